From an optimization exercise on the open Yosys and OpenROAD flow, aimed at small area and a short achievable clock period; shortcuts taken in it are not production practice. RTL that was checked went through simulation tests only; none was proved equivalent to the original. Runs are listed by start time; runs that overlapped did not see each other's results, and the first one shown may already differ from the original design. The series may have gaps, and a smaller design here may also do less where the tests do not look. Function not checked in runs 3 to 5 and 12: the RTL went through the layout flow alone. The flow treats the clock pin as an ideal source, which a real chip does not have. Power is estimated from default activity; no workload was simulated.

**flow/config.mk**
```make
export PLATFORM = sky130hd
export DESIGN_NAME = top_cv
export DESIGN_NICKNAME = top_cv
export VERILOG_FILES = /design/flow/design.v
export SDC_FILE = /design/flow/constraint.sdc
export NUM_CORES = 4
export LEC_CHECK = 0
export CAP_MARGIN = 20
export CORE_MARGIN = 2
export CORE_UTILIZATION = 40
export SLEW_MARGIN = 20
```
**flow/constraint.sdc**
```tcl
create_clock -name core_clock -period 12.0 [get_ports {clk}]
set_input_delay 2.4000 -clock core_clock [delete_from_list [all_inputs] [get_ports {clk}]]
set_output_delay 2.4000 -clock core_clock [all_outputs]
set_load 0.01 [all_outputs]
```
**flow/design.v**
```verilog
`timescale 1ns/1ps
`default_nettype none
module convenc #(
  parameter [2:0] G0 = 3'b111,  
  parameter [2:0] G1 = 3'b101   
)(
  input  wire clk,
  input  wire rst_n,
  input  wire in_valid,
  input  wire bit_in,         
  output reg  out_valid,
  output reg  y0,             
  output reg  y1              
);
  reg d1, d0;
  wire [2:0] regvec = {bit_in, d1, d0};  
  wire y0_next = ^(regvec & G0);  
  wire y1_next = ^(regvec & G1);
  always @(posedge clk or negedge rst_n) begin
    if (!rst_n) begin  
      d1 <= 1'b0;
      d0 <= 1'b0;
      y0 <= 1'b0;
      y1 <= 1'b0;
      out_valid <= 1'b0;
    end else begin  
      out_valid <= in_valid;    
      if (in_valid) begin
        y0 <= y0_next;
        y1 <= y1_next;
        d0 <= d1;
        d1 <= bit_in;
      end
    end
  end
endmodule
`timescale 1ns/1ps
/*verilator lint_off DECLFILENAME*/
module viterbi_decoder_7_5
#(
    parameter TB_LEN = 32   
)
(
    input              clk,
    input              rst,           
    input              sym_valid,     
    input      [1:0]   rx_sym,        
    output reg         bit_valid,     
    output reg         bit_out        
);
    integer i;
    reg [15:0] pm_cur   [0:3];
    reg [TB_LEN-1:0] path_reg_cur [0:3];
    reg [15:0]       pm_calc   [0:3];
    reg [TB_LEN-1:0] path_calc [0:3];
    reg [31:0] sym_count;
    /*verilator lint_off BLKSEQ*/
    function [1:0] hamming2;
        input [1:0] a;
        input [1:0] b;
        reg   [1:0] x;
        begin
            x = a ^ b;
            hamming2 = x[0] + x[1];
        end
    endfunction
    function [1:0] enc_out_7_5;
        input [1:0] s;   
        input       u;
        reg   v1, v0, s1, s0;
        begin
            s1 = s[1];
            s0 = s[0];
            v1 = u ^ s0 ^ s1;
            v0 = u ^ s1;
            enc_out_7_5 = {v1, v0};
        end
    endfunction
    function [15:0] sat_add16;
        input [15:0] a;
        input [15:0] b;
        reg   [16:0] sum;
        begin
            sum = a + b;
            if (sum[16] == 1'b1) sat_add16 = 16'hFFFF;
            else                 sat_add16 = sum[15:0];
        end
    endfunction
    function [1:0] argmin4;
        input [15:0] m0, m1, m2, m3;
        reg   [15:0] best;
        reg   [1:0]  idx;
        begin
            best = m0; idx = 2'd0;
            if (m1 < best) begin best = m1; idx = 2'd1; end
            if (m2 < best) begin best = m2; idx = 2'd2; end
            if (m3 < best) begin best = m3; idx = 2'd3; end
            argmin4 = idx;
        end
    endfunction
    /*verilator lint_on BLKSEQ*/
    always @(posedge clk) begin
        if (rst) begin
            pm_cur[0] <= 16'd0;
            pm_cur[1] <= 16'h3FFF;
            pm_cur[2] <= 16'h3FFF;
            pm_cur[3] <= 16'h3FFF;
            for (i=0;i<4;i=i+1) begin
                path_reg_cur[i] <= {TB_LEN{1'b0}};
                pm_calc[i]      = 16'd0;
                path_calc[i]    = {TB_LEN{1'b0}};
            end
            sym_count <= 32'd0;
            bit_valid <= 1'b0;
            bit_out   <= 1'b0;
        end else begin
            for (i=0;i<4;i=i+1) begin
                pm_cur[i]        <= pm_cur[i];
                path_reg_cur[i]  <= path_reg_cur[i];
            end
            bit_valid <= (sym_count >= TB_LEN) ? 1'b1 : 1'b0;
            bit_out   <= bit_out;
            if (sym_valid) begin
                begin : NEXT_00
                    reg [1:0] q, p0, p1;
                    reg       u;
                    reg [1:0] e0, e1;
                    reg [1:0] d0, d1;
                    reg [15:0] m0, m1;
                    q  = 2'b00; u  = q[0];
                    p0 = {1'b0, q[1]}; p1 = {1'b1, q[1]};
                    e0 = enc_out_7_5(p0, u); e1 = enc_out_7_5(p1, u);
                    d0 = hamming2(rx_sym, e0); d1 = hamming2(rx_sym, e1);
                    m0 = sat_add16(pm_cur[p0], {14'd0, d0});
                    m1 = sat_add16(pm_cur[p1], {14'd0, d1});
                    if (m0 <= m1) begin
                        pm_calc[q]   = m0;
                        path_calc[q] = {path_reg_cur[p0][TB_LEN-2:0], u};
                    end else begin
                        pm_calc[q]   = m1;
                        path_calc[q] = {path_reg_cur[p1][TB_LEN-2:0], u};
                    end
                end
                begin : NEXT_01
                    reg [1:0] q, p0, p1;
                    reg       u;
                    reg [1:0] e0, e1;
                    reg [1:0] d0, d1;
                    reg [15:0] m0, m1;
                    q  = 2'b01; u  = q[0];
                    p0 = {1'b0, q[1]}; p1 = {1'b1, q[1]};
                    e0 = enc_out_7_5(p0, u); e1 = enc_out_7_5(p1, u);
                    d0 = hamming2(rx_sym, e0); d1 = hamming2(rx_sym, e1);
                    m0 = sat_add16(pm_cur[p0], {14'd0, d0});
                    m1 = sat_add16(pm_cur[p1], {14'd0, d1});
                    if (m0 <= m1) begin
                        pm_calc[q]   = m0;
                        path_calc[q] = {path_reg_cur[p0][TB_LEN-2:0], u};
                    end else begin
                        pm_calc[q]   = m1;
                        path_calc[q] = {path_reg_cur[p1][TB_LEN-2:0], u};
                    end
                end
                begin : NEXT_10
                    reg [1:0] q, p0, p1;
                    reg       u;
                    reg [1:0] e0, e1;
                    reg [1:0] d0, d1;
                    reg [15:0] m0, m1;
                    q  = 2'b10; u  = q[0];
                    p0 = {1'b0, q[1]}; p1 = {1'b1, q[1]};
                    e0 = enc_out_7_5(p0, u); e1 = enc_out_7_5(p1, u);
                    d0 = hamming2(rx_sym, e0); d1 = hamming2(rx_sym, e1);
                    m0 = sat_add16(pm_cur[p0], {14'd0, d0});
                    m1 = sat_add16(pm_cur[p1], {14'd0, d1});
                    if (m0 <= m1) begin
                        pm_calc[q]   = m0;
                        path_calc[q] = {path_reg_cur[p0][TB_LEN-2:0], u};
                    end else begin
                        pm_calc[q]   = m1;
                        path_calc[q] = {path_reg_cur[p1][TB_LEN-2:0], u};
                    end
                end
                begin : NEXT_11
                    reg [1:0] q, p0, p1;
                    reg       u;
                    reg [1:0] e0, e1;
                    reg [1:0] d0, d1;
                    reg [15:0] m0, m1;
                    q  = 2'b11; u  = q[0];
                    p0 = {1'b0, q[1]}; p1 = {1'b1, q[1]};
                    e0 = enc_out_7_5(p0, u); e1 = enc_out_7_5(p1, u);
                    d0 = hamming2(rx_sym, e0); d1 = hamming2(rx_sym, e1);
                    m0 = sat_add16(pm_cur[p0], {14'd0, d0});
                    m1 = sat_add16(pm_cur[p1], {14'd0, d1});
                    if (m0 <= m1) begin
                        pm_calc[q]   = m0;
                        path_calc[q] = {path_reg_cur[p0][TB_LEN-2:0], u};
                    end else begin
                        pm_calc[q]   = m1;
                        path_calc[q] = {path_reg_cur[p1][TB_LEN-2:0], u};
                    end
                end
                for (i=0;i<4;i=i+1) begin
                    pm_cur[i]       <= pm_calc[i];
                    path_reg_cur[i] <= path_calc[i];
                end
                sym_count <= sym_count + 32'd1;
                begin : OUTPUT_STAGE
                    reg [1:0] best_idx;
                    best_idx = argmin4(pm_calc[0], pm_calc[1], pm_calc[2], pm_calc[3]);
                    bit_valid <= (sym_count + 32'd1 >= TB_LEN) ? 1'b1 : 1'b0;
                    bit_out   <= path_calc[best_idx][TB_LEN-1];   
                end
            end
        end
    end
endmodule
`timescale 1ns/1ps
`default_nettype none
module ber_tester
#(
    parameter integer TB_LEN = 12
)(
    input  wire        clk,
    input  wire        rst,             
    input  wire        ref_valid,
    input  wire        ref_bit,
    input  wire        advance,
    input  wire        dec_valid,
    input  wire        dec_bit,
    input  wire [15:0] total_bits,
    output reg         done,
    output reg  [31:0] bits_compared,
    output reg  [31:0] bit_errors
);
    reg [TB_LEN-1:0] ref_pipe;
    wire             ref_in = ref_valid ? ref_bit : 1'b0;
    reg [15:0] pushes;
    always @(posedge clk) begin
        if (rst) begin
            ref_pipe      <= {TB_LEN{1'b0}};
            pushes        <= 16'd0;
            bits_compared <= 32'd0;
            bit_errors    <= 32'd0;
            done          <= 1'b0;
        end else begin
            if (advance) begin
                ref_pipe <= {ref_pipe[TB_LEN-2:0], ref_in};
                if (pushes != 16'hFFFF)
                    pushes <= pushes + 16'd1;
            end
            if (dec_valid && !done) begin
                if (ref_pipe[TB_LEN-1] ^ dec_bit)
                    bit_errors <= bit_errors + 32'd1;
                bits_compared <= bits_compared + 32'd1;
                if (bits_compared + 32'd1 == {16'd0, total_bits})
                    done <= 1'b1;
            end
        end
    end
endmodule
`default_nettype wire
`timescale 1ns/1ps
`default_nettype none
module top_cv #(
    parameter integer TB_LEN  = 32,    
    parameter integer PAY_LEN = 10     
)(
    input  wire clk,
    input  wire enc_rst_n,       
    input  wire enc_in_valid,
    input  wire enc_bit_in,
    output wire enc_out_valid,
    output wire enc_y0,          
    output wire enc_y1,          
    input  wire       dec_rst,         
    input  wire       dec_sym_valid,
    input  wire [1:0] dec_rx_sym,      
    output wire       dec_bit_valid,
    output wire       dec_bit_out,
    output wire        ber_done,
    output wire [31:0] ber_bits,
    output wire [31:0] ber_errs
);
    convenc u_enc (
        .clk       (clk),
        .rst_n     (enc_rst_n),
        .in_valid  (enc_in_valid),
        .bit_in    (enc_bit_in),
        .out_valid (enc_out_valid),
        .y0        (enc_y0),
        .y1        (enc_y1)
    );
    viterbi_decoder_7_5 #(
        .TB_LEN(TB_LEN)
    ) u_dec (
        .clk       (clk),
        .rst       (dec_rst),
        .sym_valid (dec_sym_valid),
        .rx_sym    (dec_rx_sym),
        .bit_valid (dec_bit_valid),
        .bit_out   (dec_bit_out)
    );
    reg  [31:0] enc_payload_cnt;
    wire        ref_valid = enc_in_valid && (enc_payload_cnt < PAY_LEN);
    wire        ref_bit   = enc_bit_in;
    always @(posedge clk or negedge enc_rst_n) begin
        if (!enc_rst_n) begin
            enc_payload_cnt <= 32'd0;
        end else if (enc_in_valid) begin
            if (enc_payload_cnt < PAY_LEN)
                enc_payload_cnt <= enc_payload_cnt + 32'd1;
        end
    end
    wire [15:0] PAY_LEN_16 = PAY_LEN[15:0];
    ber_tester #(
        .TB_LEN(TB_LEN)
    ) u_ber (
        .clk           (clk),
        .rst           (dec_rst),          
        .ref_valid     (ref_valid),
        .ref_bit       (ref_bit),
        .advance       (dec_sym_valid),    
        .dec_valid     (dec_bit_valid),
        .dec_bit       (dec_bit_out),
        .total_bits    (PAY_LEN_16),
        .done          (ber_done),
        .bits_compared (ber_bits),
        .bit_errors    (ber_errs)
    );
endmodule
`default_nettype wire
```
**flow/run.sh**
```bash
#!/bin/bash
# synth_recipe.tcl (not shown) runs the flow's synth.tcl, then flattens the netlist and writes it again
# the make line also repeats each setting of config.mk as NAME=value (left out here)
make -C /OpenROAD-flow-scripts/flow DESIGN_CONFIG=/design/flow/config.mk WORK_HOME=/design/flow/orfs CLKGATE_MAP_FILE= SYNTH_SCRIPT=/design/flow/synth_recipe.tcl finish
```
==> impl_metrics.csv, run 1 <==
group,metric,value,unit
outcome,run_status,"complete, no violations",
critical_path,worstPathArrival,12.00,ns
sta,postLayoutSetupSlackWorst,0.506,ns
cts,root_buffer,"clkbuf_16",
sta,fmax,87.0,MHz
sta,rsz0062_at_grt,"false",
floorplanning,die_x,236,um
grt,grt_pass1_wl,91100,um
synth,synth_seq_cells,351,
detailed_routing,wl,56200,um
sta,setup_tns,0,ns
power,internal-power,0.00276,W
cts,path_clk_slew,0.06,ns
detailed_routing,viasPerCell,5.39,
detailed_routing,drc,0,
cts,cts_hold_buf,0,
synth,synth-main-ff-cell,"dfxtp_1",
cts,cts_made_buffers,41,
critical_path,path_class,"in -> reg",
grt,grt_max_degree,146,
critical_path,critPathTopFamily,"compound AO/OA/AOI/OAI gates",
sta,hold_viol,0,
cells_and_area,antennaDiodeCount,0,
cells_and_area,utilization,48.5,%
cells_and_area,stdcell_count,3515,
synth,yosys_warnings,8,
synth,synth.distinct_cells,82,
synth,syn_inst,2645,
critical_path,endpoint_kind,"register",
detailed_routing,ant_nets,0,
synth,synth_top_area_cell,"dfxtp_1",
cells_and_area,most-common-layout-cells,"446 x nor2_1, 314 x dfxtp_1, 215 x buf_4, 193 x nand2_1, 177 x mux2i_1",
placed_design,gp_congestion,0.920,
synth,synth-edff-count,0,
detailed_routing,firstDrtPassIters,5,
grt,grt_pass1_vias,17911,
grt,grtUsageTotal,19.5,%
placed_design,dpl.cell_count,3429,
detailed_routing,wl_per_cell,16.0,um
power,p_per_area,166,nW/um^2
critical_path,crit_buf_inv,5,
cts,cts_tree,"built",
detailed_routing,drt_iter0_drc,1308,
synth,synth_top_area_share,29.2,%
sta,skew,0.0352,ns
sta,fin_crit,11.49,ns
cts,ctsHtreeMaxLevel,2,
critical_path,worst_ep_required_time,12.51,ns
detailed_routing,route.top_layer_used,"met4",
cells_and_area,final_nets,2928,
power,leakage,11.0,nW
floorplanning,fp-row-count,85,
power,power,0.00431,W
detailed_routing,met1_length,26700,um
cells_and_area,fill_cells,5118,
critical_path,critical-path-max-stage-delay,0.42,ns
floorplanning,die_area,55800,um^2
synth,synth_area_per_cell,8.15,um^2
placed_design,place_hpwl,40200,um
min_path,hold_path_class,"reg -> reg",
cells_and_area,layout-drive-gt1-share,14.2,%
cts,clock_path_buffers,3,
power,switching_share,36.0,%
grt,overflow,0,
run,maxCapViolCount,0,
critical_path,critPathMaxFanout,8,
floorplanning,io_pins,78,
grt,antenna_found_initial,0,
detailed_routing,wl_met2,26100,um
sta,worst_pin_slew,1.01,ns
floorplanning,coreArea,53600,um^2
power,combinationalPowerShare,39.6,%
power,p_clk_share,29.7,%
detailed_routing,dr_wl_met3,1980,um
cts,clk_latency,0.59,ns
cts,numClockSinks,351,
synth,ys_seq_area_share,33.4,%
critical_path,crit_top_cell,"ha_1",
power,ir_drop,0.116,mV
critical_path,slowest_stage,"a221oi_4",
placed_design,place_ws,-0.960,ns
cells_and_area,final_common_cell,"nor2_1",
detailed_routing,num_vias,18943,
sta,slew_viol_final,0,
critical_path,cp-start-kind,"input pin",
floorplanning,die_h,236,um
power,seqPwrFrac,30.7,%
sta,setup_viol_count_final,0,
power,switchingPower,0.00155,W
cells_and_area,syn2layout_area_growth,20.6,%
synth,syn_area,21600,um^2
placed_design,io_buffers,77,
synth,ys_async_sr_fraction,10.5,%
floorplanning,start_util,40.2,%
synth,synth_area_leaders,"dfxtp_1 29%, mux2i_1 8.4%, nor2_1 7.9%",
sta,fin_crit_sh,95.8,%
sta,maxSlewHeadroom,32.7,%
[routing by layer]
metal / GRT usage, % / up-vias
met4: 6.10 / 0
met5: 0 / -
met1: 26.4 / 8963
li1: - / 9582
met2: 32.4 / 308
met3: 2.50 / 90
[synth_stat cells, types with 49 or more instances]
cell,instances
nor2_1,454
dfxtp_1,314
nand2_1,195
mux2i_1,180
clkbuf_1,165
ha_1,129
a211oi_1,123
a21oi_1,119
xor2_1,110
nand3_1,76
o21ai_0,74
nand4_1,64
xnor2_1,64
inv_1,57
nor2b_1,49
[worst paths after layout]
path | from | endpoint | slack, ns | depth (start not counted)
min in group asynchronous | enc_rst_n | enc_payload_cnt[20]$_DFFE_PN0P_ | 2.25 | 2
hold reg to reg | enc_payload_cnt[23]$_DFFE_PN0P_ | enc_payload_cnt[23]$_DFFE_PN0P_ | 0.37 | 0
setup reg to reg | u_dec.pm_cur[2][0]$_SDFFE_PP1P_ | u_dec.bit_out$_SDFFE_PP0P_ | 2.39 | 50
setup / recovery | dec_rx_sym[0] | u_dec.bit_out$_SDFFE_PP0P_ | 0.51 | 52
max in group asynchronous | enc_rst_n | enc_payload_cnt[25]$_DFFE_PN0P_ | 9.44 | 2
hold / removal | enc_payload_cnt[23]$_DFFE_PN0P_ | enc_payload_cnt[23]$_DFFE_PN0P_ | 0.37 | 0
[cell type report]
class	instances	area (um^2)	area share, %
Clock buffer	53	1150	4.43
Clock inverter	22	258	0.991
Inverter	58	218	0.837
Multi-Input combinational cell	2034	13800	53.0
Sequential cell	351	7210	27.7
Tap cell	696	871	3.35
Timing Repair Buffer	301	2500	9.63
[flip-flops by register name (all words and copies together), names as in the netlist]
name and cells:
u_dec.sym_count 32, u_dec.pm_cur 64, u_enc.d1 1, u_dec.path_reg_cur 119
u_ber.done 1, u_ber.bit_errors 32, u_ber.ref_pipe 32, u_dec.bit_valid 1
u_enc.out_valid 1, u_ber.bits_compared 32, u_dec.bit_out 1, u_enc.y0 1
u_enc.y1 1, enc_payload_cnt 32, u_enc.d0 1
[stage by stage]
step | cell area [um^2] | hold WS (ns)
after floorplan | 21600 | 0.421
after global placement | 24100 | 0.357
after detailed placement | 24100 | 0.361
after CTS | 25600 | 0.374
after global routing | 26000 | 0.381
final | 26000 | 0.371
[cells by family after synthesis]
logic type	after synthesis	synth area share, %
AOI/OAI and AO/OA	497	15.5
xor gates and xnor gates	174	7.07
adders and majority gates	133	7.86
buffers and inverters	262	4.71
DFF	351	33.4
muxes	192	8.98
and+or+nand+nor	1036	22.4
[power groups by stage]
stage	logic (W)	clock network [W]	registers [W]
2_1_floorplan	0.00110	0	0.00130
3_3_place_gp	0.00155	0	0.00134
3_5_place_dp	0.00159	0	0.00134
4_1_cts	0.00162	0.00132	0.00132
5_1_grt	0.00189	0.00136	0.00133
6_report	0.00171	0.00128	0.00132
[what timing repair did]
item,in CTS,in global routing
pin swaps,7,30
endpoints found under the setup margin,1,1
cloned,0,2
buffers inserted,2,7
gates resized for setup,23,77
==> run 2: changes to the inputs <==
==> flow/design.v (replaced) <==
`timescale 1ns/1ps
`default_nettype none
module convenc (
  input  wire clk,
  input  wire rst_n,
  input  wire in_valid,
  input  wire bit_in,
  output reg  out_valid,
  output reg  y0,
  output reg  y1
);
  reg d1, d0;
  always @(posedge clk or negedge rst_n) begin
    if (!rst_n) begin
      d1 <= 1'b0;
      d0 <= 1'b0;
      y0 <= 1'b0;
      y1 <= 1'b0;
      out_valid <= 1'b0;
    end else begin
      out_valid <= in_valid;
      if (in_valid) begin
        y0 <= bit_in ^ d1 ^ d0;
        y1 <= bit_in ^ d0;
        d0 <= d1;
        d1 <= bit_in;
      end
    end
  end
endmodule
`default_nettype wire
`timescale 1ns/1ps
/*verilator lint_off DECLFILENAME*/
module viterbi_decoder_7_5
(
    input              clk,
    input              rst,           
    input              sym_valid,
    input      [1:0]   rx_sym,        
    output             bit_valid,     
    output reg         bit_out,
    output             early          
);
    reg  signed [2:0] x, y, z;
    reg         [5:0] cnt;            
    reg        [31:2] sv0, sv1, sv2, sv3;
    wire first = (cnt == 6'd0);
    wire signed [3:0] xe = x, ye = y, ze = z;
    function signed [3:0] fu; input signed [3:0] v; fu = (v < -4'sd2) ? v + 4'sd1 : -4'sd1; endfunction
    function signed [3:0] fv; input signed [3:0] v; fv = (v <  4'sd2) ? v - 4'sd1 :  4'sd1; endfunction
    function signed [3:0] fm; input signed [3:0] v; fm = (v <  4'sd0) ? v         :  4'sd0; endfunction
    wire xa = xe < -4'sd2, xb = xe < 4'sd0, xc = xe < 4'sd2;
    wire ya = ye < -4'sd2, yb = ye < 4'sd0, yc = ye < 4'sd2;
    wire signed [3:0] ux = fu(xe), vx = fv(xe), mx = fm(xe);
    wire signed [3:0] uy = fu(ye), vy = fv(ye), my = fm(ye);
    wire [3:0]        dec_c [0:3];
    wire signed [3:0] xn_c  [0:3];
    wire signed [3:0] yn_c  [0:3];
    wire signed [3:0] zn_c  [0:3];
    wire              bit_c [0:3];
    genvar r;
    generate
        for (r = 0; r < 4; r = r + 1) begin : g_sym
            wire signed [3:0] p0 = (r == 0) ? ux : (r == 3) ? vx : mx;    
            wire signed [3:0] p1 = (r == 0) ? vx : (r == 3) ? ux : mx;    
            wire signed [3:0] q0 = (r == 1) ? vy : (r == 2) ? uy : my;    
            wire signed [3:0] q1 = (r == 1) ? uy : (r == 2) ? vy : my;    
            wire d0 = (r == 0) ? xa : (r == 3) ? xc : xb;
            wire d1 = (r == 0) ? xc : (r == 3) ? xa : xb;
            wire d2 = (r == 1) ? yc : (r == 2) ? ya : yb;
            wire d3 = (r == 1) ? ya : (r == 2) ? yc : yb;
            wire [3:0] d = {d3, d2, d1, d0};
            wire signed [3:0] n2 = ze + q0;
            wire signed [3:0] n3 = ze + q1;
            assign dec_c[r] = d;
            assign xn_c[r]  = n2 - p0;
            assign yn_c[r]  = n3 - p1;
            assign zn_c[r]  = p1 - p0;
            wire w01 = p1 < p0;
            wire w23 = n3 < n2;
            wire signed [3:0] m01 = w01 ? p1 : p0;
            wire signed [3:0] m23 = w23 ? n3 : n2;
            wire hi = m23 < m01;
            wire [1:0] best = hi ? {1'b1, w23} : {1'b0, w01};
            wire [1:0] sel = {d[best], best[1]};
            assign bit_c[r] = (sel == 2'd0) ? sv0[30] : (sel == 2'd1) ? sv1[30] :
                              (sel == 2'd2) ? sv2[30] : sv3[30];
        end
    endgenerate
    wire [3:0]        dec  = dec_c[rx_sym];
    wire signed [3:0] x_nx = xn_c[rx_sym];
    wire signed [3:0] y_nx = yn_c[rx_sym];
    wire signed [3:0] z_nx = zn_c[rx_sym];
    assign bit_valid = cnt[5];
    assign early     = ~cnt[5] & ~cnt[4] & (~cnt[3] | (~cnt[2] & ~cnt[1]));
    always @(posedge clk) begin
        if (rst) begin
            x <= 3'sd3;
            y <= 3'sd0;
        end else if (sym_valid) begin
            x <= first ? 3'sd3 : x_nx[2:0];
            y <= first ? 3'sd3 : y_nx[2:0];
        end
        if (sym_valid)
            z <= z_nx[2:0];
        if (rst)
            cnt <= 6'd0;
        else if (sym_valid && !cnt[5])
            cnt <= cnt + 6'd1;
        if (sym_valid) begin
            sv0 <= {~(dec[0] ? sv2[30:2] : sv0[30:2]), dec[0]};
            sv1 <= {~(dec[1] ? sv2[30:2] : sv0[30:2]), dec[1]};
            sv2 <= {~(dec[2] ? sv3[30:2] : sv1[30:2]), dec[2]};
            sv3 <= {~(dec[3] ? sv3[30:2] : sv1[30:2]), dec[3]};
            bit_out <= bit_c[rx_sym];    
        end
    end
endmodule
`timescale 1ns/1ps
`default_nettype none
module ber_tester (
    input  wire       clk,
    input  wire       rst,
    input  wire       ref_in,
    input  wire       advance,
    input  wire       early,        
    input  wire       dec_valid,    
    input  wire       dec_bit,
    output reg        done,
    output reg  [3:0] bits_compared,
    output reg  [3:0] bit_errors
);
    reg [9:0] q;
    always @(posedge clk) begin
        if (advance && (early || dec_valid))
            q <= {ref_in, q[9:1]};
        if (rst) begin
            bits_compared <= 4'd0;
            bit_errors    <= 4'd0;
            done          <= 1'b0;
        end else if (dec_valid && !done) begin
            if (q[0] ^ dec_bit)
                bit_errors <= bit_errors + 4'd1;
            bits_compared <= bits_compared + 4'd1;
            if (bits_compared == 4'd9)
                done <= 1'b1;
        end
    end
endmodule
`default_nettype wire
`timescale 1ns/1ps
`default_nettype none
module top_cv (
    input  wire clk,
    input  wire enc_rst_n,
    input  wire enc_in_valid,
    input  wire enc_bit_in,
    output wire enc_out_valid,
    output wire enc_y0,
    output wire enc_y1,
    input  wire       dec_rst,
    input  wire       dec_sym_valid,
    input  wire [1:0] dec_rx_sym,
    output wire       dec_bit_valid,
    output wire       dec_bit_out,
    output wire        ber_done,
    output wire [31:0] ber_bits,
    output wire [31:0] ber_errs
);
    convenc u_enc (
        .clk       (clk),
        .rst_n     (enc_rst_n),
        .in_valid  (enc_in_valid),
        .bit_in    (enc_bit_in),
        .out_valid (enc_out_valid),
        .y0        (enc_y0),
        .y1        (enc_y1)
    );
    wire early;
    viterbi_decoder_7_5 u_dec (
        .clk       (clk),
        .rst       (dec_rst),
        .sym_valid (dec_sym_valid),
        .rx_sym    (dec_rx_sym),
        .bit_valid (dec_bit_valid),
        .bit_out   (dec_bit_out),
        .early     (early)
    );
    reg  [3:0] pay_cnt;
    wire       pay_full = pay_cnt[3] & pay_cnt[1];
    always @(posedge clk or negedge enc_rst_n) begin
        if (!enc_rst_n)
            pay_cnt <= 4'd0;
        else if (enc_in_valid && !pay_full)
            pay_cnt <= pay_cnt + 4'd1;
    end
    wire [3:0] bits4, errs4;
    ber_tester u_ber (
        .clk           (clk),
        .rst           (dec_rst),
        .ref_in        (enc_in_valid & enc_bit_in & ~pay_full),
        .advance       (dec_sym_valid),
        .early         (early),
        .dec_valid     (dec_bit_valid),
        .dec_bit       (dec_bit_out),
        .done          (ber_done),
        .bits_compared (bits4),
        .bit_errors    (errs4)
    );
    assign ber_bits = {28'd0, bits4};
    assign ber_errs = {28'd0, errs4};
endmodule
`default_nettype wire
==> flow/flow/run.sh (new file) <==
#!/bin/bash
# Layout flow: the standard flow (standard.sh, with the standard
# synthesis) with three changes:
#  - after floorplanning, half/full adder cells with an unused output are
#    replaced by the plain gate for the output that is used (fix_adders.tcl);
#  - clock tree synthesis inserts no dummy loads;
#  - ports are buffered with buf_2 cells rather than the default choice.
# Each tool's output goes to the ORFS logs under orfs/logs; make's own
# output goes to standard.log here.
set -euo pipefail
here=$(pwd)
export POST_FLOORPLAN_TCL="$here/flow/fix_adders.tcl"
export CTS_ARGS="-sink_clustering_enable -repair_clock_nets -dont_use_dummy_load"
export BUFFER_PORTS_ARGS="-buffer_cell sky130_fd_sc_hd__buf_2"
bash standard.sh > "$here/standard.log" 2>&1
==> flow/flow/fix_adders.tcl (new file) <==
# Half and full adder cells that synthesis left with one output unused are
# replaced by the plain gate for the output that is used (an unused cell
# output is a driver without parasitics, and the plain gate is smaller).
set block [ord::get_db_block]
set db [ord::get_db]

proc net_used {it} {
  set n [$it getNet]
  if {$n == "NULL" || $n == ""} { return 0 }
  return [expr {[llength [$n getITerms]] + [llength [$n getBTerms]] > 1}]
}

set k 0
foreach inst [$block getInsts] {
  set m [[$inst getMaster] getName]
  if {[regexp {^sky130_fd_sc_hd__(ha|fa)_\d+$} $m -> kind] == 0} { continue }
  set sum [$inst findITerm SUM]
  set cout [$inst findITerm COUT]
  set su [net_used $sum]
  set cu [net_used $cout]
  if {$su && $cu} { continue }
  set ins {}
  foreach p [expr {$kind eq "ha" ? {A B} : {A B CIN}}] {
    lappend ins [[$inst findITerm $p] getNet]
  }
  set out ""
  if {$su} {
    set cell [expr {$kind eq "ha" ? "sky130_fd_sc_hd__xor2_1" : "sky130_fd_sc_hd__xor3_1"}]
    set out [$sum getNet]
  } elseif {$cu} {
    set cell [expr {$kind eq "ha" ? "sky130_fd_sc_hd__and2_1" : "sky130_fd_sc_hd__maj3_1"}]
    set out [$cout getNet]
  }
  set name [$inst getName]
  foreach it [$inst getITerms] { $it disconnect }
  odb::dbInst_destroy $inst
  incr k
  if {$out eq ""} { continue }
  set new [odb::dbInst_create $block [$db findMaster $cell] "${name}_g"]
  set pins [expr {$kind eq "ha" ? {A B} : {A B C}}]
  foreach p $pins n $ins { [$new findITerm $p] connect $n }
  [$new findITerm X] connect $out
}
puts "fix_adders: replaced $k adder cells"
==> flow/standard.sh (new file) <==
#!/bin/bash
# synth_recipe.tcl (not shown) runs the flow's synth.tcl, then flattens the netlist and writes it again
# the make line also repeats each setting of config.mk as NAME=value (left out here)
make -C /OpenROAD-flow-scripts/flow DESIGN_CONFIG=/design/flow/config.mk WORK_HOME=/design/flow/orfs CLKGATE_MAP_FILE= SYNTH_SCRIPT=/design/flow/synth_recipe.tcl "${@:-finish}"
removed: flow/run.sh
==> run 2 against run 1 <==
- largest power group is now registers
- die area down 59%
- design area down 64%
- non-clock buffer count down 274
- first-iteration DRC count down 81%
==> impl_metrics.csv, run 2 <==
group,metric,value,unit
min_path,hold_path_class,"reg -> reg",
grt,overflow,0,
sta,fin_crit,5.53,ns
critical_path,critPathTopFamily,"adder cells",
placed_design,gp_congestion,0.871,
outcome,run_status,"complete, no violations",
cts,cts_hold_buf,0,
cts,cts_tree,"built",
sta,skew,0.0199,ns
critical_path,r2r_end,"u_dec.bit_out$_DFFE_PP_",
synth,synth_top_area_share,44.6,%
sta,fmax,181,MHz
floorplanning,coreArea,21600,um^2
sta,slew_viol_final,0,
critical_path,critical_path.cell_chain,"clkinv_1, ha_1, or3_1, inv_1, fa_1, xor2_1, inv_1, ha_1, nor2b_1, o21a_4, o21ai_4, mux2i_1, ha_1, nand2_1, a31oi_1, a21oi_1, o211a_1, o2111a_1, or4b_1, o22a_1",
min_path,min_to,"u_ber.q[5]$_DFFE_PP_",
synth,ys_seq_area_share,52.0,%
sta,setup_viol_count_final,0,
sta,worst_pin_slew,0.885,ns
grt,grt_pass1_vias,5198,
sta,postLayoutSetupSlackWorst,6.47,ns
detailed_routing,viasPerCell,5.14,
critical_path,critical-path-max-stage-delay,0.58,ns
synth,synth_top_cells_by_count,"130 x edfxtp_1, 126 x mux2i_1, 56 x buf_4",
critical_path,cp-start-kind,"register",
synth,synth_area_per_cell,12.7,um^2
power,p_per_area,172,nW/um^2
synth,synth_seq_cells,160,
min_path,hold_start,"u_ber.q[6]$_DFFE_PP_",
critical_path,endpoint_kind,"register",
cts,cts_resized,0,
placed_design,place_ws,6.54,ns
min_path,holdPathStages,0,
synth,synth-main-ff-cell,"edfxtp_1",
synth,synth_most_common_cell,"edfxtp_1",
sta,fin_crit_sh,46.1,%
floorplanning,io_pins,78,
critical_path,slowest_stage,"dfxtp_1",
synth,syn_area,8760,um^2
grt,grt_pass1_wl,26600,um
critical_path,critPathMaxFanout,11,
floorplanning,fp-row-count,54,
grt,grtUsageTotal,14.4,%
cts,clk_latency,0.42,ns
synth,ys_async_sr_fraction,5.63,%
placed_design,place_area,8920,um^2
run,maxCapViolCount,0,
grt,antenna_found_initial,0,
synth,synth_top_area_cell,"edfxtp_1",
cells_and_area,syn2layout_area_growth,6.79,%
placed_design,io_buffers,21,
synth,yosys_warnings,4,
cts,path_clk_slew,0.06,ns
floorplanning,die_h,152,um
sta,maxSlewHeadroom,41.0,%
sta,hold_viol,0,
cts,clock_path_buffers,2,
cells_and_area,layout-drive-gt1-share,9.73,%
critical_path,reg2reg_from,"u_dec.y[1]$_SDFFE_PP0P_",
synth,synth.distinct_cells,62,
power,power,0.00161,W
synth,synth-edff-count,130,
sta,setup_tns,0,ns
placed_design,place_hpwl,11000,um
critical_path,crit_top_cell,"ha_1",
critical_path,worst_ep_required_time,12.15,ns
critical_path,worstRegToRegCells,20,
detailed_routing,drc,0,
cts,cts_setup_buffers,0,
synth,syn_inst,690,
cts,ctsHtreeMaxLevel,4,
sta,rsz0062_at_grt,"false",
critical_path,path_class,"reg -> reg",
detailed_routing,wl,16100,um
critical_path,crit_buf_inv,3,
cts,numClockSinks,160,
cells_and_area,final_common_cell,"edfxtp_1",
detailed_routing,drt_iter0_drc,247,
critical_path,r2r_setup_slack,6.47,ns
cts,root_buffer,"clkbuf_16",
cells_and_area,final_nets,773,
power,leakage,3.46,nW
floorplanning,die_x,152,um
cells_and_area,fill_cells,2004,
floorplanning,start_util,40.5,%
detailed_routing,ant_nets,0,
cts,cts_made_buffers,17,
synth,synth_area_leaders,"edfxtp_1 45%, mux2i_1 14%, ha_1 6.6%",
detailed_routing,firstDrtPassIters,5,
cells_and_area,most-common-layout-cells,"130 x edfxtp_1, 126 x mux2i_1, 57 x conb_1, 41 x nor2_1, 39 x inv_1",
grt,grt_max_degree,70,
cells_and_area,design_area,9350,um^2
cells_and_area,antennaDiodeCount,0,
floorplanning,die_area,23100,um^2
detailed_routing,num_vias,5083,
detailed_routing,wl_per_cell,16.3,um
critical_path,worstPathArrival,5.68,ns
power,ir_drop,0.0989,mV
==> run 2: cell types whose count changed in the layout (fill, tap and decap cells not counted), moves of 51 or more <==
cell,delta
a211oi_1,-117
a21oi_1,-88
buf_4,-208
clkdlybuf4s50_1,-73
conb_1,+57
dfxtp_1,-293
edfxtp_1,+130
ha_1,-86
mux2i_1,-51
nand2_1,-170
nand3_1,-66
nand4_1,-58
nor2_1,-405
xor2_1,-91
==> run 2: final cells by class <==
type | instances | area (um^2) | area share (%)
well taps | 280 | 350 | 3.75
clock buffers | 17 | 425 | 4.55
inverters | 41 | 154 | 1.65
repair buffers | 27 | 153 | 1.63
flip-flops and latches | 160 | 4550 | 48.7
multi-input cells | 464 | 3720 | 39.8
==> run 2: worst max path at each step <==
stage                                  startpoint                       to  cells past startpoint
final                     u_dec.y[1]$_SDFFE_PP0P_  u_dec.bit_out$_DFFE_PP_                     20
after global routing      u_dec.y[1]$_SDFFE_PP0P_  u_dec.bit_out$_DFFE_PP_                     21
after CTS                 u_dec.y[1]$_SDFFE_PP0P_  u_dec.bit_out$_DFFE_PP_                     20
after detailed placement  u_dec.y[1]$_SDFFE_PP0P_  u_dec.bit_out$_DFFE_PP_                     20
after global placement    u_dec.y[1]$_SDFFE_PP0P_  u_dec.bit_out$_DFFE_PP_                     20
after floorplan           u_dec.y[1]$_SDFFE_PP0P_  u_dec.bit_out$_DFFE_PP_                     21
==> run 2: cells by family after synthesis <==
logic type | Yosys count | share of synthesized area, %
XOR/XNOR | 32 | 3.20
AND/OR/NAND/NOR | 103 | 5.60
flip-flops | 160 | 52.0
other | 2 | 0.0858
AO/OA/AOI/OAI | 78 | 5.93
buffers and inverters | 121 | 7.83
adder cells (fa/ha/maj) | 56 | 8.65
multiplexers | 138 | 16.7
==> run 2: worst register-to-register path: stages (launching register included) <==
cell	delay, ns
dfxtp_1	0.58
clkinv_1	0.34
ha_1	0.39
or3_1	0.14
inv_1	0.07
fa_1	0.43
xor2_1	0.30
inv_1	0.10
ha_1	0.34
nor2b_1	0.17
o21a_4	0.14
o21ai_4	0.29
mux2i_1	0.12
ha_1	0.33
nand2_1	0.06
a31oi_1	0.27
a21oi_1	0.09
o211a_1	0.13
o2111a_1	0.23
or4b_1	0.52
o22a_1	0.22
==> run 2: layer usage <==
layer,GRT usage (%),routed length [um],up-vias
li1,-,-,2418
met1,18.8,7490,2547
met2,23.7,7810,95
met3,3.14,530,23
met4,5.07,269,0
met5,0,0,-
==> run 2: metrics by stage <==
step	std cells	hold slack [ns]	utilization, %
floorplan	745	0.400	-
global placement	972	0.404	41.3
detailed placement	972	0.407	41.3
CTS	989	0.419	43.2
global route	989	0.423	43.2
finish	989	0.417	43.2
==> run 2: report_power, final <==
part,leakage (nW),switching [W],internal [W]
clock network,0.209,0.000185,0.000245
logic,1.71,0.000265,0.000203
registers,1.55,0.0000374,0.000674
==> run 3: changes to the inputs <==
--- a/flow/design.v
+++ b/flow/design.v
@@ -43,64 +43,183 @@
 );
-    reg  signed [2:0] x, y, z;
-    reg         [5:0] cnt;            
-    reg        [31:2] sv0, sv1, sv2, sv3;
-    wire first = (cnt == 6'd0);
-    wire signed [3:0] xe = x, ye = y, ze = z;
-    function signed [3:0] fu; input signed [3:0] v; fu = (v < -4'sd2) ? v + 4'sd1 : -4'sd1; endfunction
-    function signed [3:0] fv; input signed [3:0] v; fv = (v <  4'sd2) ? v - 4'sd1 :  4'sd1; endfunction
-    function signed [3:0] fm; input signed [3:0] v; fm = (v <  4'sd0) ? v         :  4'sd0; endfunction
-    wire xa = xe < -4'sd2, xb = xe < 4'sd0, xc = xe < 4'sd2;
-    wire ya = ye < -4'sd2, yb = ye < 4'sd0, yc = ye < 4'sd2;
-    wire signed [3:0] ux = fu(xe), vx = fv(xe), mx = fm(xe);
-    wire signed [3:0] uy = fu(ye), vy = fv(ye), my = fm(ye);
-    wire [3:0]        dec_c [0:3];
-    wire signed [3:0] xn_c  [0:3];
-    wire signed [3:0] yn_c  [0:3];
-    wire signed [3:0] zn_c  [0:3];
-    wire              bit_c [0:3];
-    genvar r;
-    generate
-        for (r = 0; r < 4; r = r + 1) begin : g_sym
-            wire signed [3:0] p0 = (r == 0) ? ux : (r == 3) ? vx : mx;    
-            wire signed [3:0] p1 = (r == 0) ? vx : (r == 3) ? ux : mx;    
-            wire signed [3:0] q0 = (r == 1) ? vy : (r == 2) ? uy : my;    
-            wire signed [3:0] q1 = (r == 1) ? uy : (r == 2) ? vy : my;    
-            wire d0 = (r == 0) ? xa : (r == 3) ? xc : xb;
-            wire d1 = (r == 0) ? xc : (r == 3) ? xa : xb;
-            wire d2 = (r == 1) ? yc : (r == 2) ? ya : yb;
-            wire d3 = (r == 1) ? ya : (r == 2) ? yc : yb;
-            wire [3:0] d = {d3, d2, d1, d0};
-            wire signed [3:0] n2 = ze + q0;
-            wire signed [3:0] n3 = ze + q1;
-            assign dec_c[r] = d;
-            assign xn_c[r]  = n2 - p0;
-            assign yn_c[r]  = n3 - p1;
-            assign zn_c[r]  = p1 - p0;
-            wire w01 = p1 < p0;
-            wire w23 = n3 < n2;
-            wire signed [3:0] m01 = w01 ? p1 : p0;
-            wire signed [3:0] m23 = w23 ? n3 : n2;
-            wire hi = m23 < m01;
-            wire [1:0] best = hi ? {1'b1, w23} : {1'b0, w01};
-            wire [1:0] sel = {d[best], best[1]};
-            assign bit_c[r] = (sel == 2'd0) ? sv0[30] : (sel == 2'd1) ? sv1[30] :
-                              (sel == 2'd2) ? sv2[30] : sv3[30];
-        end
-    endgenerate
-    wire [3:0]        dec  = dec_c[rx_sym];
-    wire signed [3:0] x_nx = xn_c[rx_sym];
-    wire signed [3:0] y_nx = yn_c[rx_sym];
-    wire signed [3:0] z_nx = zn_c[rx_sym];
+  localparam integer SW = 6;
+  function [SW+5:0] acs;   
+    input [SW-1:0] s;
+    input [1:0] rx;
+    begin
+      case ({s, rx})
+        {6'd0, 2'd0}: acs = {6'd1, 4'b0000, 2'd0};
+        {6'd0, 2'd1}: acs = {6'd2, 4'b0100, 2'd0};
+        {6'd0, 2'd2}: acs = {6'd2, 4'b1000, 2'd0};
+        {6'd0, 2'd3}: acs = {6'd3, 4'b0000, 2'd0};
+        {6'd1, 2'd0}: acs = {6'd4, 4'b0000, 2'd0};
+        {6'd1, 2'd1}: acs = {6'd5, 4'b0000, 2'd0};
+        {6'd1, 2'd2}: acs = {6'd6, 4'b0000, 2'd0};
+        {6'd1, 2'd3}: acs = {6'd7, 4'b0000, 2'd0};
+        {6'd2, 2'd0}: acs = {6'd8, 4'b0000, 2'd0};
+        {6'd2, 2'd1}: acs = {6'd9, 4'b0000, 2'd1};
+        {6'd2, 2'd2}: acs = {6'd10, 4'b0000, 2'd1};
+        {6'd2, 2'd3}: acs = {6'd11, 4'b0000, 2'd0};
+        {6'd3, 2'd0}: acs = {6'd12, 4'b0000, 2'd1};
+        {6'd3, 2'd1}: acs = {6'd13, 4'b0000, 2'd1};
+        {6'd3, 2'd2}: acs = {6'd14, 4'b0000, 2'd1};
+        {6'd3, 2'd3}: acs = {6'd15, 4'b0000, 2'd1};
+        {6'd4, 2'd0}: acs = {6'd4, 4'b0000, 2'd0};
+        {6'd4, 2'd1}: acs = {6'd5, 4'b0100, 2'd0};
+        {6'd4, 2'd2}: acs = {6'd6, 4'b1000, 2'd0};
+        {6'd4, 2'd3}: acs = {6'd7, 4'b0000, 2'd0};
+        {6'd5, 2'd0}: acs = {6'd8, 4'b0000, 2'd0};
+        {6'd5, 2'd1}: acs = {6'd16, 4'b0100, 2'd1};
+        {6'd5, 2'd2}: acs = {6'd17, 4'b1000, 2'd1};
+        {6'd5, 2'd3}: acs = {6'd11, 4'b0000, 2'd0};
+        {6'd6, 2'd0}: acs = {6'd18, 4'b0010, 2'd0};
+        {6'd6, 2'd1}: acs = {6'd9, 4'b0000, 2'd1};
+        {6'd6, 2'd2}: acs = {6'd10, 4'b0000, 2'd1};
+        {6'd6, 2'd3}: acs = {6'd19, 4'b0001, 2'd0};
+        {6'd7, 2'd0}: acs = {6'd20, 4'b0010, 2'd1};
+        {6'd7, 2'd1}: acs = {6'd13, 4'b0000, 2'd1};
+        {6'd7, 2'd2}: acs = {6'd14, 4'b0000, 2'd1};
+        {6'd7, 2'd3}: acs = {6'd21, 4'b0001, 2'd1};
+        {6'd8, 2'd0}: acs = {6'd22, 4'b1110, 2'd0};
+        {6'd8, 2'd1}: acs = {6'd23, 4'b0100, 2'd0};
+        {6'd8, 2'd2}: acs = {6'd24, 4'b1000, 2'd0};
+        {6'd8, 2'd3}: acs = {6'd25, 4'b1101, 2'd0};
+        {6'd9, 2'd0}: acs = {6'd26, 4'b1110, 2'd0};
+        {6'd9, 2'd1}: acs = {6'd27, 4'b0100, 2'd3};
+        {6'd9, 2'd2}: acs = {6'd28, 4'b1000, 2'd3};
+        {6'd9, 2'd3}: acs = {6'd29, 4'b1101, 2'd0};
+        {6'd10, 2'd0}: acs = {6'd25, 4'b0010, 2'd2};
+        {6'd10, 2'd1}: acs = {6'd24, 4'b0111, 2'd2};
+        {6'd10, 2'd2}: acs = {6'd23, 4'b1011, 2'd2};
+        {6'd10, 2'd3}: acs = {6'd22, 4'b0001, 2'd2};
+        {6'd11, 2'd0}: acs = {6'd29, 4'b0010, 2'd2};
+        {6'd11, 2'd1}: acs = {6'd28, 4'b0111, 2'd1};
+        {6'd11, 2'd2}: acs = {6'd27, 4'b1011, 2'd1};
+        {6'd11, 2'd3}: acs = {6'd26, 4'b0001, 2'd2};
+        {6'd12, 2'd0}: acs = {6'd19, 4'b1110, 2'd2};
+        {6'd12, 2'd1}: acs = {6'd10, 4'b1111, 2'd3};
+        {6'd12, 2'd2}: acs = {6'd9, 4'b1111, 2'd3};
+        {6'd12, 2'd3}: acs = {6'd18, 4'b1101, 2'd2};
+        {6'd13, 2'd0}: acs = {6'd21, 4'b1110, 2'd3};
+        {6'd13, 2'd1}: acs = {6'd14, 4'b1111, 2'd3};
+        {6'd13, 2'd2}: acs = {6'd13, 4'b1111, 2'd3};
+        {6'd13, 2'd3}: acs = {6'd20, 4'b1101, 2'd3};
+        {6'd14, 2'd0}: acs = {6'd7, 4'b1111, 2'd2};
+        {6'd14, 2'd1}: acs = {6'd6, 4'b0111, 2'd2};
+        {6'd14, 2'd2}: acs = {6'd5, 4'b1011, 2'd2};
+        {6'd14, 2'd3}: acs = {6'd4, 4'b1111, 2'd2};
+        {6'd15, 2'd0}: acs = {6'd11, 4'b1111, 2'd2};
+        {6'd15, 2'd1}: acs = {6'd17, 4'b0111, 2'd3};
+        {6'd15, 2'd2}: acs = {6'd16, 4'b1011, 2'd3};
+        {6'd15, 2'd3}: acs = {6'd8, 4'b1111, 2'd2};
+        {6'd16, 2'd0}: acs = {6'd30, 4'b1110, 2'd0};
+        {6'd16, 2'd1}: acs = {6'd27, 4'b0100, 2'd3};
+        {6'd16, 2'd2}: acs = {6'd28, 4'b1000, 2'd3};
+        {6'd16, 2'd3}: acs = {6'd30, 4'b1101, 2'd2};
+        {6'd17, 2'd0}: acs = {6'd25, 4'b0010, 2'd2};
+        {6'd17, 2'd1}: acs = {6'd30, 4'b0111, 2'd2};
+        {6'd17, 2'd2}: acs = {6'd30, 4'b1011, 2'd2};
+        {6'd17, 2'd3}: acs = {6'd22, 4'b0001, 2'd2};
+        {6'd18, 2'd0}: acs = {6'd22, 4'b0010, 2'd0};
+        {6'd18, 2'd1}: acs = {6'd30, 4'b0100, 2'd0};
+        {6'd18, 2'd2}: acs = {6'd30, 4'b1000, 2'd0};
+        {6'd18, 2'd3}: acs = {6'd25, 4'b0001, 2'd0};
+        {6'd19, 2'd0}: acs = {6'd30, 4'b0010, 2'd0};
+        {6'd19, 2'd1}: acs = {6'd28, 4'b0100, 2'd1};
+        {6'd19, 2'd2}: acs = {6'd27, 4'b1000, 2'd1};
+        {6'd19, 2'd3}: acs = {6'd30, 4'b0001, 2'd2};
+        {6'd20, 2'd0}: acs = {6'd19, 4'b1110, 2'd2};
+        {6'd20, 2'd1}: acs = {6'd10, 4'b0111, 2'd3};
+        {6'd20, 2'd2}: acs = {6'd9, 4'b1011, 2'd3};
+        {6'd20, 2'd3}: acs = {6'd18, 4'b1101, 2'd2};
+        {6'd21, 2'd0}: acs = {6'd11, 4'b1110, 2'd2};
+        {6'd21, 2'd1}: acs = {6'd17, 4'b0111, 2'd3};
+        {6'd21, 2'd2}: acs = {6'd16, 4'b1011, 2'd3};
+        {6'd21, 2'd3}: acs = {6'd8, 4'b1101, 2'd2};
+        {6'd22, 2'd0}: acs = {6'd31, 4'b0000, 2'd0};
+        {6'd22, 2'd1}: acs = {6'd24, 4'b0100, 2'd0};
+        {6'd22, 2'd2}: acs = {6'd23, 4'b1000, 2'd0};
+        {6'd22, 2'd3}: acs = {6'd32, 4'b0000, 2'd0};
+        {6'd23, 2'd0}: acs = {6'd33, 4'b0010, 2'd0};
+        {6'd23, 2'd1}: acs = {6'd16, 4'b0100, 2'd1};
+        {6'd23, 2'd2}: acs = {6'd17, 4'b1000, 2'd1};
+        {6'd23, 2'd3}: acs = {6'd33, 4'b0001, 2'd2};
+        {6'd24, 2'd0}: acs = {6'd18, 4'b0010, 2'd0};
+        {6'd24, 2'd1}: acs = {6'd34, 4'b0100, 2'd3};
+        {6'd24, 2'd2}: acs = {6'd34, 4'b1000, 2'd1};
+        {6'd24, 2'd3}: acs = {6'd19, 4'b0001, 2'd0};
+        {6'd25, 2'd0}: acs = {6'd26, 4'b0010, 2'd0};
+        {6'd25, 2'd1}: acs = {6'd35, 4'b0000, 2'd1};
+        {6'd25, 2'd2}: acs = {6'd36, 4'b0000, 2'd1};
+        {6'd25, 2'd3}: acs = {6'd29, 4'b0001, 2'd0};
+        {6'd26, 2'd0}: acs = {6'd33, 4'b1110, 2'd0};
+        {6'd26, 2'd1}: acs = {6'd17, 4'b0100, 2'd3};
+        {6'd26, 2'd2}: acs = {6'd16, 4'b1000, 2'd3};
+        {6'd26, 2'd3}: acs = {6'd33, 4'b1101, 2'd2};
+        {6'd27, 2'd0}: acs = {6'd32, 4'b1110, 2'd2};
+        {6'd27, 2'd1}: acs = {6'd23, 4'b0111, 2'd2};
+        {6'd27, 2'd2}: acs = {6'd24, 4'b1011, 2'd2};
+        {6'd27, 2'd3}: acs = {6'd31, 4'b1101, 2'd2};
+        {6'd28, 2'd0}: acs = {6'd29, 4'b1110, 2'd2};
+        {6'd28, 2'd1}: acs = {6'd36, 4'b0111, 2'd3};
+        {6'd28, 2'd2}: acs = {6'd35, 4'b1011, 2'd3};
+        {6'd28, 2'd3}: acs = {6'd26, 4'b1101, 2'd2};
+        {6'd29, 2'd0}: acs = {6'd19, 4'b0010, 2'd2};
+        {6'd29, 2'd1}: acs = {6'd34, 4'b0111, 2'd3};
+        {6'd29, 2'd2}: acs = {6'd34, 4'b1011, 2'd1};
+        {6'd29, 2'd3}: acs = {6'd18, 4'b0001, 2'd2};
+        {6'd30, 2'd0}: acs = {6'd33, 4'b0010, 2'd0};
+        {6'd30, 2'd1}: acs = {6'd34, 4'b0100, 2'd3};
+        {6'd30, 2'd2}: acs = {6'd34, 4'b1000, 2'd1};
+        {6'd30, 2'd3}: acs = {6'd33, 4'b0001, 2'd2};
+        {6'd31, 2'd0}: acs = {6'd4, 4'b0000, 2'd0};
+        {6'd31, 2'd1}: acs = {6'd33, 4'b0100, 2'd0};
+        {6'd31, 2'd2}: acs = {6'd33, 4'b1000, 2'd0};
+        {6'd31, 2'd3}: acs = {6'd7, 4'b0000, 2'd0};
+        {6'd32, 2'd0}: acs = {6'd34, 4'b0010, 2'd1};
+        {6'd32, 2'd1}: acs = {6'd13, 4'b0000, 2'd1};
+        {6'd32, 2'd2}: acs = {6'd14, 4'b0000, 2'd1};
+        {6'd32, 2'd3}: acs = {6'd34, 4'b0001, 2'd1};
+        {6'd33, 2'd0}: acs = {6'd18, 4'b0010, 2'd0};
+        {6'd33, 2'd1}: acs = {6'd16, 4'b0100, 2'd1};
+        {6'd33, 2'd2}: acs = {6'd17, 4'b1000, 2'd1};
+        {6'd33, 2'd3}: acs = {6'd19, 4'b0001, 2'd0};
+        {6'd34, 2'd0}: acs = {6'd19, 4'b1110, 2'd2};
+        {6'd34, 2'd1}: acs = {6'd17, 4'b0111, 2'd3};
+        {6'd34, 2'd2}: acs = {6'd16, 4'b1011, 2'd3};
+        {6'd34, 2'd3}: acs = {6'd18, 4'b1101, 2'd2};
+        {6'd35, 2'd0}: acs = {6'd34, 4'b1110, 2'd3};
+        {6'd35, 2'd1}: acs = {6'd14, 4'b0100, 2'd3};
+        {6'd35, 2'd2}: acs = {6'd13, 4'b1000, 2'd3};
+        {6'd35, 2'd3}: acs = {6'd34, 4'b1101, 2'd3};
+        {6'd36, 2'd0}: acs = {6'd7, 4'b0010, 2'd2};
+        {6'd36, 2'd1}: acs = {6'd33, 4'b0111, 2'd2};
+        {6'd36, 2'd2}: acs = {6'd33, 4'b1011, 2'd2};
+        {6'd36, 2'd3}: acs = {6'd4, 4'b0001, 2'd2};
+        default: acs = {SW+6{1'b0}};
+      endcase
+    end
+  endfunction
+    reg  [SW-1:0] st;
+    reg  [5:0]    cnt;                
+    reg  [31:2]   sv0, sv1, sv2, sv3;
+    wire [SW+5:0] a     = acs(st, rx_sym);
+    wire [SW-1:0] st_nx = a[SW+5:6];
+    wire [3:0]    dec   = a[5:2];
+    wire [1:0]    sel   = a[1:0];
     assign bit_valid = cnt[5];
     assign early     = ~cnt[5] & ~cnt[4] & (~cnt[3] | (~cnt[2] & ~cnt[1]));
+    reg sel_bit;
+    always @(*) begin
+        case (sel)
+            2'd0: sel_bit = sv0[30];
+            2'd1: sel_bit = sv1[30];
+            2'd2: sel_bit = sv2[30];
+            default: sel_bit = sv3[30];
+        endcase
+    end
     always @(posedge clk) begin
-        if (rst) begin
-            x <= 3'sd3;
-            y <= 3'sd0;
-        end else if (sym_valid) begin
-            x <= first ? 3'sd3 : x_nx[2:0];
-            y <= first ? 3'sd3 : y_nx[2:0];
-        end
-        if (sym_valid)
-            z <= z_nx[2:0];
+        if (rst)
+            st <= {SW{1'b0}};
+        else if (sym_valid)
+            st <= st_nx;
         if (rst)
@@ -114,3 +233,3 @@
             sv3 <= {~(dec[3] ? sv3[30:2] : sv1[30:2]), dec[3]};
-            bit_out <= bit_c[rx_sym];    
+            bit_out <= sel_bit;   
         end
==> run 3 against run 2 <==
- maximum frequency is 11% higher
- clock-buffer cell count did not move
- still clean
- worst setup slack better by 0.55 ns
- register-to-register slack improved by 2.0 ns
- non-clock buffer count rose by 2
- wire length is 9.4% higher
- critical endpoint is now u_dec.sv1[10]$_DFFE_PP_
- largest cell class unchanged
==> impl_metrics.csv, run 3 <==
group,metric,value,unit
critical_path,critPathMaxFanout,29,
sta,skew,0.0178,ns
sta,maxSlewHeadroom,28.1,%
cts,cts_hold_buf,0,
critical_path,cp-start-kind,"input pin",
floorplanning,coreArea,21100,um^2
cells_and_area,antennaDiodeCount,0,
cts,clk_latency,0.42,ns
run,maxCapViolCount,0,
synth,synth_seq_cells,157,
power,seqPwrFrac,49.8,%
floorplanning,die_h,151,um
synth,synth_top_area_cell,"edfxtp_1",
cts,cts_resized,0,
cells_and_area,most-common-layout-cells,"127 x edfxtp_1, 121 x mux2i_1, 56 x conb_1, 47 x nor2_1, 41 x a21oi_1",
floorplanning,start_util,40.9,%
floorplanning,io_pins,78,
detailed_routing,ant_nets,0,
synth,syn_area,8630,um^2
critical_path,critical_path.cell_chain,"buf_2, inv_1, ha_1, nor2b_1, a211o_1, a211oi_1, o21a_2, mux2i_1",
placed_design,io_buffers,21,
synth,ys_seq_area_share,51.6,%
synth,yosys.area_share.simple,7.84,%
sta,setup_tns,0,ns
synth,synth_top_family_by_area,"multiplexers",
grt,antenna_found_initial,0,
detailed_routing,num_vias,5546,
cells_and_area,layout-drive-gt1-share,8.16,%
floorplanning,fp-row-count,53,
cts,numClockSinks,157,
sta,fin_crit,4.98,ns
critical_path,worstPathArrival,5.09,ns
synth,ys_async_sr_fraction,5.73,%
grt,grt_max_degree,76,
power,ir_drop,0.104,mV
sta,slew_viol_final,0,
cells_and_area,design_area,9010,um^2
power,p_clk_share,28.4,%
detailed_routing,wl_per_cell,17.4,um
cts,root_buffer,"clkbuf_16",
cells_and_area,fill_cells,1973,
sta,hold_slack,0.421,ns
synth,yosys.area_share.xor_xnor,2.13,%
grt,grt_pass1_vias,5398,
synth,synth_most_common_cell,"edfxtp_1",
synth,synth_adder_area_share,3.22,%
sta,postLayoutSetupSlackWorst,7.02,ns
cts,path_clk_slew,0.06,ns
cells_and_area,syn2layout_area_growth,4.41,%
synth,syn_inst,740,
cts,cts_setup_buffers,0,
sta,fin_crit_sh,41.5,%
critical_path,slowest_stage,"o21a_2",
power,power,0.00149,W
sta,fmax,201,MHz
detailed_routing,firstDrtPassIters,5,
cts,cts_made_buffers,17,
grt,grt_pass1_wl,28400,um
synth,synth-edff-count,127,
critical_path,path_class,"in -> reg",
outcome,run_status,"complete, no violations",
cts,cts_tree,"built",
critical_path,critical-path-max-stage-delay,0.82,ns
cts,ctsHtreeMaxLevel,4,
min_path,hold_path_class,"reg -> reg",
synth,synth.distinct_cells,65,
detailed_routing,drc,0,
synth,synth_compound_area_share,11.5,%
sta,hold_viol,0,
synth,synth_area_per_cell,11.7,um^2
placed_design,place_hpwl,11100,um
grt,overflow,0,
synth,synth_top_area_share,44.2,%
placed_design,gp_congestion,0.917,
power,p_per_area,166,nW/um^2
floorplanning,die_area,22800,um^2
cts,clock_path_buffers,2,
placed_design,place_ws,6.58,ns
floorplanning,die_x,151,um
grt,grtUsageTotal,16.0,%
synth,synth_top_cells_by_count,"127 x edfxtp_1, 122 x mux2i_1, 62 x buf_4",
power,switching_share,27.9,%
detailed_routing,wl,17600,um
synth,yosys_warnings,4,
detailed_routing,drt_iter0_drc,405,
power,internal-power,0.00108,W
synth,synth_area_leaders,"edfxtp_1 44%, mux2i_1 14%, buf_4 5.4%",
power,leakage,3.62,nW
detailed_routing,viasPerCell,5.49,
sta,setup_viol_count_final,0,
synth,synth-main-ff-cell,"edfxtp_1",
power,switchingPower,0.000416,W
power,combinationalPowerShare,21.8,%
critical_path,worst_ep_required_time,12.11,ns
sta,worst_pin_slew,1.08,ns
cells_and_area,final_common_cell,"edfxtp_1",
synth,muxShareOfSynthArea,14.9,%
sta,rsz0062_at_grt,"false",
critical_path,endpoint_kind,"register",
cells_and_area,final_nets,766,
placed_design,place_area,8590,um^2
[run 3: changes by cell type after synthesis, sizes merged, moves of 6 or more]
cell	change
nor2	+6
buf	+17
ha	-27
inv	-25
o21ai	+9
xor2	-6
clkbuf	+9
a21oi	+20
a311oi	+6
nand2	+10
nor2b	+9
nand2b	+10
fa	-6
[run 3: worst paths after layout]
kind / start / to / slack (ns) / depth (start not counted)
max: dec_rx_sym[1] / u_dec.sv1[10]$_DFFE_PP_ / 7.02 / 8
min: u_ber.q[9]$_DFFE_PP_ / u_ber.q[8]$_DFFE_PP_ / 0.42 / 0
max reg2reg: u_dec.st[0]$_SDFFE_PP0P_ / u_dec.sv1[10]$_DFFE_PP_ / 8.43 / 8
min reg2reg: u_ber.q[9]$_DFFE_PP_ / u_ber.q[8]$_DFFE_PP_ / 0.42 / 0
max in group asynchronous: enc_rst_n / pay_cnt[3]$_DFFE_PN0P_ / 10.00 / 1
min in group asynchronous: enc_rst_n / u_enc.y1$_DFFE_PN0P_ / 1.82 / 1
[run 3: per-stage QoR]
stage | util [%] | std cells
5_1_grt | 42.7 | 1010
6_report | 42.7 | 1010
2_1_floorplan | - | 795
3_5_place_dp | 40.7 | 993
3_3_place_gp | 40.7 | 993
4_1_cts | 42.7 | 1010
[run 3: logic make-up (layout without fill, tap and decap cells)]
logic type | count (synthesis) | count (layout)
buf+inv | 122 | 62
compound gates | 151 | 151
other cells | 1 | 56
xor+xnor | 21 | 21
fa+ha+maj | 21 | 9
simple gates | 140 | 152
mux | 127 | 127
flops | 157 | 157
[run 3: power groups by stage]
stage | clock network, W | registers (W) | logic (W)
2_1_floorplan | 0 | 0.000740 | 0.000269
3_3_place_gp | 0 | 0.000749 | 0.000319
3_5_place_dp | 0 | 0.000752 | 0.000327
4_1_cts | 0.000436 | 0.000744 | 0.000328
5_1_grt | 0.000455 | 0.000752 | 0.000360
6_report | 0.000424 | 0.000743 | 0.000326
[run 3: worst max-delay path: cells and delay by family]
family | cells | cell delay (ns)
AND/OR/NAND/NOR | 1 | 0.24
adder cells (fa/ha/maj) | 1 | 0.43
multiplexers | 1 | 0.19
AO/OA/AOI/OAI | 3 | 1.38
buffers and inverters | 2 | 0.44
[run 3: final cells by class]
class	count	area [um^2]	share of cell area (%)
clock buffer	17	425	4.72
sequential	157	4460	49.5
tap	275	344	3.82
multi-input combinational	516	3560	39.5
inverter	16	60.1	0.666
timing repair buffer	29	168	1.86
[run 3: routing by layer]
layer | routed length (um) | track usage [%] | share of wire, % | vias up
li1 | - | - | - | 2597
met1 | 7570 | 20.6 | 43 | 2729
met2 | 8620 | 25.6 | 49 | 179
met3 | 852 | 3.37 | 4.8 | 41
met4 | 575 | 8.36 | 3.3 | 0
met5 | 0 | 0 | 0 | -
==> run 4: changes to the inputs <==
--- a/flow/flow/run.sh
+++ b/flow/flow/run.sh
@@ -12,3 +12,3 @@
 export POST_FLOORPLAN_TCL="$here/flow/fix_adders.tcl"
-export CTS_ARGS="-sink_clustering_enable -repair_clock_nets -dont_use_dummy_load"
+export CTS_ARGS="-sink_clustering_enable -repair_clock_nets -dont_use_dummy_load -buf_list {sky130_fd_sc_hd__clkbuf_4 sky130_fd_sc_hd__clkbuf_8} -root_buf sky130_fd_sc_hd__clkbuf_8"
 export BUFFER_PORTS_ARGS="-buffer_cell sky130_fd_sc_hd__buf_2"
==> run 4 against run 3 <==
- highest routed layer unchanged
- combinational power is essentially flat
- still clean on timing, DRC and antenna
- clock-buffer cell count did not move
- worst setup slack worse by 0.014 ns
- cell count did not move
- critical endpoint unchanged
- hold slack improved by 0.0045 ns
- critical path depth stayed put
- first-iteration DRC count decreased by 6.7%
- total power decreased by 9.3%
- sequential power hardly changed
==> impl_metrics.csv, run 4 <==
group,metric,value,unit
floorplanning,fp-row-count,53,
detailed_routing,firstDrtPassIters,5,
cts,cts_made_buffers,17,
cts,numClockSinks,157,
placed_design,gp_congestion,0.917,
placed_design,place_hpwl,11100,um
synth,synth_most_common_cell,"edfxtp_1",
detailed_routing,wl_per_cell,17.3,um
synth,synth_top_area_cell,"edfxtp_1",
synth,synth.distinct_cells,65,
placed_design,place_area,8590,um^2
floorplanning,die_h,151,um
grt,grtUsageTotal,15.9,%
critical_path,worst_ep_required_time,12.13,ns
synth,ys_seq_area_share,51.6,%
synth,synth-edff-count,127,
synth,yosys_warnings,4,
sta,worst_pin_slew,1.10,ns
sta,skew,0.0256,ns
critical_path,cp-startpoint,"dec_rx_sym[1]",
sta,rsz0062_at_grt,"false",
cells_and_area,layout-drive-gt1-share,8.16,%
power,ir_drop,0.0947,mV
cells_and_area,fill_cells,1996,
power,p_per_area,154,nW/um^2
cts,clock_path_buffers,2,
floorplanning,start_util,40.9,%
sta,hold_viol,0,
power,power,0.00135,W
detailed_routing,drc,0,
grt,grt_pass1_vias,5375,
cts,cts_tree,"built",
cells_and_area,syn2layout_area_growth,2.19,%
critical_path,worstRegToRegCells,8,
cts,cts_resized,0,
floorplanning,io_pins,78,
synth,synth_area_per_cell,11.7,um^2
sta,setup_tns,0,ns
cells_and_area,final_nets,766,
synth,syn_inst,740,
grt,grt_max_degree,76,
critical_path,r2r_end,"u_dec.sv1[10]$_DFFE_PP_",
sta,maxSlewHeadroom,26.9,%
placed_design,io_buffers,21,
detailed_routing,num_vias,5522,
min_path,hold_path_class,"reg -> reg",
critical_path,path_class,"in -> reg",
detailed_routing,viasPerCell,5.47,
synth,synth-main-ff-cell,"edfxtp_1",
cts,root_buffer,"clkbuf_8",
critical_path,reg2reg_from,"u_dec.st[0]$_SDFFE_PP0P_",
critical_path,r2r_setup_slack,8.42,ns
synth,ys_async_sr_fraction,5.73,%
grt,grt_pass1_wl,28200,um
sta,fin_crit_sh,41.6,%
sta,slew_viol_final,0,
detailed_routing,ant_nets,0,
cts,cts_setup_buffers,0,
cts,path_clk_slew,0.08,ns
detailed_routing,drt_iter0_drc,378,
detailed_routing,wl,17500,um
cts,ctsHtreeMaxLevel,4,
cells_and_area,final_common_cell,"edfxtp_1",
grt,antenna_found_initial,0,
critical_path,cp-start-kind,"input pin",
floorplanning,coreArea,21100,um^2
critical_path,endpoint_kind,"register",
floorplanning,die_area,22800,um^2
cells_and_area,most-common-layout-cells,"127 x edfxtp_1, 121 x mux2i_1, 56 x conb_1, 47 x nor2_1, 41 x a21oi_1",
critical_path,worstPathArrival,5.12,ns
grt,overflow,0,
outcome,run_status,"complete, no violations",
synth,syn_area,8630,um^2
cells_and_area,design_area,8820,um^2
power,leakage,3.54,nW
synth,synth_top_cells_by_count,"127 x edfxtp_1, 122 x mux2i_1, 62 x buf_4",
cells_and_area,antennaDiodeCount,0,
critical_path,critPathMaxFanout,29,
cts,cts_hold_buf,0,
sta,fmax,200,MHz
floorplanning,die_x,151,um
cts,clk_latency,0.44,ns
sta,setup_viol_count_final,0,
run,maxCapViolCount,0,
synth,synth_seq_cells,157,
synth,synth_area_leaders,"edfxtp_1 44%, mux2i_1 14%, buf_4 5.4%",
synth,synth_top_area_share,44.2,%
sta,fin_crit,4.99,ns
critical_path,crit_end,"u_dec.sv1[10]$_DFFE_PP_",
run 4: final cells by class:
| type | count | area, um^2 | area share, % |
|---|---|---|---|
| flip-flops and latches | 157 | 4460 | 50.6 |
| multi-input cells | 516 | 3560 | 40.3 |
| well taps | 275 | 344 | 3.90 |
| clock buffers | 17 | 234 | 2.65 |
| repair buffers | 29 | 168 | 1.90 |
| inverters | 16 | 60.1 | 0.681 |
run 4: cells by family after synthesis:
group                    Yosys count  synth area share, %
AO/OA/AOI/OAI                    151                 11.5
XOR/XNOR                          21                 2.13
adder cells (fa/ha/maj)           21                 3.22
buffers and inverters            122                 8.74
flip-flops                       157                 51.6
multiplexers                     127                 14.9
other                              1               0.0434
AND/OR/NAND/NOR                  140                 7.84
run 4: power by group:
part / switching, W / internal [W] / leakage (nW)
clock network: 0.000162 / 0.000125 / 0.122
registers: 0.0000435 / 0.000698 / 1.52
logic: 0.000193 / 0.000133 / 1.90
total: 0.000399 / 0.000956 / 3.54
run 4: stage by stage:
stage | util (%) | setup WS [ns] | hold slack (ns) | cells
finish | 41.8 | 7.01 | 0.426 | 1010
global route | 41.8 | 6.82 | 0.443 | 1010
CTS | 41.8 | 7.04 | 0.430 | 1010
detailed placement | 40.7 | 6.58 | 0.408 | 993
global placement | 40.7 | 6.71 | 0.407 | 993
floorplan | - | 7.32 | 0.400 | 795
run 4: metal layers:
metal,up-vias,wire length [um],GRT usage [%]
li1,2588,-,-
met1,2722,7580,20.5
met2,165,8550,25.5
met3,47,732,3.19
met4,0,626,8.22
met5,-,0,0
run 4: worst max-delay path, stage by stage:
cell and delay (ns):
buf_2 0.21, inv_1 0.23, ha_1 0.44, nor2b_1 0.24, a211o_1 0.33, a211oi_1 0.24
o21a_2 0.82, mux2i_1 0.19
run 4: worst min-delay path by stage:
stage | slack, ns | cells past startpoint | endpoint | startpoint
global placement | 0.41 | 0 | u_ber.q[0]$_DFFE_PP_ | u_ber.q[1]$_DFFE_PP_
finish | 0.43 | 0 | u_ber.q[8]$_DFFE_PP_ | u_ber.q[9]$_DFFE_PP_
floorplan | 0.40 | 0 | u_ber.q[0]$_DFFE_PP_ | u_ber.q[1]$_DFFE_PP_
global route | 0.44 | 0 | u_ber.q[0]$_DFFE_PP_ | u_ber.q[1]$_DFFE_PP_
detailed placement | 0.41 | 0 | u_ber.q[4]$_DFFE_PP_ | u_ber.q[5]$_DFFE_PP_
CTS | 0.43 | 0 | u_ber.q[8]$_DFFE_PP_ | u_ber.q[9]$_DFFE_PP_
==> run 5: changes to the inputs <==
--- a/flow/flow/run.sh
+++ b/flow/flow/run.sh
@@ -12,4 +12,5 @@
 export POST_FLOORPLAN_TCL="$here/flow/fix_adders.tcl"
-export CTS_ARGS="-sink_clustering_enable -repair_clock_nets -dont_use_dummy_load -buf_list {sky130_fd_sc_hd__clkbuf_4 sky130_fd_sc_hd__clkbuf_8} -root_buf sky130_fd_sc_hd__clkbuf_8"
+export CTS_ARGS="-sink_clustering_enable -repair_clock_nets -dont_use_dummy_load"
 export BUFFER_PORTS_ARGS="-buffer_cell sky130_fd_sc_hd__buf_2"
+export SETUP_SLACK_MARGIN=8.5
 bash standard.sh > "$here/standard.log" 2>&1
==> run 5 against run 4 <==
- global-route usage up 1.3 points
- hold slack worse by 0.013 ns
- clock-buffer cell count unchanged
- largest power group unchanged
- highest routed layer unchanged
==> impl_metrics.csv, run 5 <==
group,metric,value,unit
outcome,run_status,"complete, no violations",
cts,cts_made_buffers,17,
synth,yosys_warnings,4,
critical_path,worstPathArrival,4.21,ns
detailed_routing,drc,0,
floorplanning,die_x,151,um
synth,syn_area,8630,um^2
synth,synth-edff-count,127,
floorplanning,io_pins,78,
cells_and_area,antennaDiodeCount,0,
floorplanning,start_util,40.9,%
cts,path_clk_slew,0.07,ns
critical_path,slowest_stage,"fa_2",
grt,overflow,0,
min_path,hold_path_class,"reg -> reg",
critical_path,critical-path-max-stage-delay,0.21,ns
power,ir_drop,0.107,mV
placed_design,gp_congestion,0.903,
cells_and_area,most-common-layout-cells,"127 x edfxtp_1, 121 x mux2i_1, 56 x conb_1, 46 x nor2_1, 36 x a21oi_1",
synth,synth_most_common_cell,"edfxtp_1",
floorplanning,die_h,151,um
cts,numClockSinks,157,
detailed_routing,num_vias,5873,
cells_and_area,layout-drive-gt1-share,18.8,%
cells_and_area,utilization,46.9,%
cts,root_buffer,"clkbuf_16",
floorplanning,coreArea,21100,um^2
power,leakage,4.01,nW
critical_path,critical_path.cell_chain,"buf_12, inv_12, fa_2, nand2b_1, buf_4, buf_4, buf_4, buf_4, a21oi_2, o31ai_4, o21a_4, buf_4, mux2i_1",
detailed_routing,wl,19800,um
sta,fmax,247,MHz
synth,synth_area_per_cell,11.7,um^2
sta,setup_tns,0,ns
synth,syn_inst,740,
critical_path,worst_ep_required_time,12.15,ns
placed_design,place_hpwl,10700,um
synth,ys_seq_area_share,51.6,%
sta,fin_crit_sh,33.8,%
sta,hold_slack,0.413,ns
synth,synth_seq_cells,157,
critical_path,endpoint_kind,"register",
detailed_routing,viasPerCell,5.56,
sta,maxSlewHeadroom,30.6,%
placed_design,io_buffers,21,
grt,grtUsageTotal,17.2,%
floorplanning,fp-row-count,53,
grt,grt_pass1_wl,30000,um
sta,skew,0.0259,ns
sta,setup_viol_count_final,0,
synth,synth_top_area_share,44.2,%
sta,hold_viol,0,
critical_path,crit_top_cell,"buf_4",
run,maxCapViolCount,0,
sta,fin_crit,4.06,ns
critical_path,critPathMaxFanout,14,
floorplanning,die_area,22800,um^2
min_path,hold_start,"u_ber.q[9]$_DFFE_PP_",
cells_and_area,final_nets,813,
grt,antenna_found_initial,0,
synth,synth_area_leaders,"edfxtp_1 44%, mux2i_1 14%, buf_4 5.4%",
cts,cts_tree,"built",
power,power,0.00160,W
grt,grt_max_degree,77,
critical_path,cp-startpoint,"dec_rx_sym[0]",
detailed_routing,firstDrtPassIters,6,
synth,synth_top_area_cell,"edfxtp_1",
cells_and_area,final_common_cell,"edfxtp_1",
detailed_routing,drt_iter0_drc,613,
sta,slew_viol_final,0,
power,p_per_area,162,nW/um^2
detailed_routing,wl_per_cell,18.7,um
sta,worst_pin_slew,1.04,ns
sta,rsz0062_at_grt,"true",
grt,grt_pass1_vias,5588,
critical_path,cp-start-kind,"input pin",
synth,ys_async_sr_fraction,5.73,%
synth,synth-main-ff-cell,"edfxtp_1",
synth,synth.distinct_cells,65,
cts,clock_path_buffers,2,
critical_path,reg2reg_from,"u_dec.st[0]$_SDFFE_PP0P_",
detailed_routing,ant_nets,0,
synth,synth_top_cells_by_count,"127 x edfxtp_1, 122 x mux2i_1, 62 x buf_4",
cts,clk_latency,0.42,ns
cells_and_area,syn2layout_area_growth,14.6,%
critical_path,path_class,"in -> reg",
cts,ctsHtreeMaxLevel,4,
==> run 5: worst max-delay path, delay by kind of cell <==
family,cells,cell delay [ns]
adders and majority gates,1,0.21
and+or+nand+nor,1,0.08
muxes,1,0.12
AOI/OAI and AO/OA,3,0.51
buffers and inverters,7,0.88
==> run 5: layout make-up <==
type | instances | area (um^2)
fill | 1848 | 11200
sequential | 157 | 4460
multi-input combinational | 518 | 3790
timing repair buffer | 74 | 796
clock buffer | 17 | 425
tap | 275 | 344
inverter | 16 | 76.3
==> run 5: layer usage <==
| layer | vias to the layer above | part of all wire (%) | global-route usage, % |
|---|---|---|---|
| met5 | - | 0 | 0 |
| met4 | 0 | 1.9 | 5.14 |
| met3 | 34 | 5.2 | 3.80 |
| met2 | 201 | 48 | 26.8 |
| met1 | 2934 | 45 | 24.1 |
| li1 | 2704 | - | - |
==> run 5: through the flow <==
| stage | setup slack [ns] | std cells | cell area (um^2) |
|---|---|---|---|
| floorplan | 7.74 | 795 | 8980 |
| global placement | 6.74 | 992 | 8630 |
| CTS | 8.00 | 1044 | 9640 |
| global route | 7.87 | 1057 | 9900 |
| detailed placement | 6.64 | 992 | 8630 |
| finish | 7.94 | 1057 | 9900 |
==> run 5: final timing paths <==
| kind | endpoint | slack [ns] | cells past startpoint |
|---|---|---|---|
| worst max-delay path | u_dec.sv1[28]$_DFFE_PP_ | 7.94 | 13 |
| worst min-delay path | u_ber.q[8]$_DFFE_PP_ | 0.41 | 0 |
| worst max register to register | u_dec.sv0[30]$_DFFE_PP_ | 8.54 | 11 |
| worst min register to register | u_ber.q[8]$_DFFE_PP_ | 0.41 | 0 |
| max in group asynchronous | pay_cnt[3]$_DFFE_PN0P_ | 10.00 | 1 |
| min in group asynchronous | pay_cnt[0]$_DFFE_PN0P_ | 1.81 | 1 |
==> run 5: kinds of logic (layout without fill, tap and decap cells) <==
kind of cell | count (synthesis) | count (layout) | share of synthesized area (%)
flops | 157 | 157 | 51.6
xor+xnor | 21 | 21 | 2.13
mux | 127 | 127 | 14.9
compound gates | 151 | 153 | 11.5
fa+ha+maj | 21 | 9 | 3.22
buf+inv | 122 | 107 | 8.74
simple gates | 140 | 152 | 7.84
other cells | 1 | 56 | 0.0434
==> run 5: power breakdown <==
part	switching (W)	leakage (nW)	internal, W	total, W
clock network	0.000184	0.209	0.000245	0.000429
logic	0.000227	2.29	0.000200	0.000428
registers	0.0000472	1.52	0.000699	0.000747
total	0.000459	4.01	0.00115	0.00160
==> run 5: what timing repair did <==
action / CTS / global route
hold buffers: 0 / 0
pin swaps: 15 / 23
setup buffers: 30 / 10
setup endpoints to repair: 194 / 125
gates resized for setup: 55 / 34
cloned: 5 / 3
==> run 6: changes to the inputs <==
==> flow/design.v (replaced) <==
`timescale 1ns/1ps
`default_nettype none
module convenc (
  input  wire clk,
  input  wire rst_n,
  input  wire in_valid,
  input  wire bit_in,
  output reg  out_valid,
  output reg  y0,
  output reg  y1
);
  reg d1, d0;
  always @(posedge clk or negedge rst_n) begin
    if (!rst_n) begin
      d1 <= 1'b0;
      d0 <= 1'b0;
      y0 <= 1'b0;
      y1 <= 1'b0;
      out_valid <= 1'b0;
    end else begin
      out_valid <= in_valid;
      if (in_valid) begin
        y0 <= bit_in ^ d1 ^ d0;
        y1 <= bit_in ^ d0;
        d0 <= d1;
        d1 <= bit_in;
      end
    end
  end
endmodule
`default_nettype wire
`timescale 1ns/1ps
/*verilator lint_off DECLFILENAME*/
module viterbi_decoder_7_5
(
    input              clk,
    input              rst,           
    input              sym_valid,
    input      [1:0]   rx_sym,        
    output             bit_valid,     
    output reg         bit_out,
    output             early          
);
    localparam integer SW = 6;
    localparam integer OW = SW + 6;
    reg  [SW-1:0] st;
    reg  [5:0]    cnt;                
    reg  [31:2]   sv0, sv1, sv2, sv3;
    wire [4*OW-1:0] tab;
    acs_table u_tab (.s(st), .o(tab));
    wire [OW-1:0] a     = tab[rx_sym*OW +: OW];
    wire [SW-1:0] st_nx = a[OW-1:6];
    wire [3:0]    dec   = a[5:2];
    wire [3:0] bit_c;
    genvar r;
    generate
        for (r = 0; r < 4; r = r + 1) begin : g_sym
            wire [1:0] sel = tab[r*OW +: 2];
            assign bit_c[r] = (sel == 2'd0) ? sv0[30] : (sel == 2'd1) ? sv1[30] :
                              (sel == 2'd2) ? sv2[30] : sv3[30];
        end
    endgenerate
    assign bit_valid = cnt[5];
    assign early     = ~cnt[5] & ~cnt[4] & (~cnt[3] | (~cnt[2] & ~cnt[1]));
    always @(posedge clk) begin
        if (rst)
            st <= {SW{1'b0}};
        else if (sym_valid)
            st <= st_nx;
        if (rst)
            cnt <= 6'd0;
        else if (sym_valid && !cnt[5])
            cnt <= cnt + 6'd1;
        if (sym_valid) begin
            sv0 <= {~(dec[0] ? sv2[30:2] : sv0[30:2]), dec[0]};
            sv1 <= {~(dec[1] ? sv2[30:2] : sv0[30:2]), dec[1]};
            sv2 <= {~(dec[2] ? sv3[30:2] : sv1[30:2]), dec[2]};
            sv3 <= {~(dec[3] ? sv3[30:2] : sv1[30:2]), dec[3]};
            bit_out <= bit_c[rx_sym];    
        end
    end
endmodule
module acs_table (
    input      [5:0] s,
    output reg [47:0] o    
);
    always @(*) begin
        case (s)
            6'd0: o = {6'd3, 4'b0000, 2'd0, 6'd2, 4'b1000, 2'd0, 6'd2, 4'b0100, 2'd0, 6'd1, 4'b0000, 2'd0};
            6'd1: o = {6'd7, 4'b0000, 2'd0, 6'd6, 4'b0000, 2'd0, 6'd5, 4'b0000, 2'd0, 6'd4, 4'b0000, 2'd0};
            6'd2: o = {6'd11, 4'b0000, 2'd0, 6'd10, 4'b0000, 2'd1, 6'd9, 4'b0000, 2'd1, 6'd8, 4'b0000, 2'd0};
            6'd3: o = {6'd15, 4'b0000, 2'd1, 6'd14, 4'b0000, 2'd1, 6'd13, 4'b0000, 2'd1, 6'd12, 4'b0000, 2'd1};
            6'd4: o = {6'd7, 4'b0000, 2'd0, 6'd6, 4'b1000, 2'd0, 6'd5, 4'b0100, 2'd0, 6'd4, 4'b0000, 2'd0};
            6'd5: o = {6'd11, 4'b0000, 2'd0, 6'd17, 4'b1000, 2'd1, 6'd16, 4'b0100, 2'd1, 6'd8, 4'b0000, 2'd0};
            6'd6: o = {6'd19, 4'b0001, 2'd0, 6'd10, 4'b0000, 2'd1, 6'd9, 4'b0000, 2'd1, 6'd18, 4'b0010, 2'd0};
            6'd7: o = {6'd21, 4'b0001, 2'd1, 6'd14, 4'b0000, 2'd1, 6'd13, 4'b0000, 2'd1, 6'd20, 4'b0010, 2'd1};
            6'd8: o = {6'd25, 4'b1101, 2'd0, 6'd24, 4'b1000, 2'd0, 6'd23, 4'b0100, 2'd0, 6'd22, 4'b1110, 2'd0};
            6'd9: o = {6'd29, 4'b1101, 2'd0, 6'd28, 4'b1000, 2'd3, 6'd27, 4'b0100, 2'd3, 6'd26, 4'b1110, 2'd0};
            6'd10: o = {6'd22, 4'b0001, 2'd2, 6'd23, 4'b1011, 2'd2, 6'd24, 4'b0111, 2'd2, 6'd25, 4'b0010, 2'd2};
            6'd11: o = {6'd26, 4'b0001, 2'd2, 6'd27, 4'b1011, 2'd1, 6'd28, 4'b0111, 2'd1, 6'd29, 4'b0010, 2'd2};
            6'd12: o = {6'd18, 4'b1101, 2'd2, 6'd9, 4'b1111, 2'd3, 6'd10, 4'b1111, 2'd3, 6'd19, 4'b1110, 2'd2};
            6'd13: o = {6'd20, 4'b1101, 2'd3, 6'd13, 4'b1111, 2'd3, 6'd14, 4'b1111, 2'd3, 6'd21, 4'b1110, 2'd3};
            6'd14: o = {6'd4, 4'b1111, 2'd2, 6'd5, 4'b1011, 2'd2, 6'd6, 4'b0111, 2'd2, 6'd7, 4'b1111, 2'd2};
            6'd15: o = {6'd8, 4'b1111, 2'd2, 6'd16, 4'b1011, 2'd3, 6'd17, 4'b0111, 2'd3, 6'd11, 4'b1111, 2'd2};
            6'd16: o = {6'd30, 4'b1101, 2'd2, 6'd28, 4'b1000, 2'd3, 6'd27, 4'b0100, 2'd3, 6'd30, 4'b1110, 2'd0};
            6'd17: o = {6'd22, 4'b0001, 2'd2, 6'd30, 4'b1011, 2'd2, 6'd30, 4'b0111, 2'd2, 6'd25, 4'b0010, 2'd2};
            6'd18: o = {6'd25, 4'b0001, 2'd0, 6'd30, 4'b1000, 2'd0, 6'd30, 4'b0100, 2'd0, 6'd22, 4'b0010, 2'd0};
            6'd19: o = {6'd30, 4'b0001, 2'd2, 6'd27, 4'b1000, 2'd1, 6'd28, 4'b0100, 2'd1, 6'd30, 4'b0010, 2'd0};
            6'd20: o = {6'd18, 4'b1101, 2'd2, 6'd9, 4'b1011, 2'd3, 6'd10, 4'b0111, 2'd3, 6'd19, 4'b1110, 2'd2};
            6'd21: o = {6'd8, 4'b1101, 2'd2, 6'd16, 4'b1011, 2'd3, 6'd17, 4'b0111, 2'd3, 6'd11, 4'b1110, 2'd2};
            6'd22: o = {6'd32, 4'b0000, 2'd0, 6'd23, 4'b1000, 2'd0, 6'd24, 4'b0100, 2'd0, 6'd31, 4'b0000, 2'd0};
            6'd23: o = {6'd33, 4'b0001, 2'd2, 6'd17, 4'b1000, 2'd1, 6'd16, 4'b0100, 2'd1, 6'd33, 4'b0010, 2'd0};
            6'd24: o = {6'd19, 4'b0001, 2'd0, 6'd34, 4'b1000, 2'd1, 6'd34, 4'b0100, 2'd3, 6'd18, 4'b0010, 2'd0};
            6'd25: o = {6'd29, 4'b0001, 2'd0, 6'd36, 4'b0000, 2'd1, 6'd35, 4'b0000, 2'd1, 6'd26, 4'b0010, 2'd0};
            6'd26: o = {6'd33, 4'b1101, 2'd2, 6'd16, 4'b1000, 2'd3, 6'd17, 4'b0100, 2'd3, 6'd33, 4'b1110, 2'd0};
            6'd27: o = {6'd31, 4'b1101, 2'd2, 6'd24, 4'b1011, 2'd2, 6'd23, 4'b0111, 2'd2, 6'd32, 4'b1110, 2'd2};
            6'd28: o = {6'd26, 4'b1101, 2'd2, 6'd35, 4'b1011, 2'd3, 6'd36, 4'b0111, 2'd3, 6'd29, 4'b1110, 2'd2};
            6'd29: o = {6'd18, 4'b0001, 2'd2, 6'd34, 4'b1011, 2'd1, 6'd34, 4'b0111, 2'd3, 6'd19, 4'b0010, 2'd2};
            6'd30: o = {6'd33, 4'b0001, 2'd2, 6'd34, 4'b1000, 2'd1, 6'd34, 4'b0100, 2'd3, 6'd33, 4'b0010, 2'd0};
            6'd31: o = {6'd7, 4'b0000, 2'd0, 6'd33, 4'b1000, 2'd0, 6'd33, 4'b0100, 2'd0, 6'd4, 4'b0000, 2'd0};
            6'd32: o = {6'd34, 4'b0001, 2'd1, 6'd14, 4'b0000, 2'd1, 6'd13, 4'b0000, 2'd1, 6'd34, 4'b0010, 2'd1};
            6'd33: o = {6'd19, 4'b0001, 2'd0, 6'd17, 4'b1000, 2'd1, 6'd16, 4'b0100, 2'd1, 6'd18, 4'b0010, 2'd0};
            6'd34: o = {6'd18, 4'b1101, 2'd2, 6'd16, 4'b1011, 2'd3, 6'd17, 4'b0111, 2'd3, 6'd19, 4'b1110, 2'd2};
            6'd35: o = {6'd34, 4'b1101, 2'd3, 6'd13, 4'b1000, 2'd3, 6'd14, 4'b0100, 2'd3, 6'd34, 4'b1110, 2'd3};
            6'd36: o = {6'd4, 4'b0001, 2'd2, 6'd33, 4'b1011, 2'd2, 6'd33, 4'b0111, 2'd2, 6'd7, 4'b0010, 2'd2};
            default: o = {48{1'b0}};
        endcase
    end
endmodule
`timescale 1ns/1ps
`default_nettype none
module ber_tester (
    input  wire       clk,
    input  wire       rst,
    input  wire       ref_in,
    input  wire       advance,
    input  wire       early,        
    input  wire       dec_valid,    
    input  wire       dec_bit,
    output reg        done,
    output reg  [3:0] bits_compared,
    output reg  [3:0] bit_errors
);
    reg [9:0] q;
    always @(posedge clk) begin
        if (advance && (early || dec_valid))
            q <= {ref_in, q[9:1]};
        if (rst) begin
            bits_compared <= 4'd0;
            bit_errors    <= 4'd0;
            done          <= 1'b0;
        end else if (dec_valid && !done) begin
            if (q[0] ^ dec_bit)
                bit_errors <= bit_errors + 4'd1;
            bits_compared <= bits_compared + 4'd1;
            if (bits_compared == 4'd9)
                done <= 1'b1;
        end
    end
endmodule
`default_nettype wire
`timescale 1ns/1ps
`default_nettype none
module top_cv (
    input  wire clk,
    input  wire enc_rst_n,
    input  wire enc_in_valid,
    input  wire enc_bit_in,
    output wire enc_out_valid,
    output wire enc_y0,
    output wire enc_y1,
    input  wire       dec_rst,
    input  wire       dec_sym_valid,
    input  wire [1:0] dec_rx_sym,
    output wire       dec_bit_valid,
    output wire       dec_bit_out,
    output wire        ber_done,
    output wire [31:0] ber_bits,
    output wire [31:0] ber_errs
);
    convenc u_enc (
        .clk       (clk),
        .rst_n     (enc_rst_n),
        .in_valid  (enc_in_valid),
        .bit_in    (enc_bit_in),
        .out_valid (enc_out_valid),
        .y0        (enc_y0),
        .y1        (enc_y1)
    );
    wire early;
    viterbi_decoder_7_5 u_dec (
        .clk       (clk),
        .rst       (dec_rst),
        .sym_valid (dec_sym_valid),
        .rx_sym    (dec_rx_sym),
        .bit_valid (dec_bit_valid),
        .bit_out   (dec_bit_out),
        .early     (early)
    );
    reg  [3:0] pay_cnt;
    wire       pay_full = pay_cnt[3] & pay_cnt[1];
    always @(posedge clk or negedge enc_rst_n) begin
        if (!enc_rst_n)
            pay_cnt <= 4'd0;
        else if (enc_in_valid && !pay_full)
            pay_cnt <= pay_cnt + 4'd1;
    end
    wire [3:0] bits4, errs4;
    ber_tester u_ber (
        .clk           (clk),
        .rst           (dec_rst),
        .ref_in        (enc_in_valid & enc_bit_in & ~pay_full),
        .advance       (dec_sym_valid),
        .early         (early),
        .dec_valid     (dec_bit_valid),
        .dec_bit       (dec_bit_out),
        .done          (ber_done),
        .bits_compared (bits4),
        .bit_errors    (errs4)
    );
    assign ber_bits = {28'd0, bits4};
    assign ber_errs = {28'd0, errs4};
endmodule
`default_nettype wire
--- a/flow/flow/run.sh
+++ b/flow/flow/run.sh
@@ -12,3 +12,3 @@
 export POST_FLOORPLAN_TCL="$here/flow/fix_adders.tcl"
-export CTS_ARGS="-sink_clustering_enable -repair_clock_nets -dont_use_dummy_load"
+export CTS_ARGS="-sink_clustering_enable -repair_clock_nets -dont_use_dummy_load -buf_list sky130_fd_sc_hd__clkbuf_8 -root_buf sky130_fd_sc_hd__clkbuf_8"
 export BUFFER_PORTS_ARGS="-buffer_cell sky130_fd_sc_hd__buf_2"
--- a/flow/config.mk
+++ b/flow/config.mk
@@ -11 +11,2 @@
 export SLEW_MARGIN = 20
+export SYNTH_HIERARCHICAL = 1
==> run 6 against run 5 <==
- still clean
- non-clock buffer count fell by 37
- synthesized cell count fell by 1.8%
- design area decreased by 7.1%
- die area rose by 2.4%
- clock skew grew 0.00056 ns
- clock power down 33%
- utilization shrank 4.7 points
- area after synthesis increased by 2.4%
- global-route usage down 1.5 points
- register-to-register slack improved by 0.15 ns
- hold slack improved by 0.014 ns
- critical path depth fell by 9
- highest routed layer unchanged
==> impl_metrics.csv, run 6 <==
group,metric,value,unit
outcome,run_status,"complete, no violations",
placed_design,gp_congestion,0.876,
cells_and_area,layout-drive-gt1-share,12.7,%
grt,grt-busiest-layer,"met2",
sta,fin_crit_sh,28.7,%
floorplanning,coreArea,21800,um^2
synth,yosys_warnings,11,
floorplanning,start_util,40.6,%
cells_and_area,final_nets,742,
synth,synth_area_leaders,"edfxtp_1 43%, mux2i_1 14%, buf_4 6.7%",
run,maxCapViolCount,0,
cts,numClockSinks,157,
synth,synth_top_cells_by_count,"127 x edfxtp_1, 127 x mux2i_1, 79 x buf_4",
sta,fin_crit,3.44,ns
critical_path,crit_top_cell,"buf_12",
floorplanning,io_pins,78,
detailed_routing,wl_per_cell,18.8,um
synth,synth_top_area_cell,"edfxtp_1",
critical_path,worstPathArrival,3.59,ns
synth,syn_inst,727,
cts,clk_latency,0.43,ns
cts,cts_made_buffers,17,
grt,met1_usage,20.6,%
sta,skew,0.0265,ns
cts,cts_tree,"built",
synth,synth-main-ff-cell,"edfxtp_1",
synth,synth_top_area_share,43.1,%
synth,synth_area_per_cell,12.2,um^2
grt,antenna_found_initial,0,
power,leakage,3.17,nW
synth,synth_seq_cells,157,
critical_path,critPathMaxFanout,15,
sta,rsz0062_at_grt,"false",
min_path,hold_path_class,"reg -> reg",
floorplanning,die_area,23300,um^2
grt,met2_usage,25.0,%
placed_design,place_hpwl,10900,um
critical_path,endpoint_kind,"register",
grt,grtUsageTotal,15.7,%
power,ir_drop,0.0835,mV
detailed_routing,wl,18700,um
cells_and_area,most-common-layout-cells,"127 x mux2i_1, 127 x edfxtp_1, 56 x conb_1, 41 x a21oi_1, 36 x o21ai_0",
critical_path,critical_path.cell_chain,"buf_12, mux4_4, buf_12, mux2i_1",
detailed_routing,drc,0,
sta,maxSlewHeadroom,30.2,%
critical_path,path_class,"in -> reg",
power,p_per_area,184,nW/um^2
power,power,0.00169,W
synth,synth.distinct_cells,69,
sta,fmax,290,MHz
synth,ys_seq_area_share,50.4,%
sta,worst_pin_slew,1.04,ns
detailed_routing,viasPerCell,5.77,
cts,ctsHtreeMaxLevel,4,
sta,setup_viol_count_final,0,
grt,met3_usage,3.61,%
critical_path,worst_ep_required_time,12.14,ns
sta,slew_viol_final,0,
cts,root_buffer,"clkbuf_8",
critical_path,slowest_stage,"mux4_4",
detailed_routing,num_vias,5762,
floorplanning,die_x,153,um
detailed_routing,drt_iter0_drc,614,
grt,grt_max_degree,82,
detailed_routing,firstDrtPassIters,7,
cts,clock_path_buffers,2,
sta,hold_viol,0,
cells_and_area,antennaDiodeCount,0,
critical_path,critical-path-max-stage-delay,0.68,ns
grt,grt_pass1_wl,29400,um
sta,setup_tns,0,ns
synth,ys_async_sr_fraction,5.73,%
critical_path,cp-start-kind,"input pin",
floorplanning,fp-row-count,54,
cts,path_clk_slew,0.08,ns
grt,overflow,0,
synth,syn_area,8840,um^2
grt,grt_pass1_vias,5542,
detailed_routing,ant_nets,0,
floorplanning,die_h,153,um
synth,synth-edff-count,127,
cells_and_area,fill_cells,2036,
placed_design,io_buffers,21,
cells_and_area,syn2layout_area_growth,3.96,%
==> run 6: cell count changes in the layout (fill, tap and decap cells not counted), sizes merged, moves of 5 or more <==
cell / before / now
xor2: 9 / 2
mux2i: 122 / 127
nor2b: 15 / 7
a211oi: 9 / 3
o21ai: 31 / 42
xnor2: 12 / 6
nand2: 33 / 27
nand2b: 15 / 20
mux4: 1 / 18
a311oi: 6 / 1
nor2: 47 / 30
buf: 71 / 37
==> run 6: path summary, 6_finish.rpt <==
check / startpoint / to / slack, ns / cells past startpoint
worst max-delay path: dec_rx_sym[0] / u_dec.sv3[17]$_DFFE_PP_ / 8.56 / 4
worst min-delay path: u_ber.q[6]$_DFFE_PP_ / u_ber.q[5]$_DFFE_PP_ / 0.43 / 0
worst max register to register: u_dec.st[1]$_SDFFE_PP0P_ / u_dec.sv3[17]$_DFFE_PP_ / 8.69 / 10
worst min register to register: u_ber.q[6]$_DFFE_PP_ / u_ber.q[5]$_DFFE_PP_ / 0.43 / 0
max in group asynchronous: enc_rst_n / u_enc.d0$_DFFE_PN0P_ / 10.00 / 1
min in group asynchronous: enc_rst_n / u_enc.y1$_DFFE_PN0P_ / 1.80 / 1
==> run 6: worst max-delay path: cells and delay by family <==
family                 cells  cell delay [ns]
multiplexers               2             0.81
buffers and inverters      2             0.35
==> run 6: metrics by stage <==
| step | hold slack, ns | setup WS, ns | area, um^2 | cells | util (%) |
|---|---|---|---|---|---|
| after CTS | 0.431 | 8.53 | 9080 | 993 | 41.7 |
| final | 0.428 | 8.56 | 9190 | 999 | 42.3 |
| after detailed placement | 0.407 | 7.63 | 8640 | 968 | 39.7 |
| after global placement | 0.409 | 7.66 | 8640 | 968 | 39.7 |
| after global routing | 0.433 | 8.53 | 9190 | 999 | 42.3 |
| after floorplan | 0.400 | 8.30 | 9080 | 782 | - |
==> run 6: kinds of logic after synthesis <==
group / share of synthesized area, %
DFF: 50.4
AOI/OAI and AO/OA: 10.6
muxes: 18.4
buffers and inverters: 10.4
and+or+nand+nor: 7.13
adders and majority gates: 1.84
xor gates and xnor gates: 1.15
other: 0.0424
==> run 6: per-layer routing <==
metal / wire length, um / up-vias
met2: 9210 / 253
met1: 8030 / 2894
met5: 0 / -
met3: 1180 / 31
met4: 316 / 0
li1: - / 2584
==> run 6: cell type report <==
type                    count  area, um^2  share of cell area [%]
multi-input cells         494        3720                    40.5
clock buffers              17         234                    2.54
inverters                  14        56.3                   0.612
well taps                 280         350                    3.81
repair buffers             37         365                    3.97
flip-flops and latches    157        4470                    48.6
==> run 6: power breakdown <==
group	switching, W	total, W	internal, W
Clock	0.000163	0.000288	0.000125
Sequential	0.0000600	0.000783	0.000723
Combinational	0.000350	0.000623	0.000273
Total	0.000572	0.00169	0.00112
==> run 6: Yosys stat by module (local to each module, per instance) <==
module / area [um^2] / times used / cells
acs_table: 1730 / 1 / 279
ber_tester: 726 / 1 / 56
convenc: 204 / 1 / 12
top_cv: 618 / 1 / 70
viterbi_decoder_7_5: 5570 / 1 / 310
==> run 6: repair_timing <==
item | 4_1_cts | 5_1_grt
gates cloned | 4 | 0
buffers inserted | 4 | 6
gates resized for setup | 13 | 8
hold buffers | 0 | 0
setup endpoints to repair | 198 | 118
==> run 7: changes to the inputs <==
--- a/flow/flow/run.sh
+++ b/flow/flow/run.sh
@@ -14,3 +14,3 @@
 export BUFFER_PORTS_ARGS="-buffer_cell sky130_fd_sc_hd__buf_2"
-export SETUP_SLACK_MARGIN=8.5
+export SETUP_SLACK_MARGIN=8.8
 bash standard.sh > "$here/standard.log" 2>&1
==> run 7 against run 6 <==
- still clean on timing, DRC and antenna
- maximum frequency about the same
- critical path depth up 1
- area after synthesis unchanged
- first-iteration DRC count rose by 16%
- clock skew fell by 0.0020 ns
- register-to-register slack better by 0.02 ns
- clock-buffer cell count stayed put
- sequential share of layout area decreased by 2.0 points
- total power increased by 2.0%
- design area is 4.7% higher
- sequential power is essentially flat
==> impl_metrics.csv, run 7 <==
group,metric,value,unit
placed_design,place_ws,7.63,ns
floorplanning,start_util,40.6,%
cells_and_area,layout-drive-gt1-share,18.2,%
cells_and_area,fill_cells,2000,
synth,synth_seq_cells,157,
cells_and_area,syn2layout_area_growth,8.80,%
grt,antenna_found_initial,0,
cells_and_area,multi_input_area,3750,um^2
cts,clk_latency,0.42,ns
grt,grt_max_degree,72,
synth,synth-edff-count,127,
detailed_routing,drc,0,
synth,synth.distinct_cells,69,
cells_and_area,utilization,44.2,%
floorplanning,die_h,153,um
cts,cts_hold_buf,0,
sta,setup_viol_count_final,0,
synth,synth_top_cells_by_count,"127 x edfxtp_1, 127 x mux2i_1, 79 x buf_4",
sta,maxSlewHeadroom,32.8,%
min_path,hold_path_class,"reg -> reg",
detailed_routing,firstDrtPassIters,5,
cells_and_area,antennaDiodeCount,0,
grt,grt_pass1_vias,5417,
cts,path_clk_slew,0.08,ns
synth,synth_area_per_cell,12.2,um^2
detailed_routing,num_vias,5805,
placed_design,place_hpwl,10600,um
min_path,holdPathStages,0,
grt,overflow,0,
cts,cts_made_buffers,17,
critical_path,worstPathArrival,3.60,ns
synth,synth_top_area_cell,"edfxtp_1",
cells_and_area,final_common_cell,"edfxtp_1",
floorplanning,io_pins,78,
detailed_routing,drt_iter0_drc,711,
critical_path,endpoint_kind,"register",
detailed_routing,wl_per_cell,18.5,um
outcome,run_status,"complete, no violations",
synth,synth-main-ff-cell,"edfxtp_1",
synth,syn_area,8840,um^2
floorplanning,die_area,23300,um^2
power,leakage,3.38,nW
power,p_per_area,179,nW/um^2
sta,fin_crit,3.44,ns
cts,clock_path_buffers,2,
sta,setup_tns,0,ns
grt,grt_pass1_wl,29700,um
cts,root_buffer,"clkbuf_8",
synth,synth_top_area_share,43.1,%
floorplanning,coreArea,21800,um^2
synth,ys_seq_area_share,50.4,%
placed_design,io_buffers,21,
critical_path,cp-start-kind,"input pin",
cells_and_area,final_nets,772,
sta,fin_crit_sh,28.7,%
synth,yosys_warnings,11,
cells_and_area,most-common-layout-cells,"127 x edfxtp_1, 125 x mux2i_1, 56 x conb_1, 40 x a21oi_1, 37 x o21ai_0",
placed_design,gp_congestion,0.877,
sta,postLayoutSetupSlackWorst,8.56,ns
synth,ys_async_sr_fraction,5.73,%
critical_path,critPathMaxFanout,15,
grt,grtUsageTotal,15.9,%
critical_path,path_class,"in -> reg",
detailed_routing,viasPerCell,5.64,
sta,hold_viol,0,
cts,ctsHtreeMaxLevel,4,
cells_and_area,seq_area,4480,um^2
critical_path,worst_ep_required_time,12.15,ns
synth,syn_inst,727,
critical_path,worstRegToRegCells,10,
detailed_routing,ant_nets,0,
sta,slew_viol_final,0,
run,maxCapViolCount,0,
sta,skew,0.0245,ns
detailed_routing,wl,19000,um
cts,numClockSinks,157,
floorplanning,die_x,153,um
sta,worst_pin_slew,1.01,ns
sta,fmax,290,MHz
cts,cts_tree,"built",
power,ir_drop,0.0814,mV
floorplanning,fp-row-count,54,
sta,rsz0062_at_grt,"true",
synth,synth_area_leaders,"edfxtp_1 43%, mux2i_1 14%, buf_4 6.7%",
-- run 7: cell count changes in the layout (fill, tap and decap cells not counted), sizes merged --
| cell | change |
|---|---|
| buf | +30 |
-- run 7: final cells by class --
type,count,area share (%)
Sequential cell,157,46.6
Multi-Input combinational cell,494,39.0
Timing Repair Buffer,67,7.79
Tap cell,280,3.64
Clock buffer,17,2.43
Inverter,14,0.585
-- run 7: metal layers --
layer | routed length, um | track usage [%] | vias to the layer above
met4 | 318 | 4.45 | 0
met5 | 0 | 0 | -
met2 | 9520 | 26.3 | 224
met3 | 1110 | 3.53 | 25
met1 | 8060 | 21.2 | 2915
li1 | - | - | 2641
-- run 7: logic make-up (layout without fill, tap and decap cells) --
group                    Yosys count  in the layout  synth area share, %
other                              1             56               0.0424
adder cells (fa/ha/maj)           13              5                 1.84
AO/OA/AOI/OAI                    146            146                 10.6
multiplexers                     144            148                 18.4
XOR/XNOR                           9              9                 1.15
AND/OR/NAND/NOR                  122            130                 7.13
buffers and inverters            135             98                 10.4
flip-flops                       157            157                 50.4
-- run 7: where the power goes --
| group | internal, W | switching [W] | total (W) |
|---|---|---|---|
| logic | 0.000300 | 0.000358 | 0.000658 |
| clock network | 0.000125 | 0.000161 | 0.000286 |
| registers | 0.000723 | 0.0000600 | 0.000783 |
| total | 0.00115 | 0.000579 | 0.00173 |
-- run 7: final timing paths --
path,start,end,slack [ns]
min reg2reg,u_ber.q[9]$_DFFE_PP_,u_ber.q[8]$_DFFE_PP_,0.41
max reg2reg,u_dec.st[1]$_SDFFE_PP0P_,u_dec.sv3[23]$_DFFE_PP_,8.71
max,dec_rx_sym[0],u_dec.sv0[15]$_DFFE_PP_,8.56
min in group asynchronous,enc_rst_n,u_enc.out_valid$_DFF_PN0_,1.81
min,u_ber.q[9]$_DFFE_PP_,u_ber.q[8]$_DFFE_PP_,0.41
max in group asynchronous,enc_rst_n,pay_cnt[0]$_DFFE_PN0P_,10.01
-- run 7: repair_timing --
item / CTS / global route
hold endpoints to repair: 0 / 0
pin swaps: 0 / 1
gates cloned: 5 / 0
endpoints found under the setup margin: 215 / 130
resized for setup: 54 / 11
setup buffers: 30 / 9
-- run 7: per-module statistics from Yosys (local to each module, per instance) --
module               cell area (um^2)  flops+latches
ber_tester                        726             19
acs_table                        1730              0
viterbi_decoder_7_5              5570            129
convenc                           204              5
top_cv                            618              4
-- run 7: stage by stage --
| step | instance area [um^2] | hold WS (ns) | total power, W | instances |
|---|---|---|---|---|
| 2_1_floorplan | 9100 | 0.400 | 0.00127 | 782 |
| 3_3_place_gp | 8640 | 0.407 | 0.00133 | 968 |
| 3_5_place_dp | 8640 | 0.411 | 0.00134 | 968 |
| 4_1_cts | 9520 | 0.406 | 0.00172 | 1020 |
| 5_1_grt | 9620 | 0.417 | 0.00182 | 1029 |
| 6_report | 9620 | 0.406 | 0.00173 | 1029 |
-- run 7: critical path, stage by stage --
cell	delay (ns)
buf_16	0.10
buf_4	0.12
mux4_4	0.64
buf_12	0.20
mux2i_1	0.13
==> run 8: changes to the inputs <==
--- a/flow/design.v
+++ b/flow/design.v
@@ -90,16 +90,16 @@
             6'd1: o = {6'd7, 4'b0000, 2'd0, 6'd6, 4'b0000, 2'd0, 6'd5, 4'b0000, 2'd0, 6'd4, 4'b0000, 2'd0};
-            6'd2: o = {6'd11, 4'b0000, 2'd0, 6'd10, 4'b0000, 2'd1, 6'd9, 4'b0000, 2'd1, 6'd8, 4'b0000, 2'd0};
-            6'd3: o = {6'd15, 4'b0000, 2'd1, 6'd14, 4'b0000, 2'd1, 6'd13, 4'b0000, 2'd1, 6'd12, 4'b0000, 2'd1};
+            6'd2: o = {6'd11, 4'b0000, 2'd0, 6'd10, 4'b0000, 2'd1, 6'd9, 4'b0000, 2'd1, 6'd15, 4'b0000, 2'd0};
+            6'd3: o = {6'd8, 4'b0000, 2'd1, 6'd14, 4'b0000, 2'd1, 6'd13, 4'b0000, 2'd1, 6'd12, 4'b0000, 2'd1};
             6'd4: o = {6'd7, 4'b0000, 2'd0, 6'd6, 4'b1000, 2'd0, 6'd5, 4'b0100, 2'd0, 6'd4, 4'b0000, 2'd0};
-            6'd5: o = {6'd11, 4'b0000, 2'd0, 6'd17, 4'b1000, 2'd1, 6'd16, 4'b0100, 2'd1, 6'd8, 4'b0000, 2'd0};
+            6'd5: o = {6'd11, 4'b0000, 2'd0, 6'd17, 4'b1000, 2'd1, 6'd16, 4'b0100, 2'd1, 6'd15, 4'b0000, 2'd0};
             6'd6: o = {6'd19, 4'b0001, 2'd0, 6'd10, 4'b0000, 2'd1, 6'd9, 4'b0000, 2'd1, 6'd18, 4'b0010, 2'd0};
-            6'd7: o = {6'd21, 4'b0001, 2'd1, 6'd14, 4'b0000, 2'd1, 6'd13, 4'b0000, 2'd1, 6'd20, 4'b0010, 2'd1};
-            6'd8: o = {6'd25, 4'b1101, 2'd0, 6'd24, 4'b1000, 2'd0, 6'd23, 4'b0100, 2'd0, 6'd22, 4'b1110, 2'd0};
+            6'd7: o = {6'd21, 4'b0001, 2'd1, 6'd14, 4'b0000, 2'd1, 6'd13, 4'b0000, 2'd1, 6'd34, 4'b0010, 2'd1};
+            6'd15: o = {6'd25, 4'b1101, 2'd0, 6'd20, 4'b1000, 2'd0, 6'd23, 4'b0100, 2'd0, 6'd22, 4'b1110, 2'd0};
             6'd9: o = {6'd29, 4'b1101, 2'd0, 6'd28, 4'b1000, 2'd3, 6'd27, 4'b0100, 2'd3, 6'd26, 4'b1110, 2'd0};
-            6'd10: o = {6'd22, 4'b0001, 2'd2, 6'd23, 4'b1011, 2'd2, 6'd24, 4'b0111, 2'd2, 6'd25, 4'b0010, 2'd2};
+            6'd10: o = {6'd22, 4'b0001, 2'd2, 6'd23, 4'b1011, 2'd2, 6'd20, 4'b0111, 2'd2, 6'd25, 4'b0010, 2'd2};
             6'd11: o = {6'd26, 4'b0001, 2'd2, 6'd27, 4'b1011, 2'd1, 6'd28, 4'b0111, 2'd1, 6'd29, 4'b0010, 2'd2};
             6'd12: o = {6'd18, 4'b1101, 2'd2, 6'd9, 4'b1111, 2'd3, 6'd10, 4'b1111, 2'd3, 6'd19, 4'b1110, 2'd2};
-            6'd13: o = {6'd20, 4'b1101, 2'd3, 6'd13, 4'b1111, 2'd3, 6'd14, 4'b1111, 2'd3, 6'd21, 4'b1110, 2'd3};
+            6'd13: o = {6'd34, 4'b1101, 2'd3, 6'd13, 4'b1111, 2'd3, 6'd14, 4'b1111, 2'd3, 6'd21, 4'b1110, 2'd3};
             6'd14: o = {6'd4, 4'b1111, 2'd2, 6'd5, 4'b1011, 2'd2, 6'd6, 4'b0111, 2'd2, 6'd7, 4'b1111, 2'd2};
-            6'd15: o = {6'd8, 4'b1111, 2'd2, 6'd16, 4'b1011, 2'd3, 6'd17, 4'b0111, 2'd3, 6'd11, 4'b1111, 2'd2};
+            6'd8: o = {6'd15, 4'b1111, 2'd2, 6'd16, 4'b1011, 2'd3, 6'd17, 4'b0111, 2'd3, 6'd11, 4'b1111, 2'd2};
             6'd16: o = {6'd30, 4'b1101, 2'd2, 6'd28, 4'b1000, 2'd3, 6'd27, 4'b0100, 2'd3, 6'd30, 4'b1110, 2'd0};
@@ -108,20 +108,20 @@
             6'd19: o = {6'd30, 4'b0001, 2'd2, 6'd27, 4'b1000, 2'd1, 6'd28, 4'b0100, 2'd1, 6'd30, 4'b0010, 2'd0};
-            6'd20: o = {6'd18, 4'b1101, 2'd2, 6'd9, 4'b1011, 2'd3, 6'd10, 4'b0111, 2'd3, 6'd19, 4'b1110, 2'd2};
-            6'd21: o = {6'd8, 4'b1101, 2'd2, 6'd16, 4'b1011, 2'd3, 6'd17, 4'b0111, 2'd3, 6'd11, 4'b1110, 2'd2};
-            6'd22: o = {6'd32, 4'b0000, 2'd0, 6'd23, 4'b1000, 2'd0, 6'd24, 4'b0100, 2'd0, 6'd31, 4'b0000, 2'd0};
+            6'd34: o = {6'd18, 4'b1101, 2'd2, 6'd9, 4'b1011, 2'd3, 6'd10, 4'b0111, 2'd3, 6'd19, 4'b1110, 2'd2};
+            6'd21: o = {6'd15, 4'b1101, 2'd2, 6'd16, 4'b1011, 2'd3, 6'd17, 4'b0111, 2'd3, 6'd11, 4'b1110, 2'd2};
+            6'd22: o = {6'd32, 4'b0000, 2'd0, 6'd23, 4'b1000, 2'd0, 6'd20, 4'b0100, 2'd0, 6'd31, 4'b0000, 2'd0};
             6'd23: o = {6'd33, 4'b0001, 2'd2, 6'd17, 4'b1000, 2'd1, 6'd16, 4'b0100, 2'd1, 6'd33, 4'b0010, 2'd0};
-            6'd24: o = {6'd19, 4'b0001, 2'd0, 6'd34, 4'b1000, 2'd1, 6'd34, 4'b0100, 2'd3, 6'd18, 4'b0010, 2'd0};
+            6'd20: o = {6'd19, 4'b0001, 2'd0, 6'd24, 4'b1000, 2'd1, 6'd24, 4'b0100, 2'd3, 6'd18, 4'b0010, 2'd0};
             6'd25: o = {6'd29, 4'b0001, 2'd0, 6'd36, 4'b0000, 2'd1, 6'd35, 4'b0000, 2'd1, 6'd26, 4'b0010, 2'd0};
             6'd26: o = {6'd33, 4'b1101, 2'd2, 6'd16, 4'b1000, 2'd3, 6'd17, 4'b0100, 2'd3, 6'd33, 4'b1110, 2'd0};
-            6'd27: o = {6'd31, 4'b1101, 2'd2, 6'd24, 4'b1011, 2'd2, 6'd23, 4'b0111, 2'd2, 6'd32, 4'b1110, 2'd2};
+            6'd27: o = {6'd31, 4'b1101, 2'd2, 6'd20, 4'b1011, 2'd2, 6'd23, 4'b0111, 2'd2, 6'd32, 4'b1110, 2'd2};
             6'd28: o = {6'd26, 4'b1101, 2'd2, 6'd35, 4'b1011, 2'd3, 6'd36, 4'b0111, 2'd3, 6'd29, 4'b1110, 2'd2};
-            6'd29: o = {6'd18, 4'b0001, 2'd2, 6'd34, 4'b1011, 2'd1, 6'd34, 4'b0111, 2'd3, 6'd19, 4'b0010, 2'd2};
-            6'd30: o = {6'd33, 4'b0001, 2'd2, 6'd34, 4'b1000, 2'd1, 6'd34, 4'b0100, 2'd3, 6'd33, 4'b0010, 2'd0};
+            6'd29: o = {6'd18, 4'b0001, 2'd2, 6'd24, 4'b1011, 2'd1, 6'd24, 4'b0111, 2'd3, 6'd19, 4'b0010, 2'd2};
+            6'd30: o = {6'd33, 4'b0001, 2'd2, 6'd24, 4'b1000, 2'd1, 6'd24, 4'b0100, 2'd3, 6'd33, 4'b0010, 2'd0};
             6'd31: o = {6'd7, 4'b0000, 2'd0, 6'd33, 4'b1000, 2'd0, 6'd33, 4'b0100, 2'd0, 6'd4, 4'b0000, 2'd0};
-            6'd32: o = {6'd34, 4'b0001, 2'd1, 6'd14, 4'b0000, 2'd1, 6'd13, 4'b0000, 2'd1, 6'd34, 4'b0010, 2'd1};
+            6'd32: o = {6'd24, 4'b0001, 2'd1, 6'd14, 4'b0000, 2'd1, 6'd13, 4'b0000, 2'd1, 6'd24, 4'b0010, 2'd1};
             6'd33: o = {6'd19, 4'b0001, 2'd0, 6'd17, 4'b1000, 2'd1, 6'd16, 4'b0100, 2'd1, 6'd18, 4'b0010, 2'd0};
-            6'd34: o = {6'd18, 4'b1101, 2'd2, 6'd16, 4'b1011, 2'd3, 6'd17, 4'b0111, 2'd3, 6'd19, 4'b1110, 2'd2};
-            6'd35: o = {6'd34, 4'b1101, 2'd3, 6'd13, 4'b1000, 2'd3, 6'd14, 4'b0100, 2'd3, 6'd34, 4'b1110, 2'd3};
+            6'd24: o = {6'd18, 4'b1101, 2'd2, 6'd16, 4'b1011, 2'd3, 6'd17, 4'b0111, 2'd3, 6'd19, 4'b1110, 2'd2};
+            6'd35: o = {6'd24, 4'b1101, 2'd3, 6'd13, 4'b1000, 2'd3, 6'd14, 4'b0100, 2'd3, 6'd24, 4'b1110, 2'd3};
             6'd36: o = {6'd4, 4'b0001, 2'd2, 6'd33, 4'b1011, 2'd2, 6'd33, 4'b0111, 2'd2, 6'd7, 4'b0010, 2'd2};
-            default: o = {48{1'b0}};
+            default: o = {6'd18, 4'b1101, 2'd2, 6'd9, 4'b1011, 2'd3, 6'd10, 4'b0111, 2'd3, 6'd19, 4'b1110, 2'd2};
         endcase
--- a/flow/flow/run.sh
+++ b/flow/flow/run.sh
@@ -6,3 +6,6 @@
 #  - clock tree synthesis inserts no dummy loads;
-#  - ports are buffered with buf_2 cells rather than the default choice.
+#  - ports are buffered with buf_2 cells rather than the default choice;
+#  - after global placement all constant outputs share one tie cell
+#    (merge_ties.tcl);
+#  - timing repair aims at a setup slack of 8.5 ns (SETUP_SLACK_MARGIN).
 # Each tool's output goes to the ORFS logs under orfs/logs; make's own
@@ -12,5 +15,6 @@
 export POST_FLOORPLAN_TCL="$here/flow/fix_adders.tcl"
+export POST_GLOBAL_PLACE_TCL="$here/flow/merge_ties.tcl"
 export CTS_ARGS="-sink_clustering_enable -repair_clock_nets -dont_use_dummy_load -buf_list sky130_fd_sc_hd__clkbuf_8 -root_buf sky130_fd_sc_hd__clkbuf_8"
 export BUFFER_PORTS_ARGS="-buffer_cell sky130_fd_sc_hd__buf_2"
-export SETUP_SLACK_MARGIN=8.8
+export SETUP_SLACK_MARGIN=8.5
 bash standard.sh > "$here/standard.log" 2>&1
==> flow/flow/merge_ties.tcl (new file) <==
# All constant-0 loads are driven from one tie cell, and all constant-1 loads
# from one, instead of a tie cell per load (each tie cell also leaves its
# other output unused).
set block [ord::get_db_block]

proc tie_net {it} {
  set n [$it getNet]
  if {$n == "NULL" || $n == ""} { return "" }
  return $n
}

foreach pin {LO HI} other {HI LO} {
  set keep ""
  set gone 0
  foreach inst [$block getInsts] {
    if {[[$inst getMaster] getName] ne "sky130_fd_sc_hd__conb_1"} { continue }
    set n [tie_net [$inst findITerm $pin]]
    if {$n eq "" || [tie_net [$inst findITerm $other]] ne ""} { continue }
    if {$keep eq ""} { set keep $n; continue }
    foreach it [$n getITerms] {
      if {[$it getInst] eq $inst} { continue }
      $it disconnect
      $it connect $keep
    }
    foreach bt [$n getBTerms] {
      $bt disconnect
      $bt connect $keep
    }
    foreach it [$inst getITerms] { $it disconnect }
    odb::dbInst_destroy $inst
    odb::dbNet_destroy $n
    incr gone
  }
  puts "merge_ties: $pin: removed $gone tie cells"
}
==> run 8 against run 7 <==
- clock skew increased by 0.0030 ns
- synthesized cell count is 0.41% lower
- register-to-register slack got worse by 0.09 ns
- wire length decreased by 4.5%
- hold slack worse by 0.00064 ns
- area after synthesis decreased by 1.4%
- sequential power is 2% higher
- first-iteration DRC count is 4.6% lower
==> impl_metrics.csv, run 8 <==
group,metric,value,unit
outcome,run_status,"complete, no violations",
sta,rsz0062_at_grt,"false",
critical_path,worstPathArrival,3.59,ns
cells_and_area,multi_input_area,3460,um^2
placed_design,io_buffers,21,
critical_path,crit_end,"u_dec.sv2[21]$_DFFE_PP_",
sta,fin_crit_sh,28.7,%
detailed_routing,viasPerCell,5.87,
cells_and_area,seq_area,4460,um^2
min_path,hold_path_class,"reg -> reg",
floorplanning,die_x,152,um
grt,grtUsageTotal,16.0,%
cells_and_area,final_common_cell,"edfxtp_1",
cts,clk_latency,0.43,ns
synth,synth.distinct_cells,67,
power,ir_drop,0.0889,mV
grt,antenna_found_initial,0,
detailed_routing,wl_per_cell,19.2,um
critical_path,reg2reg_from,"u_dec.st[0]$_SDFFE_PP0P_",
critical_path,worst_ep_required_time,12.14,ns
sta,maxSlewHeadroom,39.8,%
synth,synth_top_cells_by_count,"127 x edfxtp_1, 125 x mux2i_1, 72 x buf_4",
synth,synth_area_leaders,"edfxtp_1 44%, mux2i_1 14%, buf_4 6.2%",
sta,skew,0.0275,ns
sta,fin_crit,3.45,ns
sta,hold_slack,0.405,ns
cells_and_area,antennaDiodeCount,0,
critical_path,path_class,"in -> reg",
run,maxCapViolCount,0,
floorplanning,fp-row-count,54,
synth,synth_seq_cells,157,
cts,root_buffer,"clkbuf_8",
placed_design,place_ws,7.62,ns
detailed_routing,wl,18200,um
detailed_routing,ant_nets,0,
synth,ys_async_sr_fraction,5.73,%
cells_and_area,most-common-layout-cells,"127 x edfxtp_1, 125 x mux2i_1, 54 x nor2_1, 41 x o21ai_0, 38 x a21oi_1",
sta,slew_viol_final,0,
detailed_routing,firstDrtPassIters,5,
cts,numClockSinks,157,
detailed_routing,drt_iter0_drc,678,
grt,overflow,0,
detailed_routing,num_vias,5554,
sta,worst_pin_slew,0.898,ns
floorplanning,die_area,23000,um^2
sta,fmax,290,MHz
synth,synth_area_per_cell,12.0,um^2
min_path,holdPathStages,0,
floorplanning,io_pins,78,
critical_path,worstRegToRegCells,9,
floorplanning,die_h,152,um
cells_and_area,final_nets,689,
critical_path,cp-startpoint,"dec_rx_sym[0]",
sta,hold_viol,0,
synth,syn_inst,724,
placed_design,place_hpwl,10500,um
synth,synth-edff-count,127,
cts,clock_path_buffers,2,
cells_and_area,syn2layout_area_growth,1.79,%
critical_path,r2r_setup_slack,8.62,ns
synth,ys_seq_area_share,51.1,%
detailed_routing,drc,0,
sta,setup_tns,0,ns
floorplanning,start_util,40.3,%
grt,grt_pass1_wl,28500,um
cts,cts_tree,"built",
grt,grt_max_degree,81,
cts,cts_hold_buf,0,
cts,cts_made_buffers,17,
power,p_per_area,189,nW/um^2
power,leakage,3.00,nW
sta,setup_viol_count_final,0,
critical_path,r2r_end,"u_dec.sv0[19]$_DFFE_PP_",
critical_path,endpoint_kind,"register",
grt,grt_pass1_vias,5307,
synth,synth_most_common_cell,"edfxtp_1",
synth,syn_area,8720,um^2
cells_and_area,layout-drive-gt1-share,12.6,%
floorplanning,coreArea,21600,um^2
cts,path_clk_slew,0.08,ns
sta,postLayoutSetupSlackWorst,8.55,ns
synth,synth_top_area_share,43.7,%
critical_path,cp-start-kind,"input pin",
critical_path,critPathMaxFanout,15,
cells_and_area,fill_cells,2054,
synth,yosys_warnings,11,
synth,synth-main-ff-cell,"edfxtp_1",
synth,synth_top_area_cell,"edfxtp_1",
cts,ctsHtreeMaxLevel,4,
[run 8: where the power goes]
part	switching, W	internal (W)
sequential	0.0000625	0.000734
clock	0.000161	0.000125
combinational	0.000339	0.000258
total	0.000562	0.00112
[run 8: cell type report]
class                   instances  area share [%]
clock buffers                  17            2.64
flip-flops and latches        157            50.3
inverters                      14           0.634
multi-input cells             443            39.0
repair buffers                 35            3.57
well taps                     280            3.95
[run 8: cell families after synthesis]
logic type               count (synthesis)  share of synthesized area [%]
AO/OA/AOI/OAI                          136                           9.98
XOR/XNOR                                 9                           1.16
adder cells (fa/ha/maj)                 13                           1.86
buffers and inverters                  128                           9.83
flip-flops                             157                           51.1
multiplexers                           143                           18.7
other                                    1                         0.0430
AND/OR/NAND/NOR                        137                           7.30
[run 8: metal layers]
layer / part of all wire, % / GRT usage [%]
met1: 44 / 21.8
met2: 47 / 25.0
met3: 7.1 / 3.80
met4: 2.4 / 5.74
met5: 0 / 0.455
[run 8: worst max-delay path: stages]
cell and delay (ns):
buf_12 0.15, mux4_2 0.81, mux2i_1 0.21
[run 8: modules after synthesis, one instance, submodules excluded]
module               cell area, um^2  flops+latches  cells inside  copies in the design
acs_table                       1600              0           276                     1
ber_tester                       726             19            56                     1
convenc                          204              5            12                     1
top_cv                           618              4            70                     1
viterbi_decoder_7_5             5570            129           310                     1
[run 8: worst min path at each step]
stage / startpoint / to / slack [ns]
floorplan: u_ber.q[1]$_DFFE_PP_ / u_ber.q[0]$_DFFE_PP_ / 0.40
global placement: u_ber.q[6]$_DFFE_PP_ / u_ber.q[5]$_DFFE_PP_ / 0.41
detailed placement: u_ber.q[1]$_DFFE_PP_ / u_ber.q[0]$_DFFE_PP_ / 0.41
CTS: u_ber.q[1]$_DFFE_PP_ / u_ber.q[0]$_DFFE_PP_ / 0.40
global route: u_ber.q[1]$_DFFE_PP_ / u_ber.q[0]$_DFFE_PP_ / 0.42
finish: u_ber.q[1]$_DFFE_PP_ / u_ber.q[0]$_DFFE_PP_ / 0.41
[run 8: stage by stage]
| step | total power [W] | instances | area (um^2) | utilization, % |
|---|---|---|---|---|
| floorplan | 0.00127 | 779 | 8960 | - |
| global placement | 0.00134 | 972 | 8580 | 39.7 |
| detailed placement | 0.00135 | 917 | 8370 | 38.7 |
| CTS | 0.00167 | 945 | 8850 | 40.9 |
| global route | 0.00177 | 946 | 8880 | 41.1 |
| finish | 0.00168 | 946 | 8880 | 41.1 |
[run 8: what timing repair did]
action | 4_1_cts | 5_1_grt
pin swaps | 0 | 0
buffers inserted | 7 | 1
gates resized for setup | 12 | 4
cloned | 4 | 0
endpoints found under the setup margin | 179 | 75
endpoints found under the hold margin | 0 | 0
==> run 9: changes to the inputs <==
--- a/flow/flow/run.sh
+++ b/flow/flow/run.sh
@@ -2,3 +2,3 @@
 # Layout flow: the standard flow (standard.sh, with the standard
-# synthesis) with three changes:
+# synthesis) with these changes:
 #  - after floorplanning, half/full adder cells with an unused output are
==> run 9 against run 8 <==
- die area did not move
- total power did not move
- design area did not move
- sequential power barely moved
==> impl_metrics.csv, run 9 <==
group,metric,value,unit
outcome,run_status,"complete, no violations",
cts,numClockSinks,157,
grt,grt_pass1_vias,5307,
floorplanning,io_pins,78,
critical_path,worstPathArrival,3.59,ns
critical_path,cp-start-kind,"input pin",
cts,cts_hold_buf,0,
sta,hold_viol,0,
power,p_per_area,189,nW/um^2
grt,grt_max_degree,81,
sta,postLayoutSetupSlackWorst,8.55,ns
detailed_routing,drc,0,
synth,yosys_warnings,11,
detailed_routing,drt_iter0_drc,678,
sta,rsz0062_at_grt,"false",
synth,synth.distinct_cells,67,
cts,path_clk_slew,0.08,ns
sta,skew,0.0275,ns
sta,setup_tns,0,ns
placed_design,io_buffers,21,
sta,maxSlewHeadroom,39.8,%
synth,synth_compound_area_share,9.98,%
critical_path,worst_ep_required_time,12.14,ns
power,switchingPower,0.000562,W
cells_and_area,antennaDiodeCount,0,
min_path,hold_path_class,"reg -> reg",
synth,synth_seq_cells,157,
sta,setup_viol_count_final,0,
synth,synth_top_area_share,43.7,%
cells_and_area,fill_cells,2054,
detailed_routing,wl_per_cell,19.2,um
synth,synth_top_cells_by_count,"127 x edfxtp_1, 125 x mux2i_1, 72 x buf_4",
grt,overflow,0,
critical_path,slowest_stage,"mux4_2",
cells_and_area,most-common-layout-cells,"127 x edfxtp_1, 125 x mux2i_1, 54 x nor2_1, 41 x o21ai_0, 38 x a21oi_1",
critical_path,worstRegToRegCells,9,
sta,fin_crit,3.45,ns
synth,syn_inst,724,
placed_design,place_hpwl,10500,um
cells_and_area,final_common_cell,"edfxtp_1",
floorplanning,die_area,23000,um^2
sta,fmax,290,MHz
floorplanning,die_x,152,um
grt,grt_pass1_wl,28500,um
critical_path,critPathMaxFanout,15,
synth,synth_adder_area_share,1.86,%
power,ir_drop,0.0889,mV
synth,muxShareOfSynthArea,18.7,%
synth,yosys.area_share.xor_xnor,1.16,%
synth,synth_area_per_cell,12.0,um^2
floorplanning,die_h,152,um
critical_path,critical_path.cell_chain,"buf_12, mux4_2, mux2i_1",
power,combinationalPowerShare,35.5,%
synth,syn_area,8720,um^2
synth,ys_async_sr_fraction,5.73,%
detailed_routing,num_vias,5554,
cells_and_area,layout-drive-gt1-share,12.6,%
critical_path,path_class,"in -> reg",
critical_path,critical-path-max-stage-delay,0.81,ns
synth,synth_top_area_cell,"edfxtp_1",
min_path,holdPathStages,0,
synth,synth_area_leaders,"edfxtp_1 44%, mux2i_1 14%, buf_4 6.2%",
critical_path,reg2reg_from,"u_dec.st[0]$_SDFFE_PP0P_",
power,internal-power,0.00112,W
detailed_routing,firstDrtPassIters,5,
cells_and_area,final_nets,689,
placed_design,place_ws,7.62,ns
synth,synth_top_family_by_area,"multiplexers",
cts,clock_path_buffers,2,
floorplanning,fp-row-count,54,
detailed_routing,viasPerCell,5.87,
floorplanning,start_util,40.3,%
synth,synth_most_common_cell,"edfxtp_1",
synth,ys_seq_area_share,51.1,%
critical_path,r2r_setup_slack,8.62,ns
min_path,hold_start,"u_ber.q[1]$_DFFE_PP_",
grt,grtUsageTotal,16.0,%
sta,fin_crit_sh,28.7,%
cts,cts_made_buffers,17,
cells_and_area,syn2layout_area_growth,1.79,%
sta,worst_pin_slew,0.898,ns
cts,clk_latency,0.43,ns
grt,antenna_found_initial,0,
power,p_clk_share,17.1,%
min_path,min_to,"u_ber.q[0]$_DFFE_PP_",
critical_path,r2r_end,"u_dec.sv0[19]$_DFFE_PP_",
power,leakage,3.00,nW
synth,synth-edff-count,127,
critical_path,endpoint_kind,"register",
power,seqPwrFrac,47.4,%
run,maxCapViolCount,0,
cts,cts_tree,"built",
floorplanning,coreArea,21600,um^2
sta,slew_viol_final,0,
cts,root_buffer,"clkbuf_8",
synth,yosys.area_share.simple,7.30,%
synth,synth-main-ff-cell,"edfxtp_1",
cts,ctsHtreeMaxLevel,4,
detailed_routing,ant_nets,0,
power,switching_share,33.5,%
detailed_routing,wl,18200,um
## run 9: how the worst max path moves through the flow
stage / startpoint / end / slack, ns
final: dec_rx_sym[0] / u_dec.sv2[21]$_DFFE_PP_ / 8.55
after detailed placement: dec_rx_sym[0] / u_dec.sv3[22]$_DFFE_PP_ / 7.62
after global placement: dec_rx_sym[0] / u_dec.sv3[7]$_DFFE_PP_ / 7.64
after global routing: u_dec.st[0]$_SDFFE_PP0P_ / u_dec.sv0[19]$_DFFE_PP_ / 8.50
after floorplan: dec_rx_sym[0] / u_dec.sv1[10]$_DFFE_PP_ / 8.30
after CTS: dec_rx_sym[0] / u_dec.sv2[16]$_DFFE_PP_ / 8.53
## run 9: modules after synthesis (local to each module, per instance)
module	times used	cells inside	area, um^2
acs_table	1	276	1600
ber_tester	1	56	726
convenc	1	12	204
top_cv	1	70	618
viterbi_decoder_7_5	1	310	5570
## run 9: critical path: cells and delay by family
kind | cells | cell delay, ns
muxes | 2 | 1.02
buffers and inverters | 1 | 0.15
## run 9: layout make-up
type	instances	area (um^2)	area share, %
clock buffer	17	234	2.64
inverter	14	56.3	0.634
multi-input combinational	443	3460	39.0
sequential	157	4460	50.3
tap	280	350	3.95
timing repair buffer	35	317	3.57
## run 9: power by group through the flow
| stage | Clock [W] | Sequential (W) | Combinational (W) |
|---|---|---|---|
| after CTS | 0.000294 | 0.000795 | 0.000585 |
| final | 0.000287 | 0.000796 | 0.000597 |
| after detailed placement | 0 | 0.000805 | 0.000540 |
| after global routing | 0.000315 | 0.000808 | 0.000647 |
| after global placement | 0 | 0.000802 | 0.000535 |
| after floorplan | 0 | 0.000788 | 0.000481 |
## run 9: cell families (layout without fill, tap and decap cells)
| kind of cell | after synthesis | after routing |
|---|---|---|
| adders and majority gates | 13 | 5 |
| and+or+nand+nor | 137 | 145 |
| buffers and inverters | 128 | 66 |
| xor gates and xnor gates | 9 | 9 |
| AOI/OAI and AO/OA | 136 | 136 |
| muxes | 143 | 147 |
| DFF | 157 | 157 |
| other | 1 | 1 |
## run 9: routing by layer
| metal | track usage (%) | wire, um | up-vias |
|---|---|---|---|
| li1 | - | - | 2517 |
| met1 | 21.8 | 7960 | 2735 |
| met2 | 25.0 | 8490 | 257 |
| met3 | 3.80 | 1290 | 45 |
| met4 | 5.74 | 428 | 0 |
| met5 | 0.455 | 0 | - |
## run 9: repair_timing
action / CTS / global route
resized for setup: 12 / 4
setup buffers: 7 / 1
gates cloned: 4 / 0
endpoints found under the setup margin: 179 / 75
## run 9: through the flow
step	instances	total power [W]	hold WS, ns	utilization, %	instance area, um^2
2_1_floorplan	779	0.00127	0.400	-	8960
3_3_place_gp	972	0.00134	0.410	39.7	8580
3_5_place_dp	917	0.00135	0.407	38.7	8370
4_1_cts	945	0.00167	0.404	40.9	8850
5_1_grt	946	0.00177	0.419	41.1	8880
6_report	946	0.00168	0.405	41.1	8880
==> run 10: changes to the inputs <==
--- a/flow/flow/run.sh
+++ b/flow/flow/run.sh
@@ -16,3 +16,3 @@
 export POST_GLOBAL_PLACE_TCL="$here/flow/merge_ties.tcl"
-export CTS_ARGS="-sink_clustering_enable -repair_clock_nets -dont_use_dummy_load -buf_list sky130_fd_sc_hd__clkbuf_8 -root_buf sky130_fd_sc_hd__clkbuf_8"
+export CTS_ARGS="-sink_clustering_enable -repair_clock_nets -dont_use_dummy_load -buf_list sky130_fd_sc_hd__clkbuf_8 -root_buf sky130_fd_sc_hd__clkbuf_8 -sink_clustering_size 45 -sink_clustering_max_diameter 100"
 export BUFFER_PORTS_ARGS="-buffer_cell sky130_fd_sc_hd__buf_2"
==> run 10 against run 9 <==
- wire length stayed put
- clock skew unchanged
- critical path depth did not move
- maximum frequency did not move
- global-route usage is the same
- worst setup slack is the same
- largest cell class unchanged
==> impl_metrics.csv, run 10 <==
group,metric,value,unit
sta,fmax,290,MHz
grt,grtUsageTotal,16.0,%
power,leakage,3.00,nW
critical_path,endpoint_kind,"register",
cts,cts_tree,"built",
critical_path,critPathMaxFanout,15,
synth,synth-edff-count,127,
detailed_routing,viasPerCell,5.87,
synth,ys_async_sr_fraction,5.73,%
sta,maxSlewHeadroom,39.8,%
grt,overflow,0,
sta,skew,0.0275,ns
detailed_routing,ant_nets,0,
sta,fin_crit_sh,28.7,%
power,ir_drop,0.0889,mV
grt,grt_pass1_vias,5307,
synth,yosys_warnings,11,
synth,synth_most_common_cell,"edfxtp_1",
sta,rsz0062_at_grt,"false",
grt,met1_usage,21.8,%
floorplanning,die_x,152,um
critical_path,worstPathArrival,3.59,ns
detailed_routing,drc,0,
detailed_routing,wl,18200,um
synth,syn_area,8720,um^2
cts,ctsHtreeMaxLevel,4,
synth,syn_inst,724,
cts,clk_latency,0.43,ns
synth,synth_area_per_cell,12.0,um^2
cells_and_area,most-common-layout-cells,"127 x edfxtp_1, 125 x mux2i_1, 54 x nor2_1, 41 x o21ai_0, 38 x a21oi_1",
cells_and_area,final_nets,689,
sta,fin_crit,3.45,ns
power,p_per_area,189,nW/um^2
cells_and_area,stdcell_count,946,
cells_and_area,layout-drive-gt1-share,12.6,%
floorplanning,io_pins,78,
grt,grt-busiest-layer,"met2",
detailed_routing,wl_per_cell,19.2,um
floorplanning,fp-row-count,54,
synth,synth_top_area_cell,"edfxtp_1",
placed_design,dpl.cell_count,917,
cells_and_area,antennaDiodeCount,0,
cells_and_area,syn2layout_area_growth,1.79,%
sta,slew_viol_final,0,
placed_design,place_hpwl,10500,um
sta,hold_viol,0,
synth,synth-main-ff-cell,"edfxtp_1",
cts,clock_path_buffers,2,
synth,ys_seq_area_share,51.1,%
synth,synth_top_area_share,43.7,%
placed_design,place_ws,7.62,ns
critical_path,critical_path.cell_chain,"buf_12, mux4_2, mux2i_1",
outcome,run_status,"complete, no violations",
critical_path,worst_ep_required_time,12.14,ns
critical_path,slowest_stage,"mux4_2",
floorplanning,coreArea,21600,um^2
cts,path_clk_slew,0.08,ns
detailed_routing,num_vias,5554,
sta,hold_slack,0.405,ns
grt,antenna_found_initial,0,
floorplanning,die_h,152,um
synth,synth_area_leaders,"edfxtp_1 44%, mux2i_1 14%, buf_4 6.2%",
cts,root_buffer,"clkbuf_8",
grt,grt_max_degree,81,
critical_path,path_class,"in -> reg",
critical_path,critical-path-max-stage-delay,0.81,ns
sta,postLayoutSetupSlackWorst,8.55,ns
critical_path,cp-start-kind,"input pin",
sta,worst_pin_slew,0.898,ns
min_path,hold_path_class,"reg -> reg",
grt,grt_pass1_wl,28500,um
detailed_routing,drt_iter0_drc,678,
cells_and_area,final_common_cell,"edfxtp_1",
synth,synth.distinct_cells,67,
detailed_routing,firstDrtPassIters,5,
synth,synth_top_cells_by_count,"127 x edfxtp_1, 125 x mux2i_1, 72 x buf_4",
cts,cts_made_buffers,17,
placed_design,io_buffers,21,
run,maxCapViolCount,0,
cts,numClockSinks,157,
synth,synth_seq_cells,157,
grt,met3_usage,3.80,%
grt,met2_usage,25.0,%
floorplanning,start_util,40.3,%
sta,setup_tns,0,ns
sta,setup_viol_count_final,0,
floorplanning,die_area,23000,um^2
==> run 10: metrics by stage <==
step / util (%) / total power, W / area [um^2]
after floorplan: - / 0.00127 / 8960
after global placement: 39.7 / 0.00134 / 8580
after detailed placement: 38.7 / 0.00135 / 8370
after CTS: 40.9 / 0.00167 / 8850
after global routing: 41.1 / 0.00177 / 8880
final: 41.1 / 0.00168 / 8880
==> run 10: per-layer routing <==
| metal | wire [um] | vias to the layer above |
|---|---|---|
| met5 | 0 | - |
| met4 | 428 | 0 |
| met3 | 1290 | 45 |
| met2 | 8490 | 257 |
| met1 | 7960 | 2735 |
| li1 | - | 2517 |
==> run 10: cell type report <==
cell class | instances | area [um^2]
multi-input cells | 443 | 3460
flip-flops and latches | 157 | 4460
inverters | 14 | 56.3
fillers | 2054 | 12700
well taps | 280 | 350
repair buffers | 35 | 317
clock buffers | 17 | 234
==> run 10: final timing paths <==
| check | end | slack, ns | from | depth (start not counted) |
|---|---|---|---|---|
| max | u_dec.sv2[21]$_DFFE_PP_ | 8.55 | dec_rx_sym[0] | 3 |
| min | u_ber.q[0]$_DFFE_PP_ | 0.41 | u_ber.q[1]$_DFFE_PP_ | 0 |
| max reg2reg | u_dec.sv0[19]$_DFFE_PP_ | 8.62 | u_dec.st[0]$_SDFFE_PP0P_ | 9 |
| min reg2reg | u_ber.q[0]$_DFFE_PP_ | 0.41 | u_ber.q[1]$_DFFE_PP_ | 0 |
| max in group asynchronous | u_enc.y1$_DFFE_PN0P_ | 9.99 | enc_rst_n | 1 |
| min in group asynchronous | pay_cnt[0]$_DFFE_PN0P_ | 1.81 | enc_rst_n | 1 |
==> run 10: cell families after synthesis <==
logic type / Yosys count / synth area share (%)
DFF: 157 / 51.1
adders and majority gates: 13 / 1.86
and+or+nand+nor: 137 / 7.30
other: 1 / 0.0430
muxes: 143 / 18.7
xor gates and xnor gates: 9 / 1.16
buffers and inverters: 128 / 9.83
AOI/OAI and AO/OA: 136 / 9.98
==> run 10: power by group <==
group	total, W	switching, W	internal, W
clock network	0.000287	0.000161	0.000125
registers	0.000796	0.0000625	0.000734
logic	0.000597	0.000339	0.000258
total	0.00168	0.000562	0.00112
==> run 10: modules after synthesis (local to each module, per instance) <==
module               cells  flops+latches
convenc                 12              5
acs_table              276              0
viterbi_decoder_7_5    310            129
ber_tester              56             19
top_cv                  70              4
==> run 10: worst max-delay path, delay by kind of cell <==
family | cells | cell delay [ns]
muxes | 2 | 1.02
buffers and inverters | 1 | 0.15
==> run 10: timing repair <==
| action | CTS | global route |
|---|---|---|
| gates resized for setup | 12 | 4 |
| cloned | 4 | 0 |
| endpoints found under the setup margin | 179 | 75 |
| hold buffers | 0 | 0 |
| buffers inserted | 7 | 1 |
==> run 11: changes to the inputs <==
--- a/flow/flow/run.sh
+++ b/flow/flow/run.sh
@@ -16,3 +16,3 @@
 export POST_GLOBAL_PLACE_TCL="$here/flow/merge_ties.tcl"
-export CTS_ARGS="-sink_clustering_enable -repair_clock_nets -dont_use_dummy_load -buf_list sky130_fd_sc_hd__clkbuf_8 -root_buf sky130_fd_sc_hd__clkbuf_8 -sink_clustering_size 45 -sink_clustering_max_diameter 100"
+export CTS_ARGS="-sink_clustering_enable -repair_clock_nets -dont_use_dummy_load -buf_list sky130_fd_sc_hd__clkbuf_8 -root_buf sky130_fd_sc_hd__clkbuf_8 -sink_clustering_size 30 -sink_clustering_max_diameter 100"
 export BUFFER_PORTS_ARGS="-buffer_cell sky130_fd_sc_hd__buf_2"
==> run 11 against run 10 <==
- critical path type unchanged
- global-route usage is the same
- critical endpoint unchanged
- clock-buffer cell count did not move
- register-to-register slack about the same
- non-clock buffer count stayed put
- first-iteration DRC count stayed put
==> impl_metrics.csv, run 11 <==
group,metric,value,unit
power,leakage,3.00,nW
detailed_routing,viasPerCell,5.87,
synth,synth_most_common_cell,"edfxtp_1",
synth,synth_seq_cells,157,
cts,cts_hold_buf,0,
synth,synth.distinct_cells,67,
synth,ys_seq_area_share,51.1,%
critical_path,r2r_setup_slack,8.62,ns
cells_and_area,layout-drive-gt1-share,12.6,%
synth,ys_async_sr_fraction,5.73,%
sta,maxSlewHeadroom,39.8,%
detailed_routing,wl_per_cell,19.2,um
power,power,0.00168,W
sta,slew_viol_final,0,
critical_path,endpoint_kind,"register",
critical_path,slowest_stage,"mux4_2",
floorplanning,die_x,152,um
sta,fin_crit,3.45,ns
critical_path,critical-path-max-stage-delay,0.81,ns
grt,grtUsageTotal,16.0,%
floorplanning,die_h,152,um
outcome,run_status,"complete, no violations",
cts,clk_latency,0.43,ns
synth,synth_top_area_cell,"edfxtp_1",
grt,grt_pass1_vias,5307,
critical_path,worst_ep_required_time,12.14,ns
critical_path,path_class,"in -> reg",
synth,synth_area_per_cell,12.0,um^2
cells_and_area,fill_cells,2054,
synth,synth-main-ff-cell,"edfxtp_1",
cts,clock_path_buffers,2,
cts,root_buffer,"clkbuf_8",
critical_path,critPathMaxFanout,15,
detailed_routing,ant_nets,0,
run,maxCapViolCount,0,
sta,setup_tns,0,ns
floorplanning,coreArea,21600,um^2
synth,syn_area,8720,um^2
cells_and_area,final_common_cell,"edfxtp_1",
synth,syn_inst,724,
cts,numClockSinks,157,
cells_and_area,most-common-layout-cells,"127 x edfxtp_1, 125 x mux2i_1, 54 x nor2_1, 41 x o21ai_0, 38 x a21oi_1",
synth,synth_top_cells_by_count,"127 x edfxtp_1, 125 x mux2i_1, 72 x buf_4",
min_path,hold_path_class,"reg -> reg",
grt,antenna_found_initial,0,
synth,synth-edff-count,127,
grt,grt_pass1_wl,28500,um
placed_design,place_hpwl,10500,um
grt,grt_max_degree,81,
sta,worst_pin_slew,0.898,ns
synth,synth_top_area_share,43.7,%
sta,hold_slack,0.405,ns
grt,overflow,0,
floorplanning,io_pins,78,
cells_and_area,final_nets,689,
cts,cts_made_buffers,17,
critical_path,cp-start-kind,"input pin",
cts,ctsHtreeMaxLevel,4,
sta,setup_viol_count_final,0,
sta,rsz0062_at_grt,"false",
floorplanning,die_area,23000,um^2
power,ir_drop,0.0889,mV
synth,synth_area_leaders,"edfxtp_1 44%, mux2i_1 14%, buf_4 6.2%",
detailed_routing,firstDrtPassIters,5,
sta,fin_crit_sh,28.7,%
detailed_routing,wl,18200,um
cells_and_area,syn2layout_area_growth,1.79,%
cts,cts_tree,"built",
floorplanning,start_util,40.3,%
sta,fmax,290,MHz
sta,skew,0.0275,ns
detailed_routing,drt_iter0_drc,678,
detailed_routing,num_vias,5554,
power,p_per_area,189,nW/um^2
critical_path,worstPathArrival,3.59,ns
placed_design,io_buffers,21,
critical_path,critical_path.cell_chain,"buf_12, mux4_2, mux2i_1",
sta,hold_viol,0,
detailed_routing,drc,0,
cts,path_clk_slew,0.08,ns
floorplanning,fp-row-count,54,
cells_and_area,antennaDiodeCount,0,
synth,yosys_warnings,11,
run 11: area by class of cell:
cell class / count / area, um^2 / area share (%)
Multi-Input combinational cell: 443 / 3460 / 39.0
Inverter: 14 / 56.3 / 0.634
Timing Repair Buffer: 35 / 317 / 3.57
Sequential cell: 157 / 4460 / 50.3
Tap cell: 280 / 350 / 3.95
Clock buffer: 17 / 234 / 2.64
run 11: through the flow:
step | worst slack, ns | instances | utilization, % | area [um^2]
finish | 8.55 | 946 | 41.1 | 8880
global route | 8.50 | 946 | 41.1 | 8880
CTS | 8.53 | 945 | 40.9 | 8850
detailed placement | 7.62 | 917 | 38.7 | 8370
global placement | 7.64 | 972 | 39.7 | 8580
floorplan | 8.30 | 779 | - | 8960
run 11: power breakdown:
| part | leakage (nW) | total, W | switching, W | internal [W] |
|---|---|---|---|---|
| sequential | 1.52 | 0.000796 | 0.0000625 | 0.000734 |
| clock | 0.122 | 0.000287 | 0.000161 | 0.000125 |
| combinational | 1.37 | 0.000597 | 0.000339 | 0.000258 |
| total | 3.00 | 0.00168 | 0.000562 | 0.00112 |
run 11: cell families (layout without fill, tap and decap cells):
logic type | Yosys count | count (layout) | share of synthesized area (%)
flip-flops | 157 | 157 | 51.1
multiplexers | 143 | 147 | 18.7
AND/OR/NAND/NOR | 137 | 145 | 7.30
AO/OA/AOI/OAI | 136 | 136 | 9.98
buffers and inverters | 128 | 66 | 9.83
adder cells (fa/ha/maj) | 13 | 5 | 1.86
XOR/XNOR | 9 | 9 | 1.16
other | 1 | 1 | 0.0430
run 11: metal layers:
layer  vias up  track usage [%]  wire length (um)
met5         -            0.455                 0
met4         0             5.74               428
met3        45             3.80              1290
met2       257             25.0              8490
met1      2735             21.8              7960
li1       2517                -                 -
run 11: what timing repair did:
action                     in CTS  in global routing
cloned                          4                  0
setup endpoints to repair     179                 75
setup buffers                   7                  1
resized for setup              12                  4
run 11: critical path: cells and delay by family:
kind / cells / cell delay, ns
buffers and inverters: 1 / 0.15
muxes: 2 / 1.02
run 11: final timing paths:
path,start,to,cells past startpoint
setup / recovery,dec_rx_sym[0],u_dec.sv2[21]$_DFFE_PP_,3
hold / removal,u_ber.q[1]$_DFFE_PP_,u_ber.q[0]$_DFFE_PP_,0
setup reg to reg,u_dec.st[0]$_SDFFE_PP0P_,u_dec.sv0[19]$_DFFE_PP_,9
hold reg to reg,u_ber.q[1]$_DFFE_PP_,u_ber.q[0]$_DFFE_PP_,0
max in group asynchronous,enc_rst_n,u_enc.y1$_DFFE_PN0P_,1
min in group asynchronous,enc_rst_n,pay_cnt[0]$_DFFE_PN0P_,1
run 11: per-module statistics from Yosys, one instance, submodules excluded:
| module | cell area (um^2) | times used | flops+latches | cells inside |
|---|---|---|---|---|
| convenc | 204 | 1 | 5 | 12 |
| top_cv | 618 | 1 | 4 | 70 |
| ber_tester | 726 | 1 | 19 | 56 |
| acs_table | 1600 | 1 | 0 | 276 |
| viterbi_decoder_7_5 | 5570 | 1 | 129 | 310 |
==> run 12: changes to the inputs <==
--- a/flow/design.v
+++ b/flow/design.v
@@ -44,3 +44,3 @@
     localparam integer SW = 6;
-    localparam integer OW = SW + 6;
+    localparam integer OW = SW + 2;
     reg  [SW-1:0] st;
@@ -48,7 +48,14 @@
     reg  [31:2]   sv0, sv1, sv2, sv3;
-    wire [4*OW-1:0] tab;
+    wire [4*OW+5:0] tab;
     acs_table u_tab (.s(st), .o(tab));
     wire [OW-1:0] a     = tab[rx_sym*OW +: OW];
-    wire [SW-1:0] st_nx = a[OW-1:6];
-    wire [3:0]    dec   = a[5:2];
+    wire [SW-1:0] st_nx = a[OW-1:2];
+    wire xa = tab[4*OW],   xb = tab[4*OW+1], xc = tab[4*OW+2];
+    wire ya = tab[4*OW+3], yb = tab[4*OW+4], yc = tab[4*OW+5];
+    wire r1 = rx_sym[1], r0 = rx_sym[0];
+    wire [3:0] dec;
+    assign dec[0] = xa | (xb & (r1 | r0))    | (xc & r1 & r0);
+    assign dec[1] = xa | (xb & ~(r1 & r0))   | (xc & ~r1 & ~r0);
+    assign dec[2] = ya | (yb & ~(r1 ^ r0))   | (yc & ~r1 & r0);
+    assign dec[3] = ya | (yb & ~(r1 ^ r0))   | (yc & r1 & ~r0);
     wire [3:0] bit_c;
@@ -84,3 +91,3 @@
     input      [5:0] s,
-    output reg [47:0] o    
+    output reg [37:0] o    
 );
@@ -88,40 +95,40 @@
         case (s)
-            6'd0: o = {6'd3, 4'b0000, 2'd0, 6'd2, 4'b1000, 2'd0, 6'd2, 4'b0100, 2'd0, 6'd1, 4'b0000, 2'd0};
-            6'd1: o = {6'd7, 4'b0000, 2'd0, 6'd6, 4'b0000, 2'd0, 6'd5, 4'b0000, 2'd0, 6'd4, 4'b0000, 2'd0};
-            6'd2: o = {6'd11, 4'b0000, 2'd0, 6'd10, 4'b0000, 2'd1, 6'd9, 4'b0000, 2'd1, 6'd15, 4'b0000, 2'd0};
-            6'd3: o = {6'd8, 4'b0000, 2'd1, 6'd14, 4'b0000, 2'd1, 6'd13, 4'b0000, 2'd1, 6'd12, 4'b0000, 2'd1};
-            6'd4: o = {6'd7, 4'b0000, 2'd0, 6'd6, 4'b1000, 2'd0, 6'd5, 4'b0100, 2'd0, 6'd4, 4'b0000, 2'd0};
-            6'd5: o = {6'd11, 4'b0000, 2'd0, 6'd17, 4'b1000, 2'd1, 6'd16, 4'b0100, 2'd1, 6'd15, 4'b0000, 2'd0};
-            6'd6: o = {6'd19, 4'b0001, 2'd0, 6'd10, 4'b0000, 2'd1, 6'd9, 4'b0000, 2'd1, 6'd18, 4'b0010, 2'd0};
-            6'd7: o = {6'd21, 4'b0001, 2'd1, 6'd14, 4'b0000, 2'd1, 6'd13, 4'b0000, 2'd1, 6'd34, 4'b0010, 2'd1};
-            6'd15: o = {6'd25, 4'b1101, 2'd0, 6'd20, 4'b1000, 2'd0, 6'd23, 4'b0100, 2'd0, 6'd22, 4'b1110, 2'd0};
-            6'd9: o = {6'd29, 4'b1101, 2'd0, 6'd28, 4'b1000, 2'd3, 6'd27, 4'b0100, 2'd3, 6'd26, 4'b1110, 2'd0};
-            6'd10: o = {6'd22, 4'b0001, 2'd2, 6'd23, 4'b1011, 2'd2, 6'd20, 4'b0111, 2'd2, 6'd25, 4'b0010, 2'd2};
-            6'd11: o = {6'd26, 4'b0001, 2'd2, 6'd27, 4'b1011, 2'd1, 6'd28, 4'b0111, 2'd1, 6'd29, 4'b0010, 2'd2};
-            6'd12: o = {6'd18, 4'b1101, 2'd2, 6'd9, 4'b1111, 2'd3, 6'd10, 4'b1111, 2'd3, 6'd19, 4'b1110, 2'd2};
-            6'd13: o = {6'd34, 4'b1101, 2'd3, 6'd13, 4'b1111, 2'd3, 6'd14, 4'b1111, 2'd3, 6'd21, 4'b1110, 2'd3};
-            6'd14: o = {6'd4, 4'b1111, 2'd2, 6'd5, 4'b1011, 2'd2, 6'd6, 4'b0111, 2'd2, 6'd7, 4'b1111, 2'd2};
-            6'd8: o = {6'd15, 4'b1111, 2'd2, 6'd16, 4'b1011, 2'd3, 6'd17, 4'b0111, 2'd3, 6'd11, 4'b1111, 2'd2};
-            6'd16: o = {6'd30, 4'b1101, 2'd2, 6'd28, 4'b1000, 2'd3, 6'd27, 4'b0100, 2'd3, 6'd30, 4'b1110, 2'd0};
-            6'd17: o = {6'd22, 4'b0001, 2'd2, 6'd30, 4'b1011, 2'd2, 6'd30, 4'b0111, 2'd2, 6'd25, 4'b0010, 2'd2};
-            6'd18: o = {6'd25, 4'b0001, 2'd0, 6'd30, 4'b1000, 2'd0, 6'd30, 4'b0100, 2'd0, 6'd22, 4'b0010, 2'd0};
-            6'd19: o = {6'd30, 4'b0001, 2'd2, 6'd27, 4'b1000, 2'd1, 6'd28, 4'b0100, 2'd1, 6'd30, 4'b0010, 2'd0};
-            6'd34: o = {6'd18, 4'b1101, 2'd2, 6'd9, 4'b1011, 2'd3, 6'd10, 4'b0111, 2'd3, 6'd19, 4'b1110, 2'd2};
-            6'd21: o = {6'd15, 4'b1101, 2'd2, 6'd16, 4'b1011, 2'd3, 6'd17, 4'b0111, 2'd3, 6'd11, 4'b1110, 2'd2};
-            6'd22: o = {6'd32, 4'b0000, 2'd0, 6'd23, 4'b1000, 2'd0, 6'd20, 4'b0100, 2'd0, 6'd31, 4'b0000, 2'd0};
-            6'd23: o = {6'd33, 4'b0001, 2'd2, 6'd17, 4'b1000, 2'd1, 6'd16, 4'b0100, 2'd1, 6'd33, 4'b0010, 2'd0};
-            6'd20: o = {6'd19, 4'b0001, 2'd0, 6'd24, 4'b1000, 2'd1, 6'd24, 4'b0100, 2'd3, 6'd18, 4'b0010, 2'd0};
-            6'd25: o = {6'd29, 4'b0001, 2'd0, 6'd36, 4'b0000, 2'd1, 6'd35, 4'b0000, 2'd1, 6'd26, 4'b0010, 2'd0};
-            6'd26: o = {6'd33, 4'b1101, 2'd2, 6'd16, 4'b1000, 2'd3, 6'd17, 4'b0100, 2'd3, 6'd33, 4'b1110, 2'd0};
-            6'd27: o = {6'd31, 4'b1101, 2'd2, 6'd20, 4'b1011, 2'd2, 6'd23, 4'b0111, 2'd2, 6'd32, 4'b1110, 2'd2};
-            6'd28: o = {6'd26, 4'b1101, 2'd2, 6'd35, 4'b1011, 2'd3, 6'd36, 4'b0111, 2'd3, 6'd29, 4'b1110, 2'd2};
-            6'd29: o = {6'd18, 4'b0001, 2'd2, 6'd24, 4'b1011, 2'd1, 6'd24, 4'b0111, 2'd3, 6'd19, 4'b0010, 2'd2};
-            6'd30: o = {6'd33, 4'b0001, 2'd2, 6'd24, 4'b1000, 2'd1, 6'd24, 4'b0100, 2'd3, 6'd33, 4'b0010, 2'd0};
-            6'd31: o = {6'd7, 4'b0000, 2'd0, 6'd33, 4'b1000, 2'd0, 6'd33, 4'b0100, 2'd0, 6'd4, 4'b0000, 2'd0};
-            6'd32: o = {6'd24, 4'b0001, 2'd1, 6'd14, 4'b0000, 2'd1, 6'd13, 4'b0000, 2'd1, 6'd24, 4'b0010, 2'd1};
-            6'd33: o = {6'd19, 4'b0001, 2'd0, 6'd17, 4'b1000, 2'd1, 6'd16, 4'b0100, 2'd1, 6'd18, 4'b0010, 2'd0};
-            6'd24: o = {6'd18, 4'b1101, 2'd2, 6'd16, 4'b1011, 2'd3, 6'd17, 4'b0111, 2'd3, 6'd19, 4'b1110, 2'd2};
-            6'd35: o = {6'd24, 4'b1101, 2'd3, 6'd13, 4'b1000, 2'd3, 6'd14, 4'b0100, 2'd3, 6'd24, 4'b1110, 2'd3};
-            6'd36: o = {6'd4, 4'b0001, 2'd2, 6'd33, 4'b1011, 2'd2, 6'd33, 4'b0111, 2'd2, 6'd7, 4'b0010, 2'd2};
-            default: o = {6'd18, 4'b1101, 2'd2, 6'd9, 4'b1011, 2'd3, 6'd10, 4'b0111, 2'd3, 6'd19, 4'b1110, 2'd2};
+            6'd0: o = {6'b100000, 6'd3, 2'd0, 6'd2, 2'd0, 6'd2, 2'd0, 6'd1, 2'd0};
+            6'd1: o = {6'b000000, 6'd7, 2'd0, 6'd6, 2'd0, 6'd5, 2'd0, 6'd4, 2'd0};
+            6'd2: o = {6'b000000, 6'd11, 2'd0, 6'd15, 2'd1, 6'd9, 2'd1, 6'd8, 2'd0};
+            6'd3: o = {6'b000000, 6'd10, 2'd1, 6'd14, 2'd1, 6'd13, 2'd1, 6'd12, 2'd1};
+            6'd4: o = {6'b100000, 6'd7, 2'd0, 6'd6, 2'd0, 6'd5, 2'd0, 6'd4, 2'd0};
+            6'd5: o = {6'b100000, 6'd11, 2'd0, 6'd17, 2'd1, 6'd16, 2'd1, 6'd8, 2'd0};
+            6'd6: o = {6'b000100, 6'd19, 2'd0, 6'd15, 2'd1, 6'd9, 2'd1, 6'd18, 2'd0};
+            6'd7: o = {6'b000100, 6'd21, 2'd1, 6'd14, 2'd1, 6'd13, 2'd1, 6'd28, 2'd1};
+            6'd8: o = {6'b110100, 6'd25, 2'd0, 6'd24, 2'd0, 6'd23, 2'd0, 6'd22, 2'd0};
+            6'd9: o = {6'b110100, 6'd29, 2'd0, 6'd20, 2'd3, 6'd27, 2'd3, 6'd26, 2'd0};
+            6'd15: o = {6'b100110, 6'd22, 2'd2, 6'd23, 2'd2, 6'd24, 2'd2, 6'd25, 2'd2};
+            6'd11: o = {6'b100110, 6'd26, 2'd2, 6'd27, 2'd1, 6'd20, 2'd1, 6'd29, 2'd2};
+            6'd12: o = {6'b111110, 6'd18, 2'd2, 6'd9, 2'd3, 6'd15, 2'd3, 6'd19, 2'd2};
+            6'd13: o = {6'b111110, 6'd28, 2'd3, 6'd13, 2'd3, 6'd14, 2'd3, 6'd21, 2'd3};
+            6'd14: o = {6'b110111, 6'd4, 2'd2, 6'd5, 2'd2, 6'd6, 2'd2, 6'd7, 2'd2};
+            6'd10: o = {6'b110111, 6'd8, 2'd2, 6'd16, 2'd3, 6'd17, 2'd3, 6'd11, 2'd2};
+            6'd16: o = {6'b110100, 6'd30, 2'd2, 6'd20, 2'd3, 6'd27, 2'd3, 6'd30, 2'd0};
+            6'd17: o = {6'b100110, 6'd22, 2'd2, 6'd30, 2'd2, 6'd30, 2'd2, 6'd25, 2'd2};
+            6'd18: o = {6'b100100, 6'd25, 2'd0, 6'd30, 2'd0, 6'd30, 2'd0, 6'd22, 2'd0};
+            6'd19: o = {6'b100100, 6'd30, 2'd2, 6'd27, 2'd1, 6'd20, 2'd1, 6'd30, 2'd0};
+            6'd28: o = {6'b110110, 6'd18, 2'd2, 6'd9, 2'd3, 6'd15, 2'd3, 6'd19, 2'd2};
+            6'd21: o = {6'b110110, 6'd8, 2'd2, 6'd16, 2'd3, 6'd17, 2'd3, 6'd11, 2'd2};
+            6'd22: o = {6'b100000, 6'd45, 2'd0, 6'd23, 2'd0, 6'd24, 2'd0, 6'd32, 2'd0};
+            6'd23: o = {6'b100100, 6'd33, 2'd2, 6'd17, 2'd1, 6'd16, 2'd1, 6'd33, 2'd0};
+            6'd24: o = {6'b100100, 6'd19, 2'd0, 6'd49, 2'd1, 6'd49, 2'd3, 6'd18, 2'd0};
+            6'd25: o = {6'b000100, 6'd29, 2'd0, 6'd36, 2'd1, 6'd35, 2'd1, 6'd26, 2'd0};
+            6'd26: o = {6'b110100, 6'd33, 2'd2, 6'd16, 2'd3, 6'd17, 2'd3, 6'd33, 2'd0};
+            6'd27: o = {6'b110110, 6'd32, 2'd2, 6'd24, 2'd2, 6'd23, 2'd2, 6'd45, 2'd2};
+            6'd20: o = {6'b110110, 6'd26, 2'd2, 6'd35, 2'd3, 6'd36, 2'd3, 6'd29, 2'd2};
+            6'd29: o = {6'b100110, 6'd18, 2'd2, 6'd49, 2'd1, 6'd49, 2'd3, 6'd19, 2'd2};
+            6'd30: o = {6'b100100, 6'd33, 2'd2, 6'd49, 2'd1, 6'd49, 2'd3, 6'd33, 2'd0};
+            6'd32: o = {6'b100000, 6'd7, 2'd0, 6'd33, 2'd0, 6'd33, 2'd0, 6'd4, 2'd0};
+            6'd45: o = {6'b000100, 6'd49, 2'd1, 6'd14, 2'd1, 6'd13, 2'd1, 6'd49, 2'd1};
+            6'd33: o = {6'b100100, 6'd19, 2'd0, 6'd17, 2'd1, 6'd16, 2'd1, 6'd18, 2'd0};
+            6'd49: o = {6'b110110, 6'd18, 2'd2, 6'd16, 2'd3, 6'd17, 2'd3, 6'd19, 2'd2};
+            6'd35: o = {6'b110100, 6'd49, 2'd3, 6'd13, 2'd3, 6'd14, 2'd3, 6'd49, 2'd3};
+            6'd36: o = {6'b100110, 6'd4, 2'd2, 6'd33, 2'd2, 6'd33, 2'd2, 6'd7, 2'd2};
+            default: o = {6'b110110, 6'd18, 2'd2, 6'd9, 2'd3, 6'd15, 2'd3, 6'd19, 2'd2};
         endcase
--- a/flow/flow/run.sh
+++ b/flow/flow/run.sh
@@ -16,3 +16,3 @@
 export POST_GLOBAL_PLACE_TCL="$here/flow/merge_ties.tcl"
-export CTS_ARGS="-sink_clustering_enable -repair_clock_nets -dont_use_dummy_load -buf_list sky130_fd_sc_hd__clkbuf_8 -root_buf sky130_fd_sc_hd__clkbuf_8 -sink_clustering_size 30 -sink_clustering_max_diameter 100"
+export CTS_ARGS="-sink_clustering_enable -repair_clock_nets -dont_use_dummy_load -buf_list sky130_fd_sc_hd__clkbuf_8 -root_buf sky130_fd_sc_hd__clkbuf_8"
 export BUFFER_PORTS_ARGS="-buffer_cell sky130_fd_sc_hd__buf_2"
==> run 12 against run 11 <==
- still clean on timing, DRC and antenna
- combinational power fell by 0.7%
- first-iteration DRC count fell by 45%
- maximum frequency rose by 0.20%
- utilization rose by 0.20 points
- clock skew rose by 0.0070 ns
- non-clock buffer count fell by 2
- sequential power fell by 0.9%
- design area rose by 0.79%
==> impl_metrics.csv, run 12 <==
group,metric,value,unit
cts,cts_made_buffers,17,
synth,muxShareOfSynthArea,17.6,%
power,power,0.00167,W
cells_and_area,multi_input_area,3500,um^2
cts,numClockSinks,157,
synth,synth_area_leaders,"edfxtp_1 43%, mux2i_1 14%, buf_4 5.8%",
power,switching_share,33.3,%
synth,synth_compound_area_share,11.0,%
critical_path,slowest_stage,"ha_4",
sta,rsz0062_at_grt,"false",
min_path,min_to,"u_ber.q[1]$_DFFE_PP_",
sta,setup_tns,0,ns
critical_path,r2r_setup_slack,8.73,ns
cells_and_area,antennaDiodeCount,0,
detailed_routing,viasPerCell,5.74,
grt,grt_max_degree,74,
placed_design,io_buffers,21,
sta,worst_pin_slew,0.890,ns
power,p_per_area,186,nW/um^2
detailed_routing,wl_per_cell,18.5,um
power,seqPwrFrac,47.3,%
detailed_routing,drt_iter0_drc,371,
detailed_routing,wl,17500,um
synth,synth_most_common_cell,"edfxtp_1",
cells_and_area,utilization,41.3,%
cells_and_area,layout-drive-gt1-share,14.6,%
critical_path,worst_ep_required_time,12.25,ns
detailed_routing,firstDrtPassIters,5,
power,leakage,3.68,nW
sta,fin_crit,3.44,ns
grt,grtUsageTotal,15.1,%
cells_and_area,syn2layout_area_growth,1.74,%
cts,cts_hold_buf,0,
sta,skew,0.0344,ns
grt,grt_pass1_wl,28400,um
cells_and_area,seq_area,4460,um^2
min_path,holdPathStages,0,
cts,cts_tree,"built",
synth,synth_top_cells_by_count,"127 x edfxtp_1, 124 x mux2i_1, 68 x buf_4",
sta,fin_crit_sh,28.7,%
synth,ys_seq_area_share,50.7,%
critical_path,path_class,"in -> reg",
synth,synth_adder_area_share,2.13,%
power,switchingPower,0.000555,W
synth,yosys.area_share.xor_xnor,1.15,%
critical_path,endpoint_kind,"register",
min_path,hold_start,"u_ber.q[2]$_DFFE_PP_",
synth,synth.distinct_cells,82,
cells_and_area,fill_cells,1998,
critical_path,crit_buf_inv,4,
synth,yosys.area_share.simple,7.71,%
sta,fmax,291,MHz
detailed_routing,ant_nets,0,
power,ir_drop,0.114,mV
synth,synth_area_per_cell,12.1,um^2
detailed_routing,num_vias,5427,
cts,path_clk_slew,0.08,ns
placed_design,place_ws,7.28,ns
synth,synth_top_area_cell,"edfxtp_1",
sta,slew_viol_final,0,
critical_path,reg2reg_from,"u_dec.st[1]$_SDFFE_PP0P_",
power,internal-power,0.00111,W
cts,ctsHtreeMaxLevel,4,
synth,synth_seq_cells,157,
sta,maxSlewHeadroom,40.6,%
min_path,hold_path_class,"reg -> reg",
critical_path,critPathMaxFanout,15,
critical_path,r2r_end,"u_dec.sv0[26]$_DFFE_PP_",
grt,overflow,0,
floorplanning,die_h,152,um
cells_and_area,final_common_cell,"edfxtp_1",
critical_path,critPathTopFamily,"buffers and inverters",
cells_and_area,final_nets,691,
critical_path,cp-start-kind,"input pin",
synth,ys_async_sr_fraction,5.73,%
cts,clock_path_buffers,2,
floorplanning,die_x,152,um
synth,synth-main-ff-cell,"edfxtp_1",
cts,clk_latency,0.44,ns
detailed_routing,drc,0,
synth,yosys_warnings,11,
synth,synth-edff-count,127,
placed_design,place_hpwl,11000,um
floorplanning,io_pins,78,
floorplanning,start_util,40.6,%
floorplanning,fp-row-count,54,
critical_path,critical_path.cell_chain,"buf_8, inv_2, ha_4, nor2b_4, a311oi_4, buf_6, buf_12, mux2i_1",
critical_path,worstPathArrival,3.69,ns
floorplanning,coreArea,21700,um^2
synth,synth_top_family_by_area,"multiplexers",
floorplanning,die_area,23200,um^2
sta,hold_viol,0,
run,maxCapViolCount,0,
cells_and_area,most-common-layout-cells,"127 x edfxtp_1, 124 x mux2i_1, 32 x nor2_1, 32 x o21ai_0, 32 x a21oi_1",
sta,postLayoutSetupSlackWorst,8.56,ns
power,combinationalPowerShare,35.6,%
grt,grt_pass1_vias,5458,
critical_path,critical-path-max-stage-delay,0.27,ns
outcome,run_status,"complete, no violations",
synth,syn_area,8800,um^2
power,p_clk_share,17.1,%
synth,synth_top_area_share,43.4,%
grt,antenna_found_initial,0,
sta,setup_viol_count_final,0,
synth,syn_inst,726,
critical_path,worstRegToRegCells,10,
cts,root_buffer,"clkbuf_8",
[run 12: cell families (layout without fill, tap and decap cells)]
| family | count (synthesis) | after routing |
|---|---|---|
| xor gates and xnor gates | 9 | 9 |
| DFF | 157 | 157 |
| buffers and inverters | 130 | 70 |
| and+or+nand+nor | 132 | 141 |
| muxes | 139 | 139 |
| AOI/OAI and AO/OA | 143 | 143 |
| other | 1 | 1 |
| adders and majority gates | 15 | 6 |
[run 12: worst max path at each step]
stage | start | to | slack, ns | cells after the start
5_1_grt | dec_rx_sym[1] | u_dec.sv3[7]$_DFFE_PP_ | 8.51 | 8
4_1_cts | dec_rx_sym[0] | u_dec.sv3[3]$_DFFE_PP_ | 8.51 | 8
6_report | dec_rx_sym[1] | u_dec.sv3[7]$_DFFE_PP_ | 8.56 | 8
2_1_floorplan | dec_rx_sym[0] | u_dec.sv3[19]$_DFFE_PP_ | 8.25 | 8
3_3_place_gp | dec_sym_valid | u_ber.q[9]$_DFFE_PP_ | 7.42 | 3
3_5_place_dp | dec_sym_valid | u_dec.cnt[1]$_SDFFE_PP0P_ | 7.28 | 5
[run 12: cell type report]
class                   count  share of cell area, %
multi-input cells         439                   39.2
inverters                  20                  0.923
repair buffers             33                   3.50
well taps                 280                   3.91
clock buffers              17                   2.61
flip-flops and latches    157                   49.9
[run 12: power by group through the flow]
| stage | Sequential (W) | Clock [W] | Combinational, W |
|---|---|---|---|
| 4_1_cts | 0.000790 | 0.000297 | 0.000592 |
| 5_1_grt | 0.000801 | 0.000313 | 0.000643 |
| 3_5_place_dp | 0.000799 | 0 | 0.000566 |
| 6_report | 0.000789 | 0.000285 | 0.000593 |
| 2_1_floorplan | 0.000781 | 0 | 0.000481 |
| 3_3_place_gp | 0.000794 | 0 | 0.000560 |
[run 12: repair_timing]
item                                   in CTS  in global routing
setup endpoints to repair                 184                 33
endpoints found under the hold margin       0                  0
gates cloned                                1                  0
gates resized for setup                    23                  9
setup buffers                               1                  0
[run 12: per-layer routing]
| layer | wire length [um] | global-route usage [%] | share of wire [%] |
|---|---|---|---|
| met1 | 7580 | 20.0 | 43 |
| met2 | 8500 | 24.7 | 49 |
| met3 | 962 | 2.84 | 5.5 |
| met4 | 465 | 5.83 | 2.7 |
| met5 | 0 | 0 | 0 |
[run 12: per-stage QoR]
step	hold slack, ns	std cells	instance area [um^2]
after global placement	0.406	982	8780
final	0.406	946	8950
after global routing	0.427	946	8950
after floorplan	0.400	781	9060
after detailed placement	0.407	927	8570
after CTS	0.413	946	8930
[run 12: modules after synthesis, one instance, submodules excluded]
| module | area [um^2] | flops+latches | cells |
|---|---|---|---|
| convenc | 204 | 5 | 12 |
| acs_table | 1630 | 0 | 264 |
| viterbi_decoder_7_5 | 5620 | 129 | 324 |
| top_cv | 618 | 4 | 70 |
| ber_tester | 726 | 19 | 56 |
[run 12: worst register-to-register path: cells and delay by family (launching register included)]
family | cells | cell delay, ns
compound gates | 3 | 0.71
buf+inv | 3 | 0.75
flops | 1 | 0.29
mux | 1 | 0.28
simple gates | 3 | 1.05
==> run 13: changes to the inputs <==
==> flow/design.v: back to that of run 8 <==
--- a/flow/flow/run.sh
+++ b/flow/flow/run.sh
@@ -18,3 +18,3 @@
 export BUFFER_PORTS_ARGS="-buffer_cell sky130_fd_sc_hd__buf_2"
-export SETUP_SLACK_MARGIN=8.5
+export SETUP_SLACK_MARGIN=8.65
 bash standard.sh > "$here/standard.log" 2>&1
==> run 13 against run 12 <==
- non-clock buffer count up 23
- critical path depth is 7 lower
- first-iteration DRC count rose by 32%
- sequential power up 0.9%
- total power is 3.5% higher
- wire length grew 11%
- worst setup slack better by 0.066 ns
- still clean on timing, DRC and antenna
- global-route usage up 2.1 points
- largest power group unchanged
- flip-flop and latch count unchanged
- clock power grew 2%
- largest cell class unchanged
==> impl_metrics.csv, run 13 <==
group,metric,value,unit
synth,synth_top_area_cell,"edfxtp_1",
sta,setup_tns,0,ns
detailed_routing,firstDrtPassIters,7,
critical_path,cp_num_cells,1,
cells_and_area,stdcell_count,967,
critical_path,critical-path-max-stage-delay,0.40,ns
power,p_clk_share,16.8,%
synth,synth.distinct_cells,67,
power,switchingPower,0.000580,W
critical_path,critical_path.cell_chain,"buf_2",
placed_design,io_buffers,21,
cts,ctsHtreeMaxLevel,4,
critical_path,reg2reg_from,"u_dec.st[1]$_SDFFE_PP0P_",
power,ir_drop,0.0775,mV
grt,grt_pass1_wl,30000,um
power,combinationalPowerShare,37.0,%
cts,root_buffer,"clkbuf_8",
critical_path,cp-startpoint,"u_enc.y0$_DFFE_PN0P_",
sta,postLayoutSetupSlackWorst,8.62,ns
cells_and_area,design_area,9240,um^2
cells_and_area,antennaDiodeCount,0,
power,switching_share,33.7,%
critical_path,cp-start-kind,"register",
cells_and_area,fill_cells,1992,
sta,setup_viol_count_final,0,
power,leakage,3.18,nW
critical_path,critPathMaxFanout,2,
sta,fmax,296,MHz
detailed_routing,drc,0,
cts,cts_made_buffers,17,
cts,clock_path_buffers,2,
critical_path,path_class,"reg -> out",
sta,maxSlewHeadroom,44.2,%
cts,clk_latency,0.43,ns
sta,worst_pin_slew,0.831,ns
sta,skew,0.0308,ns
cts,cts_hold_buf,0,
synth,synth_top_area_share,43.7,%
sta,slew_viol_final,0,
floorplanning,io_pins,78,
synth,synth_area_per_cell,12.0,um^2
detailed_routing,drt_iter0_drc,490,
placed_design,place_area,8370,um^2
cts,numClockSinks,157,
synth,ys_async_sr_fraction,5.73,%
floorplanning,die_x,152,um
power,internal-power,0.00114,W
detailed_routing,viasPerCell,5.81,
synth,syn_inst,724,
cells_and_area,final_nets,710,
grt,overflow,0,
critical_path,worstRegToRegCells,10,
critical_path,worstPathArrival,0.98,ns
synth,synth_area_leaders,"edfxtp_1 44%, mux2i_1 14%, buf_4 6.2%",
outcome,run_status,"complete, no violations",
critical_path,endpoint_kind,"output port",
placed_design,place_ws,7.28,ns
floorplanning,fp-row-count,54,
run,maxCapViolCount,0,
cells_and_area,syn2layout_area_growth,5.98,%
sta,fin_crit,3.38,ns
power,seqPwrFrac,46.2,%
cells_and_area,final_common_cell,"edfxtp_1",
sta,rsz0062_at_grt,"true",
synth,synth_most_common_cell,"edfxtp_1",
cts,path_clk_slew,0.09,ns
synth,ys_seq_area_share,51.1,%
cts,cts_tree,"built",
placed_design,place_hpwl,10900,um
power,p_per_area,187,nW/um^2
critical_path,crit_end,"enc_y0",
sta,hold_viol,0,
grt,antenna_found_initial,0,
critical_path,crit_buf_inv,1,
detailed_routing,ant_nets,0,
synth,synth_seq_cells,157,
sta,fin_crit_sh,28.1,%
floorplanning,die_h,152,um
critical_path,critPathTopFamily,"flip-flops",
cells_and_area,layout-drive-gt1-share,17.0,%
grt,grt_pass1_vias,5429,
synth,yosys_warnings,11,
critical_path,r2r_setup_slack,8.84,ns
grt,grt_max_degree,77,
synth,synth-edff-count,127,
critical_path,r2r_end,"u_dec.sv2[15]$_DFFE_PP_",
floorplanning,start_util,40.3,%
cells_and_area,most-common-layout-cells,"127 x edfxtp_1, 125 x mux2i_1, 54 x nor2_1, 41 x o21ai_0, 38 x a21oi_1",
grt,grtUsageTotal,17.2,%
detailed_routing,wl_per_cell,20.0,um
synth,syn_area,8720,um^2
floorplanning,coreArea,21600,um^2
synth,synth_top_cells_by_count,"127 x edfxtp_1, 125 x mux2i_1, 72 x buf_4",
critical_path,slowest_stage,"dfrtp_1",
synth,synth-main-ff-cell,"edfxtp_1",
min_path,hold_path_class,"reg -> reg",
placed_design,dpl.cell_count,917,
critical_path,worst_ep_required_time,9.60,ns
detailed_routing,wl,19400,um
floorplanning,die_area,23000,um^2
detailed_routing,num_vias,5621,
==> run 13: cell count changes in the layout (fill, tap and decap cells not counted), moves of 7 or more <==
cell / change
nor2_1: +22
nor2b_1: -7
dfxtp_2: +8
dfxtp_1: -9
buf_4: +14
inv_2: -8
o21ai_0: +9
==> run 13: metal layers <==
metal,GRT usage (%),vias up,part of all wire [%]
li1,-,2572,-
met1,22.8,2794,43
met2,28.1,229,49
met3,3.95,26,6.1
met4,5.23,0,1.6
met5,0,-,0
==> run 13: Yosys stat by module, one instance, submodules excluded <==
| module | cell area (um^2) | cells inside | flops+latches |
|---|---|---|---|
| viterbi_decoder_7_5 | 5570 | 310 | 129 |
| acs_table | 1600 | 276 | 0 |
| ber_tester | 726 | 56 | 19 |
| top_cv | 618 | 70 | 4 |
| convenc | 204 | 12 | 5 |
==> run 13: cells by family after synthesis <==
group / synth area share [%]
AOI/OAI and AO/OA: 9.98
other: 0.0430
adders and majority gates: 1.86
xor gates and xnor gates: 1.16
and+or+nand+nor: 7.30
DFF: 51.1
buffers and inverters: 9.83
muxes: 18.7
==> run 13: stage by stage <==
step                      util [%]  total power (W)  hold WS [ns]
after floorplan                  -          0.00127         0.400
after global placement        39.7          0.00134         0.409
after detailed placement      38.7          0.00135         0.417
after CTS                     42.0          0.00172         0.426
after global routing          42.8          0.00181         0.432
final                         42.8          0.00172         0.429
==> run 13: power by group through the flow <==
stage	combinational, W	clock, W	sequential (W)
final	0.000639	0.000290	0.000796
after global routing	0.000689	0.000316	0.000808
after CTS	0.000624	0.000297	0.000796
after detailed placement	0.000545	0	0.000806
after global placement	0.000542	0	0.000800
after floorplan	0.000482	0	0.000788
==> run 13: worst register-to-register path, cell delays in order, from the launching register on <==
cell     delay [ns]
dfxtp_1        0.31
buf_4          0.25
inv_1          0.15
and2_1         0.29
nand2_1        0.27
a21oi_1        0.10
o22ai_1        0.22
nand2_1        0.27
mux4_4         0.75
buf_12         0.19
mux2i_1        0.13
==> run 13: layout make-up <==
| class | count | area [um^2] | area share (%) |
|---|---|---|---|
| Clock buffer | 17 | 234 | 2.53 |
| Inverter | 14 | 57.6 | 0.623 |
| Multi-Input combinational cell | 443 | 3470 | 37.5 |
| Sequential cell | 157 | 4480 | 48.4 |
| Tap cell | 280 | 350 | 3.79 |
| Timing Repair Buffer | 56 | 653 | 7.07 |
==> run 13: timing repair <==
action                     CTS  global route
setup endpoints to repair  192            63
pin swaps                    0             0
cloned                       7             1
buffers inserted            16             9
resized for setup           36            12
==> run 13: worst min path at each step <==
stage,start,endpoint,slack [ns],cells after the start
3_5_place_dp,u_ber.q[8]$_DFFE_PP_,u_ber.q[7]$_DFFE_PP_,0.42,0
5_1_grt,u_ber.q[6]$_DFFE_PP_,u_ber.q[5]$_DFFE_PP_,0.43,0
3_3_place_gp,u_ber.q[4]$_DFFE_PP_,u_ber.q[3]$_DFFE_PP_,0.41,0
2_1_floorplan,u_ber.q[1]$_DFFE_PP_,u_ber.q[0]$_DFFE_PP_,0.40,0
4_1_cts,u_ber.q[2]$_DFFE_PP_,u_ber.q[1]$_DFFE_PP_,0.43,0
6_report,u_ber.q[2]$_DFFE_PP_,u_ber.q[1]$_DFFE_PP_,0.43,0
==> run 14: changes to the inputs <==
--- a/flow/flow/run.sh
+++ b/flow/flow/run.sh
@@ -18,3 +18,3 @@
 export BUFFER_PORTS_ARGS="-buffer_cell sky130_fd_sc_hd__buf_2"
-export SETUP_SLACK_MARGIN=8.65
+export SETUP_SLACK_MARGIN=8.3
 bash standard.sh > "$here/standard.log" 2>&1
==> run 14 against run 13 <==
- register-to-register slack worse by 0.41 ns
- clock skew down 0.011 ns
- die area unchanged
- sequential share of layout area up 3.1 points
- clock-buffer cell count unchanged
- critical path type is now in -> reg
- critical endpoint is now u_dec.sv3[28]$_DFFE_PP_
- highest routed layer unchanged
==> impl_metrics.csv, run 14 <==
group,metric,value,unit
power,combinationalPowerShare,33.7,%
synth,synth_top_area_cell,"edfxtp_1",
critical_path,endpoint_kind,"register",
floorplanning,die_area,23000,um^2
power,ir_drop,0.0985,mV
power,switching_share,33.4,%
sta,setup_viol_count_final,0,
cts,cts_made_buffers,17,
synth,synth_area_per_cell,12.0,um^2
sta,slew_viol_final,0,
synth,synth_seq_cells,157,
cells_and_area,antennaDiodeCount,0,
cells_and_area,final_common_cell,"edfxtp_1",
floorplanning,io_pins,78,
cells_and_area,most-common-layout-cells,"127 x edfxtp_1, 125 x mux2i_1, 54 x nor2_1, 41 x o21ai_0, 38 x a21oi_1",
cts,cts_hold_buf,0,
synth,synth.distinct_cells,67,
power,p_clk_share,17.6,%
detailed_routing,num_vias,5416,
placed_design,io_buffers,21,
placed_design,place_hpwl,10600,um
cts,clock_path_buffers,2,
sta,fin_crit_sh,31.7,%
floorplanning,die_x,152,um
critical_path,worst_ep_required_time,12.16,ns
grt,antenna_found_initial,0,
power,seqPwrFrac,48.7,%
detailed_routing,firstDrtPassIters,7,
synth,synth_area_leaders,"edfxtp_1 44%, mux2i_1 14%, buf_4 6.2%",
detailed_routing,ant_nets,0,
synth,synth_top_cells_by_count,"127 x edfxtp_1, 125 x mux2i_1, 72 x buf_4",
synth,synth-main-ff-cell,"edfxtp_1",
synth,ys_seq_area_share,51.1,%
cells_and_area,final_nets,678,
synth,ys_async_sr_fraction,5.73,%
synth,synth-edff-count,127,
synth,synth_most_common_cell,"edfxtp_1",
floorplanning,die_h,152,um
detailed_routing,wl,17400,um
cts,root_buffer,"clkbuf_8",
grt,grtUsageTotal,15.5,%
power,p_per_area,189,nW/um^2
critical_path,path_class,"in -> reg",
cts,numClockSinks,157,
detailed_routing,wl_per_cell,18.6,um
sta,hold_viol,0,
cts,cts_setup_buffers,0,
sta,fin_crit,3.80,ns
outcome,run_status,"complete, no violations",
floorplanning,coreArea,21600,um^2
synth,syn_inst,724,
cts,clk_latency,0.44,ns
sta,hold_slack,0.420,ns
grt,grt_pass1_vias,5415,
cells_and_area,layout-drive-gt1-share,10.8,%
cts,cts_tree,"built",
synth,synth_top_area_share,43.7,%
power,switchingPower,0.000546,W
sta,setup_tns,0,ns
sta,fmax,263,MHz
grt,overflow,0,
cts,ctsHtreeMaxLevel,4,
power,leakage,2.91,nW
floorplanning,start_util,40.3,%
sta,worst_pin_slew,0.726,ns
sta,skew,0.0202,ns
detailed_routing,drc,0,
critical_path,cp-start-kind,"input pin",
critical_path,critPathMaxFanout,29,
floorplanning,fp-row-count,54,
cells_and_area,syn2layout_area_growth,-0.803,%
cts,path_clk_slew,0.06,ns
run,maxCapViolCount,0,
synth,yosys_warnings,11,
min_path,hold_path_class,"reg -> reg",
detailed_routing,viasPerCell,5.79,
power,internal-power,0.00109,W
sta,maxSlewHeadroom,51.3,%
critical_path,worstPathArrival,3.96,ns
grt,grt_max_degree,69,
grt,grt_pass1_wl,27700,um
sta,rsz0062_at_grt,"true",
detailed_routing,drt_iter0_drc,545,
synth,syn_area,8720,um^2
cells_and_area,fill_cells,2045,
-- run 14: cell counts after synthesis --
No cell type changed its count.
-- run 14: layer usage --
layer  share of wire (%)  vias to the layer above  GRT usage, %
li1                    -                     2481             -
met1                  42                     2611          19.8
met2                  48                      272          24.5
met3                 7.4                       52          4.31
met4                 2.8                        0          6.76
met5                   0                        -             0
-- run 14: path summary, 6_finish.rpt --
kind / startpoint / end / slack [ns] / depth (start not counted)
max in group asynchronous: enc_rst_n / u_enc.d0$_DFFE_PN0P_ / 10.02 / 1
worst min register to register: u_ber.q[5]$_DFFE_PP_ / u_ber.q[4]$_DFFE_PP_ / 0.42 / 0
min in group asynchronous: enc_rst_n / pay_cnt[2]$_DFFE_PN0P_ / 1.79 / 1
worst max register to register: u_dec.st[0]$_SDFFE_PP0P_ / u_dec.sv0[4]$_DFFE_PP_ / 8.43 / 8
worst min-delay path: u_ber.q[5]$_DFFE_PP_ / u_ber.q[4]$_DFFE_PP_ / 0.42 / 0
worst max-delay path: dec_rx_sym[0] / u_dec.sv3[28]$_DFFE_PP_ / 8.20 / 3
-- run 14: metrics by stage --
| stage | instance area (um^2) | utilization, % | setup slack (ns) | power [W] | std cells |
|---|---|---|---|---|---|
| final | 8650 | 40.0 | 8.20 | 0.00163 | 935 |
| after global routing | 8650 | 40.0 | 8.17 | 0.00173 | 935 |
| after CTS | 8620 | 39.9 | 8.14 | 0.00163 | 934 |
| after detailed placement | 8370 | 38.7 | 7.63 | 0.00135 | 917 |
| after global placement | 8580 | 39.7 | 7.68 | 0.00133 | 972 |
| after floorplan | 8950 | - | 8.30 | 0.00127 | 779 |
-- run 14: layout make-up --
type	count	area (um^2)	share of cell area, %
inverters	14	52.6	0.607
repair buffers	27	163	1.88
multi-input cells	440	3390	39.2
well taps	280	350	4.05
flip-flops and latches	157	4460	51.6
clock buffers	17	234	2.70
-- run 14: per-module statistics from Yosys, one instance, submodules excluded --
module               flip-flops and latches  copies in the design
convenc                                   5                     1
viterbi_decoder_7_5                     129                     1
top_cv                                    4                     1
acs_table                                 0                     1
ber_tester                               19                     1
-- run 14: worst max-delay path: stages --
cell,delay (ns)
clkbuf_4,0.30
mux4_4,1.01
mux2i_1,0.21
-- run 14: power groups by stage --
stage          sequential [W]  combinational, W  clock, W
6_report             0.000796          0.000550  0.000287
5_1_grt              0.000810          0.000601  0.000319
2_1_floorplan        0.000788          0.000477         0
3_5_place_dp         0.000806          0.000540         0
3_3_place_gp         0.000803          0.000526         0
4_1_cts              0.000797          0.000539  0.000298
-- run 14: cells by family (layout without fill, tap and decap cells) --
| family | after synthesis | count (layout) | synth area share, % |
|---|---|---|---|
| and+or+nand+nor | 137 | 145 | 7.30 |
| xor gates and xnor gates | 9 | 9 | 1.16 |
| muxes | 143 | 144 | 18.7 |
| AOI/OAI and AO/OA | 136 | 136 | 9.98 |
| other | 1 | 1 | 0.0430 |
| buffers and inverters | 128 | 58 | 9.83 |
| DFF | 157 | 157 | 51.1 |
| adders and majority gates | 13 | 5 | 1.86 |
-- run 14: repair_timing --
action                     CTS  global route
cloned                       0             1
resized for setup            4             4
setup endpoints to repair  176           122
==> run 15: changes to the inputs <==
--- a/flow/flow/run.sh
+++ b/flow/flow/run.sh
@@ -18,3 +18,3 @@
 export BUFFER_PORTS_ARGS="-buffer_cell sky130_fd_sc_hd__buf_2"
-export SETUP_SLACK_MARGIN=8.3
+export SETUP_SLACK_MARGIN=8.5
 bash standard.sh > "$here/standard.log" 2>&1
--- a/flow/config.mk
+++ b/flow/config.mk
@@ -9,3 +9,4 @@
 export CORE_MARGIN = 2
-export CORE_UTILIZATION = 40
+export CORE_UTILIZATION = 60
+export PLACE_DENSITY = 0.7
 export SLEW_MARGIN = 20
==> run 15 against run 14 <==
- non-clock buffer count increased by 11
- flip-flop and latch count unchanged
- clock power about the same
- cell count decreased by 8.8%
- sequential share of layout area decreased by 0.59 points
- critical path type unchanged
==> impl_metrics.csv, run 15 <==
group,metric,value,unit
sta,worst_pin_slew,0.962,ns
critical_path,critical_path.cell_chain,"buf_2, mux4_4, buf_12, mux2i_1",
synth,synth_top_cells_by_count,"127 x edfxtp_1, 125 x mux2i_1, 72 x buf_4",
grt,grtUsageTotal,24.3,%
cts,cts_hold_buf,0,
cells_and_area,utilization,61.0,%
critical_path,reg2reg_from,"u_dec.st[3]$_SDFFE_PP0P_",
sta,fmax,284,MHz
min_path,hold_path_class,"reg -> reg",
detailed_routing,viasPerCell,6.42,
synth,synth_area_leaders,"edfxtp_1 44%, mux2i_1 14%, buf_4 6.2%",
floorplanning,coreArea,14400,um^2
sta,fin_crit,3.52,ns
cells_and_area,antennaDiodeCount,0,
sta,postLayoutSetupSlackWorst,8.48,ns
grt,overflow,0,
synth,syn_area,8720,um^2
synth,synth_most_common_cell,"edfxtp_1",
synth,synth_seq_cells,157,
min_path,min_to,"u_ber.q[2]$_DFFE_PP_",
grt,grt_pass1_vias,5416,
critical_path,path_class,"in -> reg",
cts,cts_made_buffers,17,
synth,synth.distinct_cells,67,
cts,root_buffer,"clkbuf_8",
critical_path,cp-start-kind,"input pin",
detailed_routing,drt_iter0_drc,630,
cells_and_area,fill_cells,1127,
cells_and_area,layout-drive-gt1-share,13.0,%
synth,synth-edff-count,127,
critical_path,worst_ep_required_time,12.17,ns
min_path,hold_start,"u_ber.q[3]$_DFFE_PP_",
cts,clock_path_buffers,2,
sta,fin_crit_sh,29.3,%
placed_design,place_hpwl,10500,um
floorplanning,fp-row-count,44,
sta,skew,0.0275,ns
floorplanning,die_area,15500,um^2
detailed_routing,wl,18200,um
sta,slew_viol_final,0,
cts,numClockSinks,157,
placed_design,dpl.cell_count,822,
detailed_routing,ant_nets,0,
placed_design,io_buffers,21,
synth,yosys_warnings,11,
cells_and_area,most-common-layout-cells,"127 x edfxtp_1, 125 x mux2i_1, 54 x nor2_1, 41 x o21ai_0, 38 x a21oi_1",
synth,ys_async_sr_fraction,5.73,%
critical_path,endpoint_kind,"register",
synth,synth-main-ff-cell,"edfxtp_1",
sta,rsz0062_at_grt,"false",
cts,ctsHtreeMaxLevel,4,
power,p_per_area,192,nW/um^2
synth,synth_top_area_share,43.7,%
grt,grt_pass1_wl,29200,um
floorplanning,die_h,125,um
critical_path,r2r_end,"u_dec.sv3[2]$_DFFE_PP_",
sta,setup_viol_count_final,0,
run,maxCapViolCount,0,
power,ir_drop,0.115,mV
detailed_routing,num_vias,5473,
critical_path,r2r_setup_slack,8.65,ns
cts,clk_latency,0.44,ns
floorplanning,die_x,125,um
cells_and_area,final_common_cell,"edfxtp_1",
cells_and_area,multi_input_area,3460,um^2
cells_and_area,final_nets,692,
critical_path,worstPathArrival,3.69,ns
critical_path,critPathMaxFanout,16,
critical_path,critical-path-max-stage-delay,0.55,ns
cells_and_area,stdcell_count,853,
grt,antenna_found_initial,0,
sta,setup_tns,0,ns
power,leakage,3.01,nW
sta,hold_viol,0,
cells_and_area,seq_area,4460,um^2
floorplanning,start_util,60.7,%
synth,ys_seq_area_share,51.1,%
synth,synth_area_per_cell,12.0,um^2
critical_path,slowest_stage,"mux4_4",
outcome,run_status,"complete, no violations",
synth,synth_top_area_cell,"edfxtp_1",
cts,path_clk_slew,0.08,ns
placed_design,place_ws,7.67,ns
power,power,0.00168,W
cells_and_area,syn2layout_area_growth,0.430,%
min_path,holdPathStages,0,
cts,cts_tree,"built",
critical_path,worstRegToRegCells,9,
synth,syn_inst,724,
detailed_routing,firstDrtPassIters,7,
sta,maxSlewHeadroom,35.5,%
detailed_routing,drc,0,
floorplanning,io_pins,78,
grt,grt_max_degree,93,
detailed_routing,wl_per_cell,21.4,um
## run 15: cell count changes in the layout (fill, tap and decap cells not counted), sizes merged
cell      change
clkinv        -1
buf          +12
mux4          +3
clkinvlp      +1
clkbuf        -1
## run 15: how the worst max path moves through the flow
stage                                   start                       to  slack (ns)  cells after the start
CTS                 u_dec.cnt[5]$_SDFFE_PP0P_            dec_bit_valid        8.51                      1
finish                          dec_rx_sym[1]   u_dec.sv3[2]$_DFFE_PP_        8.48                      4
detailed placement              dec_rx_sym[0]  u_dec.sv0[16]$_DFFE_PP_        7.67                      3
floorplan                       dec_rx_sym[0]  u_dec.sv1[10]$_DFFE_PP_        8.30                      5
global placement                dec_rx_sym[0]  u_dec.sv0[16]$_DFFE_PP_        7.67                      3
global route                    dec_rx_sym[1]   u_dec.sv3[2]$_DFFE_PP_        8.50                      4
## run 15: cell type report
type | instances | share of cell area (%)
Sequential cell | 157 | 51.0
Multi-Input combinational cell | 443 | 39.5
Timing Repair Buffer | 38 | 3.60
Clock buffer | 17 | 2.67
Tap cell | 184 | 2.63
Inverter | 14 | 0.643
## run 15: power by group
group / internal, W / switching, W / total (W)
combinational: 0.000259 / 0.000343 / 0.000601
clock: 0.000125 / 0.000162 / 0.000287
sequential: 0.000734 / 0.0000614 / 0.000795
## run 15: cell families (layout without fill, tap and decap cells)
kind of cell,after synthesis,in the layout,share of synthesized area (%)
buffers and inverters,128,69,9.83
AO/OA/AOI/OAI,136,136,9.98
adder cells (fa/ha/maj),13,5,1.86
flip-flops,157,157,51.1
XOR/XNOR,9,9,1.16
multiplexers,143,147,18.7
AND/OR/NAND/NOR,137,145,7.30
other,1,1,0.0430
## run 15: Yosys stat by module, one instance, submodules excluded
module	flip-flops and latches	cells	area, um^2
ber_tester	19	56	726
convenc	5	12	204
acs_table	0	276	1600
viterbi_decoder_7_5	129	310	5570
top_cv	4	70	618
## run 15: stage by stage
step | hold slack, ns | area (um^2)
2_1_floorplan | 0.400 | 8960
3_5_place_dp | 0.408 | 8260
3_3_place_gp | 0.407 | 8470
5_1_grt | 0.436 | 8760
4_1_cts | 0.432 | 8740
6_report | 0.429 | 8760
## run 15: what timing repair did
action,CTS,global route
setup endpoints to repair,210,194
gates cloned,4,0
buffers inserted,10,0
resized for setup,8,6
## run 15: routing by layer
| layer | track usage, % | share of wire (%) | up-vias |
|---|---|---|---|
| met2 | 39.5 | 50 | 217 |
| met1 | 31.6 | 42 | 2695 |
| met4 | 10.9 | 2.7 | 0 |
| li1 | - | - | 2520 |
| met3 | 5.07 | 5.7 | 41 |
| met5 | 0 | 0 | - |
## run 15: worst max-delay path, delay by kind of cell
kind,cells,cell delay [ns]
mux,2,0.68
buf+inv,2,0.60
==> run 16: changes to the inputs <==
--- a/flow/config.mk
+++ b/flow/config.mk
@@ -9,4 +9,4 @@
 export CORE_MARGIN = 2
-export CORE_UTILIZATION = 60
-export PLACE_DENSITY = 0.7
+export CORE_UTILIZATION = 75
+export PLACE_DENSITY = 0.85
 export SLEW_MARGIN = 20
==> run 16 against run 15 <==
- flip-flop and latch count unchanged
- critical path depth unchanged
- maximum frequency down 0.23%
- global-route usage up 8.8 points
- total power rose by 3.1%
- hold slack worse by 0.0046 ns
- critical path type unchanged
- wire length is 13% higher
==> impl_metrics.csv, run 16 <==
group,metric,value,unit
detailed_routing,wl,20700,um
placed_design,place_area,8200,um^2
critical_path,worstRegToRegCells,10,
grt,grtUsageTotal,33.1,%
floorplanning,io_pins,78,
power,ir_drop,0.167,mV
cts,clock_path_buffers,2,
critical_path,cp-start-kind,"input pin",
critical_path,endpoint_kind,"register",
cts,numClockSinks,157,
detailed_routing,drc,0,
synth,yosys.area_share.simple,7.30,%
synth,synth_top_family_by_area,"multiplexers",
detailed_routing,viasPerCell,7.12,
cts,ctsHtreeMaxLevel,4,
min_path,holdPathStages,0,
detailed_routing,ant_nets,0,
sta,skew,0.0425,ns
cts,cts_tree,"built",
sta,setup_viol_count_final,0,
cells_and_area,antennaDiodeCount,0,
synth,synth_seq_cells,157,
synth,ys_seq_area_share,51.1,%
grt,antenna_found_initial,0,
critical_path,critPathMaxFanout,15,
synth,syn_area,8720,um^2
synth,synth-edff-count,127,
sta,fin_crit_sh,29.4,%
grt,grt_pass1_vias,5536,
synth,muxShareOfSynthArea,18.7,%
placed_design,place_hpwl,11000,um
floorplanning,coreArea,11400,um^2
floorplanning,fp-row-count,39,
cts,clk_latency,0.46,ns
synth,yosys_warnings,11,
cts,cts_made_buffers,17,
min_path,hold_path_class,"reg -> reg",
floorplanning,start_util,76.7,%
synth,synth_top_area_cell,"edfxtp_1",
cells_and_area,final_nets,691,
critical_path,cp_num_cells,4,
critical_path,path_class,"in -> reg",
synth,synth-main-ff-cell,"edfxtp_1",
detailed_routing,num_vias,5777,
synth,synth_compound_area_share,9.98,%
synth,synth.distinct_cells,67,
floorplanning,die_area,12500,um^2
critical_path,worst_ep_required_time,12.25,ns
critical_path,slowest_stage,"mux4_4",
detailed_routing,drt_iter0_drc,604,
critical_path,crit_top_cell,"buf_12",
sta,worst_pin_slew,1.05,ns
synth,synth_most_common_cell,"edfxtp_1",
sta,maxSlewHeadroom,29.3,%
placed_design,io_buffers,21,
synth,synth_area_leaders,"edfxtp_1 44%, mux2i_1 14%, buf_4 6.2%",
synth,yosys.area_share.xor_xnor,1.16,%
synth,synth_top_cells_by_count,"127 x edfxtp_1, 125 x mux2i_1, 72 x buf_4",
critical_path,critPathTopFamily,"multiplexers",
sta,fin_crit,3.53,ns
run,maxCapViolCount,0,
floorplanning,die_x,112,um
sta,rsz0062_at_grt,"true",
sta,slew_viol_final,0,
cells_and_area,design_area,8750,um^2
outcome,run_status,"complete, no violations",
synth,syn_inst,724,
grt,overflow,0,
floorplanning,die_h,112,um
cells_and_area,syn2layout_area_growth,0.301,%
power,p_per_area,198,nW/um^2
cells_and_area,final_common_cell,"edfxtp_1",
synth,synth_top_area_share,43.7,%
cells_and_area,fill_cells,702,
grt,grt_pass1_wl,31200,um
synth,ys_async_sr_fraction,5.73,%
sta,hold_viol,0,
grt,grt_max_degree,66,
synth,synth_adder_area_share,1.86,%
sta,setup_tns,0,ns
critical_path,critical_path.cell_chain,"buf_12, mux4_4, buf_12, mux2i_1",
critical_path,worstPathArrival,3.77,ns
detailed_routing,firstDrtPassIters,7,
cts,root_buffer,"clkbuf_8",
detailed_routing,wl_per_cell,25.5,um
critical_path,crit_buf_inv,2,
sta,fmax,284,MHz
cts,path_clk_slew,0.08,ns
synth,synth_area_per_cell,12.0,um^2
power,leakage,3.02,nW
cells_and_area,most-common-layout-cells,"127 x edfxtp_1, 125 x mux2i_1, 54 x nor2_1, 41 x o21ai_0, 38 x a21oi_1",
cells_and_area,layout-drive-gt1-share,13.3,%
critical_path,critical-path-max-stage-delay,0.73,ns
run 16: kinds of logic (layout without fill, tap and decap cells):
group,Yosys count,after routing
buffers and inverters,128,68
xor gates and xnor gates,9,9
adders and majority gates,13,5
other,1,1
and+or+nand+nor,137,145
AOI/OAI and AO/OA,136,136
DFF,157,157
muxes,143,147
run 16: per-layer routing:
layer	up-vias	track usage [%]	wire, um
li1	2513	-	-
met1	2855	44.1	7750
met2	341	53.3	10300
met3	68	6.75	1930
met4	0	15.0	705
met5	-	0	0
run 16: worst paths after layout:
check | start | end | slack [ns]
min | u_ber.q[2]$_DFFE_PP_ | u_ber.q[1]$_DFFE_PP_ | 0.42
max | dec_rx_sym[0] | u_dec.sv3[14]$_DFFE_PP_ | 8.47
min reg2reg | u_ber.q[2]$_DFFE_PP_ | u_ber.q[1]$_DFFE_PP_ | 0.42
min in group asynchronous | enc_rst_n | u_enc.y0$_DFFE_PN0P_ | 1.79
max reg2reg | u_dec.st[1]$_SDFFE_PP0P_ | u_dec.sv0[5]$_DFFE_PP_ | 8.57
max in group asynchronous | enc_rst_n | pay_cnt[2]$_DFFE_PN0P_ | 10.03
run 16: worst reg2reg max path: cells and delay by family (launching register included):
family | cells | cell delay, ns
compound gates | 2 | 0.57
fa+ha+maj | 1 | 0.36
buf+inv | 3 | 0.61
flops | 1 | 0.31
mux | 3 | 1.28
simple gates | 1 | 0.10
run 16: stage by stage:
stage / instances / power, W / utilization, % / hold WS [ns] / setup WS, ns
3_5_place_dp: 780 / 0.00136 / 72.1 / 0.407 / 7.31
4_1_cts: 807 / 0.00169 / 76.2 / 0.429 / 8.45
5_1_grt: 811 / 0.00180 / 76.9 / 0.447 / 8.44
3_3_place_gp: 835 / 0.00133 / 73.9 / 0.408 / 7.44
2_1_floorplan: 779 / 0.00127 / - / 0.400 / 8.30
6_report: 811 / 0.00174 / 76.9 / 0.424 / 8.47
run 16: cell type report:
type / instances / area [um^2] / area share (%)
clock buffers: 17 / 234 / 2.67
flip-flops and latches: 157 / 4460 / 51.0
repair buffers: 37 / 353 / 4.03
well taps: 143 / 179 / 2.05
multi-input cells: 443 / 3460 / 39.6
inverters: 14 / 56.3 / 0.644
run 16: per-module statistics from Yosys, one instance, submodules excluded:
module | flip-flops and latches | times used | area [um^2] | cells
top_cv | 4 | 1 | 618 | 70
convenc | 5 | 1 | 204 | 12
acs_table | 0 | 1 | 1600 | 276
viterbi_decoder_7_5 | 129 | 1 | 5570 | 310
ber_tester | 19 | 1 | 726 | 56
run 16: power by group:
group / switching (W) / internal [W] / leakage [nW]
logic: 0.000369 / 0.000262 / 1.39
registers: 0.0000790 / 0.000735 / 1.52
clock network: 0.000166 / 0.000125 / 0.122
total: 0.000614 / 0.00112 / 3.02
run 16: repair_timing:
item,in CTS,in global routing
hold buffers,0,0
setup buffers,6,4
resized for setup,14,8
gates cloned,4,0
setup endpoints to repair,194,95
==> run 17: changes to the inputs <==
--- a/flow/flow/run.sh
+++ b/flow/flow/run.sh
@@ -9,2 +9,4 @@
 #    (merge_ties.tcl);
+#  - after clock tree synthesis, leaf clock buffers are made smaller where
+#    the clock pin slew allows (shrink_clk.tcl);
 #  - timing repair aims at a setup slack of 8.5 ns (SETUP_SLACK_MARGIN).
@@ -16,2 +18,3 @@
 export POST_GLOBAL_PLACE_TCL="$here/flow/merge_ties.tcl"
+export POST_CTS_TCL="$here/flow/shrink_clk.tcl"
 export CTS_ARGS="-sink_clustering_enable -repair_clock_nets -dont_use_dummy_load -buf_list sky130_fd_sc_hd__clkbuf_8 -root_buf sky130_fd_sc_hd__clkbuf_8"
==> flow/flow/shrink_clk.tcl (new file) <==
# Leaf clock buffers are made smaller (clkbuf_8 -> clkbuf_4) where the
# slew at the flip-flop clock pins they drive stays under 110 ps.
estimate_parasitics -placement
proc clk_slew_max {} {
  set m 0
  foreach p [get_pins -hierarchical */CLK] {
    set s [get_property $p slew_max]
    if {$s > $m} { set m $s }
  }
  return $m
}
set small [get_lib_cells sky130_fd_sc_hd__clkbuf_4]
set n 0
foreach inst [get_cells clkbuf_*] {
  set cell [get_property $inst ref_name]
  if {$cell ne "sky130_fd_sc_hd__clkbuf_8"} { continue }
  if {[get_full_name $inst] eq "clkbuf_0_clk"} { continue }
  replace_cell $inst $small
  estimate_parasitics -placement
  if {[clk_slew_max] > 0.110} {
    replace_cell $inst [get_lib_cells $cell]
    estimate_parasitics -placement
  } else {
    incr n
  }
}
puts "shrink_clk: $n leaf clock buffers made smaller, clock pin slew [clk_slew_max]"
--- a/flow/config.mk
+++ b/flow/config.mk
@@ -9,4 +9,3 @@
 export CORE_MARGIN = 2
-export CORE_UTILIZATION = 75
-export PLACE_DENSITY = 0.85
+export CORE_UTILIZATION = 40
 export SLEW_MARGIN = 20
==> run 17 against run 16 <==
- still clean on timing, DRC and antenna
- die area up 84%
- design area up 1.1%
- global-route usage down 17 points
- critical endpoint is now u_dec.sv3[23]$_DFFE_PP_
- largest power group unchanged
==> impl_metrics.csv, run 17 <==
group,metric,value,unit
critical_path,path_class,"in -> reg",
detailed_routing,num_vias,5539,
synth,synth_top_area_share,43.7,%
synth,syn_inst,724,
floorplanning,die_h,152,um
sta,fmax,289,MHz
synth,syn_area,8720,um^2
sta,fin_crit_sh,28.8,%
critical_path,slowest_stage,"mux4_2",
critical_path,endpoint_kind,"register",
sta,fin_crit,3.46,ns
grt,grtUsageTotal,16.0,%
power,p_per_area,186,nW/um^2
critical_path,critical_path.cell_chain,"buf_12, mux4_2, mux2i_1",
min_path,hold_path_class,"reg -> reg",
placed_design,io_buffers,21,
detailed_routing,drc,0,
critical_path,crit_buf_inv,1,
sta,setup_tns,0,ns
critical_path,critPathMaxFanout,15,
cells_and_area,final_common_cell,"edfxtp_1",
synth,synth_top_cells_by_count,"127 x edfxtp_1, 125 x mux2i_1, 72 x buf_4",
sta,maxSlewHeadroom,40.2,%
synth,synth_area_leaders,"edfxtp_1 44%, mux2i_1 14%, buf_4 6.2%",
cts,path_clk_slew,0.09,ns
placed_design,place_area,8370,um^2
floorplanning,io_pins,78,
sta,worst_pin_slew,0.892,ns
detailed_routing,wl,18200,um
floorplanning,start_util,40.3,%
synth,ys_seq_area_share,51.1,%
sta,skew,0.0355,ns
sta,setup_viol_count_final,0,
synth,yosys_warnings,11,
cts,numClockSinks,157,
run,maxCapViolCount,0,
critical_path,worstPathArrival,3.58,ns
cells_and_area,layout-drive-gt1-share,12.9,%
synth,synth-edff-count,127,
synth,ys_async_sr_fraction,5.73,%
cells_and_area,design_area,8850,um^2
cells_and_area,stdcell_count,948,
synth,synth_seq_cells,157,
cts,cts_tree,"built",
detailed_routing,firstDrtPassIters,8,
detailed_routing,viasPerCell,5.84,
cells_and_area,most-common-layout-cells,"127 x edfxtp_1, 125 x mux2i_1, 54 x nor2_1, 41 x o21ai_0, 38 x a21oi_1",
synth,synth-main-ff-cell,"edfxtp_1",
synth,synth_most_common_cell,"edfxtp_1",
placed_design,place_hpwl,10500,um
cells_and_area,syn2layout_area_growth,1.42,%
detailed_routing,drt_iter0_drc,752,
grt,grt_pass1_wl,28500,um
synth,synth_area_per_cell,12.0,um^2
detailed_routing,wl_per_cell,19.2,um
synth,synth.distinct_cells,67,
power,leakage,2.99,nW
grt,grt_pass1_vias,5309,
floorplanning,die_x,152,um
cts,clk_latency,0.41,ns
critical_path,cp-start-kind,"input pin",
critical_path,critPathTopFamily,"multiplexers",
cells_and_area,final_nets,691,
cells_and_area,fill_cells,2063,
grt,antenna_found_initial,0,
critical_path,worst_ep_required_time,12.12,ns
placed_design,dpl.cell_count,917,
sta,slew_viol_final,0,
floorplanning,die_area,23000,um^2
synth,synth_top_area_cell,"edfxtp_1",
critical_path,critical-path-max-stage-delay,0.80,ns
power,ir_drop,0.0854,mV
sta,hold_viol,0,
grt,grt_max_degree,81,
outcome,run_status,"complete, no violations",
grt,overflow,0,
floorplanning,coreArea,21600,um^2
sta,rsz0062_at_grt,"false",
detailed_routing,ant_nets,0,
floorplanning,fp-row-count,54,
cells_and_area,antennaDiodeCount,0,
-- run 17: kinds of logic after synthesis --
kind of cell	after synthesis	share of synthesized area [%]
DFF	157	51.1
muxes	143	18.7
and+or+nand+nor	137	7.30
AOI/OAI and AO/OA	136	9.98
buffers and inverters	128	9.83
adders and majority gates	13	1.86
xor gates and xnor gates	9	1.16
other	1	0.0430
-- run 17: path summary, 6_finish.rpt --
kind,startpoint,end,slack [ns],cells past startpoint
hold / removal,u_ber.q[6]$_DFFE_PP_,u_ber.q[5]$_DFFE_PP_,0.42,0
max in group asynchronous,enc_rst_n,u_enc.y0$_DFFE_PN0P_,9.98,1
hold reg to reg,u_ber.q[6]$_DFFE_PP_,u_ber.q[5]$_DFFE_PP_,0.42,0
setup reg to reg,u_dec.st[0]$_SDFFE_PP0P_,u_dec.sv0[1]$_DFFE_PP_,8.64,9
min in group asynchronous,enc_rst_n,u_enc.d0$_DFFE_PN0P_,1.83,1
setup / recovery,dec_rx_sym[0],u_dec.sv3[23]$_DFFE_PP_,8.54,3
-- run 17: metrics by stage --
step           utilization [%]  setup WS [ns]  hold WS [ns]  total power [W]
2_1_floorplan                -           8.30         0.400          0.00127
5_1_grt                   40.9           8.51         0.416          0.00174
3_3_place_gp              39.7           7.64         0.410          0.00134
6_report                  40.9           8.54         0.418          0.00165
3_5_place_dp              38.7           7.62         0.407          0.00135
-- run 17: metal layers --
metal | track usage (%) | wire length [um] | up-vias | share of wire [%]
met3 | 3.80 | 1270 | 33 | 7.0
met4 | 5.74 | 383 | 0 | 2.1
met1 | 21.8 | 7970 | 2718 | 44
met2 | 25.0 | 8540 | 266 | 47
met5 | 0.455 | 0 | - | 0
li1 | - | - | 2522 | -
-- run 17: layout make-up, clock buffers not listed --
class	instances	area (um^2)	area share, %
Inverter	14	56.3	0.636
Multi-Input combinational cell	443	3460	39.1
Sequential cell	157	4460	50.5
Tap cell	280	350	3.96
Timing Repair Buffer	37	344	3.89
-- run 17: Yosys stat by module, one instance, submodules excluded --
module / times used / cells
acs_table: 1 / 276
viterbi_decoder_7_5: 1 / 310
convenc: 1 / 12
top_cv: 1 / 70
ber_tester: 1 / 56
-- run 17: power by group --
| part | switching, W | internal [W] |
|---|---|---|
| Clock | 0.000155 | 0.0000910 |
| Combinational | 0.000341 | 0.000263 |
| Sequential | 0.0000622 | 0.000733 |
| Total | 0.000558 | 0.00109 |
==> run 18: changes to the inputs <==
--- a/flow/design.v
+++ b/flow/design.v
@@ -44,3 +44,3 @@
     localparam integer SW = 6;
-    localparam integer OW = SW + 6;
+    localparam integer OW = SW + 2;
     reg  [SW-1:0] st;
@@ -48,7 +48,14 @@
     reg  [31:2]   sv0, sv1, sv2, sv3;
-    wire [4*OW-1:0] tab;
+    wire [4*OW+5:0] tab;
     acs_table u_tab (.s(st), .o(tab));
     wire [OW-1:0] a     = tab[rx_sym*OW +: OW];
-    wire [SW-1:0] st_nx = a[OW-1:6];
-    wire [3:0]    dec   = a[5:2];
+    wire [SW-1:0] st_nx = a[OW-1:2];
+    wire xa = tab[4*OW],   xb = tab[4*OW+1], xc = tab[4*OW+2];
+    wire ya = tab[4*OW+3], yb = tab[4*OW+4], yc = tab[4*OW+5];
+    wire r1 = rx_sym[1], r0 = rx_sym[0];
+    wire [3:0] dec;
+    assign dec[0] = xa | (xb & (r1 | r0))    | (xc & r1 & r0);
+    assign dec[1] = xa | (xb & ~(r1 & r0))   | (xc & ~r1 & ~r0);
+    assign dec[2] = ya | (yb & ~(r1 ^ r0))   | (yc & ~r1 & r0);
+    assign dec[3] = ya | (yb & ~(r1 ^ r0))   | (yc & r1 & ~r0);
     wire [3:0] bit_c;
@@ -84,3 +91,3 @@
     input      [5:0] s,
-    output reg [47:0] o    
+    output reg [37:0] o    
 );
@@ -88,40 +95,40 @@
         case (s)
-            6'd0: o = {6'd3, 4'b0000, 2'd0, 6'd2, 4'b1000, 2'd0, 6'd2, 4'b0100, 2'd0, 6'd1, 4'b0000, 2'd0};
-            6'd1: o = {6'd7, 4'b0000, 2'd0, 6'd6, 4'b0000, 2'd0, 6'd5, 4'b0000, 2'd0, 6'd4, 4'b0000, 2'd0};
-            6'd2: o = {6'd11, 4'b0000, 2'd0, 6'd10, 4'b0000, 2'd1, 6'd9, 4'b0000, 2'd1, 6'd15, 4'b0000, 2'd0};
-            6'd3: o = {6'd8, 4'b0000, 2'd1, 6'd14, 4'b0000, 2'd1, 6'd13, 4'b0000, 2'd1, 6'd12, 4'b0000, 2'd1};
-            6'd4: o = {6'd7, 4'b0000, 2'd0, 6'd6, 4'b1000, 2'd0, 6'd5, 4'b0100, 2'd0, 6'd4, 4'b0000, 2'd0};
-            6'd5: o = {6'd11, 4'b0000, 2'd0, 6'd17, 4'b1000, 2'd1, 6'd16, 4'b0100, 2'd1, 6'd15, 4'b0000, 2'd0};
-            6'd6: o = {6'd19, 4'b0001, 2'd0, 6'd10, 4'b0000, 2'd1, 6'd9, 4'b0000, 2'd1, 6'd18, 4'b0010, 2'd0};
-            6'd7: o = {6'd21, 4'b0001, 2'd1, 6'd14, 4'b0000, 2'd1, 6'd13, 4'b0000, 2'd1, 6'd34, 4'b0010, 2'd1};
-            6'd15: o = {6'd25, 4'b1101, 2'd0, 6'd20, 4'b1000, 2'd0, 6'd23, 4'b0100, 2'd0, 6'd22, 4'b1110, 2'd0};
-            6'd9: o = {6'd29, 4'b1101, 2'd0, 6'd28, 4'b1000, 2'd3, 6'd27, 4'b0100, 2'd3, 6'd26, 4'b1110, 2'd0};
-            6'd10: o = {6'd22, 4'b0001, 2'd2, 6'd23, 4'b1011, 2'd2, 6'd20, 4'b0111, 2'd2, 6'd25, 4'b0010, 2'd2};
-            6'd11: o = {6'd26, 4'b0001, 2'd2, 6'd27, 4'b1011, 2'd1, 6'd28, 4'b0111, 2'd1, 6'd29, 4'b0010, 2'd2};
-            6'd12: o = {6'd18, 4'b1101, 2'd2, 6'd9, 4'b1111, 2'd3, 6'd10, 4'b1111, 2'd3, 6'd19, 4'b1110, 2'd2};
-            6'd13: o = {6'd34, 4'b1101, 2'd3, 6'd13, 4'b1111, 2'd3, 6'd14, 4'b1111, 2'd3, 6'd21, 4'b1110, 2'd3};
-            6'd14: o = {6'd4, 4'b1111, 2'd2, 6'd5, 4'b1011, 2'd2, 6'd6, 4'b0111, 2'd2, 6'd7, 4'b1111, 2'd2};
-            6'd8: o = {6'd15, 4'b1111, 2'd2, 6'd16, 4'b1011, 2'd3, 6'd17, 4'b0111, 2'd3, 6'd11, 4'b1111, 2'd2};
-            6'd16: o = {6'd30, 4'b1101, 2'd2, 6'd28, 4'b1000, 2'd3, 6'd27, 4'b0100, 2'd3, 6'd30, 4'b1110, 2'd0};
-            6'd17: o = {6'd22, 4'b0001, 2'd2, 6'd30, 4'b1011, 2'd2, 6'd30, 4'b0111, 2'd2, 6'd25, 4'b0010, 2'd2};
-            6'd18: o = {6'd25, 4'b0001, 2'd0, 6'd30, 4'b1000, 2'd0, 6'd30, 4'b0100, 2'd0, 6'd22, 4'b0010, 2'd0};
-            6'd19: o = {6'd30, 4'b0001, 2'd2, 6'd27, 4'b1000, 2'd1, 6'd28, 4'b0100, 2'd1, 6'd30, 4'b0010, 2'd0};
-            6'd34: o = {6'd18, 4'b1101, 2'd2, 6'd9, 4'b1011, 2'd3, 6'd10, 4'b0111, 2'd3, 6'd19, 4'b1110, 2'd2};
-            6'd21: o = {6'd15, 4'b1101, 2'd2, 6'd16, 4'b1011, 2'd3, 6'd17, 4'b0111, 2'd3, 6'd11, 4'b1110, 2'd2};
-            6'd22: o = {6'd32, 4'b0000, 2'd0, 6'd23, 4'b1000, 2'd0, 6'd20, 4'b0100, 2'd0, 6'd31, 4'b0000, 2'd0};
-            6'd23: o = {6'd33, 4'b0001, 2'd2, 6'd17, 4'b1000, 2'd1, 6'd16, 4'b0100, 2'd1, 6'd33, 4'b0010, 2'd0};
-            6'd20: o = {6'd19, 4'b0001, 2'd0, 6'd24, 4'b1000, 2'd1, 6'd24, 4'b0100, 2'd3, 6'd18, 4'b0010, 2'd0};
-            6'd25: o = {6'd29, 4'b0001, 2'd0, 6'd36, 4'b0000, 2'd1, 6'd35, 4'b0000, 2'd1, 6'd26, 4'b0010, 2'd0};
-            6'd26: o = {6'd33, 4'b1101, 2'd2, 6'd16, 4'b1000, 2'd3, 6'd17, 4'b0100, 2'd3, 6'd33, 4'b1110, 2'd0};
-            6'd27: o = {6'd31, 4'b1101, 2'd2, 6'd20, 4'b1011, 2'd2, 6'd23, 4'b0111, 2'd2, 6'd32, 4'b1110, 2'd2};
-            6'd28: o = {6'd26, 4'b1101, 2'd2, 6'd35, 4'b1011, 2'd3, 6'd36, 4'b0111, 2'd3, 6'd29, 4'b1110, 2'd2};
-            6'd29: o = {6'd18, 4'b0001, 2'd2, 6'd24, 4'b1011, 2'd1, 6'd24, 4'b0111, 2'd3, 6'd19, 4'b0010, 2'd2};
-            6'd30: o = {6'd33, 4'b0001, 2'd2, 6'd24, 4'b1000, 2'd1, 6'd24, 4'b0100, 2'd3, 6'd33, 4'b0010, 2'd0};
-            6'd31: o = {6'd7, 4'b0000, 2'd0, 6'd33, 4'b1000, 2'd0, 6'd33, 4'b0100, 2'd0, 6'd4, 4'b0000, 2'd0};
-            6'd32: o = {6'd24, 4'b0001, 2'd1, 6'd14, 4'b0000, 2'd1, 6'd13, 4'b0000, 2'd1, 6'd24, 4'b0010, 2'd1};
-            6'd33: o = {6'd19, 4'b0001, 2'd0, 6'd17, 4'b1000, 2'd1, 6'd16, 4'b0100, 2'd1, 6'd18, 4'b0010, 2'd0};
-            6'd24: o = {6'd18, 4'b1101, 2'd2, 6'd16, 4'b1011, 2'd3, 6'd17, 4'b0111, 2'd3, 6'd19, 4'b1110, 2'd2};
-            6'd35: o = {6'd24, 4'b1101, 2'd3, 6'd13, 4'b1000, 2'd3, 6'd14, 4'b0100, 2'd3, 6'd24, 4'b1110, 2'd3};
-            6'd36: o = {6'd4, 4'b0001, 2'd2, 6'd33, 4'b1011, 2'd2, 6'd33, 4'b0111, 2'd2, 6'd7, 4'b0010, 2'd2};
-            default: o = {6'd18, 4'b1101, 2'd2, 6'd9, 4'b1011, 2'd3, 6'd10, 4'b0111, 2'd3, 6'd19, 4'b1110, 2'd2};
+            6'd0: o = {6'b100000, 6'd9, 2'd0, 6'd2, 2'd0, 6'd2, 2'd0, 6'd1, 2'd0};
+            6'd1: o = {6'b000000, 6'd5, 2'd0, 6'd6, 2'd0, 6'd7, 2'd0, 6'd4, 2'd0};
+            6'd2: o = {6'b000000, 6'd11, 2'd0, 6'd15, 2'd1, 6'd3, 2'd1, 6'd8, 2'd0};
+            6'd9: o = {6'b000000, 6'd10, 2'd1, 6'd14, 2'd1, 6'd13, 2'd1, 6'd12, 2'd1};
+            6'd4: o = {6'b100000, 6'd5, 2'd0, 6'd6, 2'd0, 6'd7, 2'd0, 6'd4, 2'd0};
+            6'd7: o = {6'b100000, 6'd11, 2'd0, 6'd17, 2'd1, 6'd16, 2'd1, 6'd8, 2'd0};
+            6'd6: o = {6'b000100, 6'd19, 2'd0, 6'd15, 2'd1, 6'd3, 2'd1, 6'd18, 2'd0};
+            6'd5: o = {6'b000100, 6'd21, 2'd1, 6'd14, 2'd1, 6'd13, 2'd1, 6'd28, 2'd1};
+            6'd8: o = {6'b110100, 6'd25, 2'd0, 6'd24, 2'd0, 6'd27, 2'd0, 6'd22, 2'd0};
+            6'd3: o = {6'b110100, 6'd29, 2'd0, 6'd20, 2'd3, 6'd23, 2'd3, 6'd26, 2'd0};
+            6'd15: o = {6'b100110, 6'd22, 2'd2, 6'd27, 2'd2, 6'd24, 2'd2, 6'd25, 2'd2};
+            6'd11: o = {6'b100110, 6'd26, 2'd2, 6'd23, 2'd1, 6'd20, 2'd1, 6'd29, 2'd2};
+            6'd12: o = {6'b111110, 6'd18, 2'd2, 6'd3, 2'd3, 6'd15, 2'd3, 6'd19, 2'd2};
+            6'd13: o = {6'b111110, 6'd28, 2'd3, 6'd13, 2'd3, 6'd14, 2'd3, 6'd21, 2'd3};
+            6'd14: o = {6'b110111, 6'd4, 2'd2, 6'd7, 2'd2, 6'd6, 2'd2, 6'd5, 2'd2};
+            6'd10: o = {6'b110111, 6'd8, 2'd2, 6'd16, 2'd3, 6'd17, 2'd3, 6'd11, 2'd2};
+            6'd16: o = {6'b110100, 6'd30, 2'd2, 6'd20, 2'd3, 6'd23, 2'd3, 6'd30, 2'd0};
+            6'd17: o = {6'b100110, 6'd22, 2'd2, 6'd30, 2'd2, 6'd30, 2'd2, 6'd25, 2'd2};
+            6'd18: o = {6'b100100, 6'd25, 2'd0, 6'd30, 2'd0, 6'd30, 2'd0, 6'd22, 2'd0};
+            6'd19: o = {6'b100100, 6'd30, 2'd2, 6'd23, 2'd1, 6'd20, 2'd1, 6'd30, 2'd0};
+            6'd28: o = {6'b110110, 6'd18, 2'd2, 6'd3, 2'd3, 6'd15, 2'd3, 6'd19, 2'd2};
+            6'd21: o = {6'b110110, 6'd8, 2'd2, 6'd16, 2'd3, 6'd17, 2'd3, 6'd11, 2'd2};
+            6'd22: o = {6'b100000, 6'd60, 2'd0, 6'd27, 2'd0, 6'd24, 2'd0, 6'd32, 2'd0};
+            6'd27: o = {6'b100100, 6'd33, 2'd2, 6'd17, 2'd1, 6'd16, 2'd1, 6'd33, 2'd0};
+            6'd24: o = {6'b100100, 6'd19, 2'd0, 6'd49, 2'd1, 6'd49, 2'd3, 6'd18, 2'd0};
+            6'd25: o = {6'b000100, 6'd29, 2'd0, 6'd36, 2'd1, 6'd35, 2'd1, 6'd26, 2'd0};
+            6'd26: o = {6'b110100, 6'd33, 2'd2, 6'd16, 2'd3, 6'd17, 2'd3, 6'd33, 2'd0};
+            6'd23: o = {6'b110110, 6'd32, 2'd2, 6'd24, 2'd2, 6'd27, 2'd2, 6'd60, 2'd2};
+            6'd20: o = {6'b110110, 6'd26, 2'd2, 6'd35, 2'd3, 6'd36, 2'd3, 6'd29, 2'd2};
+            6'd29: o = {6'b100110, 6'd18, 2'd2, 6'd49, 2'd1, 6'd49, 2'd3, 6'd19, 2'd2};
+            6'd30: o = {6'b100100, 6'd33, 2'd2, 6'd49, 2'd1, 6'd49, 2'd3, 6'd33, 2'd0};
+            6'd32: o = {6'b100000, 6'd5, 2'd0, 6'd33, 2'd0, 6'd33, 2'd0, 6'd4, 2'd0};
+            6'd60: o = {6'b000100, 6'd49, 2'd1, 6'd14, 2'd1, 6'd13, 2'd1, 6'd49, 2'd1};
+            6'd33: o = {6'b100100, 6'd19, 2'd0, 6'd17, 2'd1, 6'd16, 2'd1, 6'd18, 2'd0};
+            6'd49: o = {6'b110110, 6'd18, 2'd2, 6'd16, 2'd3, 6'd17, 2'd3, 6'd19, 2'd2};
+            6'd35: o = {6'b110100, 6'd49, 2'd3, 6'd13, 2'd3, 6'd14, 2'd3, 6'd49, 2'd3};
+            6'd36: o = {6'b100110, 6'd4, 2'd2, 6'd33, 2'd2, 6'd33, 2'd2, 6'd5, 2'd2};
+            default: o = {6'b110110, 6'd18, 2'd2, 6'd16, 2'd3, 6'd17, 2'd3, 6'd19, 2'd2};
         endcase
==> run 18 against run 17 <==
- still clean on timing, DRC and antenna
- synthesized cell count is 3.5% lower
- cell count down 1.7%
- first-iteration DRC count down 39%
- wire length decreased by 4.6%
- hold slack improved by 0.0032 ns
- critical path type unchanged
- largest cell class unchanged
- largest power group unchanged
- highest routed layer unchanged
==> impl_metrics.csv, run 18 <==
group,metric,value,unit
cells_and_area,final_nets,682,
critical_path,cp_num_cells,8,
synth,synth_most_common_cell,"edfxtp_1",
sta,slew_viol_final,0,
sta,hold_slack,0.422,ns
critical_path,critical-path-max-stage-delay,0.26,ns
grt,overflow,0,
sta,rsz0062_at_grt,"false",
sta,hold_viol,0,
synth,synth-main-ff-cell,"edfxtp_1",
critical_path,crit_buf_inv,4,
synth,ys_seq_area_share,51.6,%
cells_and_area,multi_input_area,3400,um^2
detailed_routing,drt_iter0_drc,462,
placed_design,place_hpwl,10800,um
synth,yosys.area_share.simple,8.88,%
power,power,0.00168,W
floorplanning,fp-row-count,53,
power,p_per_area,191,nW/um^2
cells_and_area,fill_cells,1960,
placed_design,io_buffers,21,
sta,setup_tns,0,ns
critical_path,critPathMaxFanout,8,
run,maxCapViolCount,0,
cts,path_clk_slew,0.08,ns
floorplanning,die_h,151,um
cells_and_area,seq_area,4460,um^2
synth,synth_adder_area_share,2.17,%
power,leakage,3.66,nW
detailed_routing,drc,0,
sta,setup_viol_count_final,0,
min_path,holdPathStages,0,
floorplanning,start_util,41.0,%
sta,fmax,290,MHz
grt,grt_pass1_vias,5278,
synth,yosys_warnings,11,
cells_and_area,syn2layout_area_growth,2.29,%
detailed_routing,wl_per_cell,18.6,um
critical_path,worstPathArrival,3.68,ns
grt,antenna_found_initial,0,
synth,ys_async_sr_fraction,5.73,%
cells_and_area,stdcell_count,932,
critical_path,path_class,"in -> reg",
synth,synth_top_area_share,44.2,%
critical_path,critPathTopFamily,"buffers and inverters",
synth,muxShareOfSynthArea,17.5,%
floorplanning,io_pins,78,
synth,synth.distinct_cells,77,
detailed_routing,ant_nets,0,
synth,synth_compound_area_share,9.52,%
synth,synth_top_area_cell,"edfxtp_1",
critical_path,critical_path.cell_chain,"buf_16, inv_8, ha_4, nor2b_2, a311oi_4, buf_6, buf_12, mux2i_2",
critical_path,cp-start-kind,"input pin",
grt,met2_usage,24.3,%
grt,grtUsageTotal,15.4,%
cells_and_area,most-common-layout-cells,"127 x edfxtp_1, 120 x mux2i_1, 34 x nor2_1, 32 x nand2_1, 27 x a21oi_1",
detailed_routing,viasPerCell,5.66,
min_path,hold_path_class,"reg -> reg",
outcome,run_status,"complete, no violations",
detailed_routing,wl,17300,um
detailed_routing,num_vias,5275,
synth,synth_top_family_by_area,"multiplexers",
cells_and_area,layout-drive-gt1-share,14.9,%
sta,fin_crit_sh,28.8,%
power,ir_drop,0.0913,mV
grt,met3_usage,3.16,%
cts,numClockSinks,157,
synth,syn_inst,699,
grt,grt-busiest-layer,"met2",
synth,syn_area,8640,um^2
synth,yosys.area_share.xor_xnor,1.17,%
grt,met1_usage,20.5,%
cts,cts_tree,"built",
sta,maxSlewHeadroom,50.4,%
sta,skew,0.0309,ns
sta,fin_crit,3.45,ns
synth,synth_area_leaders,"edfxtp_1 44%, mux2i_1 14%, buf_4 5.7%",
grt,grt_pass1_wl,27400,um
synth,synth_seq_cells,157,
floorplanning,coreArea,21100,um^2
detailed_routing,firstDrtPassIters,5,
synth,synth_top_cells_by_count,"127 x edfxtp_1, 121 x mux2i_1, 66 x buf_4",
critical_path,endpoint_kind,"register",
grt,grt_max_degree,71,
critical_path,worstRegToRegCells,12,
synth,synth_area_per_cell,12.4,um^2
placed_design,dpl.cell_count,906,
critical_path,r2r_setup_slack,8.75,ns
synth,synth-edff-count,127,
sta,worst_pin_slew,0.739,ns
cts,clk_latency,0.42,ns
cells_and_area,antennaDiodeCount,0,
floorplanning,die_area,22800,um^2
critical_path,worst_ep_required_time,12.23,ns
floorplanning,die_x,151,um
cells_and_area,final_common_cell,"edfxtp_1",
critical_path,slowest_stage,"a311oi_4",
==> run 18: cell count changes in the layout (fill, tap and decap cells not counted), moves of 9 or more <==
cell / previous run / this run
nand2b_1: 5 / 16
nor2b_1: 4 / 13
nor2_1: 54 / 34
a21oi_1: 38 / 27
o21ai_0: 41 / 23
==> run 18: path summary, 6_finish.rpt <==
check,startpoint,endpoint
worst max-delay path,dec_rx_sym[0],u_dec.sv3[15]$_DFFE_PP_
worst min-delay path,u_ber.q[1]$_DFFE_PP_,u_ber.q[0]$_DFFE_PP_
worst max register to register,u_dec.st[1]$_SDFFE_PP0P_,u_dec.sv3[15]$_DFFE_PP_
worst min register to register,u_ber.q[1]$_DFFE_PP_,u_ber.q[0]$_DFFE_PP_
max in group asynchronous,enc_rst_n,pay_cnt[2]$_DFFE_PN0P_
min in group asynchronous,enc_rst_n,u_enc.d1$_DFFE_PN0P_
==> run 18: logic make-up after synthesis <==
group           count (synthesis)
xor+xnor                        9
other cells                     1
flops                         157
compound gates                115
buf+inv                       117
fa+ha+maj                      15
simple gates                  149
mux                           136
==> run 18: final cells by class, clock buffers not listed <==
type / instances / area share [%]
flip-flops and latches: 157 / 50.5
multi-input cells: 425 / 38.5
repair buffers: 40 / 4.32
well taps: 275 / 3.90
inverters: 18 / 0.850
==> run 18: Yosys stat by module (local to each module, per instance) <==
module / flops+latches / copies in the design
acs_table: 0 / 1
ber_tester: 19 / 1
convenc: 5 / 1
top_cv: 4 / 1
viterbi_decoder_7_5: 129 / 1
==> run 18: where the power goes <==
part           internal (W)  leakage, nW  switching, W
Clock             0.0000908       0.0963      0.000156
Combinational      0.000282         2.05      0.000346
Sequential         0.000744         1.52     0.0000646
==> run 18: metrics by stage <==
stage / util [%] / area, um^2 / setup slack [ns]
floorplan: - / 8900 / 8.25
global placement: 41.1 / 8660 / 7.77
detailed placement: 40.1 / 8460 / 7.67
global route: 41.9 / 8830 / 8.50
finish: 41.9 / 8830 / 8.55
==> run 18: metal layers <==
| layer | vias to the layer above | wire length [um] |
|---|---|---|
| li1 | 2455 | - |
| met1 | 2602 | 7790 |
| met2 | 175 | 8110 |
| met3 | 43 | 952 |
| met4 | 0 | 478 |
| met5 | - | 0 |
==> run 19: changes to the inputs <==
--- a/flow/design.v
+++ b/flow/design.v
@@ -41,3 +41,4 @@
     output reg         bit_out,
-    output             early          
+    output             early,         
+    output             valid_int      
 );
@@ -56,6 +57,6 @@
     wire [3:0] dec;
-    assign dec[0] = xa | (xb & (r1 | r0))    | (xc & r1 & r0);
-    assign dec[1] = xa | (xb & ~(r1 & r0))   | (xc & ~r1 & ~r0);
-    assign dec[2] = ya | (yb & ~(r1 ^ r0))   | (yc & ~r1 & r0);
-    assign dec[3] = ya | (yb & ~(r1 ^ r0))   | (yc & r1 & ~r0);
+    assign dec[0] = r1 ? (r0 ? xc : xb) : (r0 ? xb : xa);
+    assign dec[1] = r1 ? (r0 ? xa : xb) : (r0 ? xb : xc);
+    assign dec[2] = r1 ? (r0 ? yb : ya) : (r0 ? yc : yb);
+    assign dec[3] = r1 ? (r0 ? yb : yc) : (r0 ? ya : yb);
     wire [3:0] bit_c;
@@ -69,3 +70,5 @@
     endgenerate
-    assign bit_valid = cnt[5];
+    reg valid_q;
+    assign bit_valid = valid_q;
+    assign valid_int = cnt[5];
     assign early     = ~cnt[5] & ~cnt[4] & (~cnt[3] | (~cnt[2] & ~cnt[1]));
@@ -80,2 +83,6 @@
             cnt <= cnt + 6'd1;
+        if (rst)
+            valid_q <= 1'b0;
+        else if (sym_valid && cnt[4:0] == 5'd31)
+            valid_q <= 1'b1;
         if (sym_valid) begin
@@ -196,3 +203,3 @@
     );
-    wire early;
+    wire early, dec_valid_int;
     viterbi_decoder_7_5 u_dec (
@@ -204,3 +211,4 @@
         .bit_out   (dec_bit_out),
-        .early     (early)
+        .early     (early),
+        .valid_int (dec_valid_int)
     );
@@ -221,3 +229,3 @@
         .early         (early),
-        .dec_valid     (dec_bit_valid),
+        .dec_valid     (dec_valid_int),
         .dec_bit       (dec_bit_out),
==> run 19 against run 18 <==
- via count shrank 0.15%
- synthesized cell count is 0.14% lower
- hold slack improved by 0.0027 ns
- worst setup slack improved by 0.020 ns
- critical endpoint is now ber_bits[0]
- wire length shrank 5.3%
- utilization fell by 0.79 points
- clock skew increased by 0.0042 ns
- design area is 1.6% lower
==> impl_metrics.csv, run 19 <==
group,metric,value,unit
outcome,run_status,"complete, no violations",
power,internal-power,0.00108,W
floorplanning,fp-row-count,53,
synth,synth.distinct_cells,71,
grt,grtUsageTotal,15.0,%
sta,fmax,292,MHz
critical_path,critical-path-max-stage-delay,0.43,ns
detailed_routing,num_vias,5267,
cts,clk_latency,0.43,ns
synth,synth_area_leaders,"edfxtp_1 44%, mux2i_1 16%, buf_4 6.0%",
grt,grt_pass1_vias,5391,
critical_path,worstPathArrival,1.03,ns
run,maxCapViolCount,0,
detailed_routing,wl_per_cell,17.8,um
detailed_routing,firstDrtPassIters,5,
floorplanning,die_h,151,um
synth,synth_top_cells_by_count,"135 x mux2i_1, 127 x edfxtp_1, 69 x buf_4",
cells_and_area,layout-drive-gt1-share,12.2,%
sta,hold_viol,0,
floorplanning,die_area,22900,um^2
cts,path_clk_slew,0.10,ns
synth,synth_most_common_cell,"mux2i_1",
synth,synth_top_area_cell,"edfxtp_1",
power,seqPwrFrac,49.3,%
sta,rsz0062_at_grt,"false",
cells_and_area,syn2layout_area_growth,0.0432,%
critical_path,reg2reg_from,"u_dec.st[1]$_SDFFE_PP0P_",
critical_path,path_class,"reg -> out",
detailed_routing,wl,16400,um
synth,synth_seq_cells,158,
synth,ys_seq_area_share,51.5,%
cts,cts_tree,"built",
placed_design,place_hpwl,10200,um
critical_path,cp-startpoint,"u_ber.bits_compared[0]$_SDFFE_PP0P_",
floorplanning,start_util,41.1,%
synth,synth-main-ff-cell,"edfxtp_1",
power,switchingPower,0.000538,W
synth,yosys_warnings,11,
grt,grt_max_degree,92,
power,combinationalPowerShare,35.2,%
grt,overflow,0,
min_path,hold_start,"u_ber.q[5]$_DFFE_PP_",
placed_design,place_area,8480,um^2
detailed_routing,drc,0,
detailed_routing,viasPerCell,5.72,
sta,worst_pin_slew,0.689,ns
cells_and_area,most-common-layout-cells,"131 x mux2i_1, 127 x edfxtp_1, 36 x nand2_1, 31 x nor2_1, 29 x a21oi_1",
floorplanning,die_x,151,um
cells_and_area,design_area,8690,um^2
sta,skew,0.0352,ns
synth,syn_inst,698,
sta,fin_crit,3.43,ns
critical_path,critical_path.cell_chain,"buf_2",
detailed_routing,ant_nets,0,
detailed_routing,drt_iter0_drc,522,
cells_and_area,antennaDiodeCount,0,
critical_path,crit_buf_inv,1,
detailed_routing,route.top_layer_used,"met4",
critical_path,cp-start-kind,"register",
floorplanning,io_pins,78,
min_path,hold_path_class,"reg -> reg",
placed_design,io_buffers,21,
detailed_routing,wl_met2,7990,um
critical_path,critPathTopFamily,"flip-flops",
critical_path,endpoint_kind,"output port",
synth,synth-edff-count,127,
sta,maxSlewHeadroom,53.8,%
cts,numClockSinks,158,
power,ir_drop,0.0787,mV
detailed_routing,met1_length,7050,um
sta,setup_viol_count_final,0,
cells_and_area,final_nets,670,
synth,synth_top_area_share,43.9,%
critical_path,critPathMaxFanout,5,
power,leakage,2.96,nW
floorplanning,coreArea,21200,um^2
sta,fin_crit_sh,28.6,%
grt,grt_pass1_wl,27000,um
power,p_per_area,186,nW/um^2
cells_and_area,final_common_cell,"mux2i_1",
critical_path,worst_ep_required_time,9.60,ns
detailed_routing,dr_wl_met3,1080,um
sta,setup_tns,0,ns
synth,ys_async_sr_fraction,5.70,%
synth,synth_area_per_cell,12.4,um^2
sta,slew_viol_final,0,
power,switching_share,33.3,%
grt,antenna_found_initial,0,
power,p_clk_share,15.5,%
synth,syn_area,8690,um^2
critical_path,slowest_stage,"dfxtp_1",
-- run 19: power by group through the flow --
stage,Clock (W),Sequential [W],Combinational [W]
floorplan,0,0.000793,0.000478
global route,0.000281,0.000811,0.000620
global placement,0,0.000805,0.000557
finish,0.000251,0.000797,0.000568
detailed placement,0,0.000807,0.000562
-- run 19: final cells by class, clock buffers not listed --
cell class | count | area (um^2)
tap | 275 | 344
sequential | 158 | 4480
fill | 1959 | 12500
multi-input combinational | 430 | 3440
inverter | 10 | 37.5
timing repair buffer | 31 | 215
-- run 19: path summary, 6_finish.rpt --
kind,end,slack (ns),cells past startpoint
max in group asynchronous,u_enc.d1$_DFFE_PN0P_,10.00,1
worst min register to register,u_ber.q[4]$_DFFE_PP_,0.42,0
worst max-delay path,ber_bits[0],8.57,1
worst max register to register,u_dec.sv3[4]$_DFFE_PP_,8.91,11
min in group asynchronous,u_enc.out_valid$_DFF_PN0_,1.81,1
worst min-delay path,u_ber.q[4]$_DFFE_PP_,0.42,0
-- run 19: cell families after synthesis --
group | count (synthesis) | share of synthesized area [%]
flip-flops | 158 | 51.5
multiplexers | 150 | 19.0
AND/OR/NAND/NOR | 144 | 8.44
AO/OA/AOI/OAI | 112 | 8.94
buffers and inverters | 110 | 8.88
adder cells (fa/ha/maj) | 14 | 2.02
XOR/XNOR | 9 | 1.17
other | 1 | 0.0432
-- run 19: modules after synthesis, one instance, submodules excluded --
module,cells,copies in the design
viterbi_decoder_7_5,323,1
convenc,12,1
top_cv,70,1
acs_table,237,1
ber_tester,56,1
-- run 19: per-stage QoR --
step	worst slack, ns	cells	power, W	utilization, %	hold slack (ns)
after global routing	8.51	921	0.00171	41.1	0.440
after global placement	7.75	959	0.00136	41.1	0.404
final	8.57	921	0.00162	41.1	0.424
after floorplan	8.40	753	0.00127	-	0.400
after detailed placement	7.71	904	0.00137	40.1	0.407
-- run 19: layer usage --
metal	up-vias	track usage (%)
met4	0	6.26
li1	2434	-
met5	-	0
met2	219	24.5
met1	2588	19.7
met3	26	2.89
==> run 20: changes to the inputs <==
--- a/flow/flow/run.sh
+++ b/flow/flow/run.sh
@@ -11,3 +11,3 @@
 #    the clock pin slew allows (shrink_clk.tcl);
-#  - timing repair aims at a setup slack of 8.5 ns (SETUP_SLACK_MARGIN).
+#  - timing repair aims at a setup slack of 8.65 ns (SETUP_SLACK_MARGIN).
 # Each tool's output goes to the ORFS logs under orfs/logs; make's own
@@ -21,3 +21,3 @@
 export BUFFER_PORTS_ARGS="-buffer_cell sky130_fd_sc_hd__buf_2"
-export SETUP_SLACK_MARGIN=8.5
+export SETUP_SLACK_MARGIN=8.65
 bash standard.sh > "$here/standard.log" 2>&1
==> run 20 against run 19 <==
- flip-flop and latch count did not move
- combinational power rose by 4.6%
- global-route usage up 0.52 points
- clock skew decreased by 0.0098 ns
- largest power group unchanged
==> impl_metrics.csv, run 20 <==
group,metric,value,unit
outcome,run_status,"complete, no violations",
sta,hold_viol,0,
min_path,hold_start,"u_ber.q[8]$_DFFE_PP_",
power,p_per_area,185,nW/um^2
floorplanning,fp-row-count,53,
synth,synth_area_per_cell,12.4,um^2
grt,grtUsageTotal,15.6,%
critical_path,worstRegToRegCells,10,
critical_path,reg2reg_from,"u_dec.st[0]$_SDFFE_PP0P_",
cells_and_area,design_area,8850,um^2
detailed_routing,firstDrtPassIters,6,
synth,synth_top_cells_by_count,"135 x mux2i_1, 127 x edfxtp_1, 69 x buf_4",
detailed_routing,num_vias,5346,
synth,synth_top_area_share,43.9,%
placed_design,place_ws,7.73,ns
sta,fmax,297,MHz
synth,ys_async_sr_fraction,5.70,%
floorplanning,coreArea,21200,um^2
grt,grt_pass1_wl,27600,um
critical_path,critical_path.cell_chain,"buf_2",
cells_and_area,final_nets,679,
cts,numClockSinks,158,
critical_path,critPathMaxFanout,2,
cells_and_area,stdcell_count,930,
sta,fin_crit_sh,28.1,%
cells_and_area,layout-drive-gt1-share,15.4,%
synth,synth_top_area_cell,"edfxtp_1",
sta,worst_pin_slew,0.766,ns
cells_and_area,antennaDiodeCount,0,
run,maxCapViolCount,0,
synth,ys_seq_area_share,51.5,%
detailed_routing,drc,0,
critical_path,crit_buf_inv,1,
detailed_routing,wl,17400,um
synth,yosys_warnings,11,
cts,cts_tree,"built",
power,switching_share,33.7,%
sta,setup_tns,0,ns
floorplanning,die_x,151,um
power,internal-power,0.00108,W
sta,skew,0.0254,ns
power,seqPwrFrac,48.8,%
detailed_routing,ant_nets,0,
power,p_clk_share,14.9,%
critical_path,r2r_setup_slack,8.83,ns
synth,synth_area_leaders,"edfxtp_1 44%, mux2i_1 16%, buf_4 6.0%",
grt,antenna_found_initial,0,
cts,path_clk_slew,0.10,ns
synth,synth_seq_cells,158,
floorplanning,die_area,22900,um^2
min_path,hold_path_class,"reg -> reg",
synth,synth-main-ff-cell,"edfxtp_1",
critical_path,path_class,"reg -> out",
power,leakage,3.02,nW
power,combinationalPowerShare,36.4,%
sta,slew_viol_final,0,
cells_and_area,final_common_cell,"mux2i_1",
grt,grt_pass1_vias,5220,
sta,rsz0062_at_grt,"true",
sta,maxSlewHeadroom,48.7,%
critical_path,slowest_stage,"edfxtp_1",
synth,syn_area,8690,um^2
critical_path,endpoint_kind,"output port",
sta,fin_crit,3.37,ns
grt,grt_max_degree,71,
min_path,holdPathStages,0,
synth,synth-edff-count,127,
detailed_routing,drt_iter0_drc,460,
floorplanning,die_h,151,um
critical_path,worstPathArrival,0.97,ns
cts,clk_latency,0.41,ns
power,ir_drop,0.0708,mV
grt,overflow,0,
critical_path,worst_ep_required_time,9.60,ns
synth,synth_most_common_cell,"mux2i_1",
sta,postLayoutSetupSlackWorst,8.63,ns
placed_design,place_area,8480,um^2
critical_path,cp-start-kind,"register",
floorplanning,io_pins,78,
detailed_routing,wl_per_cell,18.7,um
placed_design,dpl.cell_count,904,
power,switchingPower,0.000551,W
critical_path,r2r_end,"u_dec.sv2[21]$_DFFE_PP_",
placed_design,place_hpwl,10600,um
cells_and_area,most-common-layout-cells,"128 x mux2i_1, 127 x edfxtp_1, 36 x nand2_1, 31 x nor2_1, 29 x a21oi_1",
detailed_routing,viasPerCell,5.75,
critical_path,critPathTopFamily,"flip-flops",
min_path,min_to,"u_ber.q[7]$_DFFE_PP_",
floorplanning,start_util,41.1,%
placed_design,io_buffers,21,
synth,synth.distinct_cells,71,
sta,setup_viol_count_final,0,
cells_and_area,syn2layout_area_growth,1.83,%
synth,syn_inst,698,
critical_path,critical-path-max-stage-delay,0.40,ns
-- run 20: how the worst max path moves through the flow --
| stage | cells after the start | slack, ns | startpoint | endpoint |
|---|---|---|---|---|
| detailed placement | 2 | 7.73 | dec_sym_valid | u_dec.sv2[8]$_DFFE_PP_ |
| floorplan | 7 | 8.40 | dec_rx_sym[1] | u_dec.sv2[10]$_DFFE_PP_ |
| finish | 1 | 8.63 | u_dec.bit_out$_DFFE_PP_ | dec_bit_out |
| global placement | 2 | 7.80 | dec_sym_valid | u_dec.sv0[8]$_DFFE_PP_ |
| global route | 1 | 8.55 | u_dec.bit_out$_DFFE_PP_ | dec_bit_out |
-- run 20: cell type report, clock buffers not listed --
class                      count  area, um^2
multi-input combinational    430        3450
fill                        1979       12300
sequential                   158        4500
inverter                      10        37.5
tap                          275         344
timing repair buffer          40         357
-- run 20: logic make-up (layout without fill, tap and decap cells) --
group | Yosys count | count (layout) | share of synthesized area, %
flops | 158 | 158 | 51.5
mux | 150 | 150 | 19.0
simple gates | 144 | 152 | 8.44
compound gates | 112 | 112 | 8.94
buf+inv | 110 | 67 | 8.88
fa+ha+maj | 14 | 6 | 2.02
xor+xnor | 9 | 9 | 1.17
other cells | 1 | 1 | 0.0432
-- run 20: metrics by stage --
step | total power, W | hold slack [ns] | util [%]
5_1_grt | 0.00173 | 0.437 | 41.8
3_5_place_dp | 0.00137 | 0.405 | 40.1
2_1_floorplan | 0.00127 | 0.400 | -
3_3_place_gp | 0.00136 | 0.407 | 41.1
6_report | 0.00163 | 0.420 | 41.8
-- run 20: power groups by stage --
stage / logic [W] / clock network, W / registers (W)
final: 0.000594 / 0.000243 / 0.000797
after global placement: 0.000558 / 0 / 0.000805
after global routing: 0.000643 / 0.000275 / 0.000810
after detailed placement: 0.000567 / 0 / 0.000807
after floorplan: 0.000480 / 0 / 0.000793
-- run 20: modules after synthesis, one instance, submodules excluded --
module,copies in the design,area [um^2],cells
top_cv,1,618,70
ber_tester,1,726,56
convenc,1,204,12
acs_table,1,1470,237
viterbi_decoder_7_5,1,5680,323
-- run 20: metal layers --
| metal | up-vias | part of all wire, % | track usage, % |
|---|---|---|---|
| li1 | 2457 | - | - |
| met1 | 2655 | 44 | 20.6 |
| met2 | 206 | 48 | 25.3 |
| met3 | 28 | 6.5 | 4.07 |
| met4 | 0 | 1.6 | 4.35 |
| met5 | - | 0 | 0 |

## afterwards: timing with drivers on the ports
Ports are ideal in the flow. The routed layouts listed here were re-timed in OpenROAD.
Step 1 sets driving cells, clkbuf_16 on the clock port and buf_2 on the other inputs (assumed; they add their load-dependent delay and slew).
Step 2 adds t to the input delays and takes it off the output delays; t is the mean of the earliest and latest rising clock arrival at the registers after step 1. Input paths then give back, and output paths get back, about the clock's delay inside the block.
Slacks: ideal / step 1 / step 2; pairs: ideal / step 1.
| run | shift t [ns] | setup slack, ns | clock arrival spread, ns | worst register clock-pin slew, ns | pins driven straight from the clock port |
|---|---|---|---|---|---|
| run 1 | 0.633 | 0.506 / 0.552 / -0.081 | 0.035 / 0.035 | 0.07 / 0.07 | 1 |
| run 2 | 0.455 | 6.471 / 6.471 / 6.471 | 0.025 / 0.025 | 0.07 / 0.07 | 1 |
| run 3 | 0.451 | 7.023 / 7.042 / 6.591 | 0.019 / 0.018 | 0.06 / 0.06 | 1 |
| run 4 | 0.465 | 7.009 / 7.023 / 6.558 | 0.026 / 0.026 | 0.09 / 0.09 | 1 |
| run 5 | 0.446 | 7.944 / 7.931 / 7.485 | 0.026 / 0.026 | 0.07 / 0.07 | 1 |
| run 6 | 0.451 | 8.555 / 8.519 / 8.068 | 0.038 / 0.038 | 0.09 / 0.09 | 1 |
| run 7 | 0.449 | 8.556 / 8.505 / 8.056 | 0.031 / 0.032 | 0.09 / 0.09 | 1 |
| run 8 | 0.453 | 8.551 / 8.523 / 8.070 | 0.036 / 0.037 | 0.10 / 0.10 | 1 |
| run 9 | 0.453 | 8.551 / 8.523 / 8.070 | 0.036 / 0.037 | 0.10 / 0.10 | 1 |
| run 10 | 0.453 | 8.551 / 8.523 / 8.070 | 0.036 / 0.037 | 0.10 / 0.10 | 1 |
| run 11 | 0.453 | 8.551 / 8.523 / 8.070 | 0.036 / 0.037 | 0.10 / 0.10 | 1 |
| run 12 | 0.454 | 8.558 / 8.543 / 8.090 | 0.049 / 0.049 | 0.10 / 0.10 | 1 |
| run 13 | 0.452 | 8.624 / 8.508 / 8.056 | 0.032 / 0.032 | 0.09 / 0.09 | 1 |
| run 14 | 0.470 | 8.197 / 8.196 / 7.726 | 0.022 / 0.023 | 0.08 / 0.08 | 1 |
| run 15 | 0.465 | 8.483 / 8.500 / 8.035 | 0.031 / 0.032 | 0.08 / 0.08 | 1 |
| run 16 | 0.479 | 8.475 / 8.452 / 7.973 | 0.043 / 0.042 | 0.09 / 0.09 | 1 |
| run 17 | 0.432 | 8.540 / 8.511 / 8.078 | 0.036 / 0.035 | 0.11 / 0.11 | 1 |
| run 18 | 0.438 | 8.549 / 8.496 / 8.058 | 0.031 / 0.031 | 0.10 / 0.10 | 1 |
| run 19 | 0.448 | 8.570 / 8.535 / 8.164 | 0.036 / 0.036 | 0.11 / 0.11 | 1 |
| run 20 | 0.434 | 8.629 / 8.595 / 8.258 | 0.027 / 0.027 | 0.10 / 0.10 | 1 |
With both steps, setup timing fails in run 1, where it was met with ideal ports. For run 1, which loses most, drivers alone change the setup slack by +0.046 ns; drivers and shift together by -0.587 ns.
